This design comes from an exercise in tuning for small area and a short achievable clock period on the open sky130 flow, not from production work.
At most, simulation tests tie the RTL to the original design; equivalence was not proved.
Order is by start time. A run may have started before the one above it ended, and the first run may already hold edits.
Some runs may be left out. An edit can pass the tests and still lose a function that they never use.
Only the layout flow was run in run 3; the RTL was not checked for function there.
Power is estimated from default activity; no workload was simulated.

==> flow/design.v <==
`timescale 1ns / 1ps
module ctrl(
    input [31:0] instr,
	 output [1:0] NPC_Sel,
	 output NPCOp,
	 output [2:0] CmpOp,
    output [1:0] ExtOp,
	 output ALUASrc,
	 output ALUBSrc,
    output [3:0] ALUOp,
	 output [1:0] BEOp, 
	 output MemWrite,
	 output [1:0] RegDst,
	 output LoadExtOp, 
	 output [1:0] DataSrc,
    output RegWrite,
	 output [3:0] ic,
	 output [5:0] A1,
	 output [5:0] A2,
	 output [5:0] A3,
	 output RI_exp,
	 output iseret,
	 output iscp0,
	 output cp0_we
    );
	wire [31:26] OpCode; 
	wire [25:21] rs; 
	wire [20:16] rt; 
	wire [15:11] rd; 
	wire [10:6] Shamt; 
	wire [5:0] Funct;
	wire [15:0] imm;
	wire [25:0] instr_index;
	assign OpCode = instr[31:26];
	assign rs = instr[25:21];
	assign rt = instr[20:16];
	assign rd = instr[15:11];
	assign Shamt = instr[10:6];
	assign Funct = instr[5:0];
		assign nop = (instr == 32'h0000_0000) ? 1'b1 : 1'b0;
		assign sll = (OpCode == 6'b000000 && rs == 5'b0 && (rt != 5'b0 || rd != 5'b0 || Shamt != 5'b0) && Funct == 6'b000000) ? 1'b1 : 1'b0;
		assign srl = (OpCode == 6'b000000 && rs == 5'b0 && Funct == 6'b000010) ? 1'b1 : 1'b0;
		assign sra = (OpCode == 6'b000000 && rs == 5'b0 && Funct == 6'b000011) ? 1'b1 : 1'b0;
		assign sllv = (OpCode == 6'b000000 && Shamt == 5'b0 && Funct == 6'b000100) ? 1'b1 : 1'b0;
		assign srlv = (OpCode == 6'b000000 && Shamt == 5'b0 && Funct == 6'b000110) ? 1'b1 : 1'b0;
		assign srav = (OpCode == 6'b000000 && Shamt == 5'b0 && Funct == 6'b000111) ? 1'b1 : 1'b0;
		assign jr = (OpCode == 6'b000000 && rt == 5'b0 && rd == 5'b0 && Shamt == 5'b0 && Funct == 6'b001000) ? 1'b1 : 1'b0;
		assign jalr = (OpCode == 6'b000000 && rt == 5'b0 && Shamt == 5'b0 && Funct == 6'b001001) ? 1'b1 : 1'b0;
		assign add = (OpCode == 6'b000000 && Shamt == 5'b0 && Funct == 6'b100000) ? 1'b1 : 1'b0;
		assign addu = (OpCode == 6'b000000 && Shamt == 5'b0 && Funct == 6'b100001) ? 1'b1 : 1'b0;
		assign sub = (OpCode == 6'b000000 && Shamt == 5'b0 && Funct == 6'b100010) ? 1'b1 : 1'b0;
		assign subu = (OpCode == 6'b000000 && Shamt == 5'b0 && Funct == 6'b100011) ? 1'b1 : 1'b0;
		assign is_and = (OpCode == 6'b000000 && Shamt == 5'b0 && Funct == 6'b100100) ? 1'b1 : 1'b0;
		assign is_nor = (OpCode == 6'b000000 && Shamt == 5'b0 && Funct == 6'b100111) ? 1'b1 : 1'b0;
		assign is_or = (OpCode == 6'b000000 && Shamt == 5'b0 && Funct == 6'b100101) ? 1'b1 : 1'b0;
		assign is_xor = (OpCode == 6'b000000 && Shamt == 5'b0 && Funct == 6'b100110) ? 1'b1 : 1'b0;
		assign slt = (OpCode == 6'b000000 && Shamt == 5'b0 && Funct == 6'b101010) ? 1'b1 : 1'b0;
		assign sltu = (OpCode == 6'b000000 && Shamt == 5'b0 && Funct == 6'b101011) ? 1'b1 : 1'b0;
		assign bgez = (OpCode == 6'b000001 && rt == 5'b00001) ? 1'b1 : 1'b0;
		assign bltz = (OpCode == 6'b000001 && rt == 5'b00000) ? 1'b1 : 1'b0;
		assign beq = (OpCode == 6'b000100) ? 1'b1 : 1'b0;
		assign bne = (OpCode == 6'b000101) ? 1'b1 : 1'b0;
		assign blez = (OpCode == 6'b000110 && rt == 5'b00000) ? 1'b1 : 1'b0;
		assign bgtz = (OpCode == 6'b000111 && rt == 5'b00000) ? 1'b1 : 1'b0;
		assign addi = (OpCode == 6'b001000) ? 1'b1 : 1'b0;
		assign addiu = (OpCode == 6'b001001) ? 1'b1 : 1'b0;
		assign slti = (OpCode == 6'b001010) ? 1'b1 : 1'b0;
		assign sltiu = (OpCode == 6'b001011) ? 1'b1 : 1'b0;
		assign andi = (OpCode == 6'b001100) ? 1'b1 : 1'b0;
		assign ori = (OpCode == 6'b001101) ? 1'b1 : 1'b0;
		assign xori = (OpCode == 6'b001110) ? 1'b1 : 1'b0;
		assign lui = (OpCode == 6'b001111 && rs == 5'b0) ? 1'b1 : 1'b0;
		assign lb = (OpCode == 6'b100000) ? 1'b1 : 1'b0;
		assign lh = (OpCode == 6'b100001) ? 1'b1 : 1'b0;
		assign lw = (OpCode == 6'b100011) ? 1'b1 : 1'b0;
		assign lbu = (OpCode == 6'b100100) ? 1'b1 : 1'b0;
		assign lhu = (OpCode == 6'b100101) ? 1'b1 : 1'b0;
		assign sb = (OpCode == 6'b101000) ? 1'b1 : 1'b0;
		assign sh = (OpCode == 6'b101001) ? 1'b1 : 1'b0;
		assign sw = (OpCode == 6'b101011) ? 1'b1 : 1'b0;
		assign j = (OpCode == 6'b000010) ? 1'b1 : 1'b0;
		assign jal = (OpCode == 6'b000011) ? 1'b1 : 1'b0;
		assign mfc0 = (OpCode == 6'b010000 && rs == 5'b0 && Shamt == 5'b0 && Funct == 6'b0) ? 1'b1 : 1'b0;
		assign mtc0 = (OpCode == 6'b010000 && rs == 5'b00100 && Shamt == 5'b0 && Funct == 6'b0) ? 1'b1 : 1'b0;
		assign eret = (instr == 32'h4200_0018) ? 1'b1 : 1'b0;
	assign iseret = eret;
	assign cp0_we = mtc0;
	assign iscp0 = (mfc0 || mtc0) ? 1'b1 : 1'b0;
	assign RI_exp = (ic == 4'b1111) ? 1'b1 : 1'b0;
	assign ic = (add + addu + is_and + is_nor + is_or + sll + sllv + slt + sltu + sra + srav + srl + srlv + sub + subu + is_xor) ? 4'b0001 : 
	            (addi + addiu + andi + lui + ori + slti + sltiu + xori) ? 4'b0010 :
					(lb + lbu + lh + lhu + lw) ? 4'b0011 :
					(sb + sh + sw) ? 4'b0100 :
					(beq + bgez + bgtz + blez + bltz + bne) ? 4'b0101 :
					(j + eret) ? 4'b0110 :
					(jr) ? 4'b0111 :
					(jal) ? 4'b1000 :
					(jalr) ? 4'b1001 :
					(mfc0) ? 4'b1101 :
					(mtc0) ? 4'b1110 :
					(nop) ? 4'b0000 :
					4'b1111;
	assign A1 = (ic == 4'b0101 || (ic == 4'b0010 && ~lui) || (ic == 4'b0001 && ~sll && ~sra && ~srl) || jalr || jr || ic == 4'b0011 || ic == 4'b0100) ? {1'b0, rs} :
					(ic == 4'b1101) ? {1'b1, rd} :
					6'b0;
	assign A2 = (beq || bne || ic == 4'b0001 || ic == 4'b0100 || mtc0) ? {1'b0, rt} :
					6'b0;
	assign A3 = (ic == 4'b0001 || jalr) ? {1'b0, rd} :
					(ic == 4'b0010 || ic == 4'b0011 || mfc0) ? {1'b0, rt} :
					(jal) ? 6'b011111 :
					(mtc0) ? {1'b1, rd} :
					6'b0;
	assign NPC_Sel = (ic == 4'b0000 || ic == 4'b0010 || ic == 4'b0001 || ic == 4'b0011 || mfc0 || mtc0 || ic == 4'b0100) ? 2'b00 :
	                 (j + jal) ? 2'b01 :
						  (ic == 4'b0101) ? 2'b10 :
						  (jr + jalr) ? 2'b11 :
						  2'b00;
	assign NPCOp = (j + jal) ? 1'b1 :
	               (ic == 4'b0101) ? 1'b0 :
						1'b0;
	assign CmpOp = (beq) ? 3'b000 :
						(bgez) ? 3'b001 :
						(bgtz) ? 3'b010 :
						(blez) ? 3'b011 :
						(bltz) ? 3'b100 :
						(bne) ? 3'b101 :
						3'b000;
	assign ExtOp = (andi + xori + ori) ? 2'b00 :
	               (addi || addiu || slti || sltiu || ic == 4'b0011 || ic == 4'b0100) ? 2'b01 :
						(lui) ? 2'b10 :
						2'b11; 
	assign ALUASrc = (ic == 4'b0010 || (ic == 4'b0001 && ~sll && ~sra && ~srl) || ic == 4'b0011 || ic == 4'b0100) ? 1'b0 :
							(sll + sra + srl) ? 1'b1 :
							1'b0;
	assign ALUBSrc = (ic == 4'b0001) ? 1'b0 :
	                (ic == 4'b0010 || ic == 4'b0011 || ic == 4'b0100) ? 1'b1 :
						 1'b0;
	assign ALUOp = ((addi + addiu + add + addu) || ic == 4'b0011 || ic == 4'b0100) ? 4'b0001 :
	               (sub + subu) ? 4'b0010 :
						(andi + is_and) ? 4'b0011 : 
						(lui + ori + is_or) ? 4'b0100 :
						(is_nor) ? 4'b0101 :
						(xori + is_xor) ? 4'b0110 :
						(slti + slt) ? 4'b0111 :
						(sltiu + sltu) ? 4'b1000 :
						(sll + sllv) ? 4'b1001 :
						(sra + srav) ? 4'b1010 :
						(srl + srlv) ? 4'b1011 :
						4'b1111;
	assign BEOp = (lb + lbu + sb) ? 2'b00 :
						(lh + lhu + sh) ? 2'b01 :
						(lw + sw + mfc0) ? 2'b10 :
						2'b11; 
	assign MemWrite = (ic == 4'b0100) ? 1'b1 : 1'b0;
	assign RegDst = (ic == 4'b0001 || jalr) ? 2'b00 :
	                (ic == 4'b0010 || ic == 4'b0011 || mfc0) ? 2'b01 :
						 (jal) ? 2'b10 :
						 2'b11;
	assign LoadExtOp = (lb + lh) ? 1'b0 :
								(lbu + lhu) ? 1'b1 : 
								1'b0;
	assign DataSrc = (ic == 4'b0001 || ic == 4'b0010) ? 2'b00 :
	                 (ic == 4'b0011 || mfc0) ? 2'b01 :
						  (jalr + jal) ? 2'b10 :
						  2'b11;
	assign RegWrite = (ic == 4'b0010 || ic == 4'b0001 || ic == 4'b0011 || jal || jalr || mfc0) ? 1'b1 : 1'b0;
endmodule
`timescale 1ns / 1ps
module MUX_RF_A3(
    input [4:0] A3,
    input [4:0] A2,
    input [1:0] RegDst,
    output [4:0] RegDstOut
    );
	assign RegDstOut = (RegDst == 2'b00) ? A3 :
					(RegDst == 2'b01) ? A2 :
					(RegDst == 2'b10) ? 5'b11111 :
					5'b00000;
endmodule
module MUX_ALU_A(
    input [31:0] Rd1,
	 input [31:0] Shamt,
	 input ALUSrc,
	 output [31:0] ALUSrcOut
	 );
	assign ALUSrcOut = (ALUSrc == 1'b1) ? Shamt : Rd1;
endmodule
module MUX_ALU_B(
    input [31:0] Rd2,
	 input [31:0] Ext,
	 input ALUSrc,
	 output [31:0] ALUSrcOut
	 );
	assign ALUSrcOut = (ALUSrc == 1'b1) ? Ext : Rd2;
endmodule
module MUX_RF_WD(
    input [31:0] C,
	 input [31:0] Dout,
	 input [31:0] PC,
	 input [1:0] DataSrc,
	 output [31:0] DataSrcOut
	 );
	assign DataSrcOut = (DataSrc == 2'b00) ? C :
								(DataSrc == 2'b01) ? Dout : 
								(DataSrc == 2'b10) ? PC :
								32'h17230008;
endmodule
module MUX_PC(
	 input [31:0] add4,
	 input [31:0] NPC,
	 input [31:0] mf,
	 input [1:0] NPC_Sel,
	 input Branch,
	 output [31:0] MUX_PC_OUT
	 );
	assign MUX_PC_OUT = (NPC_Sel == 2'b00) ? add4 :
								(NPC_Sel == 2'b01) ? NPC :
								(NPC_Sel == 2'b10) ? ((Branch == 1'b1) ? NPC : add4) :
								(NPC_Sel == 2'b11) ? mf :
								32'h17230009;
endmodule
`timescale 1ns / 1ps
module mf(
    input [31:0] PC4E,
    input [31:0] AO,
    input [31:0] PC4M,
    input [31:0] Wd,
    input [31:0] Rd,
    input [2:0] Forward_Sel,
    output [31:0] MF_OUT
    );
	assign MF_OUT = (Forward_Sel == 3'b100) ? (PC4E+4) : 
	                (Forward_Sel == 3'b011) ? AO : 
						 (Forward_Sel == 3'b010) ? (PC4M+4) : 
						 (Forward_Sel == 3'b001) ? Wd : 
						 (Forward_Sel == 3'b000) ? Rd : 
						 32'h17230007; 
endmodule
`timescale 1ns / 1ps
module alu(
    input [31:0] A,
    input [31:0] B,
    input [3:0] ALUOp,
    output reg [31:0] C,
    output N,
    output Z,
    output reg V,
    output reg Carry
    );
	assign N = C[31];
	assign Z = ~(|C);
	reg CS;
	integer i;
	always @(*) begin
		case (ALUOp)
			4'b0000: begin
				C = 32'b0;
				CS = 0;
				V = 0;
				Carry = 0;
			end
			4'b0001: begin
				{CS, C[30:0]} = A[30:0] + B[30:0];
				{Carry, C[31]} = A[31] + B[31] + CS;
				V = CS ^ Carry;
			end
			4'b0010: begin
				{CS, C[30:0]} = A[30:0] - B[30:0];
				{Carry, C[31]} = A[31] - B[31] - CS;
				V = CS ^ Carry;
			end
			4'b0011: begin
				C = A & B;
				CS = 0;
				V = 0;
				Carry = 0;
			end
			4'b0100: begin
				C = A | B;
				CS = 0;
				V = 0;
				Carry = 0;
			end
			4'b0101: begin
				C = ~(A|B);
				CS = 0;
				V = 0;
				Carry = 0;
			end
			4'b0110: begin
				C = A ^ B;
				CS = 0;
				V = 0;
				Carry = 0;
			end
			4'b0111: begin
				C = ($signed(A)<$signed(B)) ? 32'b1 : 32'b0;
				CS = 0;
				V = 0;
				Carry = 0;
			end
			4'b1000: begin
				C = ($unsigned(A)<$unsigned(B)) ? 32'b1 : 32'b0;
				CS = 0;
				V = 0;
				Carry = 0;
			end
			4'b1001: begin
				C = B << A[4:0];
				CS = 0;
				V = 0;
				Carry = 0;
			end
			4'b1010: begin
				C = $signed(B) >>> A[4:0];
				CS = 0;
				V = 0;
				Carry = 0;
			end
			4'b1011: begin
				C = B >> A[4:0];
				CS = 0;
				V = 0;
				Carry = 0;
			end
			4'b1100: begin
				C = 32'h17230100;
				CS = 0;
				V = 0;
				Carry = 0;
			end
			4'b1101: begin
				C = 32'h17230101;
				CS = 0;
				V = 0;
				Carry = 0;
			end
			4'b1110: begin
				C = 32'h17230110;
				CS = 0;
				V = 0;
				Carry = 0;
			end
			4'b1111: begin
				C = 32'h17230010;
				CS = 0;
				V = 0;
				Carry = 0;
			end
		endcase
	end
endmodule
`timescale 1ns / 1ps
module be(
    input [1:0] Addr,
    input [1:0] BEOp,
    output reg [3:0] Be
    );
	always @(*) begin
		case (BEOp)
			2'b00: begin
				Be = (Addr[1:0] == 2'b00) ? 4'b0001 :
						(Addr[1:0] == 2'b01) ? 4'b0010 :
						(Addr[1:0] == 2'b10) ? 4'b0100 :
						(Addr[1:0] == 2'b11) ? 4'b1000 :
						4'b0000;
			end
			2'b01: begin
				Be = (Addr[1] == 1'b0) ? 4'b0011 : 
						(Addr[1] == 1'b1) ? 4'b1100 :
						4'b0000;
			end
			2'b10: begin
				Be = 4'b1111;
			end
			2'b11: begin
				Be = 4'b0000;
			end
		endcase
	end
endmodule
`timescale 1ns / 1ps
module cmp(
    input [31:0] Rd1,
    input [31:0] Rd2,
    input [2:0] CmpOp,
    output Branch
    );
	assign Branch = ((CmpOp == 3'b000 && Rd1 == Rd2) || 
							(CmpOp == 3'b001 && $signed(Rd1) >= 0) || 
							(CmpOp == 3'b010 && $signed(Rd1) > 0) ||
							(CmpOp == 3'b011 && $signed(Rd1) <= 0) || 
							(CmpOp == 3'b100 && $signed(Rd1) < 0) || 
							(CmpOp == 3'b101 && Rd1 != Rd2)) ? 1'b1 : 1'b0;
endmodule
`timescale 1ns / 1ps
module ext(
    input [1:0] ExtOp,
    input [15:0] Imm,
    output [31:0] Ext
    );
	assign Ext = (ExtOp == 2'b00) ? {16'b0, Imm} :
						(ExtOp == 2'b01) ? {{16{Imm[15]}}, Imm} :
						(ExtOp == 2'b10) ? {Imm, 16'b0} :
						32'h17230006;
endmodule
`timescale 1ns / 1ps
module npc(
    input [31:0] PC4,
    input [25:0] I26,
    input NPCOp,
    output [31:0] NPC
    );
	assign NPC = (NPCOp == 1'b1) ? {PC4[31:28], I26[25:0], 2'b00} :
						(NPCOp == 1'b0) ? PC4 + {{14{I26[15]}}, I26[15:0], 2'b00} :
						32'h17230003;
endmodule
`timescale 1ns / 1ps
module grf(
    input [4:0] A1,
    input [4:0] A2,
    input [4:0] A3,
    input [31:0] Wd,
    input We,
    input Clk,
    input Reset,
    output [31:0] Rd1,
    output [31:0] Rd2
    );
	reg [31:0] generalRegister[31:1];
	integer i;
	assign Rd1 = (A1 != 5'b0) ? generalRegister[A1] : 32'b0;
	assign Rd2 = (A2 != 5'b0) ? generalRegister[A2] : 32'b0;
	always @(posedge Clk) begin
		if (Reset) begin
			for(i=1; i<32; i=i+1) begin
				generalRegister[i] <= 0;
			end
		end else begin
			if (We == 1 && A3 != 0) begin
				generalRegister[A3] <= Wd;
			end
		end
	end
endmodule
`timescale 1ns / 1ps
module LoadExt(
    input [31:0] Dr,
    input [1:0] Addr,
    input [1:0] BEOp,
    input LoadExtOp,
    output reg [31:0] Ext
    );
	always @(*) begin
		case (BEOp) 
			2'b00: begin
				case (Addr)
					2'b00: Ext = (LoadExtOp == 1'b0) ? {{24{Dr[7]}}, Dr[7:0]} : {24'b0, Dr[7:0]};
					2'b01: Ext = (LoadExtOp == 1'b0) ? {{24{Dr[15]}}, Dr[15:8]} : {24'b0, Dr[15:8]};
					2'b10: Ext = (LoadExtOp == 1'b0) ? {{24{Dr[23]}}, Dr[23:16]} : {24'b0, Dr[23:16]};
					2'b11: Ext = (LoadExtOp == 1'b0) ? {{24{Dr[31]}}, Dr[31:24]} : {24'b0, Dr[31:24]};
				endcase
			end
			2'b01: begin
				case (Addr[1])
					1'b0: Ext = (LoadExtOp == 1'b0) ? {{16{Dr[15]}}, Dr[15:0]} : {16'b0, Dr[15:0]};
					1'b1: Ext = (LoadExtOp == 1'b0) ? {{16{Dr[31]}}, Dr[31:16]} : {16'b0, Dr[31:16]};
				endcase
			end
			2'b10: begin
				Ext = Dr;
			end
			2'b11: begin
				Ext = 32'b0;
			end
		endcase
	end
endmodule
`timescale 1ns / 1ps
module pc(
    input [31:0] NPC,
    input Clk,
    input Reset,
    input En,
    output reg [31:0] PC
    );
	always @(posedge Clk) begin
		if (Reset) begin
			PC <= 32'h0000_3000;
		end else begin
			if (En) begin
				PC <= NPC;
			end
		end
	end
endmodule
`timescale 1ns / 1ps
module expF(
    input [31:0] PC,
    output [6:2] ExcCodeF
    );
	assign addr_overflow = ~($unsigned(PC) >= 32'h0000_3000 && $unsigned(PC) < 32'h0000_5000);
	assign ExcCodeF = (PC[1:0] != 2'b00 || addr_overflow) ? 5'b00100 :
								5'b11111;
endmodule
`timescale 1ns / 1ps
module expD(
    input [6:2] ExcCodeF,
    input [31:0] IRD,
    output [6:2] ExcCodeE
    );
	wire RI_exp;
	assign ExcCodeE = (ExcCodeF != 5'b11111) ? ExcCodeF :
								(RI_exp) ? 5'b01010 :
								5'b11111;
	ctrl riD (
    .instr(IRD),
    .RI_exp(RI_exp)
    );
endmodule
`timescale 1ns / 1ps
module expE(
    input [6:2] ExcCodeE,
    input V,
    input [31:0] IRE,
    output [6:2] ExcCodeM
    );
	wire cal_ov;
	assign cal_ov = ((IRE[31:26] == 6'b000000 && IRE[10:6] == 5'b0 && IRE[5:0] == 6'b100000) ||
							(IRE[31:26] == 6'b000000 && IRE[10:6] == 5'b0 && IRE[5:0] == 6'b100010) || 
							(IRE[31:26] == 6'b001000)) ? 1'b1 : 1'b0;
	wire [3:0] ic;
	assign ExcCodeM = (ExcCodeE != 5'b11111) ? ExcCodeE :
								(V && ic == 4'b0011) ? 5'b00100 :
								(V && ic == 4'b0100) ? 5'b00101 :
								(V && cal_ov) ? 5'b01100 :
								5'b11111;
	ctrl atE (
    .instr(IRE), 
    .ic(ic)
    );
endmodule
`timescale 1ns / 1ps
module expM(
    input [6:2] ExcCodeM,
    input [31:0] AOM,
    input [31:0] IRM,
	 input [3:0] Be,
    output [6:2] ExcCode
    );
	wire [3:0] ic;
	assign addr_overflow = ~(($unsigned(AOM) >= 32'h0000_0000 && $unsigned(AOM) < 32'h0000_2000) || 
											($unsigned(AOM) >= 32'h0000_7f00 && $unsigned(AOM) < 32'h0000_7f0c && Be == 4'b1111) || 
											($unsigned(AOM) >= 32'h0000_7f10 && $unsigned(AOM) < 32'h0000_7f2c && Be == 4'b1111) ||
											($unsigned(AOM) >= 32'h0000_7f2c && $unsigned(AOM) < 32'h0000_7f34 && Be == 4'b1111) ||
											($unsigned(AOM) >= 32'h0000_7f34 && $unsigned(AOM) < 32'h0000_7f38 && Be == 4'b1111) ||
											($unsigned(AOM) >= 32'h0000_7f38 && $unsigned(AOM) < 32'h0000_7f40) ||
											($unsigned(AOM) >= 32'h0000_7f40 && $unsigned(AOM) < 32'h0000_7f44 && Be == 4'b1111));
	assign addr_overflow_load = addr_overflow && ic == 4'b0011;
	assign addr_overflow_store = (addr_overflow || AOM == 32'h00007f08) && ic == 4'b0100;
	assign ExcCode = (ExcCodeM != 5'b11111) ? ExcCodeM :
								(addr_overflow_load) ? 5'b00100 :
								(addr_overflow_store) ? 5'b00101 : 
								5'b11111;
	ctrl atM (
    .instr(IRM), 
    .ic(ic)
    );
endmodule
`timescale 1ns / 1ps
module cp0(
    input [4:0] Addr,
    input [31:0] Din,
    input [31:0] PC4M,
    input [31:0] IRW,
    input [6:2] ExcCodeM,
    input [15:10] HWInt,
    input We,
	 input EXLSet,
    input EXLClr,
    input Clk,
    input Reset,
    output IntReq,
    output [31:0] ePC,
	 output exl,
    output [31:0] Dout
    );
	reg [7:2] IM;
	reg EXL, IE;
	assign exl = EXL;
	reg BD;
	reg [7:2] IP;
	reg [6:2] ExcCode;
	reg [31:2] EPC;
	assign ePC = {EPC, 2'b00};
	assign Dout = ({1'b1, Addr} == 6'b101100) ? {16'b0, IM[7:2], 8'b0, EXL, IE} :
						({1'b1, Addr} == 6'b101101) ? {BD, 15'b0, IP[7:2], 3'b0, ExcCode[6:2], 2'b0} :
						({1'b1, Addr} == 6'b101110) ? {EPC, 2'b00} :
						({1'b1, Addr} == 6'b101111) ? 32'h1723_1173 :
						32'h17230005;
	wire [3:0] ic;
	assign IntReq = (|(HWInt & IM) && IE && ~EXL) ? 1'b1 : 1'b0;
	integer i;
	wire BD_next;
	assign BD_next = ((ic == 4'b0101) || (ic == 4'b0110 && IRW != 32'h4200_0018) || ic == 4'b0111 || ic == 4'b1000 || ic == 4'b1001) ? 1'b1 : 1'b0;
	always @(posedge Clk) begin
		if (Reset) begin
			IM <= 6'b0;
			EXL <= 1'b0;
			IE <= 1'b0;
			BD <= 1'b0;
			IP <= 6'b0;
			ExcCode <= 5'b11111;
			EPC <= 1'b0;
		end else begin
			if (~EXL)
				IP <= HWInt;
			if (EXLSet || IntReq) begin
				EXL <= 1'b1;
				BD <= BD_next;
				ExcCode <= ExcCodeM;
				EPC <= ((BD_next) ? PC4M - 8 : PC4M - 4) >> 2;
			end else if (EXLClr) begin
				EXL <= 1'b0;
			end else if (We) begin
				case ({1'b1, Addr})
					6'b101100: begin
						IM <= Din[15:10];
						{EXL, IE} <= {Din[1:0]};
					end
					6'b101110: EPC <= Din >> 2;
				endcase
			end
		end
	end
	ctrl atCP0 (
    .instr(IRW), 
    .ic(ic)
    );
endmodule
`timescale 1ns / 1ps
module exception(
    input Clk,
    input Reset,
	 input [31:0] IRM,
	 input [31:0] D2write,
	 input [31:0] PC4M,
	 input [31:0] IRW,
	 input [6:2] ExcCode,
	 input [7:2] HWInt,
	 output EXLSet, 
	 output [31:0] EPC,
	 output [31:0] Dread
    );
	wire EXL, iseret, cp0_we, IntReq;
	assign EXLSet = ((~EXL && ExcCode != 5'b11111) || IntReq) ? 1'b1 : 1'b0;
	wire [6:2] ExcCode_int;
	assign ExcCode_int = (IntReq) ? 5'b0 : ExcCode;
	cp0 CP0 (
    .Addr(IRM[15:11]), 
    .Din(D2write), 
    .PC4M(PC4M), 
    .IRW(IRW), 
    .ExcCodeM(ExcCode_int), 
    .HWInt(HWInt), 
    .We(cp0_we), 
    .EXLSet(EXLSet), 
    .EXLClr(iseret), 
    .Clk(Clk), 
    .Reset(Reset), 
    .IntReq(IntReq), 
    .ePC(EPC), 
	 .exl(EXL),
    .Dout(Dread)
    );
	ctrl controllerExp (
    .instr(IRM),
    .iseret(iseret), 
    .cp0_we(cp0_we)
    );
endmodule
`timescale 1ns / 1ps
module F(
    input [31:0] NPC,
    input [1:0] NPC_Sel,
	 input Branch,
	 input [31:0] MF_RS_D_OUT,
    input Clk,
    input Reset,
    input StallF,
    input StallD,
    output reg [31:0] IRD,
    output reg [31:0] PC4D,
	 input exp_in,
	 input iseretD,
	 input [31:0] EPC,
	 output reg [6:2] ExcCodeF,
	 output [31:0] IMAddr,
	 input [31:0] IMRD
    );
	wire [31:0] PCF_OUT, Instr, PC4, MUX_PC_OUT, NPC_exp;
	wire [6:2] ExcCode;
	assign PC4 = PCF_OUT + 4;
	assign NPC_exp = (exp_in) ? 32'h0000_4180 :
								(iseretD) ? EPC :
								MUX_PC_OUT;
	always @(posedge Clk) begin
		if (Reset || exp_in) begin
			IRD <= 32'b0;
			PC4D <= 32'b0;
			ExcCodeF <= 5'b11111;
		end else if (iseretD && ~StallD) begin
			IRD <= 32'b0;
			PC4D <= EPC + 4;
			ExcCodeF <= 5'b11111;
		end else if (~StallD) begin
			IRD <= (ExcCode == 5'b00100) ? 32'h8c001723 : Instr;
			PC4D <= PC4;
			ExcCodeF <= ExcCode;
		end
	end
	expF EXPF (
    .PC(PCF_OUT), 
    .ExcCodeF(ExcCode)
    );
	pc PCF (
    .NPC(NPC_exp), 
    .Clk(Clk), 
    .Reset(Reset), 
    .En(exp_in || ~StallF), 
    .PC(PCF_OUT)
    );
	assign IMAddr = PCF_OUT;
	assign Instr = IMRD;
	MUX_PC mux_pc_F (
    .add4(PC4), 
    .NPC(NPC), 
    .mf(MF_RS_D_OUT), 
    .NPC_Sel(NPC_Sel), 
    .Branch(Branch), 
    .MUX_PC_OUT(MUX_PC_OUT)
    );
endmodule
`timescale 1ns / 1ps
module D(
    input [31:0] IRD,
    input [31:0] PC4D,
    input Clk,
    input Reset,
    input FlushE,
    input [2:0] Forward_RS_D_Sel,
    input [2:0] Forward_RT_D_Sel,
    input [31:0] PC4fromE,
    input [31:0] AO,
    input [31:0] PC4fromM,
    input [31:0] MUX_RF_WD_OUT,
    output Branch,
    output [1:0] NPC_Sel,
    output [31:0] NPC,
	 output [31:0] MF_RS_D_OUT,
    output reg [31:0] IRE,
    output reg [31:0] PC4E,
    output reg [31:0] RSE,
    output reg [31:0] RTE,
    output reg [31:0] EXTE,
    input [4:0] MUX_RF_A3_OUT,
    input We,
	 input exp_in,
	 input [6:2] ExcCodeF,
	 output iseretD,
	 output reg [6:2] ExcCodeE
    );
	wire [31:0] Rd1, Rd2, Ext, MF_RT_D_OUT;
	wire [2:0] CmpOp;
	wire [1:0] ExtOp;
	wire NPCOp;
	wire [6:2] ExcCode;
	always @(posedge Clk) begin
		if (Reset || exp_in) begin
			IRE <= 32'b0;
			PC4E <= 32'b0;
			RSE <= 32'b0;
			RTE <= 32'b0;
			EXTE <= 32'b0;
			ExcCodeE <= 5'b11111;
		end else if (FlushE) begin
			IRE <= 32'b0;
			PC4E <= PC4D;
			RSE <= 32'b0;
			RTE <= 32'b0;
			EXTE <= 32'b0;
			ExcCodeE <= 5'b11111;
		end else begin
			IRE <= IRD;
			PC4E <= PC4D;
			RSE <= MF_RS_D_OUT;
			RTE <= MF_RT_D_OUT;
			EXTE <= Ext;
			ExcCodeE <= ExcCode;
		end
	end
	expD EXPD (
    .ExcCodeF(ExcCodeF), 
    .IRD(IRD), 
    .ExcCodeE(ExcCode)
    );
	ctrl controllerD (
    .instr(IRD),
    .NPC_Sel(NPC_Sel), 
	 .NPCOp(NPCOp),
	 .CmpOp(CmpOp),
    .ExtOp(ExtOp),
	 .iseret(iseretD)
    );
	grf GRFD (
    .A1(IRD[25:21]), 
    .A2(IRD[20:16]), 
    .A3(MUX_RF_A3_OUT), 
    .Wd(MUX_RF_WD_OUT), 
    .We(We), 
    .Clk(Clk), 
    .Reset(Reset), 
    .Rd1(Rd1), 
    .Rd2(Rd2)
    );
	cmp CMPD (
    .Rd1(MF_RS_D_OUT), 
    .Rd2(MF_RT_D_OUT), 
    .CmpOp(CmpOp), 
    .Branch(Branch)
    );
	npc NPCD (
    .PC4(PC4D), 
    .I26(IRD[25:0]), 
    .NPCOp(NPCOp), 
    .NPC(NPC)
    );
	ext EXTD (
    .ExtOp(ExtOp), 
    .Imm(IRD[15:0]), 
    .Ext(Ext)
    );
	mf MF_RS_D (
    .PC4E(PC4fromE), 
    .AO(AO), 
    .PC4M(PC4fromM), 
    .Wd(MUX_RF_WD_OUT), 
    .Rd(Rd1), 
    .Forward_Sel(Forward_RS_D_Sel), 
    .MF_OUT(MF_RS_D_OUT)
    );
	mf MF_RT_D (
    .PC4E(PC4fromE), 
    .AO(AO), 
    .PC4M(PC4fromM), 
    .Wd(MUX_RF_WD_OUT), 
    .Rd(Rd2), 
    .Forward_Sel(Forward_RT_D_Sel), 
    .MF_OUT(MF_RT_D_OUT)
    );
endmodule
`timescale 1ns / 1ps
module E(
    input [31:0] IRE,
    input [31:0] PC4E,
    input [31:0] RSE,
    input [31:0] RTE,
    input [31:0] EXTE,
    input Clk,
    input Reset,
    output reg [31:0] IRM,
    output reg [31:0] PC4M,
    output reg [31:0] AOM,
    output reg [31:0] RTM,
    input [2:0] Forward_RS_E_Sel,
    input [2:0] Forward_RT_E_Sel,
    input [31:0] AO,
    input [31:0] PC4fromM,
    input [31:0] MUX_RF_WD_OUT,
	 input exp_in,
	 input [6:2] ExcCodeE,
	 output reg [6:2] ExcCodeM
    );
	wire [31:0] ALUASrcOut, ALUBSrcOut, C, MF_RS_E_OUT, MF_RT_E_OUT;
	wire [3:0] ALUOp;
	wire ALUASrc, ALUBSrc, N, Z, V, Carry;
	wire [6:2] ExcCode;
	always @(posedge Clk) begin
		if (Reset || exp_in) begin
			IRM <= 32'b0;
			PC4M <= 32'b0;
			AOM <= 32'b0;
			RTM <= 32'b0;
			ExcCodeM <= 5'b11111;
		end else begin
			IRM <= IRE;
			PC4M <= PC4E;
			AOM <= C;
			RTM <= MF_RT_E_OUT;
			ExcCodeM <= ExcCode;
		end
	end
	expE EXPE (
    .ExcCodeE(ExcCodeE), 
    .V(V), 
    .IRE(IRE), 
    .ExcCodeM(ExcCode)
    );
	ctrl controllerE (
    .instr(IRE),
    .ALUASrc(ALUASrc),
	 .ALUBSrc(ALUBSrc),
    .ALUOp(ALUOp)
    );
	alu ALUE (
    .A(ALUASrcOut), 
    .B(ALUBSrcOut), 
    .ALUOp(ALUOp), 
    .C(C), 
    .N(N), 
    .Z(Z), 
    .V(V), 
    .Carry(Carry)
    );
	MUX_ALU_A mux_alu_a_E (
    .Rd1(MF_RS_E_OUT), 
    .Shamt({27'b0, IRE[10:6]}), 
    .ALUSrc(ALUASrc), 
    .ALUSrcOut(ALUASrcOut)
    );
	MUX_ALU_B mux_alu_b_E (
    .Rd2(MF_RT_E_OUT), 
    .Ext(EXTE), 
    .ALUSrc(ALUBSrc), 
    .ALUSrcOut(ALUBSrcOut)
    );
	mf MF_RS_E (
    .AO(AO), 
    .PC4M(PC4fromM), 
    .Wd(MUX_RF_WD_OUT), 
    .Rd(RSE), 
    .Forward_Sel(Forward_RS_E_Sel), 
    .MF_OUT(MF_RS_E_OUT)
    );
	mf MF_RT_E (
    .AO(AO), 
    .PC4M(PC4fromM), 
    .Wd(MUX_RF_WD_OUT), 
    .Rd(RTE), 
    .Forward_Sel(Forward_RT_E_Sel), 
    .MF_OUT(MF_RT_E_OUT)
    );
endmodule
`timescale 1ns / 1ps
module M(
    input [31:0] IRM,
    input [31:0] PC4M,
    input [31:0] AOM,
    input [31:0] RTM,
    input Clk,
    input Reset,
    output reg [31:0] IRW,
    output reg [31:0] PC4W,
    output reg [31:0] AOW,
    output reg [31:0] DRW,
    input [2:0] Forward_RT_M_Sel,
    input [31:0] MUX_RF_WD_OUT,
	 output [31:0] D2write,
	 input [31:0] Dread_exp,
	 input exp_in,
	 input [6:2] ExcCodeM,
	 output [6:2] ExcCode,
	 output [3:0] Be,
	 input [31:0] PrRD,
	 output [31:2] PrAddr,
	 output [31:0] PrWD,
	 output PrWe,
	 input [31:0] DMRD
    );
	wire [31:0] MF_RT_M_OUT, Dout;
	wire [1:0] BEOp;
	wire MemWrite;
	wire iscp0;
	assign D2write = MF_RT_M_OUT;
	assign PrAddr = AOM[31:2];
	assign PrWD = MF_RT_M_OUT;
	assign PrWe = MemWrite;
	always @(posedge Clk) begin
		if (Reset || exp_in) begin
			IRW <= 32'b0;
			PC4W <= 32'b0;
			AOW <= 32'b0;
			DRW <= 32'b0;
		end else begin
			IRW <= IRM;
			PC4W <= PC4M;
			AOW <= AOM;
			DRW <= (iscp0) ? Dread_exp : 
						($unsigned(AOM) >= 32'h0000_0000 && $unsigned(AOM) < 32'h0000_2000) ? Dout :
						($unsigned(AOM) >= 32'h0000_7f00 && $unsigned(AOM) < 32'h0000_7f44) ? PrRD :
						32'h17230011;
		end
	end
	expM EXPM (
    .ExcCodeM(ExcCodeM), 
    .AOM(AOM), 
    .IRM(IRM), 
	 .Be(Be),
    .ExcCode(ExcCode)
    );
	ctrl controllerM (
    .instr(IRM),
    .MemWrite(MemWrite), 
	 .BEOp(BEOp), 
	 .iscp0(iscp0)
    );
	be BE (
    .Addr(AOM[1:0]), 
    .BEOp(BEOp), 
    .Be(Be)
    );
	assign Dout = DMRD;
	mf MF_RT_M (
    .Wd(MUX_RF_WD_OUT), 
    .Rd(RTM), 
    .Forward_Sel(Forward_RT_M_Sel), 
    .MF_OUT(MF_RT_M_OUT)
    );
endmodule
`timescale 1ns / 1ps
module W(
    input [31:0] IRW,
    input [31:0] PC4W,
    input [31:0] AOW,
    input [31:0] DRW,
    output [4:0] MUX_RF_A3_OUT,
    output [31:0] MUX_RF_WD_OUT,
	 output RegWrite
    );
	wire [31:0] load_ext_out;
	wire [1:0] RegDst, DataSrc, BEOp;
	wire LoadExtOp;
	ctrl contorllerW (
    .instr(IRW),
	 .BEOp(BEOp),
	 .LoadExtOp(LoadExtOp),
    .RegDst(RegDst), 
    .DataSrc(DataSrc), 
    .RegWrite(RegWrite)
    );
	MUX_RF_A3 mux_rf_a3_W (
    .A3(IRW[15:11]), 
    .A2(IRW[20:16]), 
    .RegDst(RegDst), 
    .RegDstOut(MUX_RF_A3_OUT)
    );
	LoadExt load_ext (
    .Dr(DRW), 
    .Addr(AOW[1:0]), 
    .BEOp(BEOp), 
    .LoadExtOp(LoadExtOp), 
    .Ext(load_ext_out)
    );
	MUX_RF_WD mux_rf_wd_W (
    .C(AOW), 
    .Dout(load_ext_out), 
    .PC(PC4W+4), 
    .DataSrc(DataSrc), 
    .DataSrcOut(MUX_RF_WD_OUT)
    );
endmodule
`timescale 1ns / 1ps
module datapath(
    input StallF,
    input StallD,
    input FlushE,
    input [2:0] Forward_RS_D_Sel,
    input [2:0] Forward_RT_D_Sel,
    input [2:0] Forward_RS_E_Sel,
    input [2:0] Forward_RT_E_Sel,
    input [2:0] Forward_RT_M_Sel,
    input Clk,
    input Reset,
    output [31:0] IRD,
	 input [7:2] HWInt,
	 output [3:0] Be,
	 input [31:0] PrRD,
	 output [31:2] PrAddr,
	 output [31:0] PrWD,
	 output PrWe,
	 output [31:0] IMAddr,
	 input [31:0] IMRD,
	 input [31:0] DMRD
    );
	wire EXLSet, iseretD, cp0_we;
	wire [6:2] ExcCodeF, ExcCodeE, ExcCodeM, ExcCode;
	wire [31:0] EPC, D2write, Dread_exp;
	wire RegWrite, PrWeDM;
	assign PrWe = (PrWeDM && ~EXLSet) ? 1'b1 : 1'b0;
	wire [31:0] PC4D;
	wire [31:0] IRE, PC4E, RSE, RTE, EXTE;
	wire [31:0] IRM, PC4M, AOM, RTM;
	wire [31:0] IRW, PC4W, AOW, DRW;
	wire [31:0] NPC, MF_RS_D_OUT, MUX_RF_WD_OUT;
	wire [4:0] MUX_RF_A3_OUT;
	wire [1:0] NPC_Sel;
	wire Branch;
	wire [31:0] MF_EPC_OUT;
	assign MF_EPC_OUT = (IRD == 32'h4200_0018 && IRM[31:26] == 6'b010000 && IRM[25:21] == 5'b00100 && {1'b1, IRM[15:11]} == 6'b101110) ?
								D2write : EPC; 
	exception EXP (
    .Clk(Clk), 
    .Reset(Reset), 
    .IRM(IRM), 
    .D2write(D2write), 
    .PC4M(PC4M), 
    .IRW(IRW), 
    .ExcCode(ExcCode), 
    .HWInt(HWInt), 
    .EXLSet(EXLSet), 
    .EPC(EPC), 
    .Dread(Dread_exp)
    );
	F f (
    .NPC(NPC), 
    .NPC_Sel(NPC_Sel), 
    .Branch(Branch), 
	 .MF_RS_D_OUT(MF_RS_D_OUT),
    .Clk(Clk), 
    .Reset(Reset), 
    .StallF(StallF), 
    .StallD(StallD), 
    .IRD(IRD), 
    .PC4D(PC4D),
	 .exp_in(EXLSet),
	 .iseretD(iseretD),
	 .EPC(MF_EPC_OUT),
	 .ExcCodeF(ExcCodeF),
	 .IMAddr(IMAddr),
	 .IMRD(IMRD)
    );
	D d (
    .IRD(IRD), 
    .PC4D(PC4D), 
    .Clk(Clk), 
    .Reset(Reset), 
    .FlushE(FlushE), 
    .Forward_RS_D_Sel(Forward_RS_D_Sel), 
    .Forward_RT_D_Sel(Forward_RT_D_Sel), 
    .PC4fromE(PC4E), 
    .AO(AOM), 
    .PC4fromM(PC4M), 
    .MUX_RF_WD_OUT(MUX_RF_WD_OUT), 
    .Branch(Branch), 
    .NPC_Sel(NPC_Sel), 
    .NPC(NPC), 
	 .MF_RS_D_OUT(MF_RS_D_OUT),
    .IRE(IRE), 
    .PC4E(PC4E), 
    .RSE(RSE), 
    .RTE(RTE), 
    .EXTE(EXTE), 
    .MUX_RF_A3_OUT(MUX_RF_A3_OUT), 
    .We(RegWrite),
	 .exp_in(EXLSet),
	 .ExcCodeF(ExcCodeF),
	 .iseretD(iseretD),
	 .ExcCodeE(ExcCodeE)
    );
	E e (
    .IRE(IRE), 
    .PC4E(PC4E), 
    .RSE(RSE), 
    .RTE(RTE), 
    .EXTE(EXTE), 
    .Clk(Clk), 
    .Reset(Reset), 
    .IRM(IRM), 
    .PC4M(PC4M), 
    .AOM(AOM), 
    .RTM(RTM), 
    .Forward_RS_E_Sel(Forward_RS_E_Sel), 
    .Forward_RT_E_Sel(Forward_RT_E_Sel), 
    .AO(AOM), 
    .PC4fromM(PC4M), 
    .MUX_RF_WD_OUT(MUX_RF_WD_OUT),
	 .exp_in(EXLSet),
	 .ExcCodeE(ExcCodeE),
	 .ExcCodeM(ExcCodeM)
    );
	M m (
    .IRM(IRM), 
    .PC4M(PC4M), 
    .AOM(AOM), 
    .RTM(RTM), 
    .Clk(Clk), 
    .Reset(Reset), 
    .IRW(IRW), 
    .PC4W(PC4W), 
    .AOW(AOW), 
    .DRW(DRW), 
    .Forward_RT_M_Sel(Forward_RT_M_Sel), 
    .MUX_RF_WD_OUT(MUX_RF_WD_OUT),
	 .D2write(D2write),
	 .Dread_exp(Dread_exp),
	 .exp_in(EXLSet),
	 .ExcCodeM(ExcCodeM),
	 .ExcCode(ExcCode),
	 .Be(Be),
	 .PrRD(PrRD),
	 .PrAddr(PrAddr),
	 .PrWD(PrWD),
	 .PrWe(PrWeDM),
	 .DMRD(DMRD)
    );
	W w (
    .IRW(IRW), 
    .PC4W(PC4W), 
    .AOW(AOW), 
    .DRW(DRW), 
    .MUX_RF_A3_OUT(MUX_RF_A3_OUT), 
    .MUX_RF_WD_OUT(MUX_RF_WD_OUT), 
    .RegWrite(RegWrite)
    );
endmodule
`timescale 1ns / 1ps
module hazard(
    input [31:0] Instr,
    input Clk,
    input Reset,
    output stall,
    output [2:0] Forward_RS_D_Sel,
    output [2:0] Forward_RT_D_Sel,
    output [2:0] Forward_RS_E_Sel,
    output [2:0] Forward_RT_E_Sel,
    output [2:0] Forward_RT_M_Sel
    );
	wire [5:0] A1D, A2D, A3D;
	wire [3:0] icD;
	reg [5:0] A1E, A2E, A3E, A1M, A2M, A3M, A3W;
	reg [3:0] icE, icM, icW;
	wire stall_E, stall_M, stall_E_cal_r, stall_E_cal_i, stall_E_load, stall_M_load;
	assign stall = stall_E || stall_M || 
							(Instr == 32'h4200_0018 && icE == 4'b1110 && A3E == 6'b101110);  
		assign stall_E = (A3E != 6'b0 && (
							  (icE == 4'b0001 && stall_E_cal_r) || 
							  (icE == 4'b0010 && stall_E_cal_i) || 
							  (icE == 4'b0011 && stall_E_load) ||
							  (icE == 4'b1101 && stall_E_cp0_load)));
			assign stall_E_cal_r = ((icD == 4'b0101 && 
												((A1D != 6'b0 && A1D == A3E) || (A2D != 6'b0 && A2D == A3E))) || 
										  (icD == 4'b0111 && 
												A1D != 6'b0 && A1D == A3E) || 
										  (icD == 4'b1001 && 
												A1D != 6'b0 && A1D == A3E));
			assign stall_E_cal_i = stall_E_cal_r;
			assign stall_E_load = ((icD == 4'b0101 && 
												((A1D != 6'b0 && A1D == A3E) || (A2D != 6'b0 && A2D == A3E))) ||
										 (icD == 4'b0001 && 
												((A1D != 6'b0 && A1D == A3E) || (A2D != 6'b0 && A2D == A3E))) ||
										 (icD == 4'b0010 && 
												A1D != 6'b0 && A1D == A3E) ||
										 (icD == 4'b0011 && 
												A1D != 6'b0 && A1D == A3E) ||
										 (icD == 4'b0100 && 
												A1D != 6'b0 && A1D == A3E) ||
										 (icD == 4'b0111 && 
												A1D != 6'b0 && A1D == A3E) || 
										 (icD == 4'b1001 && 
												A1D != 6'b0 && A1D == A3E));
			assign stall_E_cp0_load = stall_E_load;
		assign stall_M = (A3M != 6'b0 && (
								(icM == 4'b0011 && stall_M_load) ||
								(icM == 4'b1101 && stall_M_cp0_load)));
			assign stall_M_load = ((icD == 4'b0101 && 
												(A1D != 6'b0 && A1D == A3M || A2D != 6'b0 && A2D == A3M)) || 
										 (icD == 4'b0111 && 
												A1D != 6'b0 && A1D == A3M) || 
										 (icD == 4'b1001 && 
												A1D != 6'b0 && A1D == A3M));
			assign stall_M_cp0_load = stall_M_load;
	assign Forward_RS_D_Sel = ((A1D != 6'b0 && A3E != 6'b0 && A1D == A3E && 
												(icE == 4'b1000 || icE == 4'b1001)) ? 3'b100 :
										(A1D != 6'b0 && A3M != 6'b0 && A1D == A3M && 
												(icM == 4'b0001 || icM == 4'b0010)) ? 3'b011 :
										(A1D != 6'b0 && A3M != 6'b0 && A1D == A3M && 
												(icM == 4'b1000 || icM == 4'b1001)) ? 3'b010 :
										(A1D != 6'b0 && A3W != 6'b0 && A1D == A3W && 
												(icW == 4'b0001 || icW == 4'b0010 || icW == 4'b0011 || icW == 4'b1000 || icW == 4'b1001 || icW == 4'b1101)) ? 3'b001 :
										3'b000);
	assign Forward_RT_D_Sel = ((A2D != 6'b0 && A3E != 6'b0 && A2D == A3E && 
												(icE == 4'b1000 || icE == 4'b1001)) ? 3'b100 :
										(A2D != 6'b0 && A3M != 6'b0 && A2D == A3M && 
												(icM == 4'b0001 || icM == 4'b0010)) ? 3'b011 :
										(A2D != 6'b0 && A3M != 6'b0 && A2D == A3M && 
												(icM == 4'b1000 || icM == 4'b1001)) ? 3'b010 :
										(A2D != 6'b0 && A3W != 6'b0 && A2D == A3W && 
												(icW == 4'b0001 || icW == 4'b0010 || icW == 4'b0011 || icW == 4'b1000 || icW == 4'b1001 || icW == 4'b1101)) ? 3'b001 :
										3'b000);
	assign Forward_RS_E_Sel = ((A1E != 6'b0 && A3M != 6'b0 && A1E == A3M && 
												(icM == 4'b0001 || icM == 4'b0010)) ? 3'b011 :
										(A1E != 6'b0 && A3M != 6'b0 && A1E == A3M && 
												(icM == 4'b1000 || icM == 4'b1001)) ? 3'b010 :
										(A1E != 6'b0 && A3W != 6'b0 && A1E == A3W && 
												(icW == 4'b0001 || icW == 4'b0010 || icW == 4'b0011 || icW == 4'b1000 || icW == 4'b1001 || icW == 4'b1101)) ? 3'b001 :
										3'b000);
	assign Forward_RT_E_Sel = ((A2E != 6'b0 && A3M != 6'b0 && A2E == A3M && 
												(icM == 4'b0001 || icM == 4'b0010)) ? 3'b011 :
										(A2E != 6'b0 && A3M != 6'b0 && A2E == A3M && 
												(icM == 4'b1000 || icM == 4'b1001)) ? 3'b010 :
										(A2E != 6'b0 && A3W != 6'b0 && A2E == A3W && 
												(icW == 4'b0001 || icW == 4'b0010 || icW == 4'b0011 || icW == 4'b1000 || icW == 4'b1001 || icW == 4'b1101)) ? 3'b001 :
										3'b000);
	assign Forward_RT_M_Sel = ((A2M != 6'b0 && A3W != 6'b0 && A2M == A3W && 
												(icW == 4'b0001 || icW == 4'b0010 || icW == 4'b0011 || icW == 4'b1000 || icW == 4'b1001 || icW == 4'b1101)) ? 3'b001 :
										3'b000);
	always @(posedge Clk) begin
		if (Reset) begin
			A1E <= 6'b0; A2E <= 6'b0; A3E <= 6'b0; 
			A1M <= 6'b0; A2M <= 6'b0; A3M <= 6'b0; 
			A3W <= 6'b0; 
			icE <= 4'b0; icM <= 4'b0; icW <= 4'b0;
		end else if (stall) begin
			A1E <= 6'b0; A2E <= 6'b0; A3E <= 6'b0; 
			A1M <= A1E; A2M <= A2E; A3M <= A3E; 
			A3W <= A3M; 
			icE <= icD; icM <= icE; icW <= icM;
		end else begin
			A1E <= A1D; A2E <= A2D; A3E <= A3D; 
			A1M <= A1E; A2M <= A2E; A3M <= A3E; 
			A3W <= A3M; 
			icE <= icD; icM <= icE; icW <= icM;
		end
	end
	ctrl at (
    .instr(Instr), 
    .A1(A1D), 
    .A2(A2D), 
    .A3(A3D), 
    .ic(icD)
    );
endmodule
`timescale 1ns / 1ps
module cpu(
    input Clk,
    input Reset,
	 input [7:2] HWInt,
	 output [3:0] Be,
	 input [31:0] PrRD,
	 output [31:2] PrAddr,
	 output [31:0] PrWD,
	 output PrWe,
	 output [31:0] IMAddr,
	 input [31:0] IMRD,
	 input [31:0] DMRD
    );
	wire Stall;
	wire [2:0] Forward_RS_D_Sel, Forward_RT_D_Sel, Forward_RS_E_Sel, Forward_RT_E_Sel, Forward_RT_M_Sel;
	wire [31:0] Instr;
	datapath pipeline_dp (
    .StallF(Stall), 
    .StallD(Stall), 
    .FlushE(Stall), 
    .Forward_RS_D_Sel(Forward_RS_D_Sel), 
    .Forward_RT_D_Sel(Forward_RT_D_Sel), 
    .Forward_RS_E_Sel(Forward_RS_E_Sel), 
    .Forward_RT_E_Sel(Forward_RT_E_Sel), 
    .Forward_RT_M_Sel(Forward_RT_M_Sel), 
    .Clk(Clk), 
    .Reset(Reset), 
    .IRD(Instr),
	 .HWInt(HWInt),
	 .Be(Be),
	 .PrRD(PrRD),
	 .PrAddr(PrAddr),
	 .PrWD(PrWD),
	 .PrWe(PrWe),
	 .IMAddr(IMAddr),
	 .IMRD(IMRD),
	 .DMRD(DMRD)
    );
	hazard pipeline_hzd (
    .Instr(Instr), 
    .Clk(Clk), 
    .Reset(Reset), 
    .stall(Stall), 
    .Forward_RS_D_Sel(Forward_RS_D_Sel), 
    .Forward_RT_D_Sel(Forward_RT_D_Sel), 
    .Forward_RS_E_Sel(Forward_RS_E_Sel), 
    .Forward_RT_E_Sel(Forward_RT_E_Sel), 
    .Forward_RT_M_Sel(Forward_RT_M_Sel)
    );
endmodule
==> flow/run.sh <==
#!/bin/bash
# synth_recipe.tcl (not shown) runs the flow's synth.tcl, then flattens the netlist and writes it again
# the make line also repeats each setting of config.mk as NAME=value (left out here)
make -C /OpenROAD-flow-scripts/flow DESIGN_CONFIG=/design/flow/config.mk WORK_HOME=/design/flow/orfs CLKGATE_MAP_FILE= SYNTH_SCRIPT=/design/flow/synth_recipe.tcl finish
==> flow/config.mk <==
export PLATFORM = sky130hd
export DESIGN_NAME = cpu
export DESIGN_NICKNAME = cpu
export VERILOG_FILES = /design/flow/design.v
export SDC_FILE = /design/flow/constraint.sdc
export NUM_CORES = 4
export LEC_CHECK = 0
export CAP_MARGIN = 20
export CORE_MARGIN = 2
export CORE_UTILIZATION = 40
export SLEW_MARGIN = 20
==> flow/constraint.sdc <==
create_clock -name core_clock -period 10.0 [get_ports {Clk}]
set_input_delay 2.0000 -clock core_clock [delete_from_list [all_inputs] [get_ports {Clk}]]
set_output_delay 2.0000 -clock core_clock [all_outputs]
set_load 0.01 [all_outputs]
==> results.txt, run 1 <==
- Final setup vio count: 0
- Latest clock arrival within the worst-skew pair: 910 ps
- Data required time of the critical path: 10700 ps
- Die Height: 495.7 um
- Post-synthesis cell type with the largest combined area: edfxtp_1
- Kind of cell with the highest combined delay on the critical path: compound AO/OA/AOI/OAI gates
- Leakage power summed over all cells: 0.03903 uW
- CP max-delay cell: or4_1
- Worst setup slack for register-to-register paths: 430 ps
- Worst slew margin relative to its limit: 15.77%
- Kind of end point of the critical path: flip-flop
- Power Internal: 17970 uW
- Number of nets at the end of the flow: 9644
- Wire length of the first global-routing pass: 645700 um
- DR WL/cell: 37.00 um
- Most common cell type on the critical path: buf_4
- Count of cell types in the netlist: 118
- Area of the core: 240500 um2
- Slack of the critical path: 429.1 ps
- Multi-input logic area: 50120 um2
- Average cell area after synthesis: 10.34 um2
- Power density over the cells: 314.5 nW/um2
- Most area-consuming cells after synthesis: edfxtp_1, mux4_2, dfxtp_1, nor2_1, clkbuf_1
- Number of clock buffers inserted by TritonCTS: 188
- Count of port buffers added during placement: 202
- GP Congestion: 1.071
- Number of iterations in the first detailed-routing pass: 8
- Fin. max-slew vios: 0
- Number of synthesized flops with an enable pin: 1024
- Setup Total Neg Slack: 0 ps
- Net switching power figure: 16750 uW
- Final hold violation count: 0
- CTS tree: built
- Maximum count of clock buffers along a single path: 3
- HPWL after detailed placement: 340900 um
- Share of synthesized area occupied by flip-flops and latches: 44.78%
- Synthesis warning total: 223
- Post-route minimum period: 9571 ps
- Leading cell type by number of instances after synthesis: nor2_1
- # Max-Cap Violations: 0
- Worst Hold Slack: 454.8 ps
- Util after Layout: 45.90%
- Most flops, register: pipeline_dp.d.GRFD.generalRegister
- Data arrival time of the critical path: 10270 ps
- Setup clock skew after layout: 73.63 ps
- Number of buffers and inverters on the critical path: 6
- Cell area after synthesis: 96690 um2
- Die Outline Area: 245700 um2
- Primary flip-flop cell chosen by synthesis mapping: edfxtp_1
- DRC Markers: 0
- Yosys top cell area share: 31.80%
- First DRT Iteration DRCs: 12.59k
- Highest cell delay on the worst timing path: 650 ps
- Register bit total from synthesis: 1651
- Maximum number of pins on one net before global-route repair: 154
- Minimum setup slack after placement: 326.5 ps
- Largest fanout on the critical path: 35
- Clock transition at path regs: 60 ps
- Syn-to-layout area delta: 14.19%
- Switching part of the total power: 48.25%
- Total vias in the final route: 84.56k
- Final period utilization: 95.71%
- Antenna violations before repair: 59
- Chip Width: 495.7 um
- Async set-or-reset flop fraction in the synthesized netlist: 0%
- Remaining antenna violation count after routing: 0
- Relative contribution of the clock network to total power: 20.9%
- Cells after Synth: 9348
- Initial standard-cell utilization of the core: 40.20%
- Transition time at the pin with the least slew margin: 1250 ps
- Std cell rows: 180
- Fraction of layout instances using a drive strength above 1: 17.58%
- Fraction of power consumed by combinational cells: 53.6%
- Vias in the first global route: 80.77k
- Cell types with the highest counts after synthesis: nor2_1, edfxtp_1, clkbuf_1
- Sinks on Clock Net: 1651
- Worst setup path class: reg2reg
- Flip-flop and latch area: 43340 um2
- Depth of the CTS H-tree: 4
- Root buffer cell: clkbuf_16
- Routed via count divided by cell count: 6.620
- Reg power frac: 25.6%
- IO Pins: 203
- Unrepaired setup endpoints after global routing: no
- Outcome: no timing/DRC/antenna violations
- Global route overflow: 0
- Number of fillers in the final layout: 22.37k
- Highest attainable clock frequency: 104.5 MHz
- Worst hold path class: reg2reg
- Critical path startpoint category: flip-flop
- Max FFs per register: 1024
- GRT Overall Usage: 37.57%
- Routed wire length: 472600 um
- Worst IR Drop VDD: 0.0003464 V
## power by group through the flow
| stage | clock network (uW) | registers (uW) | logic [uW] |
|---|---|---|---|
| 3_5_place_dp | 0 | 8960 | 17800 |
| 5_1_grt | 7530 | 8890 | 19100 |
| 4_1_cts | 7280 | 8820 | 17900 |
| 2_1_floorplan | 0 | 8350 | 10600 |
| 6_report | 7250 | 8880 | 18600 |
| 3_3_place_gp | 0 | 8940 | 17800 |
## worst paths after layout
check,from,endpoint,cells after the start
worst max-delay path,pipeline_dp.m.IRW[20],pipeline_dp.e.AOM[0],38
worst min-delay path,pipeline_dp.d.IRE[19],pipeline_dp.e.IRM[19],1
worst max register to register,pipeline_dp.m.IRW[20],pipeline_dp.e.AOM[0],38
worst min register to register,pipeline_dp.d.IRE[19],pipeline_dp.e.IRM[19],1
## cells in the final DEF (no fill, tap or decap), types with 201 or more instances in the layout
cell type / synthesis / routed
mux4_2: 642 / 642
and2_1: 233 / 232
clkdlybuf4s50_1: 0 / 201
inv_1: 227 / 226
dfxtp_1: 627 / 614
nand2_1: 656 / 624
a21oi_1: 445 / 438
mux2i_1: 216 / 213
edfxtp_1: 1024 / 1024
o21ai_0: 390 / 373
nor2_1: 1706 / 1702
buf_4: 31 / 439
## final cells by class
type                            count  area share [%]
Multi-Input combinational cell   6672           45.40
Sequential cell                  1651           39.25
Timing Repair Buffer              657           5.111
Clock buffer                      227           4.541
Tap cell                         3185           3.609
Clock inverter                    117           1.234
Inverter                          228          0.7752
Antenna cell                       36         0.08159
## worst reg2reg max path: cells and delay by family (launching register included)
kind | cells | cell delay [ps]
flops | 1 | 310
buf+inv | 6 | 1450
simple gates | 9 | 1860
fa+ha+maj | 2 | 930
compound gates | 21 | 4830
## kinds of logic (layout without fill, tap and decap cells)
kind of cell / after synthesis / in the layout / share of synthesized area [%]
XOR/XNOR: 257 / 257 / 2.328
AND/OR/NAND/NOR: 3552 / 3552 / 16.75
multiplexers: 911 / 911 / 17.83
other: 1 / 68 / 0.003878
AO/OA/AOI/OAI: 1778 / 1778 / 12.13
buffers and inverters: 1056 / 1229 / 4.291
adder cells (fa/ha/maj): 142 / 142 / 1.884
flip-flops: 1651 / 1651 / 44.78
## what timing repair did
action / 4_1_cts / 5_1_grt
endpoints found under the hold margin: 0 / 0
resized for setup: 0 / 6
setup buffers: 0 / 4
setup endpoints to repair: 0 / 5
hold buffers: 0 / 0
## per-stage QoR
step | cell area [um2] | total power (uW) | instances
after floorplan | 96810 | 18960 | 9379
after CTS | 110200 | 33980 | 12730
after global routing | 110300 | 35570 | 12740
final | 110400 | 34720 | 12770
after detailed placement | 103900 | 26760 | 12390
after global placement | 103800 | 26750 | 12390
## routing by layer
layer	share of wire [%]	wire (um)	vias to the layer above	GRT usage (%)
met4	8.0	37630	50	25.07
li1	-	-	34730	-
met2	45	214600	6137	59.14
met5	0.074	348	-	0
met3	11	51880	1563	10.20
met1	36	168100	42080	45.19
==> run 2, diff against run 1 <==
--- a/flow/config.mk
+++ b/flow/config.mk
@@ -8,4 +8,5 @@
 export CAP_MARGIN = 20
 export CORE_MARGIN = 2
 export CORE_UTILIZATION = 40
+export SETUP_SLACK_MARGIN = 4
 export SLEW_MARGIN = 20
==> run 2 against run 1 <==
Still clean. Worst setup slack gained 1600 ps. Core utilization grew 3.2 points. Total power grew 12%. Register-to-register slack gained 1600 ps. Highest routed layer unchanged.
==> results.txt, run 2 <==
- Outcome: no timing/DRC/antenna violations
- Cells after Synth: 9348 (unchanged)
- Die Outline Area: 245700 um2 (unchanged)
- Cell types with the highest counts after synthesis: nor2_1, edfxtp_1, clkbuf_1
- Critical path startpoint category: flip-flop
- Data required time of the critical path: 10760 ps (+60 ps)
- Final setup vio count: 0 (unchanged)
- Most flops, register: pipeline_dp.d.GRFD.generalRegister
- Gr busiest metal: met2
- First DRT Iteration DRCs: 13.56k (+7.8%)
- CTS tree: built
- Flip-flop and latch area: 43380 um2 (about the same)
- Std cell rows: 180 (unchanged)
- Synthesis warning total: 223 (unchanged)
- Power density over the cells: 329.6 nW/um2 (+4.8%)
- Primary flip-flop cell chosen by synthesis mapping: edfxtp_1
- Post-route minimum period: 8011 ps (-1560 ps)
- Depth of the CTS H-tree: 4 (unchanged)
- Hold wc startpoint: pipeline_dp.e.IRM[8]
- DRC Markers: 0 (unchanged)
- Global route overflow: 0 (unchanged)
- Remaining antenna violation count after routing: 0 (unchanged)
- Leakage power summed over all cells: 0.04259 uW (+9.1%)
- Worst setup path class: reg2reg
- Kind of end point of the critical path: flip-flop
- Vias in the first global route: 81.88k (+1.4%)
- Number of buffers inserted for hold repair after clock tree synthesis: 0 (unchanged)
- Maximum number of pins on one net before global-route repair: 178 (+16%)
- Chip Width: 495.7 um (unchanged)
- Multi-input logic area: 52890 um2 (+5.5%)
- Setup Total Neg Slack: 0 ps (unchanged)
- Filler-free cell count of the finished design: 13.21k (+3.4%)
- Setup clock skew after layout: 91.92 ps (+18.29 ps)
- Clock transition at path regs: 60 ps (about the same)
- Syn-to-layout area delta: 22.10%
- Wire length of the first global-routing pass: 674700 um (+4.5%)
- Sinks on Clock Net: 1651 (unchanged)
- Highest cell delay on the worst timing path: 540 ps (-110 ps)
- CP max-delay cell: or4_4
- Count of port buffers added during placement: 202 (unchanged)
- Cell area after synthesis: 96690 um2 (unchanged)
- Post-synthesis cell type with the largest combined area: edfxtp_1
- GRT Overall Usage: 39.51% (+1.9 points)
- Area of the core: 240500 um2 (unchanged)
- Top library cells by usage in the layout, fill and taps aside: nor2_1, edfxtp_1, buf_4
- Number of synthesized flops with an enable pin: 1024 (unchanged)
- Count of cell types in the netlist: 118 (unchanged)
- Initial standard-cell utilization of the core: 40.20% (unchanged)
- Transition time at the pin with the least slew margin: 1387 ps (+136.6 ps)
- Antenna violations before repair: 57 (-3.4%)
- Leading cell type by number of instances after synthesis: nor2_1
- Worst r2r src: pipeline_dp.m.IRW[15]
- Total vias in the final route: 88.01k (+4.1%)
- Unrepaired setup endpoints after global routing: yes
- DR WL/cell: 38.23 um (+3.3%)
- Fraction of layout instances using a drive strength above 1: 25.08% (+7.5 points)
- Slack of the critical path: 1989 ps (+1560 ps)
- Latest clock arrival within the worst-skew pair: 930 ps (+20 ps)
- Worst Hold Slack: 455.1 ps (+0.3300 ps)
- Final period utilization: 80.11% (-16 points)
- Worst slew margin relative to its limit: 6.570% (-9.2 points)
- Most common cell type on the critical path: buf_4
- Largest fanout on the critical path: 35 (unchanged)
- Number of placed instances with taps included: 12.36k (-0.25%)
- Routed via count divided by cell count: 6.662 (+0.62%)
- IO Pins: 203 (unchanged)
- Routing usage on met2: 59.97% (+0.83 points)
- Met1 layer usage reported by global route: 49.86% (+4.7 points)
- GP Congestion: 1.088 (+1.7%)
- Worst hold path class: reg2reg
- Number of clock buffers inserted by TritonCTS: 190 (+1.1%)
- Most common library cell in the layout ignoring fill and taps: nor2_1
- Maximum count of clock buffers along a single path: 3 (unchanged)
- Number of nets at the end of the flow: 10.06k (+4.4%)
- Async set-or-reset flop fraction in the synthesized netlist: 0% (unchanged)
- Data arrival time of the critical path: 8770 ps (-1500 ps)
- Minimum setup slack after placement: 1033 ps (+706.6 ps)
- Yosys top cell area share: 31.80% (unchanged)
- Number of iterations in the first detailed-routing pass: 27 (+19)
- Final hold violation count: 0 (unchanged)
- Number of fillers in the final layout: 21.88k (-2.2%)
- Register bit total from synthesis: 1651 (unchanged)
- Max FFs per register: 1024 (unchanged)
- Routed wire length: 505100 um (+6.9%)
- Die Height: 495.7 um (unchanged)
- HPWL after detailed placement: 343400 um (+0.74%)
- Fin. max-slew vios: 0 (unchanged)
- Source of the critical timing path: pipeline_dp.m.IRW[15]
- Average cell area after synthesis: 10.34 um2 (unchanged)
- Worst IR Drop VDD: 0.0002674 V (-23%)
- Most area-consuming cells after synthesis: edfxtp_1, mux4_2, dfxtp_1, nor2_1, clkbuf_1
- Share of synthesized area occupied by flip-flops and latches: 44.78% (unchanged)
- Root buffer cell: clkbuf_16
- Highest attainable clock frequency: 124.8 MHz (+19%)
- # Max-Cap Violations: 0 (unchanged)
- Global-route track usage on met3: 10.42% (+0.22 points)
-- run 2: timing repair --
action	4_1_cts	5_1_grt
cloned	19	19
gates resized for setup	514	364
pin swaps	150	150
buffers inserted	245	167
setup endpoints to repair	600	298
-- run 2: worst paths after layout --
check,end,slack [ps],cells after the start
max,pipeline_dp.e.AOM[0],1990,31
min,pipeline_dp.m.IRW[8],460,1
max reg2reg,pipeline_dp.e.AOM[0],1990,31
min reg2reg,pipeline_dp.m.IRW[8],460,1
-- run 2: per-layer routing --
| layer | part of all wire (%) | vias up |
|---|---|---|
| li1 | - | 35630 |
| met1 | 36 | 44140 |
| met2 | 44 | 6659 |
| met3 | 12 | 1565 |
| met4 | 7.8 | 18 |
| met5 | 0.029 | - |
-- run 2: critical path, delay by kind of cell, from the launching register on --
kind / cells / cell delay (ps)
AND/OR/NAND/NOR: 8 / 1740
AO/OA/AOI/OAI: 16 / 3980
buffers and inverters: 5 / 1020
flip-flops: 1 / 320
adder cells (fa/ha/maj): 2 / 760
-- run 2: through the flow --
| step | util (%) | instance area (um2) | total power [uW] |
|---|---|---|---|
| CTS | 47.77 | 114900 | 36360 |
| floorplan | - | 97430 | 19300 |
| global route | 49.04 | 118000 | 39740 |
| finish | 49.08 | 118100 | 38910 |
| detailed placement | 43.23 | 104000 | 26810 |
| global placement | 43.21 | 103900 | 26820 |
-- run 2: report_power, final --
part / internal (uW) / total, uW / switching, uW
Sequential: 7900 / 8900 / 1000
Clock: 3940 / 7100 / 3160
Combinational: 8560 / 22900 / 14300
Total: 20400 / 38900 / 18500
-- run 2: final cells by class --
| class | instances | area share [%] |
|---|---|---|
| multi-input combinational | 6676 | 44.80 |
| clock buffer | 249 | 4.430 |
| inverter | 228 | 0.7387 |
| tap | 3185 | 3.376 |
| sequential | 1651 | 36.74 |
| antenna | 56 | 0.1187 |
| timing repair buffer | 1071 | 8.912 |
| clock inverter | 96 | 0.8797 |
-- run 2: cell families after synthesis --
family | synth area share, %
buf+inv | 4.291
flops | 44.78
xor+xnor | 2.328
simple gates | 16.75
fa+ha+maj | 1.884
compound gates | 12.13
other cells | 0.003878
mux | 17.83
==> run 3, diff against run 2 <==
==> flow/design.v (replaced) <==
module ctrl(
    input  [31:0] instr,
    output cal_r, output cal_i, output load, output store, output br,
    output jmp,              
    output jreg,             
    output jal, output jalr, output mfc0, output mtc0, output eret,
    output ri,
    output beq, output bne, output bgez, output bltz, output blez, output bgtz,
    output [4:0] a1, output [4:0] a2, output [4:0] a3,
    output [3:0] aluop,      
    output asrc,             
    output bsrc,             
    output e_lui, output e_sgn,
    output calov,
    output [1:0] beop,       
    output lext,             
    output [1:0] dsrc,       
    output bdj,              
    output iscp0,
    output copepc            
    );
	wire [5:0] op = instr[31:26];
	wire [4:0] rs = instr[25:21];
	wire [4:0] rt = instr[20:16];
	wire [4:0] rd = instr[15:11];
	wire [4:0] sh = instr[10:6];
	wire [5:0] fn = instr[5:0];
	wire R = (op == 6'b000000);
	wire sh0 = (sh == 5'b0);
	wire rs0 = (rs == 5'b0);
	wire sll  = R && rs0 && (rt != 5'b0 || rd != 5'b0 || !sh0) && fn == 6'b000000;
	wire srl  = R && rs0 && fn == 6'b000010;
	wire sra  = R && rs0 && fn == 6'b000011;
	wire sllv = R && sh0 && fn == 6'b000100;
	wire srlv = R && sh0 && fn == 6'b000110;
	wire srav = R && sh0 && fn == 6'b000111;
	wire jr_  = R && rt == 5'b0 && rd == 5'b0 && sh0 && fn == 6'b001000;
	wire jalr_= R && rt == 5'b0 && sh0 && fn == 6'b001001;
	wire add  = R && sh0 && fn == 6'b100000;
	wire addu = R && sh0 && fn == 6'b100001;
	wire sub  = R && sh0 && fn == 6'b100010;
	wire subu = R && sh0 && fn == 6'b100011;
	wire andr = R && sh0 && fn == 6'b100100;
	wire orr  = R && sh0 && fn == 6'b100101;
	wire xorr = R && sh0 && fn == 6'b100110;
	wire norr = R && sh0 && fn == 6'b100111;
	wire slt  = R && sh0 && fn == 6'b101010;
	wire sltu = R && sh0 && fn == 6'b101011;
	wire bgez_ = op == 6'b000001 && rt == 5'b00001;
	wire bltz_ = op == 6'b000001 && rt == 5'b00000;
	wire beq_  = op == 6'b000100;
	wire bne_  = op == 6'b000101;
	wire blez_ = op == 6'b000110 && rt == 5'b0;
	wire bgtz_ = op == 6'b000111 && rt == 5'b0;
	wire addi  = op == 6'b001000;
	wire addiu = op == 6'b001001;
	wire slti  = op == 6'b001010;
	wire sltiu = op == 6'b001011;
	wire andi  = op == 6'b001100;
	wire ori   = op == 6'b001101;
	wire xori  = op == 6'b001110;
	wire lui   = op == 6'b001111 && rs0;
	wire lb  = op == 6'b100000;
	wire lh  = op == 6'b100001;
	wire lw  = op == 6'b100011;
	wire lbu = op == 6'b100100;
	wire lhu = op == 6'b100101;
	wire sb  = op == 6'b101000;
	wire sh_ = op == 6'b101001;
	wire sw  = op == 6'b101011;
	wire j_  = op == 6'b000010;
	wire jal_= op == 6'b000011;
	wire cop0 = op == 6'b010000;
	wire mfc0_ = cop0 && rs0 && sh0 && fn == 6'b0;
	wire mtc0_ = cop0 && rs == 5'b00100 && sh0 && fn == 6'b0;
	wire eret_ = instr == 32'h4200_0018;
	wire nop  = instr == 32'h0;
	assign cal_r = sll | srl | sra | sllv | srlv | srav | add | addu | sub | subu |
	               andr | orr | xorr | norr | slt | sltu;
	assign cal_i = addi | addiu | slti | sltiu | andi | ori | xori | lui;
	assign load  = lb | lh | lw | lbu | lhu;
	assign store = sb | sh_ | sw;
	assign br    = bgez_ | bltz_ | beq_ | bne_ | blez_ | bgtz_;
	assign jmp   = j_ | jal_;
	assign jreg  = jr_ | jalr_;
	assign jal   = jal_;
	assign jalr  = jalr_;
	assign mfc0  = mfc0_;
	assign mtc0  = mtc0_;
	assign eret  = eret_;
	assign ri    = ~(cal_r | cal_i | load | store | br | j_ | eret_ | jr_ | jal_ | jalr_ |
	                 mfc0_ | mtc0_ | nop);
	assign beq = beq_; assign bne = bne_; assign bgez = bgez_;
	assign bltz = bltz_; assign blez = blez_; assign bgtz = bgtz_;
	wire rs_use = br | (cal_i & ~lui) | (cal_r & ~sll & ~sra & ~srl) | jalr_ | jr_ | load | store;
	wire rt_use = beq_ | bne_ | cal_r | store | mtc0_;
	assign a1 = rs_use ? rs : 5'b0;
	assign a2 = rt_use ? rt : 5'b0;
	assign a3 = (cal_r | jalr_) ? rd :
	            (cal_i | load | mfc0_) ? rt :
	            jal_ ? 5'b11111 : 5'b0;
	assign aluop = (addi | addiu | add | addu | load | store) ? 4'd1 :
	               (sub | subu) ? 4'd2 :
	               (andi | andr) ? 4'd3 :
	               (lui | ori | orr) ? 4'd4 :
	               norr ? 4'd5 :
	               (xori | xorr) ? 4'd6 :
	               (slti | slt) ? 4'd7 :
	               (sltiu | sltu) ? 4'd8 :
	               (sll | sllv) ? 4'd9 :
	               (sra | srav) ? 4'd10 :
	               (srl | srlv) ? 4'd11 : 4'd0;
	assign asrc  = sll | sra | srl;
	assign bsrc  = cal_i | load | store;
	assign e_lui = lui;
	assign e_sgn = addi | addiu | slti | sltiu | load | store;
	assign calov = add | sub | addi;
	assign beop  = {lw | sw | mfc0_, lh | lhu | sh_};
	assign lext  = lbu | lhu;
	assign dsrc  = (cal_r | cal_i) ? 2'd1 :
	               (load | mfc0_) ? 2'd2 :
	               (jal_ | jalr_) ? 2'd3 : 2'd0;
	assign bdj   = br | j_ | jr_ | jal_ | jalr_;
	assign iscp0 = mfc0_ | mtc0_;
	assign copepc = cop0 && rs == 5'b00100 && rd == 5'd14;
endmodule
module alu(
    input  [31:0] A,
    input  [31:0] B,
    input  [3:0] ALUOp,      
    output reg [31:0] C,
    output V                 
    );
	wire sub = (ALUOp == 4'd2) | (ALUOp == 4'd7) | (ALUOp == 4'd8);
	wire [31:0] Bx = sub ? ~B : B;
	wire [33:0] s2 = {1'b0, A, 1'b1} + {1'b0, Bx, sub};
	wire [32:0] s = s2[33:1];
	wire c32 = s[32];
	wire c31 = s[31] ^ A[31] ^ Bx[31];
	assign V = c31 ^ c32;
	wire lt  = s[31] ^ V;
	wire ltu = ~c32;
	wire sll = (ALUOp == 4'd9);
	wire [31:0] x;
	genvar k;
	generate for (k = 0; k < 32; k = k + 1) begin : rev
		assign x[k] = sll ? B[31-k] : B[k];
	end endgenerate
	wire fill = (ALUOp == 4'd10) & B[31];
	wire [32:0] y33 = $signed({fill, x}) >>> A[4:0];
	wire [31:0] y = y33[31:0];
	wire [31:0] shl;
	generate for (k = 0; k < 32; k = k + 1) begin : rev2
		assign shl[k] = y[31-k];
	end endgenerate
	always @(*) begin
		case (ALUOp)
			4'd1, 4'd2: C = s[31:0];
			4'd3: C = A & B;
			4'd4: C = A | B;
			4'd5: C = ~(A | B);
			4'd6: C = A ^ B;
			4'd7: C = {31'b0, lt};
			4'd8: C = {31'b0, ltu};
			4'd9: C = shl;
			4'd10, 4'd11: C = y;
			default: C = 32'h17230010;
		endcase
	end
endmodule
module grf(
    input  [4:0] A1,
    input  [4:0] A2,
    input  [4:0] A3,
    input  [31:0] Wd,
    input  Clk,
    input  Reset,
    output [31:0] Rd1,
    output [31:0] Rd2
    );
	reg [31:0] r [1:31];
	reg [31:1] v;
	integer i;
	always @(posedge Clk) begin
		if (A3 != 5'b0)
			r[A3] <= Wd;
	end
	always @(posedge Clk) begin
		if (Reset)
			v <= 31'b0;
		else if (A3 != 5'b0)
			v[A3] <= 1'b1;
	end
	assign Rd1 = (A1 != 5'b0 && v[A1]) ? r[A1] : 32'b0;
	assign Rd2 = (A2 != 5'b0 && v[A2]) ? r[A2] : 32'b0;
endmodule
module cpu(
    input Clk,
    input Reset,
    input [7:2] HWInt,
    output [3:0] Be,
    input [31:0] PrRD,
    output [31:2] PrAddr,
    output [31:0] PrWD,
    output PrWe,
    output [31:0] IMAddr,
    input [31:0] IMRD,
    input [31:0] DMRD
    );
	reg [31:0] PC;
	reg [31:0] IRD;
	reg [31:2] PC4D;
	reg        excF;                  
	reg [31:2] PC4E;
	reg [31:0] RSE, RTE;
	reg [15:0] immE;
	reg [3:0]  aluopE;
	reg        asrcE, bsrcE, luiE, sgnE, calovE, ldE, stE;
	reg [1:0]  beopE, dsrcE;
	reg        lextE, bdjE, iscp0E, mtc0E, eretE, copepcE;
	reg [4:0]  waE;
	reg [1:0]  excE;                  
	reg [31:2] PC4M;
	reg [31:0] AOM, RTM;
	reg [4:0]  rdM;
	reg        ldM, stM;
	reg [1:0]  beopM, dsrcM;
	reg        lextM, bdjM, iscp0M, mtc0M, eretM, copepcM;
	reg [4:0]  waM;
	reg [2:0]  excM;                  
	reg [31:0] WD;
	reg [4:0]  WA;
	reg        BDW;
	reg [4:0] A1E, A2E, A3E, A2M, A3M, A3W;
	reg       hcalE, hldE, hlinkE, hepcE, hcalM, hldM, hlinkM;
	reg [7:2]  IM;
	reg        EXL, IE, BD;
	reg [7:2]  IP;
	reg [6:2]  ExcCode;
	reg [31:2] EPC;
	wire exp_in;
	wire stall;
	wire cal_r, cal_i, load, store, br, jmp, jreg, jal, jalr, mfc0, mtc0, eret, ri;
	wire beq, bne, bgez, bltz, blez, bgtz;
	wire [4:0] a1, a2, a3;
	wire [3:0] aluop;
	wire asrc, bsrc, e_lui, e_sgn, calov, lext, bdj, iscp0, copepc;
	wire [1:0] beop, dsrc;
	ctrl dec (
		.instr(IRD),
		.cal_r(cal_r), .cal_i(cal_i), .load(load), .store(store), .br(br),
		.jmp(jmp), .jreg(jreg), .jal(jal), .jalr(jalr), .mfc0(mfc0), .mtc0(mtc0),
		.eret(eret), .ri(ri),
		.beq(beq), .bne(bne), .bgez(bgez), .bltz(bltz), .blez(blez), .bgtz(bgtz),
		.a1(a1), .a2(a2), .a3(a3),
		.aluop(aluop), .asrc(asrc), .bsrc(bsrc), .e_lui(e_lui), .e_sgn(e_sgn),
		.calov(calov), .beop(beop), .lext(lext), .dsrc(dsrc), .bdj(bdj),
		.iscp0(iscp0), .copepc(copepc)
	);
	wire m1E = (a1 != 5'b0) && (a1 == A3E);
	wire m2E = (a2 != 5'b0) && (a2 == A3E);
	wire m1M = (a1 != 5'b0) && (a1 == A3M);
	wire m2M = (a2 != 5'b0) && (a2 == A3M);
	wire m1W = (a1 != 5'b0) && (a1 == A3W);
	wire m2W = (a2 != 5'b0) && (a2 == A3W);
	wire stall_E = (hcalE && ((br && (m1E || m2E)) || (jreg && m1E))) ||
	               (hldE && ((br && (m1E || m2E)) || (cal_r && (m1E || m2E)) ||
	                         ((cal_i || load || store || jreg) && m1E)));
	wire stall_M = hldM && ((br && (m1M || m2M)) || (jreg && m1M));
	assign stall = stall_E || stall_M || (eret && hepcE);
	wire [31:2] PC8E = PC4E + 30'd1;
	wire [31:2] PC8M = PC4M + 30'd1;
	wire [31:0] Rd1, Rd2;
	wire [31:0] RSD = (m1E && hlinkE) ? {PC8E, 2'b00} :
	                  (m1M && hcalM)  ? AOM :
	                  (m1M && hlinkM) ? {PC8M, 2'b00} :
	                  m1W             ? WD : Rd1;
	wire [31:0] RTD = (m2E && hlinkE) ? {PC8E, 2'b00} :
	                  (m2M && hcalM)  ? AOM :
	                  (m2M && hlinkM) ? {PC8M, 2'b00} :
	                  m2W             ? WD : Rd2;
	grf rf (
		.A1(IRD[25:21]), .A2(IRD[20:16]), .A3(WA), .Wd(WD),
		.Clk(Clk), .Reset(Reset), .Rd1(Rd1), .Rd2(Rd2)
	);
	wire eq = (RSD == RTD);
	wire z  = (RSD == 32'b0);
	wire taken = (beq & eq) | (bne & ~eq) | (bgez & ~RSD[31]) | (bltz & RSD[31]) |
	             (blez & (RSD[31] | z)) | (bgtz & ~RSD[31] & ~z);
	wire [31:0] PC4 = PC + 32'd4;
	wire [31:2] btarget = PC4D + {{14{IRD[15]}}, IRD[15:0]};
	wire [31:0] jtarget = {PC4D[31:28], IRD[25:0], 2'b00};
	wire [31:0] D2write;
	wire [31:0] EPCfwd = (eret && copepcM) ? D2write : {EPC, 2'b00};
	wire [31:0] npc = eret ? EPCfwd :
	                  jmp ? jtarget :
	                  (br & taken) ? {btarget, 2'b00} :
	                  jreg ? RSD : PC4;
	wire adelF = (PC[1:0] != 2'b00) || (PC < 32'h3000) || (PC >= 32'h5000);
	always @(posedge Clk) begin
		if (Reset)
			PC <= 32'h3000;
		else if (exp_in)
			PC <= 32'h4180;
		else if (~stall)
			PC <= npc;
	end
	always @(posedge Clk) begin
		if (Reset || exp_in) begin
			IRD <= 32'b0;
			PC4D <= 30'b0;
			excF <= 1'b0;
		end else if (~stall) begin
			if (eret) begin
				IRD <= 32'b0;
				PC4D <= EPCfwd[31:2] + 30'd1;
				excF <= 1'b0;
			end else begin
				IRD <= adelF ? 32'h8c001723 : IMRD;
				PC4D <= PC4[31:2];
				excF <= adelF;
			end
		end
	end
	assign IMAddr = PC;
	always @(posedge Clk) begin
		RSE <= RSD;
		RTE <= RTD;
		immE <= IRD[15:0];
		if (Reset || exp_in) begin
			PC4E <= 30'b0;
		end else begin
			PC4E <= PC4D;
		end
		if (Reset || exp_in || stall) begin
			aluopE <= 4'd0; asrcE <= 1'b0; bsrcE <= 1'b0; luiE <= 1'b0; sgnE <= 1'b0;
			calovE <= 1'b0; ldE <= 1'b0; stE <= 1'b0; beopE <= 2'b0; dsrcE <= 2'd0;
			lextE <= 1'b0; bdjE <= 1'b0; iscp0E <= 1'b0; mtc0E <= 1'b0; eretE <= 1'b0;
			copepcE <= 1'b0; waE <= 5'b0; excE <= 2'd0;
		end else begin
			aluopE <= aluop; asrcE <= asrc; bsrcE <= bsrc; luiE <= e_lui; sgnE <= e_sgn;
			calovE <= calov; ldE <= load; stE <= store; beopE <= beop; dsrcE <= dsrc;
			lextE <= lext; bdjE <= bdj; iscp0E <= iscp0; mtc0E <= mtc0; eretE <= eret;
			copepcE <= copepc; waE <= a3; excE <= excF ? 2'd1 : ri ? 2'd2 : 2'd0;
		end
	end
	wire f1EM = (A1E != 5'b0) && (A1E == A3M);
	wire f2EM = (A2E != 5'b0) && (A2E == A3M);
	wire f1EW = (A1E != 5'b0) && (A1E == A3W);
	wire f2EW = (A2E != 5'b0) && (A2E == A3W);
	wire [31:0] RSEf = (f1EM && hcalM)  ? AOM :
	                   (f1EM && hlinkM) ? {PC8M, 2'b00} :
	                   f1EW             ? WD : RSE;
	wire [31:0] RTEf = (f2EM && hcalM)  ? AOM :
	                   (f2EM && hlinkM) ? {PC8M, 2'b00} :
	                   f2EW             ? WD : RTE;
	wire [31:0] ext = luiE ? {immE, 16'b0} : {{16{sgnE & immE[15]}}, immE};
	wire [31:0] aluA = asrcE ? {27'b0, immE[10:6]} : RSEf;
	wire [31:0] aluB = bsrcE ? ext : RTEf;
	wire [31:0] C;
	wire V;
	alu ALU (.A(aluA), .B(aluB), .ALUOp(aluopE), .C(C), .V(V));
	always @(posedge Clk) begin
		RTM <= RTEf;
		rdM <= immE[15:11];
		if (Reset || exp_in) begin
			PC4M <= 30'b0; AOM <= 32'b0;
			ldM <= 1'b0; stM <= 1'b0; beopM <= 2'b0; dsrcM <= 2'd0; lextM <= 1'b0;
			bdjM <= 1'b0; iscp0M <= 1'b0; mtc0M <= 1'b0; eretM <= 1'b0; copepcM <= 1'b0;
			waM <= 5'b0; excM <= 3'd0;
		end else begin
			PC4M <= PC4E; AOM <= C;
			ldM <= ldE; stM <= stE; beopM <= beopE; dsrcM <= dsrcE; lextM <= lextE;
			bdjM <= bdjE; iscp0M <= iscp0E; mtc0M <= mtc0E; eretM <= eretE; copepcM <= copepcE;
			waM <= waE;
			excM <= (excE != 2'd0) ? {1'b0, excE} :
			        (V && ldE) ? 3'd1 :
			        (V && stE) ? 3'd3 :
			        (V && calovE) ? 3'd4 : 3'd0;
		end
	end
	assign D2write = (A2M != 5'b0 && A2M == A3W) ? WD : RTM;
	assign PrWD = D2write;
	assign PrAddr = AOM[31:2];
	wire word = beopM[1];
	wire half = beopM[0];
	assign Be = word ? 4'b1111 :
	            half ? (AOM[1] ? 4'b1100 : 4'b0011) :
	            (4'b0001 << AOM[1:0]);
	wire inData = (AOM[31:13] == 19'b0);
	wire hi7f   = (AOM[31:8] == 24'h00007f);
	wire [7:0] lo = AOM[7:0];
	wire inExt  = hi7f && (lo < 8'h44);
	wire okW    = (lo < 8'h0c) || (lo >= 8'h10 && lo < 8'h38) || (lo >= 8'h40 && lo < 8'h44);
	wire tube   = (lo >= 8'h38 && lo < 8'h40);
	wire ovf    = ~(inData || (hi7f && ((okW && word) || tube)));
	wire ovfL   = ovf && ldM;
	wire ovfS   = (ovf || AOM == 32'h7f08) && stM;
	wire excAny = (excM != 3'd0) || ovfL || ovfS;
	wire IntReq = (|(HWInt & IM)) && IE && ~EXL;
	assign exp_in = (~EXL && excAny) || IntReq;
	assign PrWe = stM && ~exp_in;
	wire [6:2] codeM = (excM == 3'd1) ? 5'd4 :
	                   (excM == 3'd2) ? 5'd10 :
	                   (excM == 3'd3) ? 5'd5 :
	                   (excM == 3'd4) ? 5'd12 :
	                   ovfL ? 5'd4 : 5'd5;
	wire [31:0] cp0out = (rdM == 5'd12) ? {16'b0, IM, 8'b0, EXL, IE} :
	                     (rdM == 5'd13) ? {BD, 15'b0, IP, 3'b0, ExcCode, 2'b0} :
	                     (rdM == 5'd14) ? {EPC, 2'b00} :
	                     (rdM == 5'd15) ? 32'h17231173 : 32'h17230005;
	always @(posedge Clk) begin
		if (Reset) begin
			IM <= 6'b0; EXL <= 1'b0; IE <= 1'b0; BD <= 1'b0; IP <= 6'b0;
			ExcCode <= 5'b11111; EPC <= 30'b0;
		end else begin
			if (~EXL)
				IP <= HWInt;
			if (exp_in) begin
				EXL <= 1'b1;
				BD <= BDW;
				ExcCode <= IntReq ? 5'd0 : codeM;
				EPC <= BDW ? PC4M - 30'd2 : PC4M - 30'd1;
			end else if (eretM) begin
				EXL <= 1'b0;
			end else if (mtc0M) begin
				if (rdM == 5'd12) begin
					IM <= D2write[15:10];
					EXL <= D2write[1];
					IE <= D2write[0];
				end
				if (rdM == 5'd14)
					EPC <= D2write[31:2];
			end
		end
	end
	wire [31:0] DR = iscp0M ? cp0out :
	                 inData ? DMRD :
	                 inExt ? PrRD : 32'h17230011;
	reg [31:0] LD;
	always @(*) begin
		if (word)
			LD = DR;
		else if (half)
			LD = AOM[1] ? {{16{~lextM & DR[31]}}, DR[31:16]} : {{16{~lextM & DR[15]}}, DR[15:0]};
		else case (AOM[1:0])
			2'b00: LD = {{24{~lextM & DR[7]}},  DR[7:0]};
			2'b01: LD = {{24{~lextM & DR[15]}}, DR[15:8]};
			2'b10: LD = {{24{~lextM & DR[23]}}, DR[23:16]};
			default: LD = {{24{~lextM & DR[31]}}, DR[31:24]};
		endcase
	end
	wire [31:0] WDn = (dsrcM == 2'd1) ? AOM :
	                  (dsrcM == 2'd2) ? LD :
	                  (dsrcM == 2'd3) ? {PC8M, 2'b00} : 32'h17230008;
	always @(posedge Clk) begin
		if (Reset || exp_in) begin
			WD <= 32'h17230008;
			WA <= 5'b0;
			BDW <= 1'b0;
		end else begin
			WD <= WDn;
			WA <= waM;
			BDW <= bdjM;
		end
	end
	always @(posedge Clk) begin
		if (Reset) begin
			A1E <= 5'b0; A2E <= 5'b0; A3E <= 5'b0; A2M <= 5'b0; A3M <= 5'b0; A3W <= 5'b0;
			hcalE <= 1'b0; hldE <= 1'b0; hlinkE <= 1'b0; hepcE <= 1'b0;
			hcalM <= 1'b0; hldM <= 1'b0; hlinkM <= 1'b0;
		end else begin
			A1E <= stall ? 5'b0 : a1;
			A2E <= stall ? 5'b0 : a2;
			A3E <= stall ? 5'b0 : a3;
			hepcE <= ~stall && mtc0 && IRD[15:11] == 5'd14;
			hcalE <= cal_r | cal_i;
			hldE <= load | mfc0;
			hlinkE <= jal | jalr;
			A2M <= A2E;
			A3M <= A3E;
			hcalM <= hcalE; hldM <= hldE; hlinkM <= hlinkE;
			A3W <= (hcalM | hldM | hlinkM) ? A3M : 5'b0;
		end
	end
endmodule
--- a/flow/config.mk
+++ b/flow/config.mk
@@ -8,5 +8,4 @@
 export CAP_MARGIN = 20
 export CORE_MARGIN = 2
 export CORE_UTILIZATION = 40
-export SETUP_SLACK_MARGIN = 4
 export SLEW_MARGIN = 20
==> run 3 against run 2 <==
Still clean. Combinational power is 61% lower. Final cell count shrank 20%. Clock skew fell by 31 ps. First-iteration DRC count is 21% lower. Via count down 21%. Fmax fell by 0.89%. Global-route usage down 4.8 points.
==> results.txt, run 3 <==
- Vias in the first global route: 65.92k (-19%)
- Wire length of the first global-routing pass: 526800 um (-22%)
- Leakage power summed over all cells: 0.03299 uW (-23%)
- Met1 layer usage reported by global route: 47.64% (-2.2 points)
- Syn-to-layout area delta: 13.60%
- Highest attainable clock frequency: 123.7 MHz (-0.89%)
- HPWL after detailed placement: 268400 um (-22%)
- Latest clock arrival within the worst-skew pair: 880 ps (-50 ps)
- Worst setup path class: reg2reg
- Yosys top cell area share: 35.31% (+3.5 points)
- Initial standard-cell utilization of the core: 40.25% (+0.052 points)
- Number of synthesized flops with an enable pin: 992 (-3.1%)
- Sinks on Clock Net: 1510 (-8.5%)
- Count of cell types in the netlist: 112 (-5.1%)
- Synthesis warning total: 3 (-99%)
- Final setup vio count: 0 (unchanged)
- Die Height: 463.2 um (-6.5%)
- Post-synthesis cell type with the largest combined area: edfxtp_1
- Worst setup slack for register-to-register paths: 1920 ps (-70 ps)
- Root buffer cell: clkbuf_16
- DRC Markers: 0 (unchanged)
- Worst Hold Slack: 425.7 ps (-29.42 ps)
- Number of buffers inserted for hold repair after clock tree synthesis: 0 (unchanged)
- Setup Total Neg Slack: 0 ps (unchanged)
- Count of port buffers added during placement: 202 (unchanged)
- Post_cts resized: 0 (-100%)
- Worst IR Drop VDD: 0.0001987 V (-26%)
- Clock transition at path regs: 70 ps (about the same)
- Depth of the CTS H-tree: 4 (unchanged)
- CTS tree: built
- Max FFs per register: 992 (-3.1%)
- Worst r2r src: IRD[16]
- Antenna violations before repair: 33 (-42%)
- Min-Delay Path Depth: 1 (unchanged)
- Crit path cell chain: buf_4 -> inv_1 -> ha_1 -> nor4b_2 -> nand3_1 -> or4_2 -> buf_4 -> a41oi_4 -> buf_4 -> a31o_1 -> a31oi_1 -> o311a_1 -> a21oi_2 -> nand3_1 -> a2111oi_0 -> and4_1 -> nand4b_1 -> and4b_1 -> or3b_2 -> buf_4 -> mux2i_1 -> a211oi_1 -> o31a_1
- # Max-Cap Violations: 0 (unchanged)
- Routing usage on met2: 50.77% (-9.2 points)
- Number of clock buffers inserted by TritonCTS: 168 (-12%)
- Hold wc startpoint: eretE
- Post-route minimum period: 8083 ps (+71.75 ps)
- Kind of end point of the critical path: flip-flop
- Transition time at the pin with the least slew margin: 1357 ps (-29.39 ps)
- Maximum number of pins on one net before global-route repair: 85 (-52%)
- Most area-consuming cells after synthesis: edfxtp_1, mux4_2, dfxtp_1, mux2i_1, nor2_1
- Data arrival time of the critical path: 8850 ps (+80 ps)
- Highest cell delay on the worst timing path: 850 ps (+310 ps)
- Cells after Synth: 7443 (-20%)
- Global route overflow: 0 (unchanged)
- Number of iterations in the first detailed-routing pass: 7 (-74%)
- Die Outline Area: 214600 um2 (-13%)
- Placed instance area: 90210 um2 (-13%)
- Power density over the cells: 241.6 nW/um2 (-27%)
- Std cell rows: 168 (-6.7%)
- First DRT Iteration DRCs: 10.75k (-21%)
- Largest fanout on the critical path: 54 (+54%)
- Cell area after synthesis: 84350 um2 (-13%)
- Register bit total from synthesis: 1510 (-8.5%)
- Most common cell type on the critical path: buf_4
- Top library cells by usage in the layout, fill and taps aside: edfxtp_1, nor2_1, nand2_1
- Remaining antenna violation count after routing: 0 (unchanged)
- R2r endpoint: PC[11]
- Number of nets at the end of the flow: 7802 (-22%)
- Routed wire length: 383000 um (-24%)
- Reg2Reg Depth: 23 (-26%)
- GP Congestion: 1.031 (-5.2%)
- Final hold violation count: 0 (unchanged)
- Area of the core: 209600 um2 (-13%)
- Async set-or-reset flop fraction in the synthesized netlist: 0% (unchanged)
- Most common library cell in the layout ignoring fill and taps: edfxtp_1
- Leading cell type by number of instances after synthesis: edfxtp_1
- Area of all placed cells without fillers: 95820 um2 (-19%)
- Unrepaired setup endpoints after global routing: no
- Final period utilization: 80.83% (+0.72 points)
- Most flops, register: rf.r
- Worst hold path class: reg2reg
- DR WL/cell: 36.36 um (-4.9%)
- Total setup buffers inserted after CTS: 0 (-100%)
- Total vias in the final route: 69.37k (-21%)
- Worst slew margin relative to its limit: 8.899% (+2.3 points)
- Critical path startpoint category: flip-flop
- Global-route track usage on met3: 9.598% (-0.82 points)
- Primary flip-flop cell chosen by synthesis mapping: edfxtp_1
- Fin. max-slew vios: 0 (unchanged)
- Outcome: no timing/DRC/antenna violations
- Fraction of layout instances using a drive strength above 1: 16.40% (-8.7 points)
- Gr busiest metal: met2
- IO Pins: 203 (unchanged)
- Data required time of the critical path: 10770 ps (about the same)
- Routed via count divided by cell count: 6.585 (-1.1%)
- Chip Width: 463.2 um (-6.5%)
- Average cell area after synthesis: 11.33 um2 (+9.6%)
- Endpoint, Worst Hold: eretM
- GRT Overall Usage: 34.71% (-4.8 points)
- Util after Layout: 45.72% (-3.4 points)
- Cell types with the highest counts after synthesis: edfxtp_1, nor2_1, nand2_1
- Setup clock skew after layout: 61.26 ps (-30.66 ps)
- Maximum count of clock buffers along a single path: 3 (unchanged)
- Share of synthesized area occupied by flip-flops and latches: 47.61% (+2.8 points)
- CP max-delay cell: a41oi_4
[run 3: cell count changes in the layout (fill, tap and decap cells not counted), sizes merged, moves of 100 or more]
cell,change
mux2i,+125
nand2,-105
dfxtp,-109
o21ai,-100
mux4,-145
buf,-538
nor2,-1000
[run 3: kinds of logic after synthesis]
kind of cell,count (synthesis),synth area share (%)
flip-flops,1510,47.61
adder cells (fa/ha/maj),154,2.293
XOR/XNOR,327,3.413
buffers and inverters,762,3.900
multiplexers,887,17.97
AO/OA/AOI/OAI,1719,13.20
AND/OR/NAND/NOR,2084,11.62
[run 3: area by class of cell]
| type | count | area, um2 |
|---|---|---|
| timing repair buffer | 515 | 4498 |
| sequential | 1510 | 40190 |
| antenna | 47 | 117.6 |
| clock inverter | 86 | 875.8 |
| fill | 19230 | 113700 |
| tap | 2805 | 3510 |
| clock buffer | 222 | 4548 |
| inverter | 178 | 668.1 |
| multi-input combinational | 5171 | 41410 |
[run 3: power by group]
| part | internal [uW] | switching [uW] |
|---|---|---|
| clock network | 3460 | 2760 |
| registers | 7040 | 869 |
| logic | 3140 | 5870 |
| total | 13600 | 9510 |
[run 3: routing by layer]
layer | wire, um | up-vias
met5 | 577 | -
met4 | 21230 | 26
met3 | 45260 | 951
met2 | 163700 | 4798
met1 | 152200 | 35000
li1 | - | 28590
[run 3: worst max path at each step]
stage / end / start / depth (start not counted)
floorplan: excM[1] / A3M[1] / 25
global placement: PC[11] / IRD[27] / 20
detailed placement: PC[11] / IRD[27] / 20
CTS: PC[11] / IRD[27] / 20
global route: PC[11] / IRD[16] / 23
finish: PC[11] / IRD[16] / 23
[run 3: through the flow]
stage / total power, uW / instances / worst slack, ps
floorplan: 12960 / 7443 / 4039
global placement: 16680 / 10180 / 2032
detailed placement: 16710 / 10180 / 1891
CTS: 22880 / 10480 / 1862
global route: 23810 / 10520 / 1560
finish: 23150 / 10530 / 1917
[run 3: critical path, delay by kind of cell, from the launching register on]
family                   cells  cell delay, ps
AO/OA/AOI/OAI                8            2480
multiplexers                 1             180
adder cells (fa/ha/maj)      1             220
flip-flops                   1             300
buffers and inverters        5            1580
AND/OR/NAND/NOR              8            3210
==> run 4, diff against run 3 <==
--- a/flow/design.v
+++ b/flow/design.v
@@ -156,10 +156,10 @@
 	always @(*) begin
 		case (ALUOp)
 			4'd1, 4'd2: C = s[31:0];
-			4'd3: C = A & B;
-			4'd4: C = A | B;
-			4'd5: C = ~(A | B);
-			4'd6: C = A ^ B;
+			4'd3: C = A & Bx;
+			4'd4: C = A | Bx;
+			4'd5: C = ~(A | Bx);
+			4'd6: C = A ^ Bx;
 			4'd7: C = {31'b0, lt};
 			4'd8: C = {31'b0, ltu};
 			4'd9: C = shl;
@@ -169,8 +169,8 @@
 	end
 endmodule
 module grf(
-    input  [4:0] A1,
-    input  [4:0] A2,
+    input  [4:0] A1n,
+    input  [4:0] A2n,
     input  [4:0] A3,
     input  [31:0] Wd,
     input  Clk,
@@ -180,19 +180,33 @@
     );
 	reg [31:0] r [1:31];
 	reg [31:1] v;
-	integer i;
+	reg [31:1] s1, s2;
 	always @(posedge Clk) begin
 		if (A3 != 5'b0)
 			r[A3] <= Wd;
 	end
-	always @(posedge Clk) begin
-		if (Reset)
-			v <= 31'b0;
-		else if (A3 != 5'b0)
-			v[A3] <= 1'b1;
+	wire [31:1] vn;
+	genvar i;
+	generate for (i = 1; i < 32; i = i + 1) begin : sel
+		assign vn[i] = ~Reset & (v[i] | (A3 == i));
+		always @(posedge Clk) begin
+			v[i] <= vn[i];
+			s1[i] <= (A1n == i) & vn[i];
+			s2[i] <= (A2n == i) & vn[i];
+		end
+	end endgenerate
+	reg [31:0] o1, o2;
+	integer k;
+	always @(*) begin
+		o1 = 32'b0;
+		o2 = 32'b0;
+		for (k = 1; k < 32; k = k + 1) begin
+			o1 = o1 | ({32{s1[k]}} & r[k]);
+			o2 = o2 | ({32{s2[k]}} & r[k]);
+		end
 	end
-	assign Rd1 = (A1 != 5'b0 && v[A1]) ? r[A1] : 32'b0;
-	assign Rd2 = (A2 != 5'b0 && v[A2]) ? r[A2] : 32'b0;
+	assign Rd1 = o1;
+	assign Rd2 = o2;
 endmodule
 module cpu(
     input Clk,
@@ -209,9 +223,9 @@
     );
 	reg [31:0] PC;
 	reg [31:0] IRD;
-	reg [31:2] PC4D;
+	reg [31:2] PCD;                   
 	reg        excF;                  
-	reg [31:2] PC4E;
+	reg [31:2] LE;                    
 	reg [31:0] RSE, RTE;
 	reg [15:0] immE;
 	reg [3:0]  aluopE;
@@ -220,7 +234,7 @@
 	reg        lextE, bdjE, iscp0E, mtc0E, eretE, copepcE;
 	reg [4:0]  waE;
 	reg [1:0]  excE;                  
-	reg [31:2] PC4M;
+	reg [31:2] LM;                    
 	reg [31:0] AOM, RTM;
 	reg [4:0]  rdM;
 	reg        ldM, stM;
@@ -240,23 +254,38 @@
 	reg [31:2] EPC;
 	wire exp_in;
 	wire stall;
-	wire cal_r, cal_i, load, store, br, jmp, jreg, jal, jalr, mfc0, mtc0, eret, ri;
-	wire beq, bne, bgez, bltz, blez, bgtz;
-	wire [4:0] a1, a2, a3;
+	wire cal_r, cal_i, load, store, jal, jalr, mfc0, mtc0, ri;
+	wire [4:0] a3;
 	wire [3:0] aluop;
 	wire asrc, bsrc, e_lui, e_sgn, calov, lext, bdj, iscp0, copepc;
 	wire [1:0] beop, dsrc;
 	ctrl dec (
 		.instr(IRD),
-		.cal_r(cal_r), .cal_i(cal_i), .load(load), .store(store), .br(br),
-		.jmp(jmp), .jreg(jreg), .jal(jal), .jalr(jalr), .mfc0(mfc0), .mtc0(mtc0),
-		.eret(eret), .ri(ri),
-		.beq(beq), .bne(bne), .bgez(bgez), .bltz(bltz), .blez(blez), .bgtz(bgtz),
-		.a1(a1), .a2(a2), .a3(a3),
+		.cal_r(cal_r), .cal_i(cal_i), .load(load), .store(store), .br(),
+		.jmp(), .jreg(), .jal(jal), .jalr(jalr), .mfc0(mfc0), .mtc0(mtc0),
+		.eret(), .ri(ri),
+		.beq(), .bne(), .bgez(), .bltz(), .blez(), .bgtz(),
+		.a1(), .a2(), .a3(a3),
 		.aluop(aluop), .asrc(asrc), .bsrc(bsrc), .e_lui(e_lui), .e_sgn(e_sgn),
 		.calov(calov), .beop(beop), .lext(lext), .dsrc(dsrc), .bdj(bdj),
 		.iscp0(iscp0), .copepc(copepc)
 	);
+	wire f_cal_r, f_cal_i, f_load, f_store, f_br, f_jmp, f_jreg, f_eret;
+	wire f_beq, f_bne, f_bgez, f_bltz, f_blez, f_bgtz;
+	wire [4:0] f_a1, f_a2;
+	ctrl decF (
+		.instr(IMRD),
+		.cal_r(f_cal_r), .cal_i(f_cal_i), .load(f_load), .store(f_store), .br(f_br),
+		.jmp(f_jmp), .jreg(f_jreg), .jal(), .jalr(), .mfc0(), .mtc0(),
+		.eret(f_eret), .ri(),
+		.beq(f_beq), .bne(f_bne), .bgez(f_bgez), .bltz(f_bltz), .blez(f_blez), .bgtz(f_bgtz),
+		.a1(f_a1), .a2(f_a2), .a3(),
+		.aluop(), .asrc(), .bsrc(), .e_lui(), .e_sgn(),
+		.calov(), .beop(), .lext(), .dsrc(), .bdj(),
+		.iscp0(), .copepc()
+	);
+	reg [4:0] a1, a2;
+	reg br, jmp, jreg, eret, pcal_r, pcil, beq, bne, bgez, bltz, blez, bgtz;
 	wire m1E = (a1 != 5'b0) && (a1 == A3E);
 	wire m2E = (a2 != 5'b0) && (a2 == A3E);
 	wire m1M = (a1 != 5'b0) && (a1 == A3M);
@@ -264,23 +293,25 @@
 	wire m1W = (a1 != 5'b0) && (a1 == A3W);
 	wire m2W = (a2 != 5'b0) && (a2 == A3W);
 	wire stall_E = (hcalE && ((br && (m1E || m2E)) || (jreg && m1E))) ||
-	               (hldE && ((br && (m1E || m2E)) || (cal_r && (m1E || m2E)) ||
-	                         ((cal_i || load || store || jreg) && m1E)));
+	               (hldE && ((br && (m1E || m2E)) || (pcal_r && (m1E || m2E)) ||
+	                         ((pcil || jreg) && m1E)));
 	wire stall_M = hldM && ((br && (m1M || m2M)) || (jreg && m1M));
 	assign stall = stall_E || stall_M || (eret && hepcE);
-	wire [31:2] PC8E = PC4E + 30'd1;
-	wire [31:2] PC8M = PC4M + 30'd1;
+	wire [31:2] LD = PCD + 30'd2;
 	wire [31:0] Rd1, Rd2;
-	wire [31:0] RSD = (m1E && hlinkE) ? {PC8E, 2'b00} :
+	wire [31:0] RSD = (m1E && hlinkE) ? {LE, 2'b00} :
 	                  (m1M && hcalM)  ? AOM :
-	                  (m1M && hlinkM) ? {PC8M, 2'b00} :
+	                  (m1M && hlinkM) ? {LM, 2'b00} :
 	                  m1W             ? WD : Rd1;
-	wire [31:0] RTD = (m2E && hlinkE) ? {PC8E, 2'b00} :
+	wire [31:0] RTD = (m2E && hlinkE) ? {LE, 2'b00} :
 	                  (m2M && hcalM)  ? AOM :
-	                  (m2M && hlinkM) ? {PC8M, 2'b00} :
+	                  (m2M && hlinkM) ? {LM, 2'b00} :
 	                  m2W             ? WD : Rd2;
+	wire ird_zero = Reset || exp_in || (~stall && eret) || (~stall && adelF);
+	wire [4:0] rsn = ird_zero ? 5'b0 : stall ? IRD[25:21] : IMRD[25:21];
+	wire [4:0] rtn = ird_zero ? 5'b0 : stall ? IRD[20:16] : IMRD[20:16];
 	grf rf (
-		.A1(IRD[25:21]), .A2(IRD[20:16]), .A3(WA), .Wd(WD),
+		.A1n(rsn), .A2n(rtn), .A3(WA), .Wd(WD),
 		.Clk(Clk), .Reset(Reset), .Rd1(Rd1), .Rd2(Rd2)
 	);
 	wire eq = (RSD == RTD);
@@ -288,8 +319,9 @@
 	wire taken = (beq & eq) | (bne & ~eq) | (bgez & ~RSD[31]) | (bltz & RSD[31]) |
 	             (blez & (RSD[31] | z)) | (bgtz & ~RSD[31] & ~z);
 	wire [31:0] PC4 = PC + 32'd4;
-	wire [31:2] btarget = PC4D + {{14{IRD[15]}}, IRD[15:0]};
-	wire [31:0] jtarget = {PC4D[31:28], IRD[25:0], 2'b00};
+	wire [30:0] bsum = {PCD, 1'b1} + {{14{IRD[15]}}, IRD[15:0], 1'b1};
+	wire [31:2] btarget = bsum[30:1];
+	wire [31:0] jtarget = {PCD[31:28], IRD[25:0], 2'b00};
 	wire [31:0] D2write;
 	wire [31:0] EPCfwd = (eret && copepcM) ? D2write : {EPC, 2'b00};
 	wire [31:0] npc = eret ? EPCfwd :
@@ -308,29 +340,47 @@
 	always @(posedge Clk) begin
 		if (Reset || exp_in) begin
 			IRD <= 32'b0;
-			PC4D <= 30'b0;
+			PCD <= 30'h3fffffff;
 			excF <= 1'b0;
 		end else if (~stall) begin
 			if (eret) begin
 				IRD <= 32'b0;
-				PC4D <= EPCfwd[31:2] + 30'd1;
+				PCD <= EPCfwd[31:2];
 				excF <= 1'b0;
 			end else begin
 				IRD <= adelF ? 32'h8c001723 : IMRD;
-				PC4D <= PC4[31:2];
+				PCD <= PC[31:2];
 				excF <= adelF;
 			end
 		end
 	end
+	always @(posedge Clk) begin
+		if (Reset || exp_in || (~stall && eret)) begin
+			a1 <= 5'b0; a2 <= 5'b0;
+			br <= 1'b0; jmp <= 1'b0; jreg <= 1'b0; eret <= 1'b0; pcal_r <= 1'b0; pcil <= 1'b0;
+			beq <= 1'b0; bne <= 1'b0; bgez <= 1'b0; bltz <= 1'b0; blez <= 1'b0; bgtz <= 1'b0;
+		end else if (~stall) begin
+			if (adelF) begin
+				a1 <= 5'b0; a2 <= 5'b0;
+				br <= 1'b0; jmp <= 1'b0; jreg <= 1'b0; eret <= 1'b0; pcal_r <= 1'b0; pcil <= 1'b1;
+				beq <= 1'b0; bne <= 1'b0; bgez <= 1'b0; bltz <= 1'b0; blez <= 1'b0; bgtz <= 1'b0;
+			end else begin
+				a1 <= f_a1; a2 <= f_a2;
+				br <= f_br; jmp <= f_jmp; jreg <= f_jreg; eret <= f_eret; pcal_r <= f_cal_r;
+				pcil <= f_cal_i | f_load | f_store;
+				beq <= f_beq; bne <= f_bne; bgez <= f_bgez; bltz <= f_bltz; blez <= f_blez; bgtz <= f_bgtz;
+			end
+		end
+	end
 	assign IMAddr = PC;
 	always @(posedge Clk) begin
 		RSE <= RSD;
 		RTE <= RTD;
 		immE <= IRD[15:0];
 		if (Reset || exp_in) begin
-			PC4E <= 30'b0;
+			LE <= 30'd1;
 		end else begin
-			PC4E <= PC4D;
+			LE <= LD;
 		end
 		if (Reset || exp_in || stall) begin
 			aluopE <= 4'd0; asrcE <= 1'b0; bsrcE <= 1'b0; luiE <= 1'b0; sgnE <= 1'b0;
@@ -349,10 +399,10 @@
 	wire f1EW = (A1E != 5'b0) && (A1E == A3W);
 	wire f2EW = (A2E != 5'b0) && (A2E == A3W);
 	wire [31:0] RSEf = (f1EM && hcalM)  ? AOM :
-	                   (f1EM && hlinkM) ? {PC8M, 2'b00} :
+	                   (f1EM && hlinkM) ? {LM, 2'b00} :
 	                   f1EW             ? WD : RSE;
 	wire [31:0] RTEf = (f2EM && hcalM)  ? AOM :
-	                   (f2EM && hlinkM) ? {PC8M, 2'b00} :
+	                   (f2EM && hlinkM) ? {LM, 2'b00} :
 	                   f2EW             ? WD : RTE;
 	wire [31:0] ext = luiE ? {immE, 16'b0} : {{16{sgnE & immE[15]}}, immE};
 	wire [31:0] aluA = asrcE ? {27'b0, immE[10:6]} : RSEf;
@@ -364,12 +414,12 @@
 		RTM <= RTEf;
 		rdM <= immE[15:11];
 		if (Reset || exp_in) begin
-			PC4M <= 30'b0; AOM <= 32'b0;
+			LM <= 30'd1; AOM <= 32'b0;
 			ldM <= 1'b0; stM <= 1'b0; beopM <= 2'b0; dsrcM <= 2'd0; lextM <= 1'b0;
 			bdjM <= 1'b0; iscp0M <= 1'b0; mtc0M <= 1'b0; eretM <= 1'b0; copepcM <= 1'b0;
 			waM <= 5'b0; excM <= 3'd0;
 		end else begin
-			PC4M <= PC4E; AOM <= C;
+			LM <= LE; AOM <= C;
 			ldM <= ldE; stM <= stE; beopM <= beopE; dsrcM <= dsrcE; lextM <= lextE;
 			bdjM <= bdjE; iscp0M <= iscp0E; mtc0M <= mtc0E; eretM <= eretE; copepcM <= copepcE;
 			waM <= waE;
@@ -397,7 +447,8 @@
 	wire ovfL   = ovf && ldM;
 	wire ovfS   = (ovf || AOM == 32'h7f08) && stM;
 	wire excAny = (excM != 3'd0) || ovfL || ovfS;
-	wire IntReq = (|(HWInt & IM)) && IE && ~EXL;
+	reg [7:2] IMe;
+	wire IntReq = |(HWInt & IMe);
 	assign exp_in = (~EXL && excAny) || IntReq;
 	assign PrWe = stM && ~exp_in;
 	wire [6:2] codeM = (excM == 3'd1) ? 5'd4 :
@@ -409,6 +460,17 @@
 	                     (rdM == 5'd13) ? {BD, 15'b0, IP, 3'b0, ExcCode, 2'b0} :
 	                     (rdM == 5'd14) ? {EPC, 2'b00} :
 	                     (rdM == 5'd15) ? 32'h17231173 : 32'h17230005;
+	wire wrSR = mtc0M && rdM == 5'd12;
+	always @(posedge Clk) begin
+		if (Reset || exp_in)
+			IMe <= 6'b0;
+		else if (eretM)
+			IMe <= IM & {6{IE}};
+		else if (wrSR)
+			IMe <= D2write[15:10] & {6{D2write[0] & ~D2write[1]}};
+		else
+			IMe <= IM & {6{IE & ~EXL}};
+	end
 	always @(posedge Clk) begin
 		if (Reset) begin
 			IM <= 6'b0; EXL <= 1'b0; IE <= 1'b0; BD <= 1'b0; IP <= 6'b0;
@@ -420,7 +482,7 @@
 				EXL <= 1'b1;
 				BD <= BDW;
 				ExcCode <= IntReq ? 5'd0 : codeM;
-				EPC <= BDW ? PC4M - 30'd2 : PC4M - 30'd1;
+				EPC <= LM - (BDW ? 30'd3 : 30'd2);
 			end else if (eretM) begin
 				EXL <= 1'b0;
 			end else if (mtc0M) begin
@@ -437,22 +499,22 @@
 	wire [31:0] DR = iscp0M ? cp0out :
 	                 inData ? DMRD :
 	                 inExt ? PrRD : 32'h17230011;
-	reg [31:0] LD;
+	reg [31:0] LDv;
 	always @(*) begin
 		if (word)
-			LD = DR;
+			LDv = DR;
 		else if (half)
-			LD = AOM[1] ? {{16{~lextM & DR[31]}}, DR[31:16]} : {{16{~lextM & DR[15]}}, DR[15:0]};
+			LDv = AOM[1] ? {{16{~lextM & DR[31]}}, DR[31:16]} : {{16{~lextM & DR[15]}}, DR[15:0]};
 		else case (AOM[1:0])
-			2'b00: LD = {{24{~lextM & DR[7]}},  DR[7:0]};
-			2'b01: LD = {{24{~lextM & DR[15]}}, DR[15:8]};
-			2'b10: LD = {{24{~lextM & DR[23]}}, DR[23:16]};
-			default: LD = {{24{~lextM & DR[31]}}, DR[31:24]};
+			2'b00: LDv = {{24{~lextM & DR[7]}},  DR[7:0]};
+			2'b01: LDv = {{24{~lextM & DR[15]}}, DR[15:8]};
+			2'b10: LDv = {{24{~lextM & DR[23]}}, DR[23:16]};
+			default: LDv = {{24{~lextM & DR[31]}}, DR[31:24]};
 		endcase
 	end
 	wire [31:0] WDn = (dsrcM == 2'd1) ? AOM :
-	                  (dsrcM == 2'd2) ? LD :
-	                  (dsrcM == 2'd3) ? {PC8M, 2'b00} : 32'h17230008;
+	                  (dsrcM == 2'd2) ? LDv :
+	                  (dsrcM == 2'd3) ? {LM, 2'b00} : 32'h17230008;
 	always @(posedge Clk) begin
 		if (Reset || exp_in) begin
 			WD <= 32'h17230008;
--- a/flow/config.mk
+++ b/flow/config.mk
@@ -8,4 +8,5 @@
 export CAP_MARGIN = 20
 export CORE_MARGIN = 2
 export CORE_UTILIZATION = 40
+export SETUP_SLACK_MARGIN = 5
 export SLEW_MARGIN = 20
==> run 4 against run 3 <==
Still clean on timing, DRC and antenna. Clock-buffer cell count up 3. Total power increased by 4.2%. Core utilization increased by 3.9 points. Final cell count up 0.77%. Routed wire length is 20% higher. Cell area is 0.85% higher. Flip-flop and latch count grew 80. Via count grew 13%. Worst setup slack improved by 2300 ps.
==> results.txt, run 4 <==
- Outcome: no timing/DRC/antenna violations
- Die Height: 446.7 um (-3.6%)
- First DRT Iteration DRCs: 16.85k (+57%)
- Average cell area after synthesis: 10.54 um2 (-7.0%)
- Transition time at the pin with the least slew margin: 1273 ps (-84.03 ps)
- Most flops, register: rf.r
- Highest attainable clock frequency: 173.0 MHz (+40%)
- Vias in the first global route: 71.17k (+8.0%)
- Slack of the critical path: 4220 ps (+2303 ps)
- Minimum setup slack after placement: 2883 ps (+991.9 ps)
- Yosys top cell area share: 38.00% (+2.7 points)
- Relative contribution of the clock network to total power: 28.2% (+1.3 points)
- GP Congestion: 1.002 (-2.9%)
- Worst setup path class: reg2reg
- Max FFs per register: 992 (unchanged)
- Maximum number of pins on one net before global-route repair: 78 (-8.2%)
- Number of nets at the end of the flow: 8015 (+2.7%)
- Reg power frac: 35.0% (+0.9 points)
- Fraction of layout instances using a drive strength above 1: 18.91% (+2.5 points)
- GRT Overall Usage: 44.15% (+9.4 points)
- Worst IR Drop VDD: 0.0002917 V (+47%)
- Largest fanout on the critical path: 5 (-91%)
- Leading cell type by number of instances after synthesis: edfxtp_1
- Routed via count divided by cell count: 7.362 (+12%)
- Die Outline Area: 199600 um2 (-7.0%)
- Share of synthesized area occupied by flip-flops and latches: 53.27% (+5.7 points)
- Post-route minimum period: 5780 ps (-2303 ps)
- Number of iterations in the first detailed-routing pass: 13 (+6)
- Unrepaired setup endpoints after global routing: yes
- # Max-Cap Violations: 0 (unchanged)
- Top library cells by usage in the layout, fill and taps aside: edfxtp_1, nor2_1, dfxtp_1
- Register bit total from synthesis: 1590 (+5.3%)
- Power density over the cells: 249.5 nW/um2 (+3.3%)
- Data arrival time of the critical path: 6560 ps (-2290 ps)
- IO Pins: 203 (unchanged)
- Latest clock arrival within the worst-skew pair: 910 ps (+30 ps)
- Number of synthesized flops with an enable pin: 992 (unchanged)
- Primary flip-flop cell chosen by synthesis mapping: edfxtp_1
- Wire length of the first global-routing pass: 606600 um (+15%)
- Number of buffers inserted for hold repair after clock tree synthesis: 0 (unchanged)
- Count of cell types in the netlist: 93 (-17%)
- Power Internal: 14360 uW (+5.3%)
- Power consumption: 24110 uW (+4.2%)
- Antenna violations before repair: 38 (+15%)
- Final period utilization: 57.80% (-23 points)
- Total vias in the final route: 78.14k (+13%)
- Root buffer cell: clkbuf_16
- Final hold violation count: 0 (unchanged)
- Area of all placed cells without fillers: 96640 um2 (+0.85%)
- Routed wire length: 458700 um (+20%)
- CTS tree: built
- Sinks on Clock Net: 1590 (+5.3%)
- DR WL/cell: 43.22 um (+19%)
- Fraction of power consumed by combinational cells: 36.8% (-2.2 points)
- Leakage power summed over all cells: 0.03335 uW (+1.1%)
- Cell area after synthesis: 78400 um2 (-7.1%)
- Clock transition at path regs: 60 ps (about the same)
- Chip Width: 446.7 um (-3.6%)
- Data required time of the critical path: 10780 ps (about the same)
- Count of port buffers added during placement: 202 (unchanged)
- Kind of end point of the critical path: flip-flop
- Worst slew margin relative to its limit: 15.11% (+6.2 points)
- Syn-to-layout area delta: 23.26%
- Depth of the CTS H-tree: 4 (unchanged)
- Post-synthesis cell type with the largest combined area: edfxtp_1
- Maximum count of clock buffers along a single path: 3 (unchanged)
- Critical path startpoint category: flip-flop
- Setup Total Neg Slack: 0 ps (unchanged)
- Cell types with the highest counts after synthesis: edfxtp_1, nor2_1, dfxtp_1
- Remaining antenna violation count after routing: 0 (unchanged)
- Switching part of the total power: 40.43% (-0.64 points)
- Number of clock buffers inserted by TritonCTS: 176 (+4.8%)
- Fin. max-slew vios: 0 (unchanged)
- Synthesis warning total: 3 (unchanged)
- Initial standard-cell utilization of the core: 40.25% (about the same)
- Async set-or-reset flop fraction in the synthesized netlist: 0% (unchanged)
- Setup clock skew after layout: 93.31 ps (+32.04 ps)
- HPWL after detailed placement: 286200 um (+6.6%)
- Area of the core: 194800 um2 (-7.1%)
- Net switching power figure: 9749 uW (+2.5%)
- Placed instance area: 84190 um2 (-6.7%)
- Worst hold path class: reg2reg
- Final setup vio count: 0 (unchanged)
- Cells after Synth: 7439 (-0.054%)
- Std cell rows: 162 (-3.6%)
- Global route overflow: 0 (unchanged)
- Most area-consuming cells after synthesis: edfxtp_1, dfxtp_1, a221oi_1, a22oi_1, a22o_1
- DRC Markers: 0 (unchanged)
- Most common library cell in the layout ignoring fill and taps: edfxtp_1
==> run 4: cell types whose count changed after synthesis, sizes merged, moves of 146 or more <==
cell,change
nand4,+147
a221oi,+272
a22oi,+307
mux2i,-146
a22o,+279
mux4,-492
==> run 4: worst paths after layout <==
kind            from  slack (ps)        to  depth (start not counted)
max           A3M[3]        4220   excM[0]                         25
min          IRD[10]         410  immE[10]                          0
max reg2reg   A3M[3]        4220   excM[0]                         25
min reg2reg  IRD[10]         410  immE[10]                          0
==> run 4: cell families after synthesis <==
logic type,synth area share [%]
buffers and inverters,4.028
XOR/XNOR,2.603
adder cells (fa/ha/maj),1.590
flip-flops,53.27
multiplexers,3.292
AO/OA/AOI/OAI,22.26
AND/OR/NAND/NOR,12.96
==> run 4: worst max-delay path, stage by stage (launching register included) <==
cell and delay (ps):
dfxtp_4 370, xor2_2 180, nor3_4 220, buf_12 150, buf_6 100, nand4_1 100, buf_6 190, o31ai_4 380
or2_4 210, xnor2_1 80, ha_2 210, or2_4 260, a221oi_4 210, o311ai_2 150, a31o_2 260, o311a_4 340
a21o_1 190, a211o_1 350, a31oi_4 230, o21ai_2 100, o21ai_1 140, nand2b_1 110, xnor2_2 300, xor2_4 480
nand2_2 160, o31ai_2 190
==> run 4: metal layers <==
layer / track usage [%] / routed length (um) / vias up / part of all wire [%]
met1: 57.76 / 168100 / 38090 / 37
met2: 59.40 / 178100 / 8106 / 39
met3: 19.52 / 77140 / 2125 / 17
met5: 0 / 136 / - / 0.030
li1: - / - / 29810 / -
met4: 26.40 / 35360 / 22 / 7.7
==> run 4: power groups by stage <==
stage	clock (uW)	sequential, uW	combinational [uW]
floorplan	0	7970	4300
global placement	0	8500	7260
CTS	6750	8360	8200
global route	7000	8420	9100
finish	6790	8450	8870
detailed placement	0	8500	7270
==> run 4: stage by stage <==
| stage | hold WS, ps | std cells | utilization, % |
|---|---|---|---|
| floorplan | 346.4 | 7439 | - |
| detailed placement | 395.9 | 9980 | 43.22 |
| finish | 409.2 | 10620 | 49.61 |
| global route | 409.5 | 10590 | 49.58 |
| global placement | 396.1 | 9980 | 43.20 |
| CTS | 399.6 | 10520 | 48.81 |
==> run 4: timing repair <==
item	4_1_cts	5_1_grt
pin swaps	119	105
gates cloned	23	4
gates resized for setup	758	192
setup endpoints to repair	185	101
buffers inserted	187	63
==> run 4: final cells by class <==
type	count	area, um2
antenna	28	70.07
clock buffer	225	4780
clock inverter	104	1161
fill	17550	98150
inverter	199	795.8
multi-input combinational	5061	36350
sequential	1590	42020
tap	2624	3283
timing repair buffer	783	8172
timing repair inverter	1	8.758
==> run 5, diff against run 4 <==
--- a/flow/design.v
+++ b/flow/design.v
@@ -136,8 +136,7 @@
 	wire [33:0] s2 = {1'b0, A, 1'b1} + {1'b0, Bx, sub};
 	wire [32:0] s = s2[33:1];
 	wire c32 = s[32];
-	wire c31 = s[31] ^ A[31] ^ Bx[31];
-	assign V = c31 ^ c32;
+	assign V = (A[31] & Bx[31] & ~s[31]) | (~A[31] & ~Bx[31] & s[31]);
 	wire lt  = s[31] ^ V;
 	wire ltu = ~c32;
 	wire sll = (ALUOp == 4'd9);
@@ -245,7 +244,10 @@
 	reg [31:0] WD;
 	reg [4:0]  WA;
 	reg        BDW;
-	reg [4:0] A1E, A2E, A3E, A2M, A3M, A3W;
+	reg [4:0] A3E, A3M, A3W;
+	reg m1E, m2E, m1M, m2M, m1W, m2W;
+	reg e1ao, e1lk, e1wd, e2ao, e2lk, e2wd;
+	reg x2, mwd;
 	reg       hcalE, hldE, hlinkE, hepcE, hcalM, hldM, hlinkM;
 	reg [7:2]  IM;
 	reg        EXL, IE, BD;
@@ -286,12 +288,6 @@
 	);
 	reg [4:0] a1, a2;
 	reg br, jmp, jreg, eret, pcal_r, pcil, beq, bne, bgez, bltz, blez, bgtz;
-	wire m1E = (a1 != 5'b0) && (a1 == A3E);
-	wire m2E = (a2 != 5'b0) && (a2 == A3E);
-	wire m1M = (a1 != 5'b0) && (a1 == A3M);
-	wire m2M = (a2 != 5'b0) && (a2 == A3M);
-	wire m1W = (a1 != 5'b0) && (a1 == A3W);
-	wire m2W = (a2 != 5'b0) && (a2 == A3W);
 	wire stall_E = (hcalE && ((br && (m1E || m2E)) || (jreg && m1E))) ||
 	               (hldE && ((br && (m1E || m2E)) || (pcal_r && (m1E || m2E)) ||
 	                         ((pcil || jreg) && m1E)));
@@ -394,16 +390,12 @@
 			copepcE <= copepc; waE <= a3; excE <= excF ? 2'd1 : ri ? 2'd2 : 2'd0;
 		end
 	end
-	wire f1EM = (A1E != 5'b0) && (A1E == A3M);
-	wire f2EM = (A2E != 5'b0) && (A2E == A3M);
-	wire f1EW = (A1E != 5'b0) && (A1E == A3W);
-	wire f2EW = (A2E != 5'b0) && (A2E == A3W);
-	wire [31:0] RSEf = (f1EM && hcalM)  ? AOM :
-	                   (f1EM && hlinkM) ? {LM, 2'b00} :
-	                   f1EW             ? WD : RSE;
-	wire [31:0] RTEf = (f2EM && hcalM)  ? AOM :
-	                   (f2EM && hlinkM) ? {LM, 2'b00} :
-	                   f2EW             ? WD : RTE;
+	wire [31:0] RSEf = e1ao ? AOM :
+	                   e1lk ? {LM, 2'b00} :
+	                   e1wd ? WD : RSE;
+	wire [31:0] RTEf = e2ao ? AOM :
+	                   e2lk ? {LM, 2'b00} :
+	                   e2wd ? WD : RTE;
 	wire [31:0] ext = luiE ? {immE, 16'b0} : {{16{sgnE & immE[15]}}, immE};
 	wire [31:0] aluA = asrcE ? {27'b0, immE[10:6]} : RSEf;
 	wire [31:0] aluB = bsrcE ? ext : RTEf;
@@ -429,7 +421,7 @@
 			        (V && calovE) ? 3'd4 : 3'd0;
 		end
 	end
-	assign D2write = (A2M != 5'b0 && A2M == A3W) ? WD : RTM;
+	assign D2write = mwd ? WD : RTM;
 	assign PrWD = D2write;
 	assign PrAddr = AOM[31:2];
 	wire word = beopM[1];
@@ -526,23 +518,43 @@
 			BDW <= bdjM;
 		end
 	end
+	wire [4:0] A3En = stall ? 5'b0 : a3;
+	wire [4:0] A3Wn = (hcalM | hldM | hlinkM) ? A3M : 5'b0;
+	wire [4:0] a1n = ird_zero ? 5'b0 : stall ? a1 : f_a1;
+	wire [4:0] a2n = ird_zero ? 5'b0 : stall ? a2 : f_a2;
+	wire anyE = hcalE | hldE | hlinkE;
+	wire anyM = hcalM | hldM | hlinkM;
 	always @(posedge Clk) begin
 		if (Reset) begin
-			A1E <= 5'b0; A2E <= 5'b0; A3E <= 5'b0; A2M <= 5'b0; A3M <= 5'b0; A3W <= 5'b0;
+			A3E <= 5'b0; A3M <= 5'b0; A3W <= 5'b0;
 			hcalE <= 1'b0; hldE <= 1'b0; hlinkE <= 1'b0; hepcE <= 1'b0;
 			hcalM <= 1'b0; hldM <= 1'b0; hlinkM <= 1'b0;
+			m1E <= 1'b0; m2E <= 1'b0; m1M <= 1'b0; m2M <= 1'b0; m1W <= 1'b0; m2W <= 1'b0;
+			e1ao <= 1'b0; e1lk <= 1'b0; e1wd <= 1'b0; e2ao <= 1'b0; e2lk <= 1'b0; e2wd <= 1'b0;
+			x2 <= 1'b0; mwd <= 1'b0;
 		end else begin
-			A1E <= stall ? 5'b0 : a1;
-			A2E <= stall ? 5'b0 : a2;
-			A3E <= stall ? 5'b0 : a3;
+			A3E <= A3En;
 			hepcE <= ~stall && mtc0 && IRD[15:11] == 5'd14;
 			hcalE <= cal_r | cal_i;
 			hldE <= load | mfc0;
 			hlinkE <= jal | jalr;
-			A2M <= A2E;
 			A3M <= A3E;
 			hcalM <= hcalE; hldM <= hldE; hlinkM <= hlinkE;
-			A3W <= (hcalM | hldM | hlinkM) ? A3M : 5'b0;
+			A3W <= A3Wn;
+			m1E <= (a1n != 5'b0) && (a1n == A3En);
+			m2E <= (a2n != 5'b0) && (a2n == A3En);
+			m1M <= (a1n != 5'b0) && (a1n == A3E);
+			m2M <= (a2n != 5'b0) && (a2n == A3E);
+			m1W <= (a1n != 5'b0) && (a1n == A3Wn);
+			m2W <= (a2n != 5'b0) && (a2n == A3Wn);
+			e1ao <= ~stall & m1E & hcalE;
+			e1lk <= ~stall & m1E & hlinkE;
+			e1wd <= ~stall & m1M & anyM;
+			e2ao <= ~stall & m2E & hcalE;
+			e2lk <= ~stall & m2E & hlinkE;
+			e2wd <= ~stall & m2M & anyM;
+			x2 <= ~stall & m2E & anyE;
+			mwd <= x2;
 		end
 	end
 endmodule
==> run 5 against run 4 <==
Still clean. Cell area decreased by 5.5%. Worst setup slack improved by 580 ps. Core utilization decreased by 2.6 points. Clock power about the same. Largest cell class unchanged. Global-route usage decreased by 4.7 points. Clock-buffer cell count decreased by 9.
==> results.txt, run 5 <==
- Number of placed instances with taps included: 9818 (-1.6%)
- Cell area after synthesis: 78020 um2 (-0.48%)
- HPWL after detailed placement: 255800 um (-11%)
- Top library cells by usage in the layout, fill and taps aside: edfxtp_1, nor2_1, nand2_1
- IO Pins: 203 (unchanged)
- Std cell rows: 162 (unchanged)
- Clock transition at path regs: 70 ps (about the same)
- Latest clock arrival within the worst-skew pair: 880 ps (-30 ps)
- Remaining antenna violation count after routing: 0 (unchanged)
- Global route overflow: 0 (unchanged)
- Yosys top cell area share: 38.18% (+0.18 points)
- CTS tree: built
- Setup clock skew after layout: 69.81 ps (-23.49 ps)
- Final period utilization: 51.97% (-5.8 points)
- Initial standard-cell utilization of the core: 40.14% (-0.11 points)
- Number of clock buffers inserted by TritonCTS: 170 (-3.4%)
- Post-route minimum period: 5197 ps (-583.0 ps)
- Reg2Reg Depth: 15 (-40%)
- R2r endpoint: PC[7]
- Vias in the first global route: 67.07k (-5.8%)
- Antenna violations before repair: 20 (-47%)
- Highest cell delay on the worst timing path: 490 ps (about the same)
- Worst setup path class: reg2out
- Crit path cell chain: buf_4 -> or3_4 -> nor3_4 -> and3_4 -> o21ai_2 -> a41oi_2 -> nor2_4 -> buf_12 -> and2_4 -> buf_6
- Setup Total Neg Slack: 0 ps (unchanged)
- Depth of the CTS H-tree: 4 (unchanged)
- Data arrival time of the critical path: 3200 ps (-3360 ps)
- Net switching power figure: 8811 uW (-9.6%)
- Leading cell type by number of instances after synthesis: edfxtp_1
- Share of synthesized area occupied by flip-flops and latches: 53.37% (+0.10 points)
- Unrepaired setup endpoints after global routing: yes
- Most flops, register: rf.r
- Die Height: 445.7 um (-0.24%)
- DR WL/cell: 39.97 um (-7.5%)
- Synthesis warning total: 3 (unchanged)
- Chip Width: 445.7 um (-0.24%)
- # Max-Cap Violations: 0 (unchanged)
- Largest fanout on the critical path: 8 (+3)
- Worst IR Drop VDD: 0.0002035 V (-30%)
- Slack of the critical path: 4803 ps (+583.0 ps)
- Util after Layout: 46.96% (-2.6 points)
- Maximum count of clock buffers along a single path: 3 (unchanged)
- First DRT Iteration DRCs: 15.22k (-9.6%)
- Most common library cell in the layout ignoring fill and taps: edfxtp_1
- Transition time at the pin with the least slew margin: 1327 ps (+53.37 ps)
- Average cell area after synthesis: 10.55 um2 (+0.14%)
- Async set-or-reset flop fraction in the synthesized netlist: 0% (unchanged)
- Most area-consuming cells after synthesis: edfxtp_1, dfxtp_1, a22oi_1, a221oi_1, a22o_1
- Primary flip-flop cell chosen by synthesis mapping: edfxtp_1
- Fraction of layout instances using a drive strength above 1: 13.39% (-5.5 points)
- Power Internal: 13910 uW (-3.1%)
- Switching part of the total power: 38.77% (-1.7 points)
- Fraction of power consumed by combinational cells: 33.7% (-3.1 points)
- GP Congestion: 1.032 (+3.1%)
- Number of synthesized flops with an enable pin: 992 (unchanged)
- Number of buffers and inverters on the critical path: 3 (unchanged)
- Number of iterations in the first detailed-routing pass: 7 (-6)
- Kind of cell with the highest combined delay on the critical path: simple AND/OR/NAND/NOR gates
- Syn-to-layout area delta: 17.01%
- Source of the critical timing path: AOM[17]
- Worst slew margin relative to its limit: 10.87% (-4.2 points)
- Sinks on Clock Net: 1584 (-0.38%)
- Fin. max-slew vios: 0 (unchanged)
- GRT Overall Usage: 39.45% (-4.7 points)
- Cell types with the highest counts after synthesis: edfxtp_1, nor2_1, dfxtp_1
- Root buffer cell: clkbuf_16
- Count of cell types in the netlist: 100 (+7.5%)
- Data required time of the critical path: 8000 ps (-2780 ps)
- Total vias in the final route: 73.86k (-5.5%)
- Power density over the cells: 248.9 nW/um2 (-0.23%)
- Routed wire length: 408100 um (-11%)
- Die Outline Area: 198600 um2 (-0.48%)
- Count of port buffers added during placement: 202 (unchanged)
- Worst r2r src: rf.s1[5]
- Cells after Synth: 7393 (-0.62%)
- Number of buffers inserted for hold repair after clock tree synthesis: 0 (unchanged)
- Post-synthesis cell type with the largest combined area: edfxtp_1
- Worst setup slack for register-to-register paths: 4840 ps (+620 ps)
- End point of the critical path: PrWe
- DRC Markers: 0 (unchanged)
- Register bit total from synthesis: 1584 (-0.38%)
- Relative contribution of the clock network to total power: 29.8% (+1.6 points)
- Final setup vio count: 0 (unchanged)
- Kind of end point of the critical path: output port
- Critical path startpoint category: flip-flop
- CP max-delay cell: or3_4
- Maximum number of pins on one net before global-route repair: 103 (+32%)
- Placed instance area: 83250 um2 (-1.1%)
- Filler-free cell count of the finished design: 10.21k (-3.8%)
- Leakage power summed over all cells: 0.03356 uW (+0.61%)
- Final hold violation count: 0 (unchanged)
- Number of nets at the end of the flow: 7710 (-3.8%)
- Cell count along the critical path: 10 (-60%)
- Outcome: no timing/DRC/antenna violations
- Area of all placed cells without fillers: 91290 um2 (-5.5%)
- Worst hold path class: reg2reg
- Area of the core: 194400 um2 (-0.21%)
- Highest attainable clock frequency: 192.4 MHz (+11%)
- Reg power frac: 36.5% (+1.5 points)
- Minimum setup slack after placement: 3658 ps (+774.2 ps)
- Max FFs per register: 992 (unchanged)
- Wire length of the first global-routing pass: 548300 um (-9.6%)
- Routed via count divided by cell count: 7.234 (-1.7%)
## run 5: cell count changes after synthesis, moves of 31 or more
| cell | previous run | this run |
|---|---|---|
| o21ai_0 | 280 | 222 |
| and2_1 | 119 | 81 |
| a221oi_1 | 339 | 370 |
| or3_1 | 59 | 20 |
| a222oi_1 | 64 | 11 |
| o211ai_1 | 136 | 55 |
| inv_1 | 194 | 231 |
| buf_2 | 18 | 68 |
| nand2_1 | 439 | 546 |
| a22oi_1 | 383 | 487 |
| clkbuf_1 | 449 | 412 |
| nand4_1 | 208 | 149 |
| o221ai_1 | 14 | 61 |
## run 5: stage by stage
| step | hold WS [ps] | power (uW) |
|---|---|---|
| floorplan | 329.0 | 12320 |
| global placement | 409.0 | 15230 |
| detailed placement | 410.5 | 15250 |
| CTS | 419.6 | 22110 |
| global route | 439.0 | 23300 |
| finish | 420.4 | 22720 |
## run 5: logic make-up (layout without fill, tap and decap cells)
| logic type | after synthesis | in the layout | share of synthesized area, % |
|---|---|---|---|
| adders and majority gates | 99 | 99 | 1.597 |
| other | 0 | 18 | 0 |
| buffers and inverters | 824 | 1081 | 4.275 |
| and+or+nand+nor | 2019 | 2019 | 12.39 |
| muxes | 254 | 254 | 3.347 |
| xor gates and xnor gates | 241 | 241 | 2.705 |
| AOI/OAI and AO/OA | 2372 | 2372 | 22.32 |
| DFF | 1584 | 1584 | 53.37 |
## run 5: repair_timing
| action | 4_1_cts | 5_1_grt |
|---|---|---|
| pin swaps | 18 | 22 |
| resized for setup | 192 | 175 |
| setup buffers | 30 | 21 |
| endpoints found under the setup margin | 100 | 55 |
| gates cloned | 4 | 3 |
## run 5: area by class of cell
type / count / area (um2)
Antenna cell: 18 / 45.04
Clock buffer: 216 / 4644
Clock inverter: 99 / 1294
Fill cell: 17700 / 103100
Inverter: 238 / 920.9
Multi-Input combinational cell: 4985 / 34490
Sequential cell: 1584 / 41830
Tap cell: 2542 / 3181
Timing Repair Buffer: 527 / 4883
Timing Repair inverter: 1 / 7.507
## run 5: power by group through the flow
stage | clock [uW] | combinational (uW) | sequential (uW)
after floorplan | 0 | 4430 | 7900
after global placement | 0 | 6870 | 8360
after detailed placement | 0 | 6890 | 8360
after CTS | 6750 | 7140 | 8230
after global routing | 7010 | 7990 | 8310
final | 6760 | 7670 | 8300
## run 5: how the worst min path moves through the flow
stage / start / endpoint / slack, ps / cells after the start
2_1_floorplan: IRD[0] / immE[0] / 330 / 0
3_3_place_gp: copepcE / copepcM / 410 / 1
3_5_place_dp: iscp0E / iscp0M / 410 / 1
4_1_cts: iscp0E / iscp0M / 420 / 1
5_1_grt: bdjM / BDW / 440 / 1
6_report: iscp0E / iscp0M / 420 / 1
## run 5: per-layer routing
| layer | routed length, um | vias to the layer above | track usage (%) |
|---|---|---|---|
| met1 | 148200 | 35920 | 52.19 |
| met3 | 68850 | 1753 | 16.38 |
| met2 | 160700 | 7414 | 53.97 |
| met5 | 84 | - | 0 |
| li1 | - | 28770 | - |
| met4 | 30240 | 14 | 21.99 |
==> run 6, diff against run 5 <==
--- a/flow/design.v
+++ b/flow/design.v
@@ -133,10 +133,11 @@
     );
 	wire sub = (ALUOp == 4'd2) | (ALUOp == 4'd7) | (ALUOp == 4'd8);
 	wire [31:0] Bx = sub ? ~B : B;
-	wire [33:0] s2 = {1'b0, A, 1'b1} + {1'b0, Bx, sub};
-	wire [32:0] s = s2[33:1];
+	wire [32:0] s1 = {1'b0, A[30:0], 1'b1} + {1'b0, Bx[30:0], sub};
+	wire c31 = s1[32];
+	wire [32:0] s = {(A[31] & Bx[31]) | (c31 & (A[31] | Bx[31])), A[31] ^ Bx[31] ^ c31, s1[31:1]};
 	wire c32 = s[32];
-	assign V = (A[31] & Bx[31] & ~s[31]) | (~A[31] & ~Bx[31] & s[31]);
+	assign V = (A[31] & Bx[31] & ~c31) | (~A[31] & ~Bx[31] & c31);
 	wire lt  = s[31] ^ V;
 	wire ltu = ~c32;
 	wire sll = (ALUOp == 4'd9);
@@ -170,6 +171,7 @@
 module grf(
     input  [4:0] A1n,
     input  [4:0] A2n,
+    input  Kill,             
     input  [4:0] A3,
     input  [31:0] Wd,
     input  Clk,
@@ -190,8 +192,8 @@
 		assign vn[i] = ~Reset & (v[i] | (A3 == i));
 		always @(posedge Clk) begin
 			v[i] <= vn[i];
-			s1[i] <= (A1n == i) & vn[i];
-			s2[i] <= (A2n == i) & vn[i];
+			s1[i] <= ~Kill & (A1n == i) & vn[i];
+			s2[i] <= ~Kill & (A2n == i) & vn[i];
 		end
 	end endgenerate
 	reg [31:0] o1, o2;
@@ -229,20 +231,21 @@
 	reg [15:0] immE;
 	reg [3:0]  aluopE;
 	reg        asrcE, bsrcE, luiE, sgnE, calovE, ldE, stE;
-	reg [1:0]  beopE, dsrcE;
+	reg [1:0]  beopE;
+	reg        vE;                    
 	reg        lextE, bdjE, iscp0E, mtc0E, eretE, copepcE;
-	reg [4:0]  waE;
 	reg [1:0]  excE;                  
 	reg [31:2] LM;                    
 	reg [31:0] AOM, RTM;
 	reg [4:0]  rdM;
 	reg        ldM, stM;
-	reg [1:0]  beopM, dsrcM;
+	reg [1:0]  beopM;
+	reg        vM;
 	reg        lextM, bdjM, iscp0M, mtc0M, eretM, copepcM;
-	reg [4:0]  waM;
 	reg [2:0]  excM;                  
-	reg [31:0] WD;
-	reg [4:0]  WA;
+	reg [31:0] WD;                    
+	reg [31:0] WDr;                   
+	reg        vW;
 	reg        BDW;
 	reg [4:0] A3E, A3M, A3W;
 	reg m1E, m2E, m1M, m2M, m1W, m2W;
@@ -304,10 +307,10 @@
 	                  (m2M && hlinkM) ? {LM, 2'b00} :
 	                  m2W             ? WD : Rd2;
 	wire ird_zero = Reset || exp_in || (~stall && eret) || (~stall && adelF);
-	wire [4:0] rsn = ird_zero ? 5'b0 : stall ? IRD[25:21] : IMRD[25:21];
-	wire [4:0] rtn = ird_zero ? 5'b0 : stall ? IRD[20:16] : IMRD[20:16];
+	wire [4:0] rsn = stall ? IRD[25:21] : IMRD[25:21];
+	wire [4:0] rtn = stall ? IRD[20:16] : IMRD[20:16];
 	grf rf (
-		.A1n(rsn), .A2n(rtn), .A3(WA), .Wd(WD),
+		.A1n(rsn), .A2n(rtn), .Kill(ird_zero), .A3(vW ? A3W : 5'b0), .Wd(WDr),
 		.Clk(Clk), .Reset(Reset), .Rd1(Rd1), .Rd2(Rd2)
 	);
 	wire eq = (RSD == RTD);
@@ -380,14 +383,14 @@
 		end
 		if (Reset || exp_in || stall) begin
 			aluopE <= 4'd0; asrcE <= 1'b0; bsrcE <= 1'b0; luiE <= 1'b0; sgnE <= 1'b0;
-			calovE <= 1'b0; ldE <= 1'b0; stE <= 1'b0; beopE <= 2'b0; dsrcE <= 2'd0;
+			calovE <= 1'b0; ldE <= 1'b0; stE <= 1'b0; beopE <= 2'b0; vE <= 1'b0;
 			lextE <= 1'b0; bdjE <= 1'b0; iscp0E <= 1'b0; mtc0E <= 1'b0; eretE <= 1'b0;
-			copepcE <= 1'b0; waE <= 5'b0; excE <= 2'd0;
+			copepcE <= 1'b0; excE <= 2'd0;
 		end else begin
 			aluopE <= aluop; asrcE <= asrc; bsrcE <= bsrc; luiE <= e_lui; sgnE <= e_sgn;
-			calovE <= calov; ldE <= load; stE <= store; beopE <= beop; dsrcE <= dsrc;
+			calovE <= calov; ldE <= load; stE <= store; beopE <= beop; vE <= 1'b1;
 			lextE <= lext; bdjE <= bdj; iscp0E <= iscp0; mtc0E <= mtc0; eretE <= eret;
-			copepcE <= copepc; waE <= a3; excE <= excF ? 2'd1 : ri ? 2'd2 : 2'd0;
+			copepcE <= copepc; excE <= excF ? 2'd1 : ri ? 2'd2 : 2'd0;
 		end
 	end
 	wire [31:0] RSEf = e1ao ? AOM :
@@ -402,23 +405,23 @@
 	wire [31:0] C;
 	wire V;
 	alu ALU (.A(aluA), .B(aluB), .ALUOp(aluopE), .C(C), .V(V));
+	wire [2:0] vcode = ldE ? 3'd1 : stE ? 3'd3 : calovE ? 3'd4 : 3'd0;
+	wire       excE0 = (excE == 2'd0);
+	wire [2:0] excMn = excE0 ? ({3{V}} & vcode) : {1'b0, excE};
+	reg stq;                          
 	always @(posedge Clk) begin
 		RTM <= RTEf;
 		rdM <= immE[15:11];
 		if (Reset || exp_in) begin
 			LM <= 30'd1; AOM <= 32'b0;
-			ldM <= 1'b0; stM <= 1'b0; beopM <= 2'b0; dsrcM <= 2'd0; lextM <= 1'b0;
+			ldM <= 1'b0; stM <= 1'b0; beopM <= 2'b0; vM <= 1'b0; lextM <= 1'b0;
 			bdjM <= 1'b0; iscp0M <= 1'b0; mtc0M <= 1'b0; eretM <= 1'b0; copepcM <= 1'b0;
-			waM <= 5'b0; excM <= 3'd0;
+			excM <= 3'd0; stq <= 1'b0;
 		end else begin
 			LM <= LE; AOM <= C;
-			ldM <= ldE; stM <= stE; beopM <= beopE; dsrcM <= dsrcE; lextM <= lextE;
+			ldM <= ldE; stM <= stE; beopM <= beopE; vM <= vE; lextM <= lextE;
 			bdjM <= bdjE; iscp0M <= iscp0E; mtc0M <= mtc0E; eretM <= eretE; copepcM <= copepcE;
-			waM <= waE;
-			excM <= (excE != 2'd0) ? {1'b0, excE} :
-			        (V && ldE) ? 3'd1 :
-			        (V && stE) ? 3'd3 :
-			        (V && calovE) ? 3'd4 : 3'd0;
+			excM <= excMn; stq <= stE && excE0 && ~V;
 		end
 	end
 	assign D2write = mwd ? WD : RTM;
@@ -442,7 +445,10 @@
 	reg [7:2] IMe;
 	wire IntReq = |(HWInt & IMe);
 	assign exp_in = (~EXL && excAny) || IntReq;
-	assign PrWe = stM && ~exp_in;
+	wire z17 = (AOM[31:15] == 17'b0);
+	wire okS = z17 && ((AOM[14:13] == 2'b00) ||
+	                   ((AOM[14:8] == 7'h7f) && ((okW && word && lo != 8'h08) || tube)));
+	assign PrWe = ~IntReq && ((stM && EXL) || (stq && okS));
 	wire [6:2] codeM = (excM == 3'd1) ? 5'd4 :
 	                   (excM == 3'd2) ? 5'd10 :
 	                   (excM == 3'd3) ? 5'd5 :
@@ -504,24 +510,27 @@
 			default: LDv = {{24{~lextM & DR[31]}}, DR[31:24]};
 		endcase
 	end
+	wire [1:0] dsrcM = vM ? {hlinkM | hldM, hlinkM | hcalM} : 2'd0;
 	wire [31:0] WDn = (dsrcM == 2'd1) ? AOM :
 	                  (dsrcM == 2'd2) ? LDv :
 	                  (dsrcM == 2'd3) ? {LM, 2'b00} : 32'h17230008;
+	always @(posedge Clk)
+		WDr <= WDn;
 	always @(posedge Clk) begin
 		if (Reset || exp_in) begin
 			WD <= 32'h17230008;
-			WA <= 5'b0;
+			vW <= 1'b0;
 			BDW <= 1'b0;
 		end else begin
 			WD <= WDn;
-			WA <= waM;
+			vW <= vM;
 			BDW <= bdjM;
 		end
 	end
 	wire [4:0] A3En = stall ? 5'b0 : a3;
 	wire [4:0] A3Wn = (hcalM | hldM | hlinkM) ? A3M : 5'b0;
-	wire [4:0] a1n = ird_zero ? 5'b0 : stall ? a1 : f_a1;
-	wire [4:0] a2n = ird_zero ? 5'b0 : stall ? a2 : f_a2;
+	wire [4:0] a1n = stall ? a1 : f_a1;
+	wire [4:0] a2n = stall ? a2 : f_a2;
 	wire anyE = hcalE | hldE | hlinkE;
 	wire anyM = hcalM | hldM | hlinkM;
 	always @(posedge Clk) begin
@@ -541,12 +550,12 @@
 			A3M <= A3E;
 			hcalM <= hcalE; hldM <= hldE; hlinkM <= hlinkE;
 			A3W <= A3Wn;
-			m1E <= (a1n != 5'b0) && (a1n == A3En);
-			m2E <= (a2n != 5'b0) && (a2n == A3En);
-			m1M <= (a1n != 5'b0) && (a1n == A3E);
-			m2M <= (a2n != 5'b0) && (a2n == A3E);
-			m1W <= (a1n != 5'b0) && (a1n == A3Wn);
-			m2W <= (a2n != 5'b0) && (a2n == A3Wn);
+			m1E <= ~ird_zero && (a1n != 5'b0) && (a1n == A3En);
+			m2E <= ~ird_zero && (a2n != 5'b0) && (a2n == A3En);
+			m1M <= ~ird_zero && (a1n != 5'b0) && (a1n == A3E);
+			m2M <= ~ird_zero && (a2n != 5'b0) && (a2n == A3E);
+			m1W <= ~ird_zero && (a1n != 5'b0) && (a1n == A3Wn);
+			m2W <= ~ird_zero && (a2n != 5'b0) && (a2n == A3Wn);
 			e1ao <= ~stall & m1E & hcalE;
 			e1lk <= ~stall & m1E & hlinkE;
 			e1wd <= ~stall & m1M & anyM;
==> flow/flow/run.sh (new file) <==
#!/bin/bash
# Layout flow: the standard ORFS flow (standard.sh: unchanged synthesis,
# floorplan, power grid, placement, CTS and routing) with two changes:
#  - the port buffers that placement inserts on every input and output are
#    buf_2 cells instead of the default clkdlybuf4s50 delay cells;
#  - timing repair aims at a setup slack of 5.25 ns (SETUP_SLACK_MARGIN) at
#    the design's clock period, to leave room for routing.
# The full make output goes to standard_flow.log; ORFS keeps each step's log
# under orfs/logs/.
set -euo pipefail
export BUFFER_PORTS_ARGS="-buffer_cell sky130_fd_sc_hd__buf_2"
export SETUP_SLACK_MARGIN=5.25
bash standard.sh > standard_flow.log 2>&1
==> flow/standard.sh (new file) <==
#!/bin/bash
# synth_recipe.tcl (not shown) runs the flow's synth.tcl, then flattens the netlist and writes it again
# the make line also repeats each setting of config.mk as NAME=value (left out here)
make -C /OpenROAD-flow-scripts/flow DESIGN_CONFIG=/design/flow/config.mk WORK_HOME=/design/flow/orfs CLKGATE_MAP_FILE= SYNTH_SCRIPT=/design/flow/synth_recipe.tcl "${@:-finish}"
--- a/flow/config.mk
+++ b/flow/config.mk
@@ -8,5 +8,6 @@
 export CAP_MARGIN = 20
 export CORE_MARGIN = 2
 export CORE_UTILIZATION = 40
-export SETUP_SLACK_MARGIN = 5
+export CTS_CLUSTER_DIAMETER = 60
+export CTS_CLUSTER_SIZE = 30
 export SLEW_MARGIN = 20
removed: flow/run.sh
==> run 6 against run 5 <==
Global-route usage rose by 1.5 points. First-iteration DRC count rose by 4.5%. Clock power fell by 12%. Synthesized cell count rose by 2.3%. Critical path depth rose by 10. Routed wire length rose by 4.7%. Cell area rose by 0.98%. Largest power group unchanged. Highest routed layer unchanged.
==> results.txt, run 6 <==
- Top library cells by usage in the layout, fill and taps aside: edfxtp_1, nand2_1, dfxtp_1
- Placed instance area: 83340 um2 (+0.11%)
- Synthesis warning total: 3 (unchanged)
- Combinational family with the most area after synthesis: compound AO/OA/AOI/OAI gates
- Initial standard-cell utilization of the core: 40.15% (about the same)
- Syn-to-layout area delta: 16.66%
- Highest attainable clock frequency: 198.7 MHz (+3.3%)
- Final setup vio count: 0 (unchanged)
- Count of cell types in the netlist: 94 (-6.0%)
- Kind of end point of the critical path: flip-flop
- Cell types with the highest counts after synthesis: edfxtp_1, dfxtp_1, nand2_1
- Cells after Synth: 7560 (+2.3%)
- Root buffer cell: clkbuf_16
- Primary flip-flop cell chosen by synthesis mapping: edfxtp_1
- Latest clock arrival within the worst-skew pair: 890 ps (about the same)
- Maximum number of pins on one net before global-route repair: 83 (-19%)
- Source of the critical timing path: e2lk
- GP Congestion: 1.024 (-0.81%)
- Worst Hold Slack: 427.2 ps (+6.836 ps)
- GRT Overall Usage: 40.90% (+1.5 points)
- Arithmetic-cell share of the synthesized area counting full adders, half adders and majority gates: 1.628% (+0.031 points)
- Vias in the first global route: 68.04k (+1.4%)
- Routed via count divided by cell count: 7.240 (about the same)
- Critical path startpoint category: flip-flop
- Average cell area after synthesis: 10.45 um2 (-0.96%)
- Fin. max-slew vios: 0 (unchanged)
- Power consumption: 20080 uW (-12%)
- Chip Width: 448.5 um (+0.63%)
- First DRT Iteration DRCs: 15.91k (+4.5%)
- Hold wc startpoint: bdjE
- Post-synthesis cell type with the largest combined area: edfxtp_1
- Async set-or-reset flop fraction in the synthesized netlist: 0% (unchanged)
- Number of nets at the end of the flow: 7930 (+2.9%)
- CP max-delay cell: a211oi_1
- Number of buffers inserted for hold repair after clock tree synthesis: 0 (unchanged)
- Sinks on Clock Net: 1606 (+1.4%)
- Remaining antenna violation count after routing: 0 (unchanged)
- Global route overflow: 0 (unchanged)
- Unrepaired setup endpoints after global routing: yes
- Max FFs per register: 992 (unchanged)
- Routed wire length: 427200 um (+4.7%)
- Fraction of layout instances using a drive strength above 1: 17.19% (+3.8 points)
- Post-synthesis compound-gate area fraction: 22.38% (+0.058 points)
- HPWL after detailed placement: 271200 um (+6.0%)
- Area of all placed cells without fillers: 92180 um2 (+0.98%)
- Cell area after synthesis: 79020 um2 (+1.3%)
- Crit path cell chain: buf_4 -> bufbuf_16 -> clkinvlp_2 -> a211oi_1 -> o32ai_2 -> xor2_1 -> ha_1 -> a21oi_1 -> and4_1 -> a21oi_2 -> a221oi_4 -> nor3_2 -> o22a_2 -> fa_2 -> mux2i_1 -> nand3_1 -> o311ai_2 -> a221oi_2 -> o21a_1 -> nor2_1
- Worst setup slack for register-to-register paths: 4970 ps (+130 ps)
- Number of clock buffers inserted by TritonCTS: 132 (-22%)
- Most common library cell in the layout ignoring fill and taps: edfxtp_1
- DR WL/cell: 40.73 um (+1.9%)
- Outcome: no timing/DRC/antenna violations
- Setup clock skew after layout: 68.40 ps (-1.417 ps)
- Die Outline Area: 201100 um2 (+1.3%)
- Leakage power summed over all cells: 0.03186 uW (-5.1%)
- Data required time of the critical path: 10760 ps (+2760 ps)
- Number of iterations in the first detailed-routing pass: 12 (+5)
- Yosys top cell area share: 37.70% (-0.48 points)
- Maximum count of clock buffers along a single path: 3 (unchanged)
- Number of synthesized flops with an enable pin: 992 (unchanged)
- Power density over the cells: 217.8 nW/um2 (-12%)
- Post-route minimum period: 5032 ps (-165.3 ps)
- Final period utilization: 50.32% (-1.7 points)
- Share of cell area taken by muxes after synthesis: 3.161% (-0.19 points)
- Area of the core: 196800 um2 (+1.2%)
- Wire length of the first global-routing pass: 568800 um (+3.7%)
- DRC Markers: 0 (unchanged)
- Worst slew margin relative to its limit: 16.37% (+5.5 points)
- Data arrival time of the critical path: 5800 ps (+2600 ps)
- Fraction of synthesized cell area in xor and xnor cells: 2.472% (-0.23 points)
- Leading cell type by number of instances after synthesis: edfxtp_1
- Most flops, register: rf.r
- CTS tree: built
- Min-Delay Path Depth: 1 (unchanged)
- Util after Layout: 46.84% (-0.13 points)
- Worst r2r src: e2lk
- Clock transition at path regs: 70 ps (about the same)
- Highest cell delay on the worst timing path: 470 ps (-20 ps)
- Antenna violations before repair: 25 (+25%)
- Setup Total Neg Slack: 0 ps (unchanged)
- Worst IR Drop VDD: 0.0001849 V (-9.1%)
- Most area-consuming cells after synthesis: edfxtp_1, dfxtp_1, a22oi_1, a221oi_1, a22o_1
- Simple-gate area share of the yosys netlist: 12.56% (+0.17 points)
- IO Pins: 203 (unchanged)
- Total vias in the final route: 75.94k (+2.8%)
- Largest fanout on the critical path: 11 (+3)
- Std cell rows: 163 (+0.62%)
- # Max-Cap Violations: 0 (unchanged)
- Transition time at the pin with the least slew margin: 1251 ps (-75.30 ps)
- Depth of the CTS H-tree: 4 (unchanged)
- Count of port buffers added during placement: 202 (unchanged)
- Register bit total from synthesis: 1606 (+1.4%)
- Reg2Reg Depth: 20 (+5)
- Die Height: 448.5 um (+0.63%)
- Share of synthesized area occupied by flip-flops and latches: 53.26% (-0.11 points)
- Final hold violation count: 0 (unchanged)
- Worst setup path class: reg2reg
- Worst hold path class: reg2reg
-- run 6: layout make-up --
type | count | area, um2
fillers | 18040 | 104600
well taps | 2640 | 3303
multi-input cells | 5102 | 35380
repair inverters | 2 | 10.01
clock inverters | 102 | 1471
inverters | 252 | 964.7
flip-flops and latches | 1606 | 42300
repair buffers | 629 | 5298
clock buffers | 144 | 3431
diodes | 11 | 27.53
-- run 6: repair_timing --
item                                   in CTS  in global routing
cloned                                     12                  3
endpoints found under the hold margin       0                  0
pin swaps                                  46                 70
gates resized for setup                   343                226
buffers inserted                           67                 69
setup endpoints to repair                 182                111
-- run 6: logic make-up after synthesis --
family                   count (synthesis)
buffers and inverters                  855
flip-flops                            1606
adder cells (fa/ha/maj)                101
multiplexers                           246
XOR/XNOR                               223
AO/OA/AOI/OAI                         2471
AND/OR/NAND/NOR                       2058
-- run 6: path summary, 6_finish.rpt --
path            end
max          AOM[0]
min reg2reg    bdjM
min            bdjM
max reg2reg  AOM[0]
-- run 6: per-stage QoR --
step / worst slack, ps / instances
floorplan: 5216 / 7560
global placement: 3588 / 10080
detailed placement: 3640 / 10080
CTS: 4854 / 10410
global route: 4793 / 10480
finish: 4968 / 10490
-- run 6: per-layer routing --
layer	up-vias	global-route usage [%]	share of wire, %
li1	29370	-	-
met1	36640	52.01	35
met2	7921	56.57	40
met3	1973	16.74	17
met4	33	27.02	8.9
met5	-	1.251	0.11
-- run 6: critical path, delay by kind of cell (launching register included) --
family / cells / cell delay (ps)
AO/OA/AOI/OAI: 9 / 1930
buffers and inverters: 3 / 860
multiplexers: 1 / 150
adder cells (fa/ha/maj): 2 / 840
AND/OR/NAND/NOR: 4 / 580
flip-flops: 1 / 360
XOR/XNOR: 1 / 230
-- run 6: power breakdown --
part | internal, uW | switching [uW] | total [uW]
Combinational | 2030 | 3930 | 5960
Sequential | 7390 | 764 | 8150
Clock | 2950 | 3020 | 5970
Total | 12400 | 7710 | 20100
==> run 7, diff against run 6 <==
--- a/flow/config.mk
+++ b/flow/config.mk
@@ -8,6 +8,4 @@
 export CAP_MARGIN = 20
 export CORE_MARGIN = 2
 export CORE_UTILIZATION = 40
-export CTS_CLUSTER_DIAMETER = 60
-export CTS_CLUSTER_SIZE = 30
 export SLEW_MARGIN = 20
==> run 7 against run 6 <==
Clock skew is 4.8 ps lower. Non-clock buffer count is 26 lower. Worst setup slack worse by 73 ps. Via count is 0.96% higher. Clock power is 15% higher. Critical endpoint unchanged.
==> results.txt, run 7 <==
- First DRT Iteration DRCs: 16.34k (+2.7%)
- Cell area after synthesis: 79020 um2 (unchanged)
- Kind of cell with the highest combined delay on the critical path: compound AO/OA/AOI/OAI gates
- Share of cell area taken by muxes after synthesis: 3.161% (unchanged)
- Power density over the cells: 225.7 nW/um2 (+3.6%)
- Routed wire length: 429600 um (+0.55%)
- Most area-consuming cells after synthesis: edfxtp_1, dfxtp_1, a22oi_1, a221oi_1, a22o_1
- Final hold violation count: 0 (unchanged)
- Vias in the first global route: 68.41k (+0.54%)
- R2r endpoint: AOM[0]
- Util after Layout: 47.29% (+0.45 points)
- Max FFs per register: 992 (unchanged)
- Kind of end point of the critical path: flip-flop
- Min-Delay Path Depth: 1 (unchanged)
- Cell types with the highest counts after synthesis: edfxtp_1, dfxtp_1, nand2_1
- Yosys top cell area share: 37.70% (unchanged)
- Relative contribution of the clock network to total power: 32.6% (+2.9 points)
- Share of synthesized area occupied by flip-flops and latches: 53.26% (unchanged)
- # Max-Cap Violations: 0 (unchanged)
- Arithmetic-cell share of the synthesized area counting full adders, half adders and majority gates: 1.628% (unchanged)
- Fraction of power consumed by combinational cells: 28.5% (-1.2 points)
- Average cell area after synthesis: 10.45 um2 (unchanged)
- Clock transition at path regs: 70 ps (about the same)
- Outcome: no timing/DRC/antenna violations
- CTS tree: built
- Combinational family with the most area after synthesis: compound AO/OA/AOI/OAI gates
- Root buffer cell: clkbuf_16
- Register bit total from synthesis: 1606 (unchanged)
- Latest clock arrival within the worst-skew pair: 900 ps (about the same)
- Initial standard-cell utilization of the core: 40.15% (unchanged)
- Transition time at the pin with the least slew margin: 1261 ps (+10.04 ps)
- Worst IR Drop VDD: 0.0002132 V (+15%)
- Routed via count divided by cell count: 7.269 (+0.39%)
- Number of synthesized flops with an enable pin: 992 (unchanged)
- Final setup vio count: 0 (unchanged)
- Reg power frac: 38.9% (-1.7 points)
- Primary flip-flop cell chosen by synthesis mapping: edfxtp_1
- Post-synthesis compound-gate area fraction: 22.38% (unchanged)
- Top library cells by usage in the layout, fill and taps aside: edfxtp_1, nand2_1, dfxtp_1
- Count of port buffers added during placement: 202 (unchanged)
- Sinks on Clock Net: 1606 (unchanged)
- Setup Total Neg Slack: 0 ps (unchanged)
- Worst r2r src: e2wd
- Worst setup path class: reg2reg
- Post-synthesis cell type with the largest combined area: edfxtp_1
- DRC Markers: 0 (unchanged)
- Unrepaired setup endpoints after global routing: yes
- Crit path cell chain: buf_12 -> mux2i_4 -> a211oi_4 -> o31ai_4 -> xor2_2 -> ha_4 -> nand2_4 -> nor3_4 -> a221oi_2 -> o21ai_1 -> a31o_1 -> a311o_1 -> a31oi_4 -> a21oi_2 -> a221oi_4 -> nor3_2 -> o22a_2 -> fa_2 -> mux2i_1 -> nand3_1 -> o311ai_2 -> a221oi_2 -> o21a_1 -> nor2_1
- Total vias in the final route: 76.67k (+0.96%)
- Setup clock skew after layout: 63.62 ps (-4.777 ps)
- Most flops, register: rf.r
- Data arrival time of the critical path: 5890 ps (+90 ps)
- Worst slew margin relative to its limit: 15.39% (-0.98 points)
- HPWL after detailed placement: 271200 um (unchanged)
- Critical path startpoint category: flip-flop
- Maximum count of clock buffers along a single path: 3 (unchanged)
- Post-route minimum period: 5105 ps (+73.39 ps)
- Antenna violations before repair: 24 (-4.0%)
- Cells after Synth: 7560 (unchanged)
- Switching part of the total power: 36.50% (-1.9 points)
- Largest fanout on the critical path: 7 (-4)
- Global route overflow: 0 (unchanged)
- DR WL/cell: 40.73 um (about the same)
- Chip Width: 448.5 um (unchanged)
- Most common library cell in the layout ignoring fill and taps: edfxtp_1
- GP Congestion: 1.024 (unchanged)
- GRT Overall Usage: 41.00% (+0.099 points)
- Data required time of the critical path: 10790 ps (+30 ps)
- Remaining antenna violation count after routing: 0 (unchanged)
- Final period utilization: 51.05% (+0.73 points)
- Area of the core: 196800 um2 (unchanged)
- Worst hold path class: reg2reg
- Net switching power figure: 7666 uW (-0.51%)
- Leakage power summed over all cells: 0.03227 uW (+1.3%)
- Endpoint, Worst Hold: bdjM
- CP max-delay cell: a311o_1
- Highest attainable clock frequency: 195.9 MHz (-1.4%)
- Wire length of the first global-routing pass: 570000 um (+0.22%)
- Power consumption: 21000 uW (+4.6%)
- Depth of the CTS H-tree: 4 (unchanged)
- Worst setup slack for register-to-register paths: 4890 ps (-70 ps)
- Power Internal: 13330 uW (+7.8%)
- Std cell rows: 163 (unchanged)
- Fraction of layout instances using a drive strength above 1: 17.05% (-0.13 points)
- Number of buffers inserted for hold repair after clock tree synthesis: 0 (unchanged)
- Number of clock buffers inserted by TritonCTS: 171 (+30%)
- Maximum number of pins on one net before global-route repair: 83 (unchanged)
- Leading cell type by number of instances after synthesis: edfxtp_1
- Fin. max-slew vios: 0 (unchanged)
- Reg2Reg Depth: 24 (+20%)
- Die Outline Area: 201100 um2 (unchanged)
- Synthesis warning total: 3 (unchanged)
- Number of buffers and inverters on the critical path: 1 (-2)
- Count of cell types in the netlist: 94 (unchanged)
- IO Pins: 203 (unchanged)
- Fraction of synthesized cell area in xor and xnor cells: 2.472% (unchanged)
- Syn-to-layout area delta: 17.78%
- Number of iterations in the first detailed-routing pass: 12 (unchanged)
- Simple-gate area share of the yosys netlist: 12.56% (unchanged)
- Async set-or-reset flop fraction in the synthesized netlist: 0% (unchanged)
- Highest cell delay on the worst timing path: 420 ps (-50 ps)
- Hold wc startpoint: bdjE
- Die Height: 448.5 um (unchanged)
- Most common cell type on the critical path: a221oi_2
- Number of nets at the end of the flow: 7943 (+0.16%)
-- run 7: cell counts after synthesis --
Identical to the previous run, type by type.
-- run 7: metrics by stage --
| stage | hold slack (ps) | cells | cell area (um2) | setup WS, ps |
|---|---|---|---|---|
| after floorplan | 329.0 | 7560 | 79100 | 5216 |
| final | 425.5 | 10550 | 93060 | 4895 |
| after CTS | 425.2 | 10460 | 91230 | 4787 |
| after global routing | 435.4 | 10530 | 93020 | 4766 |
| after detailed placement | 412.3 | 10080 | 83340 | 3640 |
| after global placement | 409.5 | 10080 | 83310 | 3588 |
-- run 7: area by class of cell --
type | count | area, um2
clock inverter | 99 | 1343
multi-input combinational | 5102 | 35390
sequential | 1606 | 42290
inverter | 252 | 957.2
tap | 2640 | 3303
antenna | 26 | 65.06
fill | 17960 | 103700
timing repair inverter | 2 | 10.01
timing repair buffer | 603 | 5082
clock buffer | 217 | 4622
-- run 7: repair_timing --
item	CTS	global route
gates cloned	9	9
pin swaps	38	71
gates resized for setup	307	246
setup buffers	50	57
hold endpoints to repair	0	0
setup endpoints to repair	185	107
-- run 7: how the worst max path moves through the flow --
stage / startpoint / end / slack [ps] / cells after the start
floorplan: aluopE[2] / AOM[0] / 5220 / 26
global placement: e2lk / AOM[0] / 3590 / 24
detailed placement: e2lk / AOM[0] / 3640 / 24
CTS: e2wd / AOM[0] / 4790 / 24
global route: e2wd / AOM[0] / 4770 / 25
finish: e2wd / AOM[0] / 4890 / 24
-- run 7: worst register-to-register path: stages, from the launching register on --
cell,delay [ps]
dfxtp_4,400
buf_12,170
mux2i_4,280
a211oi_4,100
o31ai_4,400
xor2_2,270
ha_4,270
nand2_4,90
nor3_4,50
a221oi_2,210
o21ai_1,90
a31o_1,240
a311o_1,420
a31oi_4,190
a21oi_2,90
a221oi_4,360
nor3_2,90
o22a_2,240
fa_2,390
mux2i_1,150
nand3_1,120
o311ai_2,120
a221oi_2,50
o21a_1,130
nor2_1,100
-- run 7: logic make-up after synthesis --
kind of cell,Yosys count
AO/OA/AOI/OAI,2471
XOR/XNOR,223
adder cells (fa/ha/maj),101
buffers and inverters,855
flip-flops,1606
multiplexers,246
AND/OR/NAND/NOR,2058
-- run 7: per-layer routing --
layer	vias up	GRT usage [%]	routed length, um
met4	17	27.20	38160
li1	29400	-	-
met3	2100	17.06	72670
met5	-	0	249
met2	8115	56.46	170100
met1	37030	52.23	148400
-- run 7: power by group through the flow --
stage | clock network [uW] | logic (uW) | registers (uW)
finish | 6850 | 5980 | 8160
global route | 7080 | 6220 | 8160
CTS | 6800 | 5520 | 8100
detailed placement | 0 | 5230 | 8230
global placement | 0 | 5220 | 8230
floorplan | 0 | 3360 | 7790
==> run 8, diff against run 7 <==
--- a/flow/config.mk
+++ b/flow/config.mk
@@ -8,4 +8,7 @@
 export CAP_MARGIN = 20
 export CORE_MARGIN = 2
 export CORE_UTILIZATION = 40
+export CTS_CLUSTER_DIAMETER = 60
+export CTS_CLUSTER_SIZE = 30
+export PLACE_DENSITY = 0.7
 export SLEW_MARGIN = 20
==> run 8 against run 7 <==
Via count fell by 1.1%. Largest cell class unchanged. Cell area fell by 2.3%. Clock-buffer cell count fell by 96. Register-to-register slack got worse by 50 ps. Sequential power barely moved. Flip-flop and latch count did not move. Critical path depth fell by 3. Worst setup slack got worse by 46 ps. Largest power group unchanged. Still clean on timing, DRC and antenna.
==> results.txt, run 8 <==
- Remaining antenna violation count after routing: 0 (unchanged)
- Data arrival time of the critical path: 5830 ps (-60 ps)
- Routed via count divided by cell count: 7.277 (+0.12%)
- Clock transition at path regs: 90 ps (+20 ps)
- Leading cell type by number of instances after synthesis: edfxtp_1
- Initial standard-cell utilization of the core: 40.15% (unchanged)
- Transition time at the pin with the least slew margin: 1342 ps (+80.63 ps)
- Setup Total Neg Slack: 0 ps (unchanged)
- Worst Hold Slack: 427.0 ps (+1.521 ps)
- Count of cell types in the netlist: 94 (unchanged)
- Latest clock arrival within the worst-skew pair: 890 ps (about the same)
- Share of synthesized area occupied by flip-flops and latches: 53.26% (unchanged)
- Maximum number of pins on one net before global-route repair: 68 (-18%)
- Most common library cell in the layout ignoring fill and taps: edfxtp_1
- Min-Delay Path Depth: 1 (unchanged)
- Yosys top cell area share: 37.70% (unchanged)
- Post-route minimum period: 5152 ps (+46.35 ps)
- Crit path cell chain: buf_12 -> buf_4 -> mux2i_1 -> o21ai_0 -> nand2b_1 -> a21oi_1 -> ha_1 -> and2_1 -> a22o_1 -> nor2_1 -> and4_1 -> a21oi_2 -> a221oi_2 -> nor3_1 -> o22a_2 -> fa_1 -> a22oi_1 -> o21ai_1 -> a21oi_1 -> o21a_1 -> nor2_1
- Root buffer cell: clkbuf_16
- Kind of end point of the critical path: flip-flop
- Synthesis warning total: 3 (unchanged)
- Number of fillers in the final layout: 18.03k (+0.40%)
- Data required time of the critical path: 10680 ps (-110 ps)
- Number of clock buffers inserted by TritonCTS: 114 (-33%)
- Setup clock skew after layout: 111.3 ps (+47.69 ps)
- Outcome: no timing/DRC/antenna violations
- Maximum count of clock buffers along a single path: 3 (unchanged)
- Kind of cell with the highest combined delay on the critical path: compound AO/OA/AOI/OAI gates
- CP max-delay cell: o21ai_0
- Number of buffers inserted for hold repair after clock tree synthesis: 0 (unchanged)
- Max FFs per register: 992 (unchanged)
- Number of buffers and inverters on the critical path: 2 (+1)
- IO Pins: 203 (unchanged)
- Cells after Synth: 7560 (unchanged)
- Final hold violation count: 0 (unchanged)
- Power consumption: 19470 uW (-7.3%)
- Final period utilization: 51.52% (+0.46 points)
- Critical path startpoint category: flip-flop
- First DRT Iteration DRCs: 16.83k (+3.0%)
- DRC Markers: 0 (unchanged)
- Antenna violations before repair: 28 (+17%)
- DR WL/cell: 39.87 um (-2.1%)
- Cell count along the critical path: 21 (-13%)
- Std cell rows: 163 (unchanged)
- Number of iterations in the first detailed-routing pass: 14 (+2)
- Die Height: 448.5 um (unchanged)
- Final setup vio count: 0 (unchanged)
- Wire length of the first global-routing pass: 551800 um (-3.2%)
- Simple-gate area share of the yosys netlist: 12.56% (unchanged)
- Largest fanout on the critical path: 8 (+1)
- Depth of the CTS H-tree: 3 (-1)
- Vias in the first global route: 68.73k (+0.47%)
- Routed wire length: 415400 um (-3.3%)
- Highest cell delay on the worst timing path: 640 ps (+220 ps)
- Combinational family with the most area after synthesis: compound AO/OA/AOI/OAI gates
- Post-synthesis cell type with the largest combined area: edfxtp_1
- Worst IR Drop VDD: 0.0001692 V (-21%)
- Register bit total from synthesis: 1606 (unchanged)
- Worst hold path class: reg2reg
- Sinks on Clock Net: 1606 (unchanged)
- Top library cells by usage in the layout, fill and taps aside: edfxtp_1, nand2_1, dfxtp_1
- Average cell area after synthesis: 10.45 um2 (unchanged)
- Highest attainable clock frequency: 194.1 MHz (-0.90%)
- Die Outline Area: 201100 um2 (unchanged)
- Total vias in the final route: 75.82k (-1.1%)
- Number of synthesized flops with an enable pin: 992 (unchanged)
- Primary flip-flop cell chosen by synthesis mapping: edfxtp_1
- Arithmetic-cell share of the synthesized area counting full adders, half adders and majority gates: 1.628% (unchanged)
- Chip Width: 448.5 um (unchanged)
- Post-synthesis compound-gate area fraction: 22.38% (unchanged)
- Leakage power summed over all cells: 0.03113 uW (-3.6%)
- Syn-to-layout area delta: 15.02%
- Global route overflow: 0 (unchanged)
- Cell types with the highest counts after synthesis: edfxtp_1, dfxtp_1, nand2_1
- Most flops, register: rf.r
- Fin. max-slew vios: 0 (unchanged)
- Flip-flop and latch area: 42300 um2 (about the same)
- Number of nets at the end of the flow: 7858 (-1.1%)
- Most area-consuming cells after synthesis: edfxtp_1, dfxtp_1, a22oi_1, a221oi_1, a22o_1
- Area of the core: 196800 um2 (unchanged)
- HPWL after detailed placement: 261600 um (-3.5%)
- Share of cell area taken by muxes after synthesis: 3.161% (unchanged)
- Multi-input logic area: 35230 um2 (-0.45%)
- Async set-or-reset flop fraction in the synthesized netlist: 0% (unchanged)
- # Max-Cap Violations: 0 (unchanged)
- CTS tree: built
- Worst setup path class: reg2reg
- Reg2Reg Depth: 21 (-13%)
- Power density over the cells: 214.2 nW/um2 (-5.1%)
- GRT Overall Usage: 39.38% (-1.6 points)
- GP Congestion: 1.097 (+7.1%)
- Worst slew margin relative to its limit: 9.986% (-5.4 points)
- Fraction of synthesized cell area in xor and xnor cells: 2.472% (unchanged)
- Fraction of layout instances using a drive strength above 1: 15.86% (-1.2 points)
- Count of port buffers added during placement: 202 (unchanged)
- Unrepaired setup endpoints after global routing: yes
- Cell area after synthesis: 79020 um2 (unchanged)
-- run 8: power by group --
group / internal (uW) / total, uW / switching [uW]
clock network: 2440 / 5340 / 2900
registers: 7390 / 8180 / 793
logic: 2010 / 5960 / 3940
-- run 8: area by class of cell --
type | instances | area share [%]
timing repair buffer | 576 | 5.296
tap | 2640 | 3.634
multi-input combinational | 5101 | 38.76
sequential | 1606 | 46.54
clock inverter | 96 | 1.428
inverter | 252 | 1.061
timing repair inverter | 2 | 0.01101
antenna | 25 | 0.06883
clock buffer | 121 | 3.204
-- run 8: through the flow --
step | util [%] | std cells | cell area (um2) | setup WS [ps]
2_1_floorplan | - | 7560 | 79100 | 5216
3_3_place_gp | 42.26 | 10060 | 83160 | 3330
3_5_place_dp | 42.28 | 10060 | 83220 | 3467
4_1_cts | 45.29 | 10330 | 89140 | 4857
5_1_grt | 46.16 | 10410 | 90850 | 4738
6_report | 46.18 | 10420 | 90890 | 4848
-- run 8: timing repair --
| item | CTS | global route |
|---|---|---|
| resized for setup | 261 | 262 |
| cloned | 9 | 6 |
| pin swaps | 34 | 63 |
| setup buffers | 48 | 53 |
| endpoints found under the setup margin | 139 | 69 |
-- run 8: final timing paths --
path / to / from / slack [ps]
worst max-delay path: AOM[31] / e1wd / 4850
worst min-delay path: bdjM / bdjE / 430
worst max register to register: AOM[31] / e1wd / 4850
worst min register to register: bdjM / bdjE / 430
-- run 8: kinds of logic after synthesis --
group                      after synthesis
buffers and inverters                  855
DFF                                   1606
and+or+nand+nor                       2058
xor gates and xnor gates               223
adders and majority gates              101
AOI/OAI and AO/OA                     2471
muxes                                  246
-- run 8: metal layers --
metal / track usage, % / up-vias / routed length (um)
met5: 0.1203 / - / 307
met4: 30.35 / 26 / 42890
met3: 19.09 / 2450 / 75860
met2: 53.64 / 8310 / 161400
met1: 47.28 / 35820 / 134900
li1: - / 29220 / -
==> run 9, diff against run 8 <==
==> flow/flow/run.sh (replaced) <==
#!/bin/bash
# Layout flow: the standard ORFS flow (standard.sh: unchanged synthesis,
# floorplan, power grid, placement, CTS and routing) with two changes:
#  - the port buffers that placement inserts on every input and output are
#    buf_2 cells instead of the default clkdlybuf4s50 delay cells;
#  - timing repair aims at a setup slack of 5.5 ns (SETUP_SLACK_MARGIN) at
#    the design's clock period, to leave room for routing.
# The full make output goes to standard_flow.log; ORFS keeps each step's log
# under orfs/logs/.
set -euo pipefail
export BUFFER_PORTS_ARGS="-buffer_cell sky130_fd_sc_hd__buf_2"
export SETUP_SLACK_MARGIN=5.5
bash standard.sh > standard_flow.log 2>&1
--- a/flow/config.mk
+++ b/flow/config.mk
@@ -10,5 +10,4 @@
 export CORE_UTILIZATION = 40
 export CTS_CLUSTER_DIAMETER = 60
 export CTS_CLUSTER_SIZE = 30
-export PLACE_DENSITY = 0.7
 export SLEW_MARGIN = 20
==> run 9 against run 8 <==
Critical endpoint unchanged. Hold slack better by 2.8 ps. Clock skew fell by 40 ps. Total power rose by 5.2%. Clock-buffer cell count increased by 29. Sequential power about the same. Via count rose by 0.45%. Cell area is 2.9% higher. Still clean. Critical path depth decreased by 2. Sequential share of layout area down 1.3 points. Clock power rose by 14%.
==> results.txt, run 9 <==
- Final period utilization: 50.67% (-0.85 points)
- Maximum count of clock buffers along a single path: 3 (unchanged)
- Fraction of layout instances using a drive strength above 1: 18.17% (+2.3 points)
- Die Height: 448.5 um (unchanged)
- Number of synthesized flops with an enable pin: 992 (unchanged)
- Remaining antenna violation count after routing: 0 (unchanged)
- Number of placed instances with taps included: 10.07k (+0.080%)
- Antenna violations before repair: 22 (-21%)
- Setup Total Neg Slack: 0 ps (unchanged)
- Std cell rows: 163 (unchanged)
- Cell count along the critical path: 19 (-9.5%)
- Transition time at the pin with the least slew margin: 1307 ps (-34.82 ps)
- Vias in the first global route: 68.24k (-0.70%)
- Wire length of the first global-routing pass: 567800 um (+2.9%)
- Final setup vio count: 0 (unchanged)
- Most common library cell in the layout ignoring fill and taps: edfxtp_1
- Kind of cell with the highest combined delay on the critical path: compound AO/OA/AOI/OAI gates
- Primary flip-flop cell chosen by synthesis mapping: edfxtp_1
- Top library cells by usage in the layout, fill and taps aside: edfxtp_1, nand2_1, dfxtp_1
- Maximum number of pins on one net before global-route repair: 69 (+1.5%)
- CP max-delay cell: a211oi_1
- Average cell area after synthesis: 10.45 um2 (unchanged)
- GRT Overall Usage: 40.81% (+1.4 points)
- Setup clock skew after layout: 71.10 ps (-40.21 ps)
- DR WL/cell: 40.83 um (+2.4%)
- Max FFs per register: 992 (unchanged)
- Number of buffers inserted for hold repair after clock tree synthesis: 0 (unchanged)
- Number of fillers in the final layout: 17.82k (-1.2%)
- IO Pins: 203 (unchanged)
- Number of buffers and inverters on the critical path: 2 (unchanged)
- Data required time of the critical path: 10700 ps (+20 ps)
- Sinks on Clock Net: 1606 (unchanged)
- Chip Width: 448.5 um (unchanged)
- Outcome: no timing/DRC/antenna violations
- Global route overflow: 0 (unchanged)
- Cells after Synth: 7560 (unchanged)
- Power density over the cells: 218.9 nW/um2 (+2.2%)
- DRC Markers: 0 (unchanged)
- Die Outline Area: 201100 um2 (unchanged)
- Syn-to-layout area delta: 18.41%
- GP Congestion: 1.067 (-2.7%)
- Register bit total from synthesis: 1606 (unchanged)
- Yosys top cell area share: 37.70% (unchanged)
- Leakage power summed over all cells: 0.03230 uW (+3.8%)
- Most common cell type on the critical path: a21oi_1
- Share of synthesized area occupied by flip-flops and latches: 53.26% (unchanged)
- Largest fanout on the critical path: 21 (+13)
- Most area-consuming cells after synthesis: edfxtp_1, dfxtp_1, a22oi_1, a221oi_1, a22o_1
- Synthesis warning total: 3 (unchanged)
- Most flops, register: rf.r
- Highest cell delay on the worst timing path: 770 ps (+130 ps)
- Clock transition at path regs: 70 ps (-20 ps)
- Multi-input logic area: 35810 um2 (+1.7%)
- Cell types with the highest counts after synthesis: edfxtp_1, dfxtp_1, nand2_1
- Filler-free cell count of the finished design: 10.53k (+1.1%)
- CTS tree: built
- Total vias in the final route: 76.16k (+0.45%)
- Data arrival time of the critical path: 5770 ps (-60 ps)
- Min-Delay Path Depth: 1 (unchanged)
- Final hold violation count: 0 (unchanged)
- Worst setup path class: reg2reg
- Worst slew margin relative to its limit: 12.32% (+2.3 points)
- Critical path startpoint category: flip-flop
- Kind of end point of the critical path: flip-flop
- Number of iterations in the first detailed-routing pass: 10 (-4)
- Post-route minimum period: 5067 ps (-85.14 ps)
- Routed wire length: 430100 um (+3.5%)
- Async set-or-reset flop fraction in the synthesized netlist: 0% (unchanged)
- Worst IR Drop VDD: 0.0001973 V (+17%)
- Fin. max-slew vios: 0 (unchanged)
- Slack of the critical path: 4933 ps (+85.14 ps)
- Util after Layout: 47.54% (+1.4 points)
- Highest attainable clock frequency: 197.4 MHz (+1.7%)
- Latest clock arrival within the worst-skew pair: 860 ps (-30 ps)
- Minimum setup slack after placement: 3696 ps (+229.1 ps)
- Routed via count divided by cell count: 7.230 (-0.65%)
- Initial standard-cell utilization of the core: 40.15% (unchanged)
- Post-synthesis cell type with the largest combined area: edfxtp_1
- Number of nets at the end of the flow: 7977 (+1.5%)
- Area of the core: 196800 um2 (unchanged)
- Crit path cell chain: buf_4 -> bufbuf_16 -> nor2b_1 -> a211oi_1 -> o32ai_2 -> xor2_1 -> ha_1 -> a21oi_1 -> and4_1 -> a21oi_2 -> a221oi_4 -> nor3_2 -> o22a_2 -> fa_2 -> a22oi_2 -> o21ai_1 -> a21oi_1 -> o21a_1 -> nor2_1
- First DRT Iteration DRCs: 16.34k (-2.9%)
- Unrepaired setup endpoints after global routing: yes
- # Max-Cap Violations: 0 (unchanged)
- Cell area after synthesis: 79020 um2 (unchanged)
- HPWL after detailed placement: 271500 um (+3.8%)
- Leading cell type by number of instances after synthesis: edfxtp_1
- Depth of the CTS H-tree: 4 (+1)
- Reg2Reg Depth: 19 (-9.5%)
- Worst hold path class: reg2reg
- Count of cell types in the netlist: 94 (unchanged)
- Flip-flop and latch area: 42320 um2 (about the same)
- Number of clock buffers inserted by TritonCTS: 133 (+17%)
- Count of port buffers added during placement: 202 (unchanged)
- Root buffer cell: clkbuf_16
==> run 9: cell counts after synthesis <==
No cell type changed its count.
==> run 9: metrics by stage <==
stage          total power [uW]  cell area (um2)  hold WS [ps]
2_1_floorplan             11150            79130         329.0
3_3_place_gp              13480            83220         409.2
3_5_place_dp              13510            83270         419.4
4_1_cts                   19850            90790         422.5
5_1_grt                   20900            93530         437.2
6_report                  20480            93560         429.8
==> run 9: cells by family (layout without fill, tap and decap cells) <==
| group | Yosys count | after routing | share of synthesized area [%] |
|---|---|---|---|
| AOI/OAI and AO/OA | 2471 | 2472 | 22.38 |
| and+or+nand+nor | 2058 | 2059 | 12.56 |
| DFF | 1606 | 1606 | 53.26 |
| buffers and inverters | 855 | 1175 | 4.546 |
| muxes | 246 | 246 | 3.161 |
| xor gates and xnor gates | 223 | 223 | 2.472 |
| adders and majority gates | 101 | 101 | 1.628 |
| other | 0 | 12 | 0 |
==> run 9: routing by layer <==
metal / wire length [um] / vias to the layer above / share of wire, % / global-route usage [%]
met5: 307 / - / 0.071 / 0
met4: 39780 / 18 / 9.2 / 28.38
met3: 72290 / 2167 / 17 / 16.99
met2: 170200 / 7887 / 40 / 56.53
met1: 147500 / 36640 / 34 / 51.21
li1: - / 29460 / - / -
==> run 9: final cells by class <==
class	count	share of cell area, %
Sequential cell	1606	45.24
Multi-Input combinational cell	5101	38.28
Timing Repair Buffer	675	6.499
Clock buffer	150	3.838
Tap cell	2640	3.530
Clock inverter	95	1.538
Inverter	252	1.031
Antenna cell	12	0.03210
Timing Repair inverter	3	0.01872
==> run 9: worst reg2reg max path, delay by kind of cell, from the launching register on <==
kind	cells	cell delay [ps]
buffers and inverters	2	460
and+or+nand+nor	4	510
DFF	1	350
xor gates and xnor gates	1	380
adders and majority gates	2	820
AOI/OAI and AO/OA	10	2450
==> run 9: worst paths after layout <==
check / startpoint / to / slack, ps
max: e2lk / AOM[31] / 4930
min reg2reg: vE / vM / 430
max reg2reg: e2lk / AOM[31] / 4930
min: vE / vM / 430
==> run 9: report_power, final <==
group / switching, uW / internal (uW)
sequential: 778 / 7380
combinational: 4050 / 2170
clock: 3020 / 3080
total: 7850 / 12600
==> run 9: what timing repair did <==
item / 4_1_cts / 5_1_grt
pin swaps: 49 / 100
resized for setup: 347 / 343
cloned: 14 / 7
setup buffers: 76 / 110
endpoints found under the setup margin: 249 / 132

[afterwards: timing with drivers on the ports]
Ports are ideal in the flow. The routed layouts listed here were re-timed in OpenROAD. Step 1: set_driving_cell puts a clkbuf_16 on Clk and a buf_2 on each other input, an assumption about the parent block. Step 2 adds t to the input delays and takes it off the output delays; t is the mean of the earliest and latest rising clock arrival at the registers after step 1. Input paths then give back, and output paths get back, about the clock's delay inside the block. Slacks: no drivers / after step 1 / after step 2; pairs: no drivers / after step 1.
run | shift t [ns] | slack for setup (ns) | cell pins on the clock port's net
run 1 | 0.966 | 0.429 / 0.429 / 0.429 | 1
run 2 | 0.965 | 1.989 / 1.989 / 1.989 | 1
run 3 | 0.932 | 1.917 / 1.917 / 1.917 | 1
run 4 | 0.962 | 4.220 / 4.220 / 4.220 | 1
run 5 | 0.945 | 4.803 / 4.704 / 4.302 | 1
run 6 | 0.947 | 4.968 / 4.968 / 4.665 | 1
run 7 | 0.960 | 4.895 / 4.895 / 4.598 | 1
run 8 | 0.900 | 4.848 / 4.848 / 4.509 | 1
run 9 | 0.917 | 4.933 / 4.933 / 4.654 | 1
After both steps every run listed still meets setup and hold. The setup slack of run 5, which loses most, moves by -0.099 ns with the drivers and by -0.501 ns with both steps.
